This design comes from an exercise in tuning for small area on the open sky130 flow, not from production work.
Where RTL was checked, it was by simulation tests only, not by an equivalence proof against the original.
The runs stand in the order in which they began. Some may have run side by side, so a run need not build on the results above it, and the first need not be the original design.
The series may have gaps, and a smaller design here may also do less where the tests do not look.
No functional check of the RTL was part of runs 2, 8 to 11, 13 to 15, 24 to 26, 28 and 29.
The flow treats the clock pin as an ideal source, which a real chip does not have.

<file path="flow/design.v">
module rc(input signed [23:0] ins, output signed [23:0] outs, input clk, input rst);
   function signed [23:0] div2(input signed [23:0] ins);
      begin
         if(ins < 0)
            div2 = ins >>> 4;
         else
            div2 = (ins + ((1 << 4)-1)) >>> 4;
      end
   endfunction
   reg signed [23:0] out_prev;
   always @ (posedge clk)
      if(rst) out_prev <= 0;
      else    out_prev <= outs;
   assign outs = ins - div2(out_prev) + out_prev; 
endmodule
module cr(input signed [23:0] ins, output signed [23:0] outs, input clk, input rst);
   function signed [23:0] div2(input signed [23:0] ins);
      begin
         if(ins < 0)
            div2 = ins >>> 4;
         else
            div2 = (ins + ((1 << 4)-1)) >>> 4;
      end
   endfunction
   reg signed [23:0] out_prev, in_prev;
   always @ (posedge clk) begin
      if(rst) begin
         out_prev <= 0;
         in_prev <= 0;
      end else begin
         out_prev <= outs;
         in_prev <= ins;
      end
   end
   assign outs = ins - in_prev + out_prev - div2(out_prev);
endmodule
module pd2(input signed [23:0] ins, 
          input signed [23:0] threshold, 
          output signed [23:0] peak_out,
          output valid_out,
          input read_shift,
          input clk,
          input rst);
   reg state;
   reg signed [23:0] peak1, peak2, peak;
   reg valid1, valid2;
   wire below_threshold = (ins < threshold) ? 1 : 0;
   wire write_shift = (state == 1) & below_threshold;
   assign peak_out = peak2;
   assign valid_out = valid2;
   always @ (posedge clk) begin
      if(rst) begin
         valid1 <= 0;
         valid2 <= 0;
         peak1 <= 0;
         peak2 <= 0;
      end else if(read_shift | write_shift) begin
         valid1 <= write_shift ? 1 : 0;
         valid2 <= valid1;
         peak1 <= write_shift ? peak : 0;  
         peak2 <= peak1;
      end
   end
   always @ (posedge clk) begin
      if(rst) begin
         state <= 0;
         peak <= 0;
      end else if(state == 0) begin
         if(below_threshold) begin
            state <= 0;
         end else begin
            state <= 1;
            peak <= ins;
         end
      end else begin
         if(below_threshold) begin
            state <= 0;
         end else begin
            if(ins > peak) peak <= ins;
            state <= 1;
         end
      end
   end
endmodule
module blink(input signed [23:0] ins, output signed [23:0] outs,
             output signed [23:0] peak_out, output valid_out,
             input clk, input rst);
   function signed [23:0] div2(input signed [23:0] ins);
      begin
         if(ins < 0)
            div2 = ins >>> 4;
         else
            div2 = (ins + ((1 << 4)-1)) >>> 4;
      end
   endfunction
   wire signed [23:0] rc1_out, rc2_out, rc3_out, rc4_out, cr1_out;
   wire read_shift = 1;
   rc rc1(ins,rc1_out,clk,rst);
   rc rc2(div2(rc1_out), rc2_out, clk,rst);
   rc rc3(div2(rc2_out), rc3_out, clk,rst);
   rc rc4(rc3_out, rc4_out, clk,rst);
   cr cr1(rc4_out, outs, clk,rst);
   pd2 pd(outs, 500, peak_out, valid_out, read_shift, clk,rst);
endmodule
</file>
<file path="flow/run.sh">
#!/bin/bash
# synth_recipe.tcl (not shown) runs the flow's synth.tcl, then flattens the netlist and writes it again
# the make line also repeats each setting of config.mk as NAME=value (left out here)
make -C /OpenROAD-flow-scripts/flow DESIGN_CONFIG=/design/flow/config.mk WORK_HOME=/design/flow/orfs CLKGATE_MAP_FILE= SYNTH_SCRIPT=/design/flow/synth_recipe.tcl finish
</file>
<file path="flow/config.mk">
export PLATFORM = sky130hd
export DESIGN_NAME = blink
export DESIGN_NICKNAME = blink
export VERILOG_FILES = /design/flow/design.v
export SDC_FILE = /design/flow/constraint.sdc
export NUM_CORES = 4
export LEC_CHECK = 0
export CAP_MARGIN = 20
export CORE_MARGIN = 2
export CORE_UTILIZATION = 40
export SLEW_MARGIN = 20
</file>
<file path="flow/constraint.sdc">
create_clock -name core_clock -period 25.0 [get_ports {clk}]
set_input_delay 5.0000 -clock core_clock [delete_from_list [all_inputs] [get_ports {clk}]]
set_output_delay 5.0000 -clock core_clock [all_outputs]
set_load 0.01 [all_outputs]
</file>
==> results_dict.tcl, run 1 <==
set metrics [dict create \
    start_kind "primary input" \
    cts.sinks 195 \
    worstHoldStart "pd.peak1[1]" \
    fillers 4253 \
    wl_per_cell_um 16.4 \
    routed_wl_mm 43.8 \
    yosysSeqAreaShare_pct 22.2 \
    r2r_start "rc1.out_prev[1]" \
    finClkSkew_ps 13.3 \
    synthArstFlopShare_pct 0 \
    setup.worst_path.class "primary input to output port" \
    critPathSlowestCell "or4_1" \
    critPathLaunch "ins[1]" \
    grt_pass1_vias 14010 \
    ys.flop_type "dfxtp_1" \
    hp-class "flip-flop to flip-flop" \
    finalSetupViolCount 0 \
    fin_crit_ps 24090 \
    hold_violations 0 \
    synth_top_area_share_pct 22.2 \
    path_clk_slew_ps 70 \
    drt_iter0_drc 832 \
    num-nets-final 2379 \
    initial_core_util_pct 40.7 \
    routabilityCongestion 0.885 \
    crit_path_end_kind "output port" \
    htreeDepth 4 \
    max_cap_violations 0 \
    avgViaCountPerCell 5.26 \
    grt_usage_pct 20.0 \
    grt_pass1_wl_mm 72.5 \
    final_area_mm2 0.0197 \
    dpl.hpwl_mm 35.6 \
    fmaxAchievable_mhz 41.5 \
    cts_hold_buf 0 \
    row_count 76 \
    ys_ff_latch 195 \
    numCtsBuffers 17 \
    drc 0 \
    die_area_mm2 0.0456 \
    area_growth_pct 12.1 \
    synth.cell_area_mm2 0.0176 \
    tritoncts "built" \
    grt_max_degree 91 \
    ios 75 \
    crit_fanout 9 \
    slew_headroom_pct 31.9 \
    placed_cell_area_mm2 0.0189 \
    slew_viol_final 0 \
    synth.avg_cell_area_um2 8.75 \
    fin_cells 2670 \
    cp.arrival_ps 19090 \
    final_antenna_net_count 0 \
    clk-insertion-delay-late_ps 470 \
    firstDrtPassIters 5 \
    synthCells 2008 \
    port_buffers 74 \
    overflow 0 \
    cts-root-buf "clkbuf_16" \
    crit_top_cell "fa_1" \
    yosysTopAreaCell "dfxtp_1" \
    layout_common_cells "inv_1, dfxtp_1, xnor2_1, ha_1, fa_1" \
    period_share_pct 96.4 \
    yosysWarnings 5 \
    rsz0062_at_grt "true" \
    clockBufferDepth 2 \
    drive_gt1_share_pct 5.18 \
    yosys-top-cells-area "dfxtp_1, fa_1, ha_1, xnor2_1, inv_1" \
    synth_edf_count 0 \
    placeableCoreArea_mm2 0.0432 \
    vias 14031 \
    synthDistinctLibCells 81 \
    tightest_slew_ps 1010 \
    die_y_um 214 \
    crit_path_max_incr_delay_ps 620 \
    crit_required_ps 20000 \
    dp_cells 2633 \
    final_common_cell "inv_1" \
    antenna_found_initial 2 \
    dieWidth_um 214 \
    n_antenna_cell 0 \
    outcome "timing/DRC/antenna clean" \
]
[final timing paths]
check                           depth (start not counted)          end  slack, ps
worst max-delay path                                   57     outs[23]        910
worst min-delay path                                    1  pd.peak2[1]        440
worst max register to register                         62  pd.peak[21]       6930
worst min register to register                          1  pd.peak2[1]        440
[timing repair]
item	in CTS	in global routing
setup endpoints to repair	3	10
pin swaps	0	5
buffers inserted	0	5
gates resized for setup	2	19
[cells by family (layout without fill, tap and decap cells)]
logic type / Yosys count / count (layout) / share of synthesized area, %
simple gates: 600 / 600 / 17.6
compound gates: 399 / 399 / 15.7
buf+inv: 294 / 371 / 6.40
fa+ha+maj: 282 / 282 / 26.0
xor+xnor: 233 / 233 / 11.8
flops: 195 / 195 / 22.2
mux: 5 / 5 / 0.313
[registers in the layout, indices dropped and copies added (netlist names)]
signal,cells
cr1.in_prev,24
cr1.out_prev,24
pd.peak1,24
pd.peak2,24
pd.peak,24
rc1.out_prev,24
rc2.out_prev,24
rc3.out_prev,24
pd.state,1
pd.valid1,1
pd.valid2,1
[through the flow]
step	hold WS [ps]	setup TNS (ps)	worst slack, ps	utilization [%]
after floorplan	414	0	1980	-
after global placement	416	0	139	43.9
after detailed placement	422	-584	-368	43.9
after CTS	441	0	43.2	45.3
after global routing	457	-64.2	-64.2	45.6
final	438	0	910	45.6
[routing by layer]
layer / global-route usage (%) / part of all wire (%)
met5: 0 / 0
met4: 5.72 / 1.7
met3: 2.83 / 3.5
met2: 34.4 / 48
met1: 26.2 / 46
[cell type report]
class / count / area [um^2] / share of cell area, %
well taps: 585 / 732 / 3.72
inverters: 245 / 922 / 4.68
clock inverters: 13 / 161 / 0.820
flip-flops and latches: 195 / 3900 / 19.8
multi-input cells: 1519 / 12600 / 64.2
clock buffers: 19 / 443 / 2.25
repair buffers: 94 / 892 / 4.53
[worst max-delay path: cells and delay by family]
kind | cells | cell delay (ps)
adder cells (fa/ha/maj) | 10 | 4120
AND/OR/NAND/NOR | 16 | 4040
AO/OA/AOI/OAI | 19 | 3360
XOR/XNOR | 7 | 1340
buffers and inverters | 5 | 1230
[Yosys cell counts (5+ instances only)]
cell type and instances:
nand4_1 28, a21oi_1 111, and3_1 26, a31oi_1 13, a311oi_1 6, nor3b_1 7, xnor2_1 145, a21o_1 42
o31ai_1 8, or2_2 5, nand2b_1 16, o21a_1 18, and2_1 31, o211ai_1 7, xor2_1 85, nor2b_1 92
o22ai_1 5, o31ai_2 19, a211oi_1 17, nand3_1 59, a2111oi_0 6, nor4_1 19, o21bai_1 16, inv_1 244
a41oi_1 5, nor3_1 43, or3_1 8, nor2_1 136, o2111ai_1 23, fa_1 138, ha_1 143, dfxtp_1 195
clkbuf_1 42, nand2_1 109, o21ai_0 64, a21boi_0 6
Power of run 1 is not shown: default switching activity piles up to over one toggle a cycle in this logic, so the estimate is an artifact.
==> run 2, diff against run 1 <==
==> flow/design.v (replaced) <==
module rca24(input [23:0] a, input [23:0] b, input ci, output [23:0] s);
   wire [24:0] c;
   assign c[0] = ci;
   genvar i;
   generate
      for (i = 0; i < 24; i = i + 1) begin : bit_
         assign s[i]   = a[i] ^ b[i] ^ c[i];
         assign c[i+1] = (a[i] & b[i]) | (a[i] & c[i]) | (b[i] & c[i]);
      end
   endgenerate
endmodule
module rbit(input [23:0] x, output r);
   assign r = ~x[23] & (|x[3:0]);
endmodule
module blink(input signed [23:0] ins, output signed [23:0] outs,
             output signed [23:0] peak_out, output valid_out,
             input clk, input rst);
   reg [23:0] h1, h2, h3, h4, e;
   wire [23:0] y1, y2, y3, y4, o;
   wire r1, r2, r3, r4, ro;
   rca24 a_y1(ins, h1, 1'b0, y1);
   rbit  b_1(y1, r1);
   rca24 a_y2({{4{y1[23]}}, y1[23:4]}, h2, r1, y2);
   rbit  b_2(y2, r2);
   rca24 a_y3({{4{y2[23]}}, y2[23:4]}, h3, r2, y3);
   rbit  b_3(y3, r3);
   rca24 a_y4(y3, h4, 1'b0, y4);
   rbit  b_4(y4, r4);
   rca24 a_o(y4, e, 1'b0, o);
   rbit  b_o(o, ro);
   assign outs = o;
   wire [23:0] n1, n2, n3, n4, ne;
   rca24 a_n1(y1, ~{{4{y1[23]}}, y1[23:4]}, ~r1, n1);
   rca24 a_n2(y2, ~{{4{y2[23]}}, y2[23:4]}, ~r2, n2);
   rca24 a_n3(y3, ~{{4{y3[23]}}, y3[23:4]}, ~r3, n3);
   rca24 a_n4(y4, ~{{4{y4[23]}}, y4[23:4]}, ~r4, n4);
   rca24 a_ne(e, ~{{4{o[23]}}, o[23:4]}, ~ro, ne);
   always @(posedge clk) begin
      if (rst) begin
         h1 <= 24'd0; h2 <= 24'd0; h3 <= 24'd0; h4 <= 24'd0; e <= 24'd0;
      end else begin
         h1 <= n1; h2 <= n2; h3 <= n3; h4 <= n4; e <= ne;
      end
   end
   reg state, valid1, valid2;
   reg signed [23:0] peak, hold;
   wire below = $signed(o) < 24'sd500;
   wire ws = state & below;
   wire load = ~below & (~state | ($signed(o) > peak));
   always @(posedge clk) begin
      if (rst) begin
         state <= 1'b0; valid1 <= 1'b0; valid2 <= 1'b0;
      end else begin
         state <= ~below;
         valid1 <= ws;
         valid2 <= valid1;
      end
   end
   always @(posedge clk) begin
      if (load) peak <= o;
      hold <= peak;
   end
   assign peak_out = valid2 ? hold : 24'd0;
   assign valid_out = valid2;
endmodule
==> run 2 against run 1 <==
Now fails the layout checks on negative setup slack. Die area is 39% lower. Worst hold slack worse by 68 ps. Synthesized area decreased by 40%. Sequential share of layout area grew 5.0 points. Clock-buffer cell count unchanged. Utilization increased by 11 points. Register-to-register slack worse by 18000 ps. Routed wire length fell by 54%. Synthesized cell count fell by 58%.
==> results_dict.tcl, run 2 <==
set metrics [dict create \
    outcome "complete, but fails checks" \
    so_faults "negative setup slack" \
    path_clk_slew_ps 70 \
    synth.avg_cell_area_um2 12.4 \
    yosys-top-cells-area "fa_1, dfxtp_1, edfxtp_1, inv_1, ha_1" \
    grt_pass1_vias 7290 \
    n_antenna_cell 0 \
    drt_iter0_drc 240 \
    area_growth_pct 40.0 \
    ys_ff_latch 171 \
    r2r_start "h1[0]" \
    die_area_mm2 0.0276 \
    placeableCoreArea_mm2 0.0260 \
    ys.flop_type "dfxtp_1" \
    max_cap_violations 0 \
    grt_max_degree 72 \
    dpl.hpwl_mm 16.1 \
    final_area_mm2 0.0148 \
    avgViaCountPerCell 4.34 \
    worstHoldStart "peak[9]" \
    slew_headroom_pct 49.3 \
    crit_required_ps 25300 \
    die_y_um 166 \
    synthArstFlopShare_pct 0 \
    rr_endpoint "e[23]" \
    routed_wl_mm 20.2 \
    cts_hold_buf 0 \
    port_buffers 74 \
    crit_top_cell "fa_2" \
    final_antenna_net_count 0 \
    slew_viol_final 0 \
    num-nets-final 1393 \
    ios 75 \
    r2r_slack_ps -10750 \
    routabilityCongestion 0.800 \
    start_kind "primary input" \
    crit_path_max_incr_delay_ps 490 \
    cp.arrival_ps 40340 \
    finalSetupViolCount 155 \
    tns_ps -1225300 \
    htreeDepth 4 \
    grt_pass1_wl_mm 35.3 \
    tightest_slew_ps 760 \
    fmaxAchievable_mhz 25.0 \
    numCtsBuffers 17 \
    row_count 59 \
    critPathLaunch "ins[0]" \
    yosysWarnings 1 \
    fin_cells 1464 \
    rsz0062_at_grt "true" \
    yosysMostFrequentCell "fa_1" \
    setup_slack_ps -15040 \
    crit_end "e[23]" \
    setup.worst_path.class "primary input to flip-flop" \
    period_share_pct 160 \
    drc 0 \
    synthDistinctLibCells 39 \
    antenna_found_initial 0 \
    placed_cell_area_mm2 0.0135 \
    crit_path_end_kind "flip-flop" \
    synth_top_area_share_pct 42.0 \
    fin_crit_ps 40040 \
    firstDrtPassIters 4 \
    drive_gt1_share_pct 43.6 \
    r2r_cells 110 \
    initial_core_util_pct 40.5 \
    vias 6358 \
    clk-insertion-delay-late_ps 430 \
    fillers 2198 \
    grt_usage_pct 16.1 \
    layout_common_cells "fa_2, inv_1, dfxtp_1" \
    dp_cells 1400 \
    hp-class "flip-flop to flip-flop" \
    wl_per_cell_um 13.8 \
    critPathSlowestCell "fa_2" \
    yosysTopAreaCell "fa_1" \
    synthCells 849 \
    clockBufferDepth 2 \
    cts-root-buf "clkbuf_16" \
    finClkSkew_ps 13.4 \
    cts.sinks 171 \
    synth_edf_count 24 \
    yosysSeqAreaShare_pct 34.8 \
    tritoncts "built" \
    synth.cell_area_mm2 0.0105 \
    dieWidth_um 166 \
    crit_fanout 2 \
    final_common_cell "fa_2" \
    dp_worst_setup_slack_ps -16560 \
    overflow 0 \
    hold_violations 0 \
    synthTopCellsByCount "fa_1, inv_1, dfxtp_1" \
]
==> run 2: changes by cell type after synthesis, sizes merged, moves of 63 or more <==
cell   change
xnor2    -133
ha       -113
nand2    -107
a21oi    -100
fa        +83
xor2      -79
inv       -63
nor2b     -63
o21ai     -63
==> run 2: final cells by class <==
class / instances / area (um^2) / share of cell area, %
multi-input combinational: 480 / 7000 / 47.5
clock inverter: 13 / 105 / 0.712
tap: 335 / 419 / 2.84
sequential: 171 / 3660 / 24.8
timing repair buffer: 264 / 2440 / 16.6
inverter: 182 / 686 / 4.65
clock buffer: 19 / 433 / 2.93
==> run 2: cells by family after synthesis <==
family          Yosys count  share of synthesized area, %
simple gates            174                          7.90
fa+ha+maj               253                          45.8
flops                   171                          34.8
compound gates           32                          2.02
buf+inv                 198                          7.06
xor+xnor                 21                          2.49
==> run 2: worst min path at each step <==
stage,to,slack (ps),cells after the start
2_1_floorplan,hold[10],350,0
3_3_place_gp,hold[2],350,0
3_5_place_dp,hold[5],350,0
4_1_cts,hold[7],370,0
5_1_grt,hold[9],370,0
6_report,hold[9],370,0
==> run 2: critical path, delay by kind of cell <==
family,cells,cell delay [ps]
buffers and inverters,6,340
AND/OR/NAND/NOR,1,50
adder cells (fa/ha/maj),94,33100
AO/OA/AOI/OAI,3,410
XOR/XNOR,7,1310
==> run 2: per-stage QoR <==
stage          utilization [%]  hold WS (ps)
2_1_floorplan                -           348
3_3_place_gp              51.9           354
3_5_place_dp              51.9           354
4_1_cts                   55.9           369
5_1_grt                   56.8           374
6_report                  56.8           370
==> run 2: repair_timing <==
action / CTS / global route
resized for setup: 179 / 38
gates cloned: 3 / 0
buffers inserted: 14 / 22
pin swaps: 39 / 41
endpoints found under the setup margin: 159 / 158
==> run 2: routing by layer <==
layer / vias to the layer above / GRT usage [%] / routed length, um
met3: 15 / 2.96 / 504
met2: 54 / 28.7 / 10900
met4: 0 / 4.09 / 242
met1: 3250 / 20.4 / 8520
met5: - / 0 / 0
li1: 3039 / - / -
Power of run 2 is left out for the same reason.
==> run 3, diff against run 2 <==
==> flow/design.v (replaced) <==
module fa(input a, input b, input c, output s, output co);
   assign s = a ^ b ^ c;
   assign co = (a & b) | (a & c) | (b & c);
endmodule
module rca24(input [23:0] a, input [23:0] b, input ci, output [23:0] s);
   wire [24:0] c;
   assign c[0] = ci;
   genvar i;
   generate
      for (i = 0; i < 24; i = i + 1) begin : bit_
         fa f(a[i], b[i], c[i], s[i], c[i+1]);
      end
   endgenerate
endmodule
module rnd(input [23:0] w, input c, output v);
   wire lo15 = &w[3:0];
   wire lo0 = ~|w[3:0];
   wire s = w[23] ^ (c & (&w[22:0]));           
   wire nz = ~((lo0 & ~c) | (lo15 & c));         
   assign v = (c & lo15) | (~s & nz);
endmodule
module blink(input signed [23:0] ins, output signed [23:0] outs,
             output signed [23:0] peak_out, output valid_out,
             input clk, input rst);
   reg [23:0] h1, a2, z3, z4, qq;
   reg b1, r1d, ud;
   wire [23:0] g2;
   rca24 a_g2(a2, ~{{4{a2[23]}}, a2[23:4]}, r1d, g2);
   wire v3, v4;
   rnd n_3(z3, ud, v3);
   rnd n_4(z4, ud, v4);
   wire [23:0] g3;
   rca24 a_g3(z3, ~{{4{z3[23]}}, z3[23:4]}, ud, g3);
   wire [23:0] g4;
   rca24 a_g4(z4, ~{{4{z4[23]}}, z4[23:4]}, ud, g4);
   wire rq = ~qq[23] & (|qq[3:0]);
   wire [23:0] fx = ~{{4{qq[23]}}, qq[23:4]};
   wire [23:0] fy = ~{{4{z4[23]}}, z4[23:4]};
   wire [23:0] fs, fc;
   genvar k;
   generate
      for (k = 0; k < 24; k = k + 1) begin : csa_
         fa f(qq[k], fx[k], fy[k], fs[k], fc[k]);
      end
   endgenerate
   wire [23:0] f;
   rca24 a_f(fs, {fc[22:0], ~rq}, ~v4, f);
   wire [23:0] y1;
   rca24 a_y1(ins, h1, b1, y1);
   wire r1 = ~y1[23] & (|y1[3:0]);
   wire [23:0] q1 = {{4{y1[23]}}, y1[23:4]};
   wire [23:0] m1;
   rca24 a_m1(y1, ~q1, 1'b0, m1);
   wire [23:0] a;
   rca24 a_a(q1, g2, ~ud, a);
   wire u;
   rnd n_2(a, r1, u);
   wire [23:0] z;
   rca24 a_z({{4{a[23]}}, a[23:4]}, g3, ~v3, z);
   wire [23:0] z4n;
   rca24 a_z4(z, g4, ~v4, z4n);
   wire [23:0] w;
   rca24 a_w(z, f, 1'b0, w);
   wire [23:0] all1;
   assign all1[0] = 1'b1;
   genvar j;
   generate
      for (j = 1; j < 24; j = j + 1) begin : inc_
         assign all1[j] = all1[j-1] & w[j-1];
      end
   endgenerate
   wire [23:0] o = w ^ ({24{u}} & all1);
   assign outs = o;
   always @(posedge clk) begin
      if (rst) begin
         h1 <= 24'd0; b1 <= 1'b0;
         a2 <= 24'd0; r1d <= 1'b0;
         z3 <= 24'd0; z4 <= 24'd0; ud <= 1'b0;
         qq <= 24'd0;
      end else begin
         h1 <= m1; b1 <= ~r1;
         a2 <= a; r1d <= r1;
         z3 <= z; z4 <= z4n; ud <= u;
         qq <= o;
      end
   end
   reg sd, vd;
   reg signed [23:0] pk;
   wire signed [23:0] qs = qq;
   wire below = qs < 24'sd500;
   wire load = ~below & (~sd | (qs > pk));
   always @(posedge clk) begin
      if (rst) begin
         sd <= 1'b0; vd <= 1'b0;
      end else begin
         sd <= ~below;
         vd <= sd & below;
      end
   end
   always @(posedge clk)
      if (load) pk <= qq;
   assign peak_out = vd ? pk : 24'd0;
   assign valid_out = vd;
endmodule
--- a/flow/config.mk
+++ b/flow/config.mk
@@ -9,3 +9,5 @@
 export CORE_MARGIN = 2
 export CORE_UTILIZATION = 40
 export SLEW_MARGIN = 20
+export SYNTH_HIERARCHICAL = 1
+export SYNTH_MINIMUM_KEEP_SIZE = 0
==> run 3 against run 2 <==
The run now finishes clean. Final area is 8.4% lower. Synthesized area is 6.8% higher. Utilization fell by 8.0 points. First-iteration DRC count shrank 7.1%. Highest routed layer unchanged.
==> results_dict.tcl, run 3 <==
set metrics [dict create \
    tns_ps 0 \
    fin_cells 1373 \
    r2r_cells 37 \
    cts.sinks 149 \
    clockBufferDepth 2 \
    row_count 61 \
    dp_worst_setup_slack_ps -646 \
    crit_fanout 3 \
    rsz0062_at_grt "false" \
    worstHoldStart "qq[0]" \
    synth_edf_count 24 \
    port_buffers 74 \
    r2r_start "h1[0]" \
    path_clk_slew_ps 60 \
    ios 75 \
    grt_pass1_wl_mm 35.7 \
    die_y_um 172 \
    cp.arrival_ps 19610 \
    outcome "timing/DRC/antenna clean" \
    max_cap_violations 0 \
    routabilityCongestion 0.829 \
    synthDistinctLibCells 46 \
    numCtsBuffers 17 \
    yosysMostFrequentCell "fa_1" \
    cts_hold_buf 0 \
    final_area_mm2 0.0135 \
    grt_pass1_vias 6854 \
    tritoncts "built" \
    yosysWarnings 7 \
    placed_cell_area_mm2 0.0127 \
    crit_path_max_incr_delay_ps 570 \
    overflow 0 \
    finalSetupViolCount 0 \
    hold_violations 0 \
    die_area_mm2 0.0295 \
    slew_viol_final 0 \
    drc 0 \
    crit_top_cell "fa_1" \
    vias 6104 \
    avgViaCountPerCell 4.45 \
    finClkSkew_ps 17.9 \
    placeableCoreArea_mm2 0.0277 \
    yosysSeqAreaShare_pct 28.6 \
    drive_gt1_share_pct 16.6 \
    crit_required_ps 20000 \
    routed_wl_mm 21.2 \
    hp-class "flip-flop to flip-flop" \
    min_to "pk[0]" \
    wl_per_cell_um 15.4 \
    drt_iter0_drc 223 \
    synthArstFlopShare_pct 0 \
    final_common_cell "fa_1" \
    dp_cells 1337 \
    period_share_pct 98.4 \
    grt_usage_pct 16.4 \
    num-nets-final 1297 \
    dpl.hpwl_mm 17.6 \
    yosysTopAreaCell "fa_1" \
    layout_common_cells "fa_1, inv_1, dfxtp_1" \
    synth.avg_cell_area_um2 13.1 \
    htreeDepth 4 \
    ys_ff_latch 149 \
    slew_headroom_pct 58.6 \
    area_growth_pct 20.1 \
    tightest_slew_ps 615 \
    start_kind "primary input" \
    cts-root-buf "clkbuf_16" \
    n_antenna_cell 0 \
    synth_top_area_share_pct 47.0 \
    yosys-top-cells-area "fa_1, dfxtp_1, edfxtp_1, nor2b_1, inv_1" \
    clk-insertion-delay-late_ps 450 \
    grt_max_degree 104 \
    fmaxAchievable_mhz 40.6 \
    dieWidth_um 172 \
    crit_path_end_kind "output port" \
    r2r_slack_ps 10320 \
    ys.flop_type "dfxtp_1" \
    fin_crit_ps 24610 \
    rr_endpoint "z4[23]" \
    initial_core_util_pct 40.6 \
    firstDrtPassIters 4 \
    antenna_found_initial 0 \
    synthCells 859 \
    synth.cell_area_mm2 0.0113 \
    holdPathStages 0 \
    critPathSlowestCell "fa_2" \
    setup.worst_path.class "primary input to output port" \
    setup_slack_ps 394 \
    synthTopCellsByCount "fa_1, inv_1, dfxtp_1" \
    final_antenna_net_count 0 \
]
[run 3: cell count changes in the layout (fill, tap and decap cells not counted), sizes merged, moves of 22 or more]
cell and change:
nor2b +86, fa +43, dfxtp -22, nor2 -91, inv -58, buf -166
clkdlybuf4s50 +23
[run 3: area by class of cell]
cell class	instances	area [um^2]
fill	2438	14200
timing repair buffer	120	1100
inverter	129	484
multi-input combinational	565	7650
sequential	149	3220
tap	378	473
clock buffer	20	458
clock inverter	12	126
[run 3: cells by family (layout without fill, tap and decap cells)]
kind of cell | after synthesis | count (layout) | share of synthesized area [%]
flip-flops | 149 | 149 | 28.6
XOR/XNOR | 23 | 23 | 2.06
buffers and inverters | 146 | 281 | 4.92
adder cells (fa/ha/maj) | 289 | 289 | 49.8
AND/OR/NAND/NOR | 225 | 225 | 13.0
other | 1 | 2 | 0.0333
AO/OA/AOI/OAI | 26 | 26 | 1.63
[run 3: critical path, delay by kind of cell]
kind | cells | cell delay (ps)
buf+inv | 2 | 590
xor+xnor | 1 | 170
fa+ha+maj | 35 | 13850
[run 3: how the worst max path moves through the flow]
| stage | to | from | cells after the start |
|---|---|---|---|
| after global routing | outs[23] | ins[0] | 38 |
| final | outs[23] | ins[0] | 38 |
| after CTS | outs[23] | ins[0] | 38 |
| after floorplan | outs[23] | ins[0] | 36 |
| after global placement | outs[23] | ins[0] | 38 |
| after detailed placement | outs[23] | ins[0] | 38 |
[run 3: timing repair]
| item | in CTS | in global routing |
|---|---|---|
| resized for setup | 47 | 23 |
| endpoints found under the setup margin | 3 | 8 |
| endpoints found under the hold margin | 0 | 0 |
| pin swaps | 21 | 13 |
| buffers inserted | 0 | 3 |
[run 3: through the flow]
step | hold WS, ps | utilization [%]
floorplan | 495 | -
global placement | 535 | 45.9
detailed placement | 535 | 45.9
CTS | 538 | 48.4
global route | 559 | 48.8
finish | 539 | 48.8
[run 3: per-module statistics from Yosys, one instance, submodules excluded, a selection]
module | flip-flops and latches | times used
blink | 149 | 1
fa | 0 | 264
rnd | 0 | 3
[run 3: layer usage]
layer / routed length, um / vias up / GRT usage (%) / part of all wire (%)
li1: - / 2867 / - / -
met1: 9200 / 3164 / 21.3 / 43
met2: 11100 / 61 / 28.1 / 53
met3: 616 / 12 / 3.45 / 2.9
met4: 226 / 0 / 3.87 / 1.1
met5: 0 / - / 0 / 0
Power of run 3 is left out for the same reason.
==> run 4, diff against run 3 <==
--- a/flow/config.mk
+++ b/flow/config.mk
@@ -7,7 +7,8 @@
 export LEC_CHECK = 0
 export CAP_MARGIN = 20
 export CORE_MARGIN = 2
-export CORE_UTILIZATION = 40
+export CORE_UTILIZATION = 65
+export CTS_BUF_LIST = sky130_fd_sc_hd__clkbuf_4 sky130_fd_sc_hd__clkbuf_8
 export SLEW_MARGIN = 20
 export SYNTH_HIERARCHICAL = 1
 export SYNTH_MINIMUM_KEEP_SIZE = 0
==> run 4 against run 3 <==
Still clean on timing, DRC and antenna. Non-clock buffer count increased by 3. Global-route usage increased by 10 points. Clock skew decreased by 1.3 ps. Largest cell class unchanged. Routed wire length increased by 0.97%. Worst setup slack got worse by 72 ps. Flip-flop and latch count unchanged. Synthesized cell count unchanged. Sequential share of layout area increased by 0.73 points. Maximum frequency decreased by 0.29%. Synthesized area unchanged.
==> results_dict.tcl, run 4 <==
set metrics [dict create \
    outcome "timing/DRC/antenna clean" \
    placeableCoreArea_mm2 0.0171 \
    drt_iter0_drc 199 \
    synthDistinctLibCells 46 \
    final_antenna_net_count 0 \
    fin_cells 1223 \
    drc 0 \
    wl_per_cell_um 17.5 \
    drive_gt1_share_pct 16.4 \
    ys.flop_type "dfxtp_1" \
    max_cap_violations 0 \
    critPathSlowestCell "fa_2" \
    routabilityCongestion 0.800 \
    clk-insertion-delay-late_ps 470 \
    die_y_um 136 \
    slew_headroom_pct 42.5 \
    crit_end "outs[23]" \
    vias 6279 \
    row_count 48 \
    crit_path_max_incr_delay_ps 510 \
    yosysMostFrequentCell "fa_1" \
    htreeDepth 4 \
    critPathLaunch "ins[0]" \
    crit_buf_inv 2 \
    hold_ws_ps 560 \
    seq_area_mm2 0.00322 \
    dieWidth_um 136 \
    placed_cell_area_mm2 0.0126 \
    yosys-top-cells-area "fa_1, dfxtp_1, edfxtp_1, nor2b_1, inv_1" \
    r2r_slack_ps 10200 \
    setup.worst_path.class "primary input to output port" \
    tritoncts "built" \
    die_area_mm2 0.0184 \
    cts_hold_buf 0 \
    yosysSeqAreaShare_pct 28.6 \
    area_growth_pct 16.6 \
    clockBufferDepth 2 \
    holdPathStages 0 \
    grt_pass1_vias 7203 \
    crit_path_end_kind "output port" \
    multi_input_area_mm2 0.00763 \
    grt_pass1_wl_mm 36.4 \
    cts.sinks 149 \
    slew_viol_final 0 \
    hold_violations 0 \
    synthTopCellsByCount "fa_1, inv_1, dfxtp_1" \
    firstDrtPassIters 4 \
    dp_worst_setup_slack_ps -782 \
    final_common_cell "fa_1" \
    finClkSkew_ps 16.6 \
    initial_core_util_pct 65.7 \
    numCtsBuffers 17 \
    fmaxAchievable_mhz 40.5 \
    r2r_cells 37 \
    dpl.hpwl_mm 17.8 \
    period_share_pct 98.7 \
    synth.avg_cell_area_um2 13.1 \
    hp-class "flip-flop to flip-flop" \
    synthArstFlopShare_pct 0 \
    path_clk_slew_ps 90 \
    antenna_found_initial 0 \
    ios 75 \
    grt_max_degree 111 \
    layout_common_cells "fa_1, inv_1, dfxtp_1" \
    fin_crit_ps 24680 \
    dp_cells 1189 \
    cts-root-buf "clkbuf_8" \
    num-nets-final 1300 \
    ys_ff_latch 149 \
    fillers 1108 \
    crit_fanout 3 \
    crit_top_cell "fa_2" \
    overflow 0 \
    synth_edf_count 24 \
    synth.cell_area_mm2 0.0113 \
    port_buffers 74 \
    synth_top_area_share_pct 47.0 \
    worstHoldStart "qq[0]" \
    avgViaCountPerCell 5.13 \
    routed_wl_mm 21.4 \
    yosysWarnings 7 \
    tightest_slew_ps 862 \
    crit_required_ps 20000 \
    cp.arrival_ps 19680 \
    grt_usage_pct 26.7 \
    setup_slack_ps 323 \
    synthCells 859 \
    start_kind "primary input" \
    r2r_start "h1[0]" \
    n_antenna_cell 0 \
    rr_endpoint "z4[23]" \
    yosysTopAreaCell "fa_1" \
    cp.depth 38 \
    finalSetupViolCount 0 \
    final_area_mm2 0.0131 \
    crit_family "adder cells" \
]
[run 4: cell counts after synthesis]
No cell type changed its count.
[run 4: worst min-delay path by stage]
stage               endpoint  slack [ps]
CTS                    pk[0]         570
global placement       pk[0]         550
detailed placement     pk[0]         560
finish                 pk[0]         560
floorplan              pk[0]         490
global route           pk[0]         570
[run 4: logic make-up (layout without fill, tap and decap cells)]
group           count (synthesis)  in the layout  share of synthesized area, %
buf+inv                       146            284                          4.92
flops                         149            149                          28.6
simple gates                  225            225                          13.0
xor+xnor                       23             23                          2.06
other cells                     1              2                        0.0333
fa+ha+maj                     289            289                          49.8
compound gates                 26             26                          1.63
[run 4: cell type report]
cell class / instances / area share (%)
Multi-Input combinational cell: 565 / 58.2
Sequential cell: 149 / 24.6
Timing Repair Buffer: 123 / 8.41
Inverter: 129 / 3.69
Tap cell: 225 / 2.15
Clock buffer: 20 / 2.10
Clock inverter: 12 / 0.897
[run 4: layer usage]
| layer | share of wire (%) | global-route usage (%) | up-vias |
|---|---|---|---|
| met2 | 56 | 47.1 | 78 |
| met5 | 0 | 0 | - |
| met1 | 40 | 35.4 | 3300 |
| met4 | 1.2 | 6.13 | 0 |
| met3 | 3.0 | 4.12 | 22 |
| li1 | - | - | 2879 |
[run 4: Yosys stat by module, one instance, submodules excluded, a selection]
module,cell area [um^2],times used
rnd,31.3,3
blink,5870,1
fa,20.0,264
[run 4: repair_timing]
action,CTS,global route
setup endpoints to repair,3,3
gates resized for setup,52,12
buffers inserted,1,1
pin swaps,24,9
[run 4: per-stage QoR]
step                      setup TNS [ps]  util [%]
after global routing               -37.4      76.6
after detailed placement           -1450      73.4
final                                  0      76.6
after CTS                              0      76.4
after global placement              -679      73.4
after floorplan                        0         -
Power of run 4 is left out for the same reason.
==> run 5, diff against run 4 <==
==> flow/design.v (replaced) <==
module fa(input a, input b, input c, output s, output co);
   assign s = a ^ b ^ c;
   assign co = (a & b) | (a & c) | (b & c);
endmodule
module rca24(input [23:0] a, input [23:0] b, input ci, output [23:0] s);
   wire [24:0] c;
   assign c[0] = ci;
   genvar i;
   generate
      for (i = 0; i < 24; i = i + 1) begin : bit_
         fa f(a[i], b[i], c[i], s[i], c[i+1]);
      end
   endgenerate
endmodule
module inv1(input a, output y);
   assign y = ~a;
endmodule
module maj(input a, input b, input c, output y);
   assign y = (a & b) | (a & c) | (b & c);
endmodule
module rnd(input [23:0] w, input c, output v);
   wire lo15 = &w[3:0];
   wire lo0 = ~|w[3:0];
   wire s = w[23] ^ (c & (&w[22:0]));           
   wire nz = ~((lo0 & ~c) | (lo15 & c));         
   assign v = (c & lo15) | (~s & nz);
endmodule
module blink(input signed [23:0] ins, output signed [23:0] outs,
             output signed [23:0] peak_out, output valid_out,
             input clk, input rst);
   reg [23:0] h1, a2n, z3n, z4n, qq;
   reg b1, r1d, ud;
   function [23:0] sh;
      input [23:0] x;
      sh = {{4{x[23]}}, x[23:4]};
   endfunction
   wire [23:0] a2 = ~a2n;
   wire [23:0] z3 = ~z3n;
   wire [23:0] z4 = ~z4n;
   wire [23:0] g2;
   rca24 a_g2(a2, sh(a2n), r1d, g2);
   wire v3, v4;
   rnd n_3(z3, ud, v3);
   rnd n_4(z4, ud, v4);
   wire [23:0] g3;
   rca24 a_g3(z3, sh(z3n), ud, g3);
   wire [23:0] g4;
   rca24 a_g4(z4, sh(z4n), ud, g4);
   wire rq = ~qq[23] & (|qq[3:0]);
   wire [23:0] fx = sh(~qq);
   wire [23:0] fy = sh(z4n);
   wire [23:0] fs, fc;
   genvar k;
   generate
      for (k = 0; k < 24; k = k + 1) begin : csa_
         fa f(qq[k], fx[k], fy[k], fs[k], fc[k]);
      end
   endgenerate
   wire [23:0] f;
   rca24 a_f(fs, {fc[22:0], ~rq}, ~v4, f);
   wire [23:0] y1;
   rca24 a_y1(ins, h1, b1, y1);
   wire r1 = ~y1[23] & (|y1[3:0]);
   wire [23:0] m1n;
   rca24 a_m1(~y1, sh(y1), 1'b1, m1n);
   wire [23:0] a;
   rca24 a_a(sh(y1), g2, ~ud, a);
   wire u;
   rnd n_2(a, r1, u);
   wire [23:0] z;
   rca24 a_z(sh(a), g3, ~v3, z);
   wire [23:0] z4x;
   rca24 a_z4(z, g4, ~v4, z4x);
   wire [23:0] w;
   rca24 a_w(z, f, 1'b0, w);
   wire [23:0] all1;
   assign all1[0] = 1'b1;
   genvar j;
   generate
      for (j = 1; j < 24; j = j + 1) begin : inc_
         assign all1[j] = all1[j-1] & w[j-1];
      end
   endgenerate
   wire [23:0] o = w ^ ({24{u}} & all1);
   assign outs = o;
   wire rstn;
   inv1 i_rstn(rst, rstn);
   always @(posedge clk) begin
      if (~rstn) begin
         h1 <= 24'd0; b1 <= 1'b0;
         a2n <= 24'hffffff; r1d <= 1'b0;
         z3n <= 24'hffffff; z4n <= 24'hffffff; ud <= 1'b0;
         qq <= 24'd0;
      end else begin
         h1 <= ~m1n; b1 <= ~r1;
         a2n <= ~a; r1d <= r1;
         z3n <= ~z; z4n <= ~z4x; ud <= u;
         qq <= o;
      end
   end
   reg sd, vd;
   reg [23:0] pkn;
   wire signed [23:0] qs = qq;
   wire below = qs < 24'sd500;
   wire [24:0] gc;
   assign gc[0] = 1'b0;
   genvar m;
   generate
      for (m = 0; m < 24; m = m + 1) begin : cmp_
         if (m == 23)
            maj c(~qq[m], ~pkn[m], gc[m], gc[m+1]);
         else
            maj c(qq[m], pkn[m], gc[m], gc[m+1]);
      end
   endgenerate
   wire load = ~below & (~sd | gc[24]);
   always @(posedge clk) begin
      if (rst) begin
         sd <= 1'b0; vd <= 1'b0;
      end else begin
         sd <= ~below;
         vd <= sd & below;
      end
   end
   always @(posedge clk)
      if (load) pkn <= ~qq;
   assign peak_out = vd ? ~pkn : 24'd0;
   assign valid_out = vd;
endmodule
==> run 5 against run 4 <==
Worst setup slack improved by 25 ps. Via count grew 0.33%. Sequential share of layout area up 0.82 points. Clock skew down 4.7 ps. Critical path type unchanged. Largest cell class unchanged.
==> results_dict.tcl, run 5 <==
set metrics [dict create \
    outcome "timing/DRC/antenna clean" \
    critPathSlowestCell "fa_2" \
    grt_pass1_vias 7444 \
    tightest_slew_ps 995 \
    num-nets-final 1258 \
    routed_wl_mm 21.4 \
    max_cap_violations 0 \
    dieWidth_um 133 \
    fillers 1020 \
    tritoncts "built" \
    final_common_cell "fa_1" \
    numCtsBuffers 17 \
    fmaxAchievable_mhz 40.6 \
    clk-insertion-delay-late_ps 470 \
    ys_ff_latch 149 \
    overflow 0 \
    drc 0 \
    synth.avg_cell_area_um2 12.8 \
    drt_iter0_drc 267 \
    wl_per_cell_um 17.9 \
    avgViaCountPerCell 5.27 \
    cts_hold_buf 0 \
    synthTopCellsByCount "fa_1, inv_1, dfxtp_1" \
    dpl.hpwl_mm 17.5 \
    yosysWarnings 7 \
    cp.arrival_ps 19650 \
    crit_fanout 2 \
    crit_family "adder cells" \
    ios 75 \
    crit_top_cell "fa_2" \
    crit_required_ps 20000 \
    synthCells 837 \
    synth.cell_area_mm2 0.0107 \
    fin_crit_ps 24650 \
    setup.worst_path.class "primary input to output port" \
    row_count 46 \
    grtUsageMet1_pct 31.8 \
    drive_gt1_share_pct 19.4 \
    die_area_mm2 0.0176 \
    antenna_found_initial 0 \
    grt_usage_pct 27.6 \
    finClkSkew_ps 11.9 \
    synthArstFlopShare_pct 0 \
    cts.sinks 149 \
    yosysMostFrequentCell "fa_1" \
    htreeDepth 4 \
    grt_max_degree 95 \
    routabilityCongestion 0.825 \
    firstDrtPassIters 5 \
    yosysTopAreaCell "fa_1" \
    use_met2_pct 50.7 \
    seq_area_mm2 0.00322 \
    area_growth_pct 18.3 \
    multi_input_area_mm2 0.00712 \
    path_clk_slew_ps 80 \
    crit_path_max_incr_delay_ps 580 \
    crit_buf_inv 2 \
    ys.flop_type "dfxtp_1" \
    yosys-top-cells-area "fa_1, dfxtp_1, edfxtp_1, inv_1, nand2_1" \
    placeableCoreArea_mm2 0.0160 \
    finalSetupViolCount 0 \
    grt_pass1_wl_mm 36.8 \
    layout_common_cells "fa_1, inv_1, dfxtp_1" \
    synth_edf_count 24 \
    slew_headroom_pct 33.7 \
    crit_path_end_kind "output port" \
    start_kind "primary input" \
    grtUsageMet3_pct 7.47 \
    yosysSeqAreaShare_pct 30.0 \
    clockBufferDepth 2 \
    synthDistinctLibCells 41 \
    hold_violations 0 \
    die_y_um 133 \
    rsz0062_at_grt "false" \
    cts-root-buf "clkbuf_8" \
    period_share_pct 98.6 \
    top_usage_layer "met2" \
    slew_viol_final 0 \
    n_antenna_cell 0 \
    port_buffers 74 \
    final_antenna_net_count 0 \
    synth_top_area_share_pct 49.2 \
    initial_core_util_pct 67.1 \
    fin_util_pct 79.3 \
    vias 6300 \
    hp-class "flip-flop to flip-flop" \
]
-- run 5: cell count changes after synthesis, sizes merged, moves of 4 or more --
cell,before,now
o21ai,2,6
nor2b,115,24
nand2,18,94
or3,0,5
nand4,17,11
maj3,0,24
xnor2,17,11
nor2,8,28
and2b,6,0
mux2i,0,4
nand3,9,5
ha,25,1
and2,28,15
-- run 5: per-stage QoR --
step / worst slack (ps) / hold slack (ps) / instance area, um^2 / setup TNS, ps / std cells
finish: 348 / 531 / 12700 / 0 / 1196
global route: 15.8 / 555 / 12700 / 0 / 1196
CTS: 13.2 / 532 / 12600 / 0 / 1195
detailed placement: -933 / 512 / 12100 / -2200 / 1161
global placement: -601 / 500 / 12100 / -1270 / 1161
floorplan: 114 / 470 / 10700 / 0 / 838
-- run 5: area by class of cell --
class	count	area share (%)
clock buffers	24	2.41
repair buffers	128	8.97
clock inverters	8	1.15
inverters	130	3.84
multi-input cells	541	56.1
flip-flops and latches	149	25.4
well taps	216	2.13
-- run 5: path summary, 6_finish.rpt --
check          from       end  slack, ps  cells past startpoint
max          ins[0]  outs[23]        350                     38
min           qq[0]    pkn[0]        530                      1
max reg2reg   h1[0]   z4n[23]      10250                     37
min reg2reg   qq[0]    pkn[0]        530                      1
-- run 5: Yosys stat by module (local to each module, per instance), a selection --
module / copies in the design / cell area (um^2) / cells
rnd: 3 / 31.3 / 4
fa: 264 / 20.0 / 1
inv1: 1 / 3.75 / 1
blink: 1 / 5080 / 536
maj: 24 / 11.3 / 1
-- run 5: repair_timing --
item | CTS | global route
gates resized for setup | 59 | 14
buffers inserted | 2 | 1
cloned | 0 | 0
endpoints found under the setup margin | 4 | 11
pin swaps | 28 | 8
-- run 5: per-layer routing --
layer / vias to the layer above / wire (um) / share of wire (%)
met1: 3342 / 7780 / 36
met4: 0 / 431 / 2.0
met3: 38 / 917 / 4.3
met2: 122 / 12200 / 57
met5: - / 0 / 0
li1: 2798 / - / -
-- run 5: cell families (layout without fill, tap and decap cells) --
family          count (synthesis)  in the layout  share of synthesized area [%]
fa+ha+maj                     289            289                           51.9
simple gates                  207            207                           9.79
flops                         149            149                           30.0
buf+inv                       148            290                           5.33
compound gates                 23             23                           1.31
xor+xnor                       15             15                           1.22
mux                             4              4                          0.373
other cells                     2              3                         0.0700
-- run 5: worst reg2reg max path, delay by kind of cell (launching register included) --
family	cells	cell delay [ps]
flip-flops	1	320
buffers and inverters	1	170
AND/OR/NAND/NOR	1	40
adder cells (fa/ha/maj)	35	14040
Power of run 5 is left out for the same reason.
==> run 6, diff against run 5 <==
--- a/flow/config.mk
+++ b/flow/config.mk
@@ -7,8 +7,10 @@
 export LEC_CHECK = 0
 export CAP_MARGIN = 20
 export CORE_MARGIN = 2
-export CORE_UTILIZATION = 65
-export CTS_BUF_LIST = sky130_fd_sc_hd__clkbuf_4 sky130_fd_sc_hd__clkbuf_8
+export CORE_UTILIZATION = 70
+export CTS_BUF_LIST = sky130_fd_sc_hd__clkbuf_8
+export CTS_CLUSTER_DIAMETER = 200
+export CTS_CLUSTER_SIZE = 40
 export SLEW_MARGIN = 20
 export SYNTH_HIERARCHICAL = 1
 export SYNTH_MINIMUM_KEEP_SIZE = 0
==> run 6 against run 5 <==
Still clean. Synthesized cell count is the same. Maximum frequency shrank 0.24%. Routed wire length grew 2.5%. Via count grew 1.0%. Largest cell class unchanged. Highest routed layer unchanged.
==> results_dict.tcl, run 6 <==
set metrics [dict create \
    critPathSlowestCell "fa_2" \
    r2r_start "h1[0]" \
    synth_edf_count 24 \
    numCtsBuffers 17 \
    final_common_cell "fa_1" \
    r2r_cells 37 \
    grt_pass1_vias 7429 \
    r2r_slack_ps 10260 \
    fin_util_pct 83.8 \
    drive_gt1_share_pct 18.9 \
    yosysWarnings 7 \
    cts_hold_buf 0 \
    clockBufferDepth 2 \
    wl_per_cell_um 18.7 \
    routabilityCongestion 0.834 \
    finClkSkew_ps 13.5 \
    num-nets-final 1257 \
    htreeDepth 4 \
    layout_common_cells "fa_1, inv_1, dfxtp_1" \
    synthDistinctLibCells 41 \
    drt_iter0_drc 300 \
    dieWidth_um 128 \
    vias 6363 \
    fin_crit_ps 24710 \
    synth.avg_cell_area_um2 12.8 \
    outcome "timing/DRC/antenna clean" \
    synth.cell_area_mm2 0.0107 \
    setup.worst_path.class "primary input to output port" \
    row_count 45 \
    ys_ff_latch 149 \
    start_kind "primary input" \
    avgViaCountPerCell 5.45 \
    worstHoldStart "qq[0]" \
    yosysMostFrequentCell "fa_1" \
    yosys-top-cells-area "fa_1, dfxtp_1, edfxtp_1, inv_1, nand2_1" \
    grt_max_degree 95 \
    period_share_pct 98.8 \
    routed_wl_mm 21.9 \
    hp-class "flip-flop to flip-flop" \
    synth_top_area_share_pct 49.2 \
    crit_top_cell "fa_2" \
    grtUsageMet3_pct 5.80 \
    path_clk_slew_ps 80 \
    grt_pass1_wl_mm 36.5 \
    dpl.hpwl_mm 17.0 \
    firstDrtPassIters 4 \
    dp_cells 1132 \
    max_cap_violations 0 \
    crit_required_ps 20000 \
    overflow 0 \
    synthTopCellsByCount "fa_1, inv_1, dfxtp_1" \
    tightest_slew_ps 984 \
    placeableCoreArea_mm2 0.0151 \
    synthCells 837 \
    top_usage_layer "met2" \
    grt_usage_pct 30.2 \
    clk-insertion-delay-late_ps 470 \
    fin_cells 1167 \
    final_antenna_net_count 0 \
    crit_path_end_kind "output port" \
    drc 0 \
    ys.flop_type "dfxtp_1" \
    port_buffers 74 \
    yosysSeqAreaShare_pct 30.0 \
    holdPathStages 1 \
    crit_fanout 3 \
    rsz0062_at_grt "false" \
    ios 75 \
    finalSetupViolCount 0 \
    die_y_um 128 \
    n_antenna_cell 0 \
    area_growth_pct 17.9 \
    slew_headroom_pct 34.4 \
    slew_viol_final 0 \
    cp.arrival_ps 19710 \
    crit_path_max_incr_delay_ps 570 \
    fmaxAchievable_mhz 40.5 \
    cts.sinks 149 \
    yosysTopAreaCell "fa_1" \
    initial_core_util_pct 71.1 \
    rr_endpoint "z4n[23]" \
    die_area_mm2 0.0163 \
    use_met2_pct 54.1 \
    cts-root-buf "clkbuf_8" \
    hold_violations 0 \
    grtUsageMet1_pct 35.7 \
    antenna_found_initial 0 \
    tritoncts "built" \
    min_to "pkn[0]" \
    synthArstFlopShare_pct 0 \
]
## run 6: cell counts after synthesis
Identical to the previous run, type by type.
## run 6: kinds of logic (layout without fill, tap and decap cells)
logic type,count (synthesis),in the layout,synth area share (%)
AO/OA/AOI/OAI,23,23,1.31
adder cells (fa/ha/maj),289,289,51.9
AND/OR/NAND/NOR,207,207,9.79
multiplexers,4,4,0.373
flip-flops,149,149,30.0
other,2,3,0.0700
buffers and inverters,148,289,5.33
XOR/XNOR,15,15,1.22
## run 6: through the flow
step                      instance area, um^2  hold WS, ps  TNS, ps  setup WS [ps]
after global placement                  12000          501     -860           -512
after detailed placement                12000          509    -2600          -1040
after global routing                    12700          542        0           10.5
final                                   12700          528        0            289
after floorplan                         10700          470        0            114
after CTS                               12600          533        0           2.49
## run 6: layer usage
metal | share of wire, % | up-vias
li1 | - | 2798
met1 | 36 | 3343
met2 | 57 | 159
met3 | 3.5 | 63
met4 | 3.4 | 0
met5 | 0 | -
## run 6: worst max-delay path, delay by kind of cell
| kind | cells | cell delay, ps |
|---|---|---|
| and+or+nand+nor | 2 | 660 |
| buffers and inverters | 2 | 980 |
| adders and majority gates | 33 | 13050 |
## run 6: cell type report
cell class                 count  area [um^2]
clock buffer                  18          248
tap                          188          235
sequential                   149         3220
multi-input combinational    541         7120
fill                         811         2440
clock inverter                14          171
inverter                     130          488
timing repair buffer         127         1160
## run 6: per-module statistics from Yosys, one instance, submodules excluded, excerpt
module	cell area, um^2	cells	flops+latches	times used
blink	5080	536	149	1
rnd	31.3	4	0	3
fa	20.0	1	0	264
maj	11.3	1	0	24
inv1	3.75	1	0	1
## run 6: how the worst max path moves through the flow
| stage | from | end | cells past startpoint |
|---|---|---|---|
| CTS | ins[0] | outs[23] | 38 |
| floorplan | ins[0] | outs[23] | 37 |
| global route | ins[0] | outs[23] | 38 |
| global placement | ins[0] | outs[23] | 38 |
| finish | ins[0] | outs[21] | 37 |
| detailed placement | ins[0] | outs[23] | 38 |
## run 6: repair_timing
action                                  4_1_cts  5_1_grt
resized for setup                            58       16
setup buffers                                 2        0
pin swaps                                    22       13
endpoints found under the setup margin        5        3
Power of run 6 is left out for the same reason.
==> run 7, diff against run 6 <==
==> flow/flow/run.sh (new file) <==
#!/bin/bash
# The standard layout, with two changes to how it is made:
#  - every port still gets a buffer, but the smallest one (buf_1) instead of
#    the delay buffer buffer_ports picks by itself;
#  - clock tree synthesis adds no dummy loads to balance the tree.
set -euo pipefail
export BUFFER_PORTS_ARGS="-buffer_cell sky130_fd_sc_hd__buf_1"
export CTS_ARGS="-sink_clustering_enable -repair_clock_nets -dont_use_dummy_load -buf_list sky130_fd_sc_hd__clkbuf_8 -sink_clustering_size 40 -sink_clustering_max_diameter 200"
bash standard.sh > standard.log 2>&1
==> flow/standard.sh (new file) <==
#!/bin/bash
# synth_recipe.tcl (not shown) runs the flow's synth.tcl, then flattens the netlist and writes it again
# the make line also repeats each setting of config.mk as NAME=value (left out here)
make -C /OpenROAD-flow-scripts/flow DESIGN_CONFIG=/design/flow/config.mk WORK_HOME=/design/flow/orfs CLKGATE_MAP_FILE= SYNTH_SCRIPT=/design/flow/synth_recipe.tcl "${@:-finish}"
removed: flow/run.sh
==> run 7 against run 6 <==
Still clean. Die area is the same. Final cell count down 4.8%. Utilization down 6.9 points. Clock skew is 10 ps higher. Via count fell by 5.0%. Critical path depth increased by 1. Flip-flop and latch count unchanged. Worst setup slack improved by 110 ps. Sequential share of layout area increased by 2.3 points. Synthesized area unchanged. Worst hold slack got worse by 3.0 ps. Largest cell class unchanged. Highest routed layer unchanged.
==> results_dict.tcl, run 7 <==
set metrics [dict create \
    rsz0062_at_grt "false" \
    ys_ff_latch 149 \
    yosys-top-cells-area "fa_1, dfxtp_1, edfxtp_1, inv_1, nand2_1" \
    setup.worst_path.class "primary input to output port" \
    htreeDepth 4 \
    clockBufferDepth 2 \
    drc 0 \
    hold_violations 0 \
    antenna_found_initial 0 \
    max_cap_violations 0 \
    crit_family "adder cells" \
    dp_worst_setup_slack_ps -189 \
    dpl.hpwl_mm 16.6 \
    period_share_pct 98.4 \
    synthTopCellsByCount "fa_1, inv_1, dfxtp_1" \
    drt_iter0_drc 370 \
    final_antenna_net_count 0 \
    fmaxAchievable_mhz 40.7 \
    cts-root-buf "clkbuf_8" \
    synth.cell_area_mm2 0.0107 \
    slew_viol_final 0 \
    grt_pass1_vias 7039 \
    hp-class "flip-flop to flip-flop" \
    row_count 45 \
    yosysSeqAreaShare_pct 30.0 \
    tns_ps 0 \
    crit_path_end_kind "output port" \
    grt_max_degree 74 \
    n_antenna_cell 0 \
    dieWidth_um 128 \
    tightest_slew_ps 764 \
    synthArstFlopShare_pct 0 \
    firstDrtPassIters 4 \
    cts.sinks 149 \
    numCtsBuffers 17 \
    crit_top_cell "fa_1" \
    final_common_cell "fa_1" \
    area_growth_pct 8.23 \
    start_kind "primary input" \
    yosysTopAreaCell "fa_1" \
    die_y_um 128 \
    crit_buf_inv 2 \
    cts_hold_buf 0 \
    grt_pass1_wl_mm 34.0 \
    die_area_mm2 0.0163 \
    num-nets-final 1216 \
    ys.flop_type "dfxtp_1" \
    path_clk_slew_ps 70 \
    synth_top_area_share_pct 49.2 \
    cp.arrival_ps 19600 \
    synth_edf_count 24 \
    tritoncts "built" \
    wl_per_cell_um 17.7 \
    routed_wl_mm 19.7 \
    initial_core_util_pct 71.1 \
    routabilityCongestion 0.824 \
    fin_crit_ps 24600 \
    critPathSlowestCell "fa_1" \
    setup_slack_ps 403 \
    yosysMostFrequentCell "fa_1" \
    synth.avg_cell_area_um2 12.8 \
    vias 6047 \
    finalSetupViolCount 0 \
    synthDistinctLibCells 41 \
    yosysWarnings 7 \
    avgViaCountPerCell 5.44 \
    overflow 0 \
    port_buffers 74 \
    outcome "timing/DRC/antenna clean" \
    crit_fanout 3 \
    ios 75 \
    clk-insertion-delay-late_ps 460 \
    grt_usage_pct 27.7 \
    slew_headroom_pct 49.1 \
    finClkSkew_ps 23.9 \
    crit_path_max_incr_delay_ps 580 \
    layout_common_cells "fa_1, inv_1, dfxtp_1" \
    placeableCoreArea_mm2 0.0151 \
    drive_gt1_share_pct 11.3 \
    crit_required_ps 20000 \
    synthCells 837 \
]
-- run 7: changes by cell type in the layout (fill, tap and decap cells not counted), moves of 2 or more --
cell and delta:
buf_1 +73, buf_4 -40, bufinv_16 -4, clkdlybuf4s50_1 -72, clkinv_2 -3, clkinv_4 -2
fa_1 +30, fa_2 -30, inv_1 -5
-- run 7: kinds of logic (layout without fill, tap and decap cells) --
logic type,after synthesis,in the layout,share of synthesized area [%]
compound gates,23,23,1.31
xor+xnor,15,15,1.22
fa+ha+maj,289,289,51.9
buf+inv,148,233,5.33
flops,149,149,30.0
mux,4,4,0.373
other cells,2,3,0.0700
simple gates,207,207,9.79
-- run 7: what timing repair did --
action / 4_1_cts / 5_1_grt
pin swaps: 0 / 6
setup buffers: 0 / 3
resized for setup: 21 / 19
endpoints found under the setup margin: 1 / 3
-- run 7: worst register-to-register path, delay by kind of cell, from the launching register on --
kind / cells / cell delay [ps]
fa+ha+maj: 35 / 14170
buf+inv: 1 / 160
flops: 1 / 330
simple gates: 1 / 50
-- run 7: layer usage --
| layer | global-route usage (%) | vias to the layer above | routed length (um) | part of all wire, % |
|---|---|---|---|---|
| met5 | 0 | - | 0 | 0 |
| met4 | 9.24 | 0 | 422 | 2.1 |
| met3 | 5.18 | 34 | 667 | 3.4 |
| met2 | 48.5 | 108 | 10900 | 56 |
| met1 | 35.4 | 3210 | 7650 | 39 |
| li1 | - | 2695 | - | - |
-- run 7: path summary, 6_finish.rpt --
check             slack [ps]       end    from  depth (start not counted)
hold / removal           520    pkn[0]   qq[0]                          1
setup reg to reg       10130   z4n[23]   h1[0]                         37
hold reg to reg          520    pkn[0]   qq[0]                          1
setup / recovery         400  outs[23]  ins[0]                         38
-- run 7: final cells by class --
type / instances / area [um^2]
Clock buffer: 17 / 234
Inverter: 130 / 488
Multi-Input combinational cell: 541 / 7050
Tap cell: 188 / 235
Timing Repair Buffer: 86 / 387
Sequential cell: 149 / 3220
Fill cell: 936 / 3470
-- run 7: per-module statistics from Yosys (local to each module, per instance), a selection --
module	times used	cell area [um^2]	cells	flip-flops and latches
blink	1	5080	536	149
fa	264	20.0	1	0
inv1	1	3.75	1	0
maj	24	11.3	1	0
rnd	3	31.3	4	0
-- run 7: per-stage QoR --
stage                     util, %  hold WS [ps]  std cells  instance area, um^2
after global routing         77.0           558       1111                11600
after floorplan                 -           470        838                10700
after detailed placement     74.4           517       1090                11200
final                        77.0           525       1111                11600
after global placement       74.4           503       1090                11200
after CTS                    76.4           535       1107                11500
Power of run 7 is left out for the same reason.
==> run 8, diff against run 7 <==
--- a/flow/design.v
+++ b/flow/design.v
@@ -17,6 +17,10 @@
 endmodule
 module maj(input a, input b, input c, output y);
    assign y = (a & b) | (a & c) | (b & c);
+endmodule
+module flipbit(input w, input p, input u, output o, output pn);
+   assign o = w ^ (u & p);
+   assign pn = p & w;
 endmodule
 module rnd(input [23:0] w, input c, output v);
    wire lo15 = &w[3:0];
@@ -73,15 +77,15 @@
    rca24 a_z4(z, g4, ~v4, z4x);
    wire [23:0] w;
    rca24 a_w(z, f, 1'b0, w);
-   wire [23:0] all1;
+   wire [24:0] all1;
+   wire [23:0] o;
    assign all1[0] = 1'b1;
    genvar j;
    generate
-      for (j = 1; j < 24; j = j + 1) begin : inc_
-         assign all1[j] = all1[j-1] & w[j-1];
+      for (j = 0; j < 24; j = j + 1) begin : inc_
+         flipbit fb(w[j], all1[j], u, o[j], all1[j+1]);
       end
    endgenerate
-   wire [23:0] o = w ^ ({24{u}} & all1);
    assign outs = o;
    wire rstn;
    inv1 i_rstn(rst, rstn);
@@ -99,21 +103,21 @@
       end
    end
    reg sd, vd;
-   reg [23:0] pkn;
+   reg [23:0] pk;
    wire signed [23:0] qs = qq;
    wire below = qs < 24'sd500;
    wire [24:0] gc;
-   assign gc[0] = 1'b0;
+   assign gc[0] = 1'b1;
    genvar m;
    generate
       for (m = 0; m < 24; m = m + 1) begin : cmp_
          if (m == 23)
-            maj c(~qq[m], ~pkn[m], gc[m], gc[m+1]);
+            maj c(~pk[m], qq[m], gc[m], gc[m+1]);
          else
-            maj c(qq[m], pkn[m], gc[m], gc[m+1]);
+            maj c(pk[m], ~qq[m], gc[m], gc[m+1]);
       end
    endgenerate
-   wire load = ~below & (~sd | gc[24]);
+   wire load = ~below & (~sd | ~gc[24]);
    always @(posedge clk) begin
       if (rst) begin
          sd <= 1'b0; vd <= 1'b0;
@@ -123,7 +127,7 @@
       end
    end
    always @(posedge clk)
-      if (load) pkn <= ~qq;
-   assign peak_out = vd ? ~pkn : 24'd0;
+      if (load) pk <= qq;
+   assign peak_out = vd ? pk : 24'd0;
    assign valid_out = vd;
 endmodule
==> flow/flow/run.sh (replaced) <==
#!/bin/bash
# The standard layout, with two changes to how it is made:
#  - every port still gets a buffer, but the smallest one (buf_1) instead of
#    the delay buffer buffer_ports picks by itself;
#  - clock tree synthesis adds no dummy loads to balance the tree.
set -euo pipefail
export BUFFER_PORTS_ARGS="-buffer_cell sky130_fd_sc_hd__buf_1"
export CTS_ARGS="-sink_clustering_enable -repair_clock_nets -dont_use_dummy_load -buf_list sky130_fd_sc_hd__clkbuf_8 -sink_clustering_size 30 -sink_clustering_max_diameter 400"
bash standard.sh > standard.log 2>&1
==> run 8 against run 7 <==
Clock-buffer cell count unchanged. Flip-flop and latch count unchanged. Non-clock buffer count decreased by 2. Worst hold slack improved by 3.3 ps. Largest cell class unchanged. Worst setup slack got worse by 20 ps. Synthesized area about the same. Utilization increased by 0.099 points. Final cell count decreased by 0.99%. Via count decreased by 5.2%. Still clean on timing, DRC and antenna. Sequential share of layout area about the same. Routed wire length decreased by 4.7%.
==> results_dict.tcl, run 8 <==
set metrics [dict create \
    outcome "timing/DRC/antenna clean" \
    yosysWarnings 7 \
    num-nets-final 1204 \
    setup.worst_path.class "primary input to output port" \
    critPathSlowestCell "fa_1" \
    clockBufferDepth 2 \
    path_clk_slew_ps 60 \
    cts.sinks 149 \
    synthCells 823 \
    tritoncts "built" \
    dr_wl_met3_um 369 \
    die_y_um 128 \
    crit_family "adder cells" \
    dpl.hpwl_mm 15.8 \
    initial_core_util_pct 71.2 \
    fillers 1003 \
    routabilityCongestion 0.812 \
    overflow 0 \
    final_antenna_net_count 0 \
    cts-root-buf "clkbuf_8" \
    grt_usage_pct 26.7 \
    vias 5732 \
    dieWidth_um 128 \
    wl_per_cell_um 17.1 \
    ios 75 \
    dp_worst_setup_slack_ps -133 \
    multi_input_area_mm2 0.00711 \
    placeableCoreArea_mm2 0.0151 \
    port_buffers 74 \
    crit_top_cell "fa_1" \
    layout_common_cells "fa_1, inv_1, dfxtp_1" \
    fin_util_pct 77.1 \
    clk-insertion-delay-late_ps 450 \
    n_antenna_cell 0 \
    drc 0 \
    routed_wl_mm 18.8 \
    crit_required_ps 20000 \
    top_layer "met4" \
    avgViaCountPerCell 5.21 \
    finalSetupViolCount 0 \
    setup_slack_ps 383 \
    die_area_mm2 0.0164 \
    crit_path_end_kind "output port" \
    route.met2.wl_mm 10.7 \
    slew_headroom_pct 43.0 \
    period_share_pct 98.5 \
    holdPathStages 0 \
    synth.avg_cell_area_um2 13.1 \
    final_common_cell "fa_1" \
    fin_crit_ps 24620 \
    max_cap_violations 0 \
    hold_violations 0 \
    grt_pass1_vias 6817 \
    fmaxAchievable_mhz 40.6 \
    numCtsBuffers 17 \
    hp-class "flip-flop to flip-flop" \
    synth.cell_area_mm2 0.0107 \
    area_growth_pct 8.29 \
    crit_buf_inv 2 \
    tightest_slew_ps 855 \
    firstDrtPassIters 4 \
    cp.arrival_ps 19620 \
    grt_max_degree 124 \
    cp.depth 38 \
    crit_path_max_incr_delay_ps 570 \
    crit_fanout 3 \
    r2r_cells 37 \
    seq_area_mm2 0.00322 \
    drive_gt1_share_pct 13.2 \
    start_kind "primary input" \
    row_count 45 \
    drt_iter0_drc 229 \
    htreeDepth 4 \
    antenna_found_initial 0 \
    route.layer.met1.wl_mm 7.34 \
    slew_viol_final 0 \
    grt_pass1_wl_mm 32.5 \
    cts_hold_buf 0 \
    finClkSkew_ps 17.5 \
]
run 8: cell count changes in the layout (fill, tap and decap cells not counted), moves of 6 or more:
cell	previous run	this run
o21ai_0	6	0
xnor2_1	11	23
and2_1	14	50
nor2_1	28	1
a21oi_1	8	0
nand4_1	9	3
and2_2	1	23
run 8: worst paths after layout:
path,from,endpoint,slack [ps]
hold / removal,qq[6],pk[6],530
hold reg to reg,qq[6],pk[6],530
setup / recovery,ins[0],outs[23],380
setup reg to reg,h1[0],qq[23],10070
run 8: per-layer routing:
metal | vias up | GRT usage [%]
met3 | 24 | 4.51
met2 | 62 | 48.8
met5 | - | 0
met1 | 3043 | 32.9
li1 | 2603 | -
met4 | 0 | 8.02
run 8: repair_timing:
| item | in CTS | in global routing |
|---|---|---|
| buffers inserted | 0 | 6 |
| endpoints found under the setup margin | 1 | 2 |
| pin swaps | 0 | 8 |
| gates resized for setup | 20 | 18 |
| endpoints found under the hold margin | 0 | 0 |
run 8: stage by stage:
| stage | hold slack [ps] | instances | setup TNS (ps) | area [um^2] |
|---|---|---|---|---|
| 2_1_floorplan | 471 | 826 | 0 | 10800 |
| 3_3_place_gp | 517 | 1077 | 0 | 11200 |
| 3_5_place_dp | 519 | 1077 | -133 | 11200 |
| 4_1_cts | 530 | 1094 | 0 | 11500 |
| 5_1_grt | 546 | 1100 | -3.03 | 11600 |
| 6_report | 528 | 1100 | 0 | 11600 |
run 8: area by class of cell:
class | count | share of cell area, %
clock buffer | 17 | 2.01
multi-input combinational | 536 | 61.1
timing repair buffer | 84 | 3.08
sequential | 149 | 27.7
inverter | 126 | 4.07
tap | 188 | 2.02
Power of run 8 is left out for the same reason.
==> run 9, diff against run 8 <==
==> flow/flow/run.sh (replaced) <==
#!/bin/bash
# The standard layout, with two changes to how it is made:
#  - every port still gets a buffer, but the smallest one (buf_1) instead of
#    the delay buffer buffer_ports picks by itself;
#  - clock tree synthesis adds no dummy loads to balance the tree.
set -euo pipefail
export BUFFER_PORTS_ARGS="-buffer_cell sky130_fd_sc_hd__buf_1"
export CTS_ARGS="-sink_clustering_enable -repair_clock_nets -dont_use_dummy_load -buf_list {sky130_fd_sc_hd__clkbuf_4 sky130_fd_sc_hd__clkbuf_8} -sink_clustering_size 16 -sink_clustering_max_diameter 100"
bash standard.sh > standard.log 2>&1
==> run 9 against run 8 <==
Worst hold slack is the same. Sequential share of layout area unchanged. Largest cell class unchanged. Routed wire length did not move. Maximum frequency did not move. First-iteration DRC count is the same. Global-route usage stayed put. Die area unchanged. Still clean on timing, DRC and antenna. Synthesized area unchanged. Register-to-register slack barely moved. Critical path depth stayed put. Critical endpoint unchanged. Highest routed layer unchanged.
==> results_dict.tcl, run 9 <==
set metrics [dict create \
    multi_input_area_mm2 0.00711 \
    clockBufferDepth 2 \
    firstDrtPassIters 4 \
    cp.arrival_ps 19620 \
    routabilityCongestion 0.812 \
    start_kind "primary input" \
    die_y_um 128 \
    synth.cell_area_mm2 0.0107 \
    port_buffers 74 \
    tns_ps 0 \
    placeableCoreArea_mm2 0.0151 \
    hp-class "flip-flop to flip-flop" \
    grtUsageMet3_pct 4.51 \
    cts-root-buf "clkbuf_8" \
    r2r_cells 37 \
    grtUsageMet1_pct 32.9 \
    outcome "timing/DRC/antenna clean" \
    finClkSkew_ps 17.5 \
    dieWidth_um 128 \
    area_growth_pct 8.29 \
    fin_crit_ps 24620 \
    grt_pass1_wl_mm 32.5 \
    r2r_start "h1[0]" \
    cts_hold_buf 0 \
    dpl.hpwl_mm 15.8 \
    routed_wl_mm 18.8 \
    max_cap_violations 0 \
    clk-insertion-delay-late_ps 450 \
    fillers 1003 \
    drt_iter0_drc 229 \
    finalSetupViolCount 0 \
    grt_usage_pct 26.7 \
    slew_headroom_pct 43.0 \
    overflow 0 \
    avgViaCountPerCell 5.21 \
    min_to "pk[6]" \
    r2r_slack_ps 10070 \
    crit_required_ps 20000 \
    htreeDepth 4 \
    final_common_cell "fa_1" \
    num-nets-final 1204 \
    ios 75 \
    tritoncts "built" \
    worstHoldStart "qq[6]" \
    top_usage_layer "met2" \
    synth.avg_cell_area_um2 13.1 \
    crit_path_max_incr_delay_ps 570 \
    drive_gt1_share_pct 13.2 \
    crit_top_cell "fa_1" \
    setup.worst_path.class "primary input to output port" \
    numCtsBuffers 17 \
    seq_area_mm2 0.00322 \
    row_count 45 \
    wl_per_cell_um 17.1 \
    use_met2_pct 48.8 \
    n_antenna_cell 0 \
    period_share_pct 98.5 \
    drc 0 \
    rr_endpoint "qq[23]" \
    final_antenna_net_count 0 \
    crit_path_end_kind "output port" \
    cts.sinks 149 \
    initial_core_util_pct 71.2 \
    vias 5732 \
    tightest_slew_ps 855 \
    grt_pass1_vias 6817 \
    slew_viol_final 0 \
    crit_fanout 3 \
    synthCells 823 \
    fmaxAchievable_mhz 40.6 \
    grt_max_degree 124 \
    layout_common_cells "fa_1, inv_1, dfxtp_1" \
    antenna_found_initial 0 \
    path_clk_slew_ps 60 \
    die_area_mm2 0.0164 \
    critPathSlowestCell "fa_1" \
    hold_violations 0 \
    yosysWarnings 7 \
    holdPathStages 0 \
]
run 9: worst max path at each step:
stage | start | slack, ps | endpoint
floorplan | ins[0] | 210 | outs[23]
global placement | ins[0] | 200 | outs[23]
detailed placement | ins[0] | -130 | outs[23]
CTS | ins[0] | 30 | outs[23]
global route | ins[0] | -3 | outs[23]
finish | ins[0] | 380 | outs[23]
run 9: per-stage QoR:
step           setup WS, ps  std cells  utilization (%)  hold slack, ps  cell area [um^2]
6_report                383       1100             77.1             528             11600
3_3_place_gp            199       1077             74.5             517             11200
5_1_grt               -3.03       1100             77.1             546             11600
2_1_floorplan           210        826                -             471             10800
3_5_place_dp           -133       1077             74.5             519             11200
4_1_cts                31.4       1094             76.4             530             11500
run 9: per-layer routing:
layer	up-vias	wire [um]
li1	2603	-
met1	3043	7340
met2	62	10700
met3	24	369
met4	0	343
met5	-	0
run 9: area by class of cell:
class / count / area share (%)
Multi-Input combinational cell: 536 / 61.1
Timing Repair Buffer: 84 / 3.08
Inverter: 126 / 4.07
Sequential cell: 149 / 27.7
Tap cell: 188 / 2.02
Clock buffer: 17 / 2.01
run 9: worst max-delay path: cells and delay by family:
kind                       cells  cell delay (ps)
adders and majority gates     35            14260
xor gates and xnor gates       1              120
buffers and inverters          2              240
run 9: timing repair:
action | in CTS | in global routing
endpoints found under the setup margin | 1 | 2
pin swaps | 0 | 8
gates resized for setup | 20 | 18
setup buffers | 0 | 6
Power of run 9 is left out for the same reason.
==> run 10, diff against run 9 <==
--- a/flow/design.v
+++ b/flow/design.v
@@ -17,10 +17,6 @@
 endmodule
 module maj(input a, input b, input c, output y);
    assign y = (a & b) | (a & c) | (b & c);
-endmodule
-module flipbit(input w, input p, input u, output o, output pn);
-   assign o = w ^ (u & p);
-   assign pn = p & w;
 endmodule
 module rnd(input [23:0] w, input c, output v);
    wire lo15 = &w[3:0];
@@ -77,15 +73,15 @@
    rca24 a_z4(z, g4, ~v4, z4x);
    wire [23:0] w;
    rca24 a_w(z, f, 1'b0, w);
-   wire [24:0] all1;
-   wire [23:0] o;
+   wire [23:0] all1;
    assign all1[0] = 1'b1;
    genvar j;
    generate
-      for (j = 0; j < 24; j = j + 1) begin : inc_
-         flipbit fb(w[j], all1[j], u, o[j], all1[j+1]);
+      for (j = 1; j < 24; j = j + 1) begin : inc_
+         assign all1[j] = all1[j-1] & w[j-1];
       end
    endgenerate
+   wire [23:0] o = w ^ ({24{u}} & all1);
    assign outs = o;
    wire rstn;
    inv1 i_rstn(rst, rstn);
==> flow/flow/run.sh (replaced) <==
#!/bin/bash
# The standard layout, with two changes to how it is made:
#  - every port still gets a buffer, but the smallest one (buf_1) instead of
#    the delay buffer buffer_ports picks by itself;
#  - clock tree synthesis adds no dummy loads to balance the tree.
set -euo pipefail
export BUFFER_PORTS_ARGS="-buffer_cell sky130_fd_sc_hd__buf_1"
export CTS_ARGS="-sink_clustering_enable -repair_clock_nets -dont_use_dummy_load -buf_list sky130_fd_sc_hd__clkbuf_4 -root_buf sky130_fd_sc_hd__clkbuf_8"
bash standard.sh > standard.log 2>&1
==> run 10 against run 9 <==
Synthesized cell count is 1.6% higher. Still clean on timing, DRC and antenna. First-iteration DRC count up 63%. Final cell count is 4.4% higher. Worst hold slack lost 11 ps. Register-to-register slack hardly changed. Synthesized area fell by 0.42%. Non-clock buffer count rose by 41.
==> results_dict.tcl, run 10 <==
set metrics [dict create \
    path_clk_slew_ps 120 \
    routed_wl_mm 20.2 \
    synth_edf_count 24 \
    synthArstFlopShare_pct 0 \
    multi_input_area_mm2 0.00708 \
    seq_area_mm2 0.00322 \
    clockBufferDepth 2 \
    final_common_cell "fa_1" \
    num-nets-final 1253 \
    synthDistinctLibCells 37 \
    die_area_mm2 0.0163 \
    placeableCoreArea_mm2 0.0151 \
    synthTopCellsByCount "fa_1, inv_1, dfxtp_1" \
    critPathSlowestCell "fa_2" \
    vias 6251 \
    layout_common_cells "fa_1, inv_1, dfxtp_1" \
    finClkSkew_ps 36.5 \
    n_antenna_cell 0 \
    cts.sinks 149 \
    overflow 0 \
    htreeDepth 4 \
    drt_iter0_drc 373 \
    fillers 989 \
    area_growth_pct 10.5 \
    dieWidth_um 128 \
    wl_per_cell_um 17.6 \
    synthCells 836 \
    rr_endpoint "qq[23]" \
    avgViaCountPerCell 5.45 \
    grt_pass1_wl_mm 34.7 \
    crit_end "outs[23]" \
    outcome "timing/DRC/antenna clean" \
    drc 0 \
    slew_headroom_pct 38.0 \
    hp-class "flip-flop to flip-flop" \
    fin_crit_ps 24650 \
    cts-root-buf "clkbuf_8" \
    tns_ps 0 \
    die_y_um 128 \
    crit_path_end_kind "output port" \
    ys_ff_latch 149 \
    yosysSeqAreaShare_pct 30.1 \
    yosys-top-cells-area "fa_1, dfxtp_1, edfxtp_1, inv_1, nand2_1" \
    synth_top_area_share_pct 49.4 \
    drive_gt1_share_pct 17.8 \
    slew_viol_final 0 \
    max_cap_violations 0 \
    start_kind "primary input" \
    r2r_slack_ps 10080 \
    grt_usage_pct 28.5 \
    antenna_found_initial 0 \
    numCtsBuffers 17 \
    yosysMostFrequentCell "fa_1" \
    fin_util_pct 78.3 \
    grt_pass1_vias 7306 \
    period_share_pct 98.6 \
    synth.cell_area_mm2 0.0107 \
    port_buffers 74 \
    ys.flop_type "dfxtp_1" \
    hold_violations 0 \
    grt_max_degree 91 \
    initial_core_util_pct 70.9 \
    cp.arrival_ps 19650 \
    yosysTopAreaCell "fa_1" \
    finalSetupViolCount 0 \
    clk-insertion-delay-late_ps 450 \
    rsz0062_at_grt "false" \
    tightest_slew_ps 930 \
    tritoncts "built" \
    critPathLaunch "ins[0]" \
    crit_required_ps 20000 \
    final_antenna_net_count 0 \
    row_count 45 \
    r2r_start "h1[0]" \
    synth.avg_cell_area_um2 12.8 \
    routabilityCongestion 0.848 \
    cts_hold_buf 0 \
    hold_ws_ps 517 \
    crit_path_max_incr_delay_ps 620 \
    ios 75 \
    dpl.hpwl_mm 17.2 \
    yosysWarnings 7 \
    fmaxAchievable_mhz 40.6 \
    crit_fanout 2 \
    firstDrtPassIters 6 \
    r2r_cells 37 \
    crit_top_cell "fa_2" \
    setup.worst_path.class "primary input to output port" \
]
## run 10: through the flow
stage               worst slack (ps)  area (um^2)  cells
floorplan                       8.16        10700    837
global placement                -148        11500   1127
detailed placement              -459        11500   1127
CTS                             9.38        11800   1146
global route                    12.5        11800   1148
finish                           353        11800   1148
## run 10: logic make-up (layout without fill, tap and decap cells)
kind of cell / count (synthesis) / in the layout / synth area share, %
compound gates: 27 / 27 / 1.54
xor+xnor: 13 / 13 / 1.06
fa+ha+maj: 289 / 289 / 52.1
buf+inv: 149 / 272 / 5.37
flops: 149 / 149 / 30.1
mux: 2 / 2 / 0.187
other cells: 2 / 3 / 0.0702
simple gates: 205 / 205 / 9.57
## run 10: layout make-up
cell class,count,area share (%)
multi-input combinational,539,59.9
sequential,149,27.3
timing repair buffer,125,5.60
inverter,130,4.13
tap,188,1.99
clock buffer,17,1.13
## run 10: modules after synthesis, one instance, submodules excluded, a selection
module | flip-flops and latches | times used
blink | 149 | 1
rnd | 0 | 3
fa | 0 | 264
maj | 0 | 24
inv1 | 0 | 1
## run 10: repair_timing
item	in CTS	in global routing
endpoints found under the hold margin	0	0
gates cloned	0	0
setup buffers	2	2
gates resized for setup	48	21
setup endpoints to repair	2	2
pin swaps	22	15
## run 10: worst min path at each step
stage | start | slack (ps) | depth (start not counted) | to
finish | qq[18] | 520 | 0 | pk[18]
global route | qq[18] | 520 | 0 | pk[18]
CTS | qq[18] | 510 | 0 | pk[18]
detailed placement | qq[6] | 510 | 0 | pk[6]
global placement | sd | 510 | 1 | vd
floorplan | sd | 470 | 1 | vd
## run 10: worst max-delay path: cells and delay by family
kind | cells | cell delay [ps]
fa+ha+maj | 35 | 13770
simple gates | 2 | 630
buf+inv | 2 | 210
## run 10: metal layers
metal | part of all wire (%) | vias up | routed length, um | global-route usage (%)
li1 | - | 2777 | - | -
met1 | 37 | 3263 | 7540 | 34.6
met2 | 56 | 147 | 11300 | 51.0
met3 | 3.1 | 64 | 622 | 4.23
met4 | 3.5 | 0 | 718 | 12.9
met5 | 0 | - | 0 | 0
Power of run 10 is left out for the same reason.
==> run 11, diff against run 10 <==
--- a/flow/design.v
+++ b/flow/design.v
@@ -98,32 +98,32 @@
          qq <= o;
       end
    end
-   reg sd, vd;
-   reg [23:0] pk;
+   reg sd, vdn;
+   reg [23:0] pkn;
    wire signed [23:0] qs = qq;
    wire below = qs < 24'sd500;
    wire [24:0] gc;
-   assign gc[0] = 1'b1;
+   assign gc[0] = 1'b0;
    genvar m;
    generate
       for (m = 0; m < 24; m = m + 1) begin : cmp_
          if (m == 23)
-            maj c(~pk[m], qq[m], gc[m], gc[m+1]);
+            maj c(~qq[m], ~pkn[m], gc[m], gc[m+1]);
          else
-            maj c(pk[m], ~qq[m], gc[m], gc[m+1]);
+            maj c(qq[m], pkn[m], gc[m], gc[m+1]);
       end
    endgenerate
-   wire load = ~below & (~sd | ~gc[24]);
+   wire load = ~below & (~sd | gc[24]);
    always @(posedge clk) begin
       if (rst) begin
-         sd <= 1'b0; vd <= 1'b0;
+         sd <= 1'b0; vdn <= 1'b1;
       end else begin
          sd <= ~below;
-         vd <= sd & below;
+         vdn <= ~(sd & below);
       end
    end
    always @(posedge clk)
-      if (load) pk <= qq;
-   assign peak_out = vd ? pk : 24'd0;
-   assign valid_out = vd;
+      if (load) pkn <= ~qq;
+   assign peak_out = ~(pkn | {24{vdn}});
+   assign valid_out = ~vdn;
 endmodule
==> flow/flow/run.sh (replaced) <==
#!/bin/bash
# The standard layout, with two changes to how it is made:
#  - every port still gets a buffer, but the smallest one (buf_1) instead of
#    the delay buffer buffer_ports picks by itself;
#  - clock tree synthesis adds no dummy loads to balance the tree.
set -euo pipefail
export BUFFER_PORTS_ARGS="-buffer_cell sky130_fd_sc_hd__buf_1"
export CTS_ARGS="-sink_clustering_enable -repair_clock_nets -dont_use_dummy_load -buf_list sky130_fd_sc_hd__clkbuf_8 -sink_clustering_size 40 -sink_clustering_max_diameter 200"
bash standard.sh > standard.log 2>&1
==> run 11 against run 10 <==
Still clean on timing, DRC and antenna. Utilization down 0.82 points. Non-clock buffer count down 31. Critical path depth down 1. Die area down 0.15%. Via count down 2.8%. Routed wire length up 1.4%. Sequential share of layout area up 0.39 points. Global-route usage about the same.
==> results_dict.tcl, run 11 <==
set metrics [dict create \
    r2r_slack_ps 10110 \
    routed_wl_mm 20.5 \
    fmaxAchievable_mhz 40.6 \
    crit_end "outs[23]" \
    hold_violations 0 \
    tritoncts "built" \
    clockBufferDepth 2 \
    final_antenna_net_count 0 \
    layout_common_cells "fa_1, inv_1, dfxtp_1" \
    clk-insertion-delay-late_ps 450 \
    outcome "timing/DRC/antenna clean" \
    grt_usage_pct 28.5 \
    synth.cell_area_mm2 0.0107 \
    die_area_mm2 0.0163 \
    area_growth_pct 9.13 \
    slew_headroom_pct 47.6 \
    placeableCoreArea_mm2 0.0150 \
    crit_fanout 3 \
    crit_path_end_kind "output port" \
    synth_edf_count 24 \
    critPathLaunch "ins[0]" \
    crit_path_max_incr_delay_ps 570 \
    cp.arrival_ps 19640 \
    n_antenna_cell 0 \
    drt_iter0_drc 352 \
    rr_endpoint "z4n[23]" \
    cts_hold_buf 0 \
    slew_viol_final 0 \
    period_share_pct 98.6 \
    tns_ps 0 \
    seq_area_mm2 0.00322 \
    vias 6076 \
    grt_pass1_wl_mm 34.6 \
    r2r_cells 37 \
    die_y_um 128 \
    yosysMostFrequentCell "fa_1" \
    grt_max_degree 76 \
    firstDrtPassIters 4 \
    dieWidth_um 128 \
    critPathSlowestCell "fa_1" \
    htreeDepth 4 \
    port_buffers 74 \
    synth.avg_cell_area_um2 12.7 \
    yosys-top-cells-area "fa_1, dfxtp_1, edfxtp_1, inv_1, nand2_1" \
    row_count 45 \
    ys.flop_type "dfxtp_1" \
    crit_top_cell "fa_2" \
    drc 0 \
    yosysTopAreaCell "fa_1" \
    ys_ff_latch 149 \
    multi_input_area_mm2 0.00702 \
    antenna_found_initial 0 \
    crit_required_ps 20000 \
    fillers 958 \
    drive_gt1_share_pct 13.4 \
    r2r_start "h1[0]" \
    synthTopCellsByCount "fa_1, inv_1, dfxtp_1" \
    initial_core_util_pct 71.0 \
    wl_per_cell_um 18.3 \
    yosysWarnings 7 \
    setup.worst_path.class "primary input to output port" \
    synthCells 839 \
    start_kind "primary input" \
    dpl.hpwl_mm 16.9 \
    synthArstFlopShare_pct 0 \
    numCtsBuffers 17 \
    max_cap_violations 0 \
    yosysSeqAreaShare_pct 30.2 \
    final_common_cell "fa_1" \
    num-nets-final 1225 \
    avgViaCountPerCell 5.43 \
    fin_crit_ps 24640 \
    finalSetupViolCount 0 \
    grt_pass1_vias 7050 \
    routabilityCongestion 0.842 \
    path_clk_slew_ps 80 \
    cts.sinks 149 \
    ios 75 \
    cts-root-buf "clkbuf_8" \
    synth_top_area_share_pct 49.5 \
    tightest_slew_ps 784 \
    finClkSkew_ps 22.1 \
    hp-class "flip-flop to flip-flop" \
    synthDistinctLibCells 40 \
    overflow 0 \
]
[run 11: cell count changes in the layout (fill, tap and decap cells not counted), sizes merged, moves of 2 or more]
cell / delta
or4: -2
nand2: +2
o31ai: -2
nor2: +23
a21oi: -2
buf: -31
and2: -24
mux2i: +2
xnor2: +2
[run 11: through the flow]
step	cell area, um^2	hold slack, ps	util (%)	cells	worst slack (ps)
final	11700	429	77.5	1120	361
after global routing	11700	449	77.5	1120	-27.0
after CTS	11500	426	76.5	1112	11.1
after detailed placement	11200	431	74.5	1094	-317
after global placement	11200	407	74.5	1094	81.8
after floorplan	10700	383	-	840	114
[run 11: logic make-up (layout without fill, tap and decap cells)]
| logic type | after synthesis | count (layout) | synth area share (%) |
|---|---|---|---|
| mux | 4 | 4 | 0.375 |
| compound gates | 23 | 23 | 1.31 |
| other cells | 2 | 3 | 0.0703 |
| simple gates | 207 | 207 | 9.27 |
| flops | 149 | 149 | 30.2 |
| buf+inv | 150 | 242 | 5.42 |
| fa+ha+maj | 289 | 289 | 52.1 |
| xor+xnor | 15 | 15 | 1.23 |
[run 11: cell type report]
type                    instances  area share, %
clock buffers                  17           2.01
repair buffers                 94           3.85
flip-flops and latches        149           27.7
well taps                     188           2.02
inverters                     131           4.22
multi-input cells             541           60.2
[run 11: worst max-delay path, delay by kind of cell]
family                     cells  cell delay [ps]
xor gates and xnor gates       1              140
adders and majority gates     35            14260
buffers and inverters          2              230
[run 11: worst min-delay path by stage]
stage                     startpoint  end  depth (start not counted)
final                             sd  vdn                          1
after global routing              sd  vdn                          1
after CTS                         sd  vdn                          1
after detailed placement          sd  vdn                          1
after global placement            sd  vdn                          1
after floorplan                   sd  vdn                          1
[run 11: timing repair]
item | CTS | global route
hold endpoints to repair | 0 | 0
buffers inserted | 1 | 7
resized for setup | 22 | 31
pin swaps | 3 | 14
gates cloned | 0 | 0
setup endpoints to repair | 1 | 3
[run 11: per-layer routing]
| metal | global-route usage (%) | up-vias | part of all wire (%) |
|---|---|---|---|
| met5 | 0 | - | 0 |
| met4 | 7.89 | 0 | 1.9 |
| met3 | 6.03 | 34 | 3.3 |
| met2 | 51.1 | 121 | 57 |
| met1 | 35.6 | 3200 | 38 |
| li1 | - | 2721 | - |
[run 11: Yosys stat by module, one instance, submodules excluded, a selection]
| module | flip-flops and latches | cells inside | copies in the design |
|---|---|---|---|
| blink | 149 | 538 | 1 |
| rnd | 0 | 4 | 3 |
| maj | 0 | 1 | 24 |
| inv1 | 0 | 1 | 1 |
| fa | 0 | 1 | 264 |
Power of run 11 is left out for the same reason.
==> run 12, diff against run 11 <==
--- a/flow/design.v
+++ b/flow/design.v
@@ -44,20 +44,9 @@
    rnd n_4(z4, ud, v4);
    wire [23:0] g3;
    rca24 a_g3(z3, sh(z3n), ud, g3);
-   wire [23:0] g4;
-   rca24 a_g4(z4, sh(z4n), ud, g4);
    wire rq = ~qq[23] & (|qq[3:0]);
-   wire [23:0] fx = sh(~qq);
-   wire [23:0] fy = sh(z4n);
-   wire [23:0] fs, fc;
-   genvar k;
-   generate
-      for (k = 0; k < 24; k = k + 1) begin : csa_
-         fa f(qq[k], fx[k], fy[k], fs[k], fc[k]);
-      end
-   endgenerate
-   wire [23:0] f;
-   rca24 a_f(fs, {fc[22:0], ~rq}, ~v4, f);
+   wire [23:0] gq;
+   rca24 a_gq(qq, sh(~qq), ~rq, gq);
    wire [23:0] y1;
    rca24 a_y1(ins, h1, b1, y1);
    wire r1 = ~y1[23] & (|y1[3:0]);
@@ -69,10 +58,12 @@
    rnd n_2(a, r1, u);
    wire [23:0] z;
    rca24 a_z(sh(a), g3, ~v3, z);
+   wire [23:0] t;
+   rca24 a_t(z, sh(z4n), ~v4, t);
    wire [23:0] z4x;
-   rca24 a_z4(z, g4, ~v4, z4x);
+   rca24 a_z4(t, z4, ud, z4x);
    wire [23:0] w;
-   rca24 a_w(z, f, 1'b0, w);
+   rca24 a_w(t, gq, 1'b0, w);
    wire [23:0] all1;
    assign all1[0] = 1'b1;
    genvar j;
==> run 12 against run 11 <==
Global-route usage shrank 0.45 points. Critical path depth grew 1. Final area shrank 0.73%. Routed wire length shrank 3.9%. Non-clock buffer count grew 32. Maximum frequency shrank 0.18%. Die area shrank 4.0%.
==> results_dict.tcl, run 12 <==
set metrics [dict create \
    outcome "timing/DRC/antenna clean" \
    fillers 881 \
    path_clk_slew_ps 80 \
    row_count 44 \
    dpl.hpwl_mm 15.6 \
    avgViaCountPerCell 5.32 \
    synth_top_area_share_pct 46.9 \
    crit_buf_inv 2 \
    firstDrtPassIters 4 \
    clk-insertion-delay-late_ps 460 \
    crit_top_cell "fa_2" \
    finClkSkew_ps 26.2 \
    ys.flop_type "dfxtp_1" \
    yosysWarnings 7 \
    setup_slack_ps 317 \
    grt_pass1_wl_mm 33.7 \
    wl_per_cell_um 17.5 \
    area_growth_pct 13.0 \
    slew_viol_final 0 \
    yosys-top-cells-area "fa_1, dfxtp_1, edfxtp_1, inv_1, nand2_1" \
    synth.cell_area_mm2 0.0102 \
    final_antenna_net_count 0 \
    n_antenna_cell 0 \
    holdPathStages 1 \
    grt_max_degree 103 \
    placeableCoreArea_mm2 0.0144 \
    start_kind "primary input" \
    die_area_mm2 0.0156 \
    period_share_pct 98.7 \
    cts-root-buf "clkbuf_8" \
    crit_family "adder cells" \
    cp.arrival_ps 19680 \
    fmaxAchievable_mhz 40.5 \
    crit_fanout 2 \
    synth_edf_count 24 \
    fin_crit_ps 24680 \
    synthDistinctLibCells 36 \
    synthArstFlopShare_pct 0 \
    tightest_slew_ps 1080 \
    critPathSlowestCell "fa_2" \
    setup.worst_path.class "primary input to output port" \
    overflow 0 \
    ios 75 \
    routabilityCongestion 0.835 \
    initial_core_util_pct 71.0 \
    grt_pass1_vias 7143 \
    worstHoldStart "sd" \
    yosysSeqAreaShare_pct 31.5 \
    yosysMostFrequentCell "fa_1" \
    fin_util_pct 80.2 \
    num-nets-final 1215 \
    grt_usage_pct 28.1 \
    htreeDepth 4 \
    port_buffers 74 \
    drt_iter0_drc 311 \
    dieWidth_um 125 \
    yosysTopAreaCell "fa_1" \
    crit_path_end_kind "output port" \
    crit_path_max_incr_delay_ps 580 \
    cp.depth 39 \
    routed_wl_mm 19.7 \
    final_common_cell "fa_1" \
    hp-class "flip-flop to flip-flop" \
    layout_common_cells "fa_1, inv_1, dfxtp_1" \
    cts.sinks 149 \
    synthTopCellsByCount "fa_1, inv_1, dfxtp_1" \
    slew_headroom_pct 28.1 \
    crit_required_ps 20000 \
    drc 0 \
    die_y_um 125 \
    synthCells 824 \
    antenna_found_initial 0 \
    ys_ff_latch 149 \
    max_cap_violations 0 \
    synth.avg_cell_area_um2 12.4 \
    hold_violations 0 \
    dp_worst_setup_slack_ps -758 \
    r2r_cells 41 \
    vias 6008 \
    drive_gt1_share_pct 22.1 \
    finalSetupViolCount 0 \
    r2r_start "b1" \
    numCtsBuffers 17 \
    critPathLaunch "ins[0]" \
    clockBufferDepth 2 \
    tritoncts "built" \
]
[run 12: changes by cell type after synthesis, sizes merged, moves of 3 or more]
cell / before / now
a21oi: 9 / 5
clkbuf: 16 / 20
fa: 264 / 240
mux2i: 4 / 8
nand2b: 3 / 8
nand3: 5 / 8
xnor2: 11 / 14
[run 12: routing by layer]
layer  share of wire [%]  up-vias  global-route usage (%)
met3                 5.2       28                    5.91
met4                 1.7        0                    7.78
met1                  36     3132                    35.1
met5                   0        -                       0
met2                  57      124                    50.4
li1                    -     2724                       -
[run 12: per-module statistics from Yosys, one instance, submodules excluded, excerpt]
module,times used,cells,flops+latches
blink,1,547,149
fa,240,1,0
inv1,1,1,0
maj,24,1,0
rnd,3,4,0
[run 12: final timing paths]
path | endpoint | slack (ps)
worst max-delay path | outs[23] | 320
worst min-delay path | vdn | 440
worst max register to register | qq[23] | 9800
worst min register to register | vdn | 440
[run 12: layout make-up]
type	count	area (um^2)	share of cell area, %
tap	184	230	1.99
multi-input combinational	526	6730	58.2
timing repair buffer	126	669	5.79
clock buffer	17	234	2.02
sequential	149	3220	27.9
inverter	128	480	4.15
[run 12: metrics by stage]
step	cell area [um^2]	hold slack [ps]	cells	TNS, ps
floorplan	10300	383	825	0
global placement	11100	405	1110	-449
detailed placement	11100	419	1110	-1530
CTS	11500	441	1128	-39.1
global route	11600	454	1130	-23.6
finish	11600	436	1130	0
[run 12: logic make-up after synthesis]
group / Yosys count / share of synthesized area, %
buffers and inverters: 150 / 5.52
adders and majority gates: 265 / 49.7
and+or+nand+nor: 216 / 9.90
muxes: 8 / 0.782
other: 2 / 0.0734
DFF: 149 / 31.5
AOI/OAI and AO/OA: 15 / 0.929
xor gates and xnor gates: 19 / 1.63
[run 12: what timing repair did]
action	4_1_cts	5_1_grt
hold endpoints to repair	0	0
endpoints found under the setup margin	3	3
pin swaps	39	32
gates resized for setup	58	14
cloned	0	0
hold buffers	0	0
setup buffers	1	2
[run 12: worst register-to-register path: cells and delay by family, from the launching register on]
kind          cells  cell delay, ps
buf+inv           3             330
fa+ha+maj        35           13930
simple gates      2             350
flops             1             320
mux               1             170
Power of run 12 is left out for the same reason.
==> run 13, diff against run 12 <==
--- a/flow/design.v
+++ b/flow/design.v
@@ -17,6 +17,10 @@
 endmodule
 module maj(input a, input b, input c, output y);
    assign y = (a & b) | (a & c) | (b & c);
+endmodule
+module flipbit(input w, input p, input u, output o, output pn);
+   assign o = w ^ (u & p);
+   assign pn = p & w;
 endmodule
 module rnd(input [23:0] w, input c, output v);
    wire lo15 = &w[3:0];
@@ -64,15 +68,15 @@
    rca24 a_z4(t, z4, ud, z4x);
    wire [23:0] w;
    rca24 a_w(t, gq, 1'b0, w);
-   wire [23:0] all1;
+   wire [24:0] all1;
+   wire [23:0] o;
    assign all1[0] = 1'b1;
    genvar j;
    generate
-      for (j = 1; j < 24; j = j + 1) begin : inc_
-         assign all1[j] = all1[j-1] & w[j-1];
+      for (j = 0; j < 24; j = j + 1) begin : inc_
+         flipbit fb(w[j], all1[j], u, o[j], all1[j+1]);
       end
    endgenerate
-   wire [23:0] o = w ^ ({24{u}} & all1);
    assign outs = o;
    wire rstn;
    inv1 i_rstn(rst, rstn);
==> run 13 against run 12 <==
Still clean on timing, DRC and antenna. Synthesized cell count is 2.7% lower. Clock-buffer cell count did not move. Sequential share of layout area is 0.088 points higher.
==> results_dict.tcl, run 13 <==
set metrics [dict create \
    fin_crit_ps 24620 \
    tightest_slew_ps 856 \
    cts-root-buf "clkbuf_8" \
    n_antenna_cell 0 \
    slew_viol_final 0 \
    hold_violations 0 \
    hp-class "flip-flop to flip-flop" \
    tns_ps 0 \
    tritoncts "built" \
    crit_required_ps 20000 \
    dieWidth_um 125 \
    crit_path_end_kind "output port" \
    synth.cell_area_mm2 0.0102 \
    crit_path_max_incr_delay_ps 610 \
    drive_gt1_share_pct 23.3 \
    htreeDepth 4 \
    dpl.hpwl_mm 14.9 \
    row_count 44 \
    fmaxAchievable_mhz 40.6 \
    drc 0 \
    ios 75 \
    max_cap_violations 0 \
    cts.sinks 149 \
    dp_cells 1092 \
    grt_pass1_vias 6921 \
    initial_core_util_pct 71.1 \
    grt_pass1_wl_mm 32.6 \
    clockBufferDepth 2 \
    path_clk_slew_ps 70 \
    final_common_cell "fa_1" \
    num-nets-final 1199 \
    die_y_um 125 \
    area_growth_pct 13.0 \
    slew_headroom_pct 42.9 \
    hold_ws_ps 526 \
    start_kind "primary input" \
    drt_iter0_drc 301 \
    layout_common_cells "fa_1, dfxtp_1, inv_1" \
    period_share_pct 98.5 \
    numCtsBuffers 17 \
    grt_max_degree 124 \
    finClkSkew_ps 19.0 \
    antenna_found_initial 0 \
    wl_per_cell_um 16.7 \
    clk-insertion-delay-late_ps 450 \
    crit_fanout 2 \
    die_area_mm2 0.0156 \
    final_antenna_net_count 0 \
    firstDrtPassIters 4 \
    outcome "timing/DRC/antenna clean" \
    finalSetupViolCount 0 \
    port_buffers 74 \
    critPathSlowestCell "fa_2" \
    crit_top_cell "fa_2" \
    cp.arrival_ps 19620 \
    synth.avg_cell_area_um2 12.7 \
    synthCells 802 \
    setup.worst_path.class "primary input to output port" \
    placeableCoreArea_mm2 0.0144 \
    grt_usage_pct 27.2 \
    routabilityCongestion 0.803 \
    dp_worst_setup_slack_ps -616 \
    overflow 0 \
    fin_cells 1115 \
    routed_wl_mm 18.6 \
    yosysWarnings 7 \
    setup_slack_ps 381 \
    cts_hold_buf 0 \
    r2r_slack_ps 9690 \
    vias 5763 \
    avgViaCountPerCell 5.17 \
]
==> run 13: stage by stage <==
| stage | util, % | cell area (um^2) |
|---|---|---|
| 2_1_floorplan | - | 10300 |
| 3_3_place_gp | 76.9 | 11100 |
| 3_5_place_dp | 76.9 | 11100 |
| 4_1_cts | 79.7 | 11400 |
| 5_1_grt | 80.3 | 11500 |
| 6_report | 80.3 | 11500 |
==> run 13: per-layer routing <==
metal	GRT usage, %	vias up	part of all wire (%)
met3	5.03	35	2.5
met5	0	-	0
met2	49.3	92	56
met1	33.4	3020	39
li1	-	2616	-
met4	8.33	0	2.0
==> run 13: path summary, 6_finish.rpt <==
| kind | start | cells past startpoint | to |
|---|---|---|---|
| worst max-delay path | ins[0] | 39 | outs[23] |
| worst min-delay path | sd | 1 | vdn |
| worst max register to register | h1[0] | 38 | z4n[23] |
| worst min register to register | sd | 1 | vdn |
==> run 13: area by class of cell <==
class                           count  area (um^2)
Multi-Input combinational cell    512         6700
Sequential cell                   149         3220
Fill cell                         867         2840
Timing Repair Buffer              125          666
Inverter                          128          480
Clock buffer                       17          234
Tap cell                          184          230
==> run 13: what timing repair did <==
action	4_1_cts	5_1_grt
buffers inserted	5	1
setup endpoints to repair	2	2
pin swaps	41	36
gates resized for setup	51	24
gates cloned	0	0
==> run 13: worst max-delay path: cells and delay by family <==
family	cells	cell delay [ps]
xor gates and xnor gates	1	180
adders and majority gates	36	14220
buffers and inverters	2	250
Power of run 13 is left out for the same reason.
==> run 14, diff against run 13 <==
--- a/flow/design.v
+++ b/flow/design.v
@@ -32,7 +32,7 @@
 module blink(input signed [23:0] ins, output signed [23:0] outs,
              output signed [23:0] peak_out, output valid_out,
              input clk, input rst);
-   reg [23:0] h1, a2n, z3n, z4n, qq;
+   reg [23:0] h1, a2n, z3n, z4n, qqn;
    reg b1, r1d, ud;
    function [23:0] sh;
       input [23:0] x;
@@ -41,6 +41,7 @@
    wire [23:0] a2 = ~a2n;
    wire [23:0] z3 = ~z3n;
    wire [23:0] z4 = ~z4n;
+   wire [23:0] qq = ~qqn;
    wire [23:0] g2;
    rca24 a_g2(a2, sh(a2n), r1d, g2);
    wire v3, v4;
@@ -50,7 +51,7 @@
    rca24 a_g3(z3, sh(z3n), ud, g3);
    wire rq = ~qq[23] & (|qq[3:0]);
    wire [23:0] gq;
-   rca24 a_gq(qq, sh(~qq), ~rq, gq);
+   rca24 a_gq(qq, sh(qqn), ~rq, gq);
    wire [23:0] y1;
    rca24 a_y1(ins, h1, b1, y1);
    wire r1 = ~y1[23] & (|y1[3:0]);
@@ -81,16 +82,19 @@
    wire rstn;
    inv1 i_rstn(rst, rstn);
    always @(posedge clk) begin
+      if (rst) begin
+         h1 <= 24'd0; b1 <= 1'b0; r1d <= 1'b0; ud <= 1'b0;
+      end else begin
+         h1 <= ~m1n; b1 <= ~r1; r1d <= r1; ud <= u;
+      end
+   end
+   always @(posedge clk) begin
       if (~rstn) begin
-         h1 <= 24'd0; b1 <= 1'b0;
-         a2n <= 24'hffffff; r1d <= 1'b0;
-         z3n <= 24'hffffff; z4n <= 24'hffffff; ud <= 1'b0;
-         qq <= 24'd0;
+         a2n <= 24'hffffff; z3n <= 24'hffffff; z4n <= 24'hffffff;
+         qqn <= 24'hffffff;
       end else begin
-         h1 <= ~m1n; b1 <= ~r1;
-         a2n <= ~a; r1d <= r1;
-         z3n <= ~z; z4n <= ~z4x; ud <= u;
-         qq <= o;
+         a2n <= ~a; z3n <= ~z; z4n <= ~z4x;
+         qqn <= ~o;
       end
    end
    reg sd, vdn;
@@ -118,7 +122,7 @@
       end
    end
    always @(posedge clk)
-      if (load) pkn <= ~qq;
+      if (load) pkn <= qqn;
    assign peak_out = ~(pkn | {24{vdn}});
    assign valid_out = ~vdn;
 endmodule
--- a/flow/flow/run.sh
+++ b/flow/flow/run.sh
@@ -6,4 +6,5 @@
 set -euo pipefail
 export BUFFER_PORTS_ARGS="-buffer_cell sky130_fd_sc_hd__buf_1"
 export CTS_ARGS="-sink_clustering_enable -repair_clock_nets -dont_use_dummy_load -buf_list sky130_fd_sc_hd__clkbuf_8 -sink_clustering_size 40 -sink_clustering_max_diameter 200"
+export SETUP_MOVE_SEQUENCE="unbuffer,sizeup,swap"
 bash standard.sh > standard.log 2>&1
==> run 14 against run 13 <==
Still clean on timing, DRC and antenna. Clock-buffer cell count stayed put. Synthesized area is 1.1% lower. Sequential share of layout area is 0.29 points higher. Die area is 1.0% lower. Non-clock buffer count is 1 lower. Synthesized cell count is 0.37% higher. Clock skew is 0.85 ps lower.
==> results_dict.tcl, run 14 <==
set metrics [dict create \
    outcome "timing/DRC/antenna clean" \
    grt_pass1_wl_mm 30.7 \
    crit_family "adder cells" \
    placed_cell_area_mm2 0.0110 \
    finClkSkew_ps 18.1 \
    crit_path_max_incr_delay_ps 600 \
    crit_fanout 2 \
    cp.arrival_ps 19650 \
    avgViaCountPerCell 5.23 \
    row_count 43 \
    r2r_cells 38 \
    tritoncts "built" \
    critPathSlowestCell "fa_2" \
    final_area_mm2 0.0114 \
    antenna_found_initial 0 \
    final_common_cell "fa_1" \
    grt_max_degree 79 \
    wl_per_cell_um 16.6 \
    clk-insertion-delay-late_ps 470 \
    n_antenna_cell 0 \
    cts-root-buf "clkbuf_8" \
    drc 0 \
    cp.depth 39 \
    max_cap_violations 0 \
    drt_iter0_drc 303 \
    routabilityCongestion 0.823 \
    period_share_pct 98.6 \
    seq_area_mm2 0.00322 \
    yosysWarnings 7 \
    placeableCoreArea_mm2 0.0140 \
    dp_worst_setup_slack_ps -611 \
    setup.worst_path.class "primary input to output port" \
    postCtsSetupBuffers 0 \
    slew_headroom_pct 28.3 \
    routed_wl_mm 18.5 \
    fin_util_pct 81.6 \
    crit_required_ps 20000 \
    slew_viol_final 0 \
    overflow 0 \
    layout_common_cells "fa_1, inv_1, dfxtp_1" \
    multi_input_area_mm2 0.00660 \
    clockBufferDepth 2 \
    ios 75 \
    synth.avg_cell_area_um2 12.5 \
    grt_pass1_vias 6734 \
    grt_usage_pct 27.1 \
    crit_top_cell "fa_2" \
    critPathLaunch "ins[0]" \
    hold_ws_ps 439 \
    crit_buf_inv 2 \
    fmaxAchievable_mhz 40.6 \
    r2r_start "b1" \
    drive_gt1_share_pct 23.8 \
    initial_core_util_pct 72.2 \
    setup_slack_ps 345 \
    crit_end "outs[23]" \
    hold_violations 0 \
    area_growth_pct 13.0 \
    fillers 838 \
    crit_path_end_kind "output port" \
    synthCells 805 \
    hp-class "flip-flop to flip-flop" \
    tightest_slew_ps 1070 \
    rsz0062_at_grt "true" \
    cts_hold_buf 0 \
    dpl.hpwl_mm 14.9 \
    numCtsBuffers 17 \
    port_buffers 74 \
    final_antenna_net_count 0 \
    die_area_mm2 0.0154 \
    cts.sinks 149 \
    htreeDepth 4 \
    dieWidth_um 124 \
    path_clk_slew_ps 70 \
    finalSetupViolCount 0 \
    fin_crit_ps 24650 \
    rr_endpoint "z4n[23]" \
    r2r_slack_ps 9750 \
    num-nets-final 1200 \
    vias 5812 \
    start_kind "primary input" \
    synth.cell_area_mm2 0.0101 \
    worstHoldStart "qqn[0]" \
    firstDrtPassIters 4 \
    die_y_um 124 \
]
## run 14: per-stage QoR
stage / TNS (ps) / cells
2_1_floorplan: 0 / 808
3_3_place_gp: -247 / 1095
3_5_place_dp: -1010 / 1095
4_1_cts: 0 / 1112
5_1_grt: -35.7 / 1112
6_report: 0 / 1112
## run 14: cell type report
class / instances / area share [%]
sequential: 149 / 28.2
multi-input combinational: 514 / 57.8
timing repair buffer: 124 / 5.73
tap: 180 / 1.97
inverter: 128 / 4.21
clock buffer: 17 / 2.05
## run 14: layer usage
metal	up-vias	track usage (%)	part of all wire, %
met4	0	10.3	2.2
li1	2622	-	-
met5	-	0	0
met2	94	48.8	57
met1	3057	32.3	38
met3	39	5.45	3.4
## run 14: worst min-delay path by stage
stage	endpoint	slack (ps)	cells after the start
2_1_floorplan	pkn[0]	410	0
3_3_place_gp	pkn[0]	430	0
3_5_place_dp	pkn[0]	430	0
4_1_cts	pkn[0]	450	0
5_1_grt	pkn[0]	470	0
6_report	pkn[0]	440	0
## run 14: repair_timing
item	CTS	global route
pin swaps	36	55
gates resized for setup	51	29
endpoints found under the setup margin	2	2
Power of run 14 is left out for the same reason.
==> run 15, diff against run 14 <==
--- a/flow/flow/run.sh
+++ b/flow/flow/run.sh
@@ -6,5 +6,4 @@
 set -euo pipefail
 export BUFFER_PORTS_ARGS="-buffer_cell sky130_fd_sc_hd__buf_1"
 export CTS_ARGS="-sink_clustering_enable -repair_clock_nets -dont_use_dummy_load -buf_list sky130_fd_sc_hd__clkbuf_8 -sink_clustering_size 40 -sink_clustering_max_diameter 200"
-export SETUP_MOVE_SEQUENCE="unbuffer,sizeup,swap"
 bash standard.sh > standard.log 2>&1
==> run 15 against run 14 <==
Clock skew increased by 1.0 ps. Clock-buffer cell count unchanged. Critical path type unchanged. Sequential share of layout area decreased by 0.056 points. Still clean. Via count increased by 0.12%. Non-clock buffer count increased by 4. Global-route usage decreased by 0.078 points. Routed wire length decreased by 0.65%. Worst hold slack about the same. Critical path depth unchanged. Synthesized cell count unchanged.
==> results_dict.tcl, run 15 <==
set metrics [dict create \
    die_y_um 124 \
    routed_wl_mm 18.4 \
    layout_common_cells "fa_1, inv_1, dfxtp_1" \
    crit_top_cell "fa_2" \
    synthCells 805 \
    dpl.hpwl_mm 14.9 \
    wl_per_cell_um 16.5 \
    synth.avg_cell_area_um2 12.5 \
    tightest_slew_ps 1040 \
    numCtsBuffers 17 \
    crit_buf_inv 2 \
    vias 5819 \
    period_share_pct 98.6 \
    cts-root-buf "clkbuf_8" \
    cts.sinks 149 \
    drive_gt1_share_pct 23.8 \
    crit_path_max_incr_delay_ps 600 \
    cts_hold_buf 0 \
    fmaxAchievable_mhz 40.6 \
    fin_cells 1116 \
    slew_headroom_pct 30.5 \
    initial_core_util_pct 72.2 \
    placeableCoreArea_mm2 0.0140 \
    finalSetupViolCount 0 \
    critPathSlowestCell "fa_2" \
    grt_usage_pct 27.1 \
    fin_util_pct 81.7 \
    area_growth_pct 13.2 \
    num-nets-final 1204 \
    grt_pass1_wl_mm 30.6 \
    clk-insertion-delay-late_ps 470 \
    placed_cell_area_mm2 0.0110 \
    yosysWarnings 7 \
    hold_violations 0 \
    hp-class "flip-flop to flip-flop" \
    start_kind "primary input" \
    grt_pass1_vias 6749 \
    crit_fanout 2 \
    path_clk_slew_ps 70 \
    grt_max_degree 79 \
    final_antenna_net_count 0 \
    fin_crit_ps 24650 \
    setup.worst_path.class "primary input to output port" \
    firstDrtPassIters 6 \
    slew_viol_final 0 \
    final_common_cell "fa_1" \
    routabilityCongestion 0.823 \
    row_count 43 \
    ios 75 \
    hold_ws_ps 439 \
    avgViaCountPerCell 5.21 \
    overflow 0 \
    finClkSkew_ps 19.1 \
    final_area_mm2 0.0114 \
    drc 0 \
    clockBufferDepth 2 \
    crit_family "adder cells" \
    port_buffers 74 \
    outcome "timing/DRC/antenna clean" \
    crit_path_end_kind "output port" \
    cp.arrival_ps 19650 \
    dieWidth_um 124 \
    dp_cells 1095 \
    tritoncts "built" \
    crit_required_ps 20000 \
    die_area_mm2 0.0154 \
    synth.cell_area_mm2 0.0101 \
    drt_iter0_drc 272 \
    antenna_found_initial 0 \
    htreeDepth 4 \
    max_cap_violations 0 \
    n_antenna_cell 0 \
]
==> run 15: layout make-up <==
type	instances	area [um^2]
Inverter	128	480
Sequential cell	149	3220
Fill cell	828	2550
Clock buffer	17	234
Tap cell	180	225
Multi-Input combinational cell	514	6590
Timing Repair Buffer	128	684
==> run 15: what timing repair did <==
action,CTS,global route
setup buffers,3,1
pin swaps,35,39
setup endpoints to repair,2,2
gates resized for setup,51,26
==> run 15: path summary, 6_finish.rpt <==
path,from,end,slack [ps],cells after the start
setup / recovery,ins[0],outs[23],350,39
hold / removal,qqn[0],pkn[0],440,0
setup reg to reg,h1[0],z4n[23],9820,38
hold reg to reg,qqn[0],pkn[0],440,0
==> run 15: worst register-to-register path: cells and delay by family (launching register included) <==
family	cells	cell delay [ps]
adders and majority gates	36	14520
buffers and inverters	1	160
DFF	1	320
and+or+nand+nor	1	50
==> run 15: per-layer routing <==
metal  global-route usage [%]  wire length, um
met1                     32.0             6850
met2                     49.0            10400
met5                        0                0
met4                     10.0              416
met3                     5.45              648
==> run 15: stage by stage <==
| step | setup WS, ps | setup TNS, ps |
|---|---|---|
| 6_report | 353 | 0 |
| 5_1_grt | -0.227 | -0.227 |
| 4_1_cts | 30.8 | 0 |
| 3_5_place_dp | -611 | -1010 |
| 3_3_place_gp | -238 | -247 |
| 2_1_floorplan | 10.3 | 0 |
Power of run 15 is left out for the same reason.
==> run 16, diff against run 15 <==
--- a/flow/design.v
+++ b/flow/design.v
@@ -22,6 +22,36 @@
    assign o = w ^ (u & p);
    assign pn = p & w;
 endmodule
+module ha(input a, input b, output s, output co);
+   assign s = a ^ b;
+   assign co = a & b;
+endmodule
+module rca24h(input [19:0] a, input [23:0] b, input ci, output [23:0] s);
+   wire [24:0] c;
+   assign c[0] = ci;
+   genvar i;
+   generate
+      for (i = 0; i < 20; i = i + 1) begin : bit_
+         fa f(a[i], b[i], c[i], s[i], c[i+1]);
+      end
+      for (i = 20; i < 24; i = i + 1) begin : top_
+         ha h(b[i], c[i], s[i], c[i+1]);
+      end
+   endgenerate
+endmodule
+module rca24o(input [23:0] a, input [19:0] b, input ci, output [23:0] s);
+   wire [24:0] c;
+   assign c[0] = ci;
+   genvar i;
+   generate
+      for (i = 0; i < 20; i = i + 1) begin : bit_
+         fa f(a[i], b[i], c[i], s[i], c[i+1]);
+      end
+      for (i = 20; i < 24; i = i + 1) begin : top_
+         fa f(a[i], 1'b1, c[i], s[i], c[i+1]);
+      end
+   endgenerate
+endmodule
 module rnd(input [23:0] w, input c, output v);
    wire lo15 = &w[3:0];
    wire lo0 = ~|w[3:0];
@@ -33,7 +63,8 @@
              output signed [23:0] peak_out, output valid_out,
              input clk, input rst);
    reg [23:0] h1, a2n, z3n, z4n, qqn;
-   reg b1, r1d, ud;
+   reg r1d, ud;
+   wire b1 = ~r1d;
    function [23:0] sh;
       input [23:0] x;
       sh = {{4{x[23]}}, x[23:4]};
@@ -43,12 +74,12 @@
    wire [23:0] z4 = ~z4n;
    wire [23:0] qq = ~qqn;
    wire [23:0] g2;
-   rca24 a_g2(a2, sh(a2n), r1d, g2);
+   rca24o a_g2(a2, {a2[23], a2n[22:4]}, r1d, g2);
    wire v3, v4;
    rnd n_3(z3, ud, v3);
    rnd n_4(z4, ud, v4);
    wire [23:0] g3;
-   rca24 a_g3(z3, sh(z3n), ud, g3);
+   rca24o a_g3(z3, {z3[23], z3n[22:4]}, ud, g3);
    wire rq = ~qq[23] & (|qq[3:0]);
    wire [23:0] gq;
    rca24 a_gq(qq, sh(qqn), ~rq, gq);
@@ -56,13 +87,14 @@
    rca24 a_y1(ins, h1, b1, y1);
    wire r1 = ~y1[23] & (|y1[3:0]);
    wire [23:0] m1n;
-   rca24 a_m1(~y1, sh(y1), 1'b1, m1n);
+   wire [23:0] y1n = ~y1;
+   rca24 a_m1(y1n, sh(y1), 1'b1, m1n);
    wire [23:0] a;
-   rca24 a_a(sh(y1), g2, ~ud, a);
+   rca24h a_a({y1n[23], y1[22:4]}, g2, ~ud, a);
    wire u;
    rnd n_2(a, r1, u);
    wire [23:0] z;
-   rca24 a_z(sh(a), g3, ~v3, z);
+   rca24h a_z({~a[23], a[22:4]}, g3, ~v3, z);
    wire [23:0] t;
    rca24 a_t(z, sh(z4n), ~v4, t);
    wire [23:0] z4x;
@@ -83,16 +115,18 @@
    inv1 i_rstn(rst, rstn);
    always @(posedge clk) begin
       if (rst) begin
-         h1 <= 24'd0; b1 <= 1'b0; r1d <= 1'b0; ud <= 1'b0;
+         r1d <= 1'b0; ud <= 1'b0;
       end else begin
-         h1 <= ~m1n; b1 <= ~r1; r1d <= r1; ud <= u;
+         r1d <= r1; ud <= u;
       end
    end
    always @(posedge clk) begin
       if (~rstn) begin
+         h1 <= 24'hffffff;
          a2n <= 24'hffffff; z3n <= 24'hffffff; z4n <= 24'hffffff;
          qqn <= 24'hffffff;
       end else begin
+         h1 <= ~m1n;
          a2n <= ~a; z3n <= ~z; z4n <= ~z4x;
          qqn <= ~o;
       end
--- a/flow/flow/run.sh
+++ b/flow/flow/run.sh
@@ -6,4 +6,5 @@
 set -euo pipefail
 export BUFFER_PORTS_ARGS="-buffer_cell sky130_fd_sc_hd__buf_1"
 export CTS_ARGS="-sink_clustering_enable -repair_clock_nets -dont_use_dummy_load -buf_list sky130_fd_sc_hd__clkbuf_8 -sink_clustering_size 40 -sink_clustering_max_diameter 200"
+export SETUP_MOVE_SEQUENCE="unbuffer,sizeup,swap"
 bash standard.sh > standard.log 2>&1
--- a/flow/config.mk
+++ b/flow/config.mk
@@ -11,6 +11,7 @@
 export CTS_BUF_LIST = sky130_fd_sc_hd__clkbuf_8
 export CTS_CLUSTER_DIAMETER = 200
 export CTS_CLUSTER_SIZE = 40
+export GPL_TIMING_DRIVEN = 0
 export SLEW_MARGIN = 20
 export SYNTH_HIERARCHICAL = 1
 export SYNTH_MINIMUM_KEEP_SIZE = 0
==> run 16 against run 15 <==
Still clean on timing, DRC and antenna. Routed wire length up 1.7%. Synthesized cell count rose by 0.12%. Synthesized area fell by 0.64%. Clock-buffer cell count unchanged. Critical path depth is the same. Worst setup slack worse by 1.9 ps. Die area down 0.62%. Largest cell class unchanged.
==> results_dict.tcl, run 16 <==
set metrics [dict create \
    outcome "timing/DRC/antenna clean" \
    yosysWarnings 7 \
    grt_max_degree 25 \
    fin_crit_ps 24650 \
    num-nets-final 1175 \
    die_area_mm2 0.0153 \
    start_kind "primary input" \
    crit_path_end_kind "output port" \
    overflow 0 \
    clk-insertion-delay-late_ps 460 \
    cts.sinks 148 \
    initial_core_util_pct 72.0 \
    grt_usage_pct 27.7 \
    routed_wl_mm 18.7 \
    row_count 43 \
    layout_common_cells "nand2_1, fa_1, inv_1" \
    cts_hold_buf 0 \
    drc 0 \
    avgViaCountPerCell 5.21 \
    port_buffers 74 \
    worstHoldStart "qqn[0]" \
    tightest_slew_ps 831 \
    path_clk_slew_ps 70 \
    cts-root-buf "clkbuf_8" \
    finClkSkew_ps 24.5 \
    antenna_found_initial 0 \
    dpl.hpwl_mm 15.1 \
    r2r_start "r1d" \
    routabilityCongestion 0.825 \
    rsz0062_at_grt "true" \
    dieWidth_um 124 \
    critPathSlowestCell "fa_2" \
    postCtsSetupBuffers 0 \
    crit_top_cell "fa_2" \
    crit_required_ps 20000 \
    finalSetupViolCount 0 \
    critPathLaunch "ins[0]" \
    numCtsBuffers 17 \
    synth.cell_area_mm2 0.0100 \
    grt_pass1_vias 6514 \
    crit_fanout 3 \
    htreeDepth 4 \
    tritoncts "built" \
    max_cap_violations 0 \
    vias 5665 \
    wl_per_cell_um 17.2 \
    fmaxAchievable_mhz 40.6 \
    ios 75 \
    final_common_cell "nand2_1" \
    period_share_pct 98.6 \
    cp.arrival_ps 19650 \
    final_antenna_net_count 0 \
    drive_gt1_share_pct 20.0 \
    synthCells 806 \
    r2r_slack_ps 9770 \
    crit_path_max_incr_delay_ps 590 \
    die_y_um 124 \
    firstDrtPassIters 4 \
    fin_util_pct 79.5 \
    slew_viol_final 0 \
    clockBufferDepth 2 \
    hold_violations 0 \
    slew_headroom_pct 44.4 \
    n_antenna_cell 0 \
    placeableCoreArea_mm2 0.0139 \
    hp-class "flip-flop to flip-flop" \
    drt_iter0_drc 198 \
    area_growth_pct 10.4 \
    grt_pass1_wl_mm 31.0 \
    setup.worst_path.class "primary input to output port" \
    synth.avg_cell_area_um2 12.4 \
    fillers 860 \
]
[run 16: worst paths after layout]
check              to  depth (start not counted)
min reg2reg    pkn[0]                          0
min            pkn[0]                          0
max reg2reg   z4n[23]                         38
max          outs[23]                         39
[run 16: what timing repair did]
| item | 4_1_cts | 5_1_grt |
|---|---|---|
| gates resized for setup | 60 | 25 |
| pin swaps | 29 | 22 |
| endpoints found under the setup margin | 3 | 2 |
| cloned | 0 | 0 |
[run 16: layer usage]
| metal | vias up | share of wire (%) | global-route usage (%) |
|---|---|---|---|
| li1 | 2571 | - | - |
| met1 | 2960 | 38 | 35.0 |
| met2 | 101 | 56 | 48.4 |
| met3 | 33 | 4.0 | 5.77 |
| met4 | 0 | 1.8 | 8.52 |
| met5 | - | 0 | 0 |
[run 16: worst max-delay path: cells and delay by family]
kind / cells / cell delay, ps
fa+ha+maj: 36 / 14240
xor+xnor: 1 / 130
buf+inv: 2 / 260
[run 16: through the flow]
step	cells	hold slack (ps)	cell area (um^2)	setup TNS, ps	setup slack (ps)
after floorplan	815	408	10100	0	26.8
after global placement	1069	425	10600	-745	-557
after detailed placement	1070	425	10600	-1690	-950
after CTS	1087	453	11000	0	5.82
after global routing	1087	462	11100	-59.6	-59.6
final	1087	461	11100	0	351
[run 16: final cells by class]
type	instances	area [um^2]	share of cell area [%]
Buffer	16	76.3	0.689
Clock buffer	17	234	2.11
Sequential cell	148	3200	28.9
Inverter	130	490	4.43
Timing Repair Buffer	75	290	2.62
Multi-Input combinational cell	521	6560	59.2
Tap cell	180	225	2.03
Power of run 16 is left out for the same reason.
==> run 17, diff against run 16 <==
==> flow/flow/run.sh (replaced) <==
#!/bin/bash
# The standard layout (standard.sh, with the standard synthesis), with three
# changes to how it is made:
#  - every port still gets a buffer, but the smallest one (buf_1) instead of
#    the delay buffer buffer_ports picks by itself;
#  - clock tree synthesis adds no dummy loads to balance the tree;
#  - setup repair only resizes gates and swaps pins (no new buffers).
# ORFS's full output goes to standard.log here; each step's own log is kept
# under orfs/logs/.
set -euo pipefail
export BUFFER_PORTS_ARGS="-buffer_cell sky130_fd_sc_hd__buf_1"
export CTS_ARGS="-sink_clustering_enable -repair_clock_nets -dont_use_dummy_load -buf_list sky130_fd_sc_hd__clkbuf_8 -sink_clustering_size 40 -sink_clustering_max_diameter 200"
export SETUP_MOVE_SEQUENCE="unbuffer,sizeup,swap"
bash standard.sh > standard.log 2>&1
==> run 17 against run 16 <==
Still clean on timing, DRC and antenna. Flip-flop and latch count unchanged. Utilization unchanged. First-iteration DRC count unchanged. Critical path type unchanged. Highest routed layer unchanged.
==> results_dict.tcl, run 17 <==
set metrics [dict create \
    avgViaCountPerCell 5.21 \
    critPathSlowestCell "fa_2" \
    crit_fanout 3 \
    postCtsSetupBuffers 0 \
    cts-root-buf "clkbuf_8" \
    hp-class "flip-flop to flip-flop" \
    hold_violations 0 \
    placeableCoreArea_mm2 0.0139 \
    clockBufferDepth 2 \
    finClkSkew_ps 24.5 \
    crit_required_ps 20000 \
    slew_viol_final 0 \
    drc 0 \
    dpl.hpwl_mm 15.1 \
    finalSetupViolCount 0 \
    r2r_cells 38 \
    firstDrtPassIters 4 \
    overflow 0 \
    n_antenna_cell 0 \
    ios 75 \
    crit_top_cell "fa_2" \
    grt_usage_pct 27.7 \
    synth.avg_cell_area_um2 12.4 \
    setup.worst_path.class "primary input to output port" \
    fin_cells 1087 \
    row_count 43 \
    num-nets-final 1175 \
    wl_per_cell_um 17.2 \
    vias 5665 \
    numCtsBuffers 17 \
    final_common_cell "nand2_1" \
    crit_path_max_incr_delay_ps 590 \
    grt_pass1_vias 6514 \
    holdPathStages 0 \
    clk-insertion-delay-late_ps 460 \
    outcome "timing/DRC/antenna clean" \
    die_area_mm2 0.0153 \
    top_usage_layer "met2" \
    slew_headroom_pct 44.4 \
    area_growth_pct 10.4 \
    routabilityCongestion 0.825 \
    initial_core_util_pct 72.0 \
    fin_crit_ps 24650 \
    drt_iter0_drc 198 \
    crit_path_end_kind "output port" \
    htreeDepth 4 \
    fmaxAchievable_mhz 40.6 \
    period_share_pct 98.6 \
    grt_max_degree 25 \
    routed_wl_mm 18.7 \
    use_met2_pct 48.4 \
    die_y_um 124 \
    rsz0062_at_grt "true" \
    synthCells 806 \
    cp.arrival_ps 19650 \
    tritoncts "built" \
    grtUsageMet3_pct 5.77 \
    max_cap_violations 0 \
    grtUsageMet1_pct 35.0 \
    final_antenna_net_count 0 \
    dieWidth_um 124 \
    tightest_slew_ps 831 \
    yosysWarnings 7 \
    start_kind "primary input" \
    path_clk_slew_ps 70 \
    synth.cell_area_mm2 0.0100 \
    layout_common_cells "nand2_1, fa_1, inv_1" \
    drive_gt1_share_pct 20.0 \
    cts.sinks 148 \
    grt_pass1_wl_mm 31.0 \
    dp_cells 1070 \
    antenna_found_initial 0 \
    port_buffers 74 \
]
## run 17: area by class of cell
type / instances / area [um^2]
buffer: 16 / 76.3
clock buffer: 17 / 234
fill: 860 / 2860
inverter: 130 / 490
multi-input combinational: 521 / 6560
sequential: 148 / 3200
tap: 180 / 225
timing repair buffer: 75 / 290
## run 17: timing repair
action,in CTS,in global routing
gates cloned,0,0
pin swaps,29,22
setup endpoints to repair,3,2
hold buffers,0,0
resized for setup,60,25
## run 17: worst paths after layout
kind              slack, ps  endpoint   start
setup reg to reg       9770   z4n[23]     r1d
hold / removal          460    pkn[0]  qqn[0]
hold reg to reg         460    pkn[0]  qqn[0]
setup / recovery        350  outs[23]  ins[0]
## run 17: worst max-delay path, delay by kind of cell
kind                     cells  cell delay (ps)
buffers and inverters        2              260
adder cells (fa/ha/maj)     36            14240
XOR/XNOR                     1              130
## run 17: metrics by stage
step	area (um^2)	setup TNS [ps]	setup slack [ps]	util, %	hold slack (ps)
floorplan	10100	0	26.8	-	408
global placement	10600	-745	-557	76.1	425
detailed placement	10600	-1690	-950	76.3	425
CTS	11000	0	5.82	79.0	453
global route	11100	-59.6	-59.6	79.5	462
finish	11100	0	351	79.5	461
## run 17: per-layer routing
metal	up-vias	wire, um
met1	2960	7170
met2	101	10400
met5	-	0
met4	0	327
li1	2571	-
met3	33	751
Power of run 17 is left out for the same reason.
==> run 18, diff against run 17 <==
--- a/flow/flow/run.sh
+++ b/flow/flow/run.sh
@@ -9,6 +9,6 @@
 # under orfs/logs/.
 set -euo pipefail
 export BUFFER_PORTS_ARGS="-buffer_cell sky130_fd_sc_hd__buf_1"
-export CTS_ARGS="-sink_clustering_enable -repair_clock_nets -dont_use_dummy_load -buf_list sky130_fd_sc_hd__clkbuf_8 -sink_clustering_size 40 -sink_clustering_max_diameter 200"
+export CTS_ARGS="-sink_clustering_enable -repair_clock_nets -dont_use_dummy_load -buf_list {sky130_fd_sc_hd__clkbuf_4 sky130_fd_sc_hd__clkbuf_8} -root_buf sky130_fd_sc_hd__clkbuf_8 -sink_clustering_size 12 -sink_clustering_max_diameter 60 -sink_clustering_buffer sky130_fd_sc_hd__clkbuf_4"
 export SETUP_MOVE_SEQUENCE="unbuffer,sizeup,swap"
 bash standard.sh > standard.log 2>&1
==> run 18 against run 17 <==
Synthesized area unchanged. Final cell count did not move. Highest routed layer unchanged. Flip-flop and latch count did not move. Routed wire length unchanged. Via count did not move. Utilization did not move. Critical path depth is the same. Clock-buffer cell count unchanged. Global-route usage unchanged.
==> results_dict.tcl, run 18 <==
set metrics [dict create \
    crit_buf_inv 2 \
    firstDrtPassIters 4 \
    finClkSkew_ps 24.5 \
    cp.depth 39 \
    crit_fanout 3 \
    r2r_cells 38 \
    vias 5665 \
    setup.worst_path.class "primary input to output port" \
    numCtsBuffers 17 \
    routed_wl_mm 18.7 \
    drc 0 \
    routabilityCongestion 0.825 \
    row_count 43 \
    die_area_mm2 0.0153 \
    synth.cell_area_mm2 0.0100 \
    cts-root-buf "clkbuf_8" \
    tightest_slew_ps 831 \
    n_antenna_cell 0 \
    period_share_pct 98.6 \
    cts_hold_buf 0 \
    hp-class "flip-flop to flip-flop" \
    die_y_um 124 \
    final_antenna_net_count 0 \
    crit_path_end_kind "output port" \
    fmaxAchievable_mhz 40.6 \
    rsz0062_at_grt "true" \
    outcome "timing/DRC/antenna clean" \
    yosysWarnings 7 \
    drt_iter0_drc 198 \
    final_common_cell "nand2_1" \
    start_kind "primary input" \
    drive_gt1_share_pct 20.0 \
    setup_slack_ps 351 \
    port_buffers 74 \
    crit_family "adder cells" \
    grt_usage_pct 27.7 \
    path_clk_slew_ps 70 \
    max_cap_violations 0 \
    wl_per_cell_um 17.2 \
    holdPathStages 0 \
    critPathSlowestCell "fa_2" \
    dieWidth_um 124 \
    hold_violations 0 \
    clk-insertion-delay-late_ps 460 \
    synthCells 806 \
    crit_required_ps 20000 \
    overflow 0 \
    tritoncts "built" \
    grt_pass1_wl_mm 31.0 \
    initial_core_util_pct 72.0 \
    postCtsSetupBuffers 0 \
    layout_common_cells "nand2_1, fa_1, inv_1" \
    slew_headroom_pct 44.4 \
    grt_pass1_vias 6514 \
    avgViaCountPerCell 5.21 \
    ios 75 \
    antenna_found_initial 0 \
    cts.sinks 148 \
    dpl.hpwl_mm 15.1 \
    finalSetupViolCount 0 \
    num-nets-final 1175 \
    crit_top_cell "fa_2" \
    htreeDepth 4 \
    area_growth_pct 10.4 \
    dp_worst_setup_slack_ps -950 \
    placeableCoreArea_mm2 0.0139 \
    cp.arrival_ps 19650 \
    fin_crit_ps 24650 \
    clockBufferDepth 2 \
    slew_viol_final 0 \
    synth.avg_cell_area_um2 12.4 \
    crit_path_max_incr_delay_ps 590 \
    grt_max_degree 25 \
]
-- run 18: repair_timing --
action,4_1_cts,5_1_grt
setup endpoints to repair,3,2
gates resized for setup,60,25
pin swaps,29,22
endpoints found under the hold margin,0,0
-- run 18: through the flow --
step | cell area (um^2) | setup TNS, ps | hold slack, ps | cells | utilization, %
final | 11100 | 0 | 461 | 1087 | 79.5
after global routing | 11100 | -59.6 | 462 | 1087 | 79.5
after CTS | 11000 | 0 | 453 | 1087 | 79.0
after detailed placement | 10600 | -1690 | 425 | 1070 | 76.3
after global placement | 10600 | -745 | 425 | 1069 | 76.1
after floorplan | 10100 | 0 | 408 | 815 | -
-- run 18: area by class of cell --
cell class / instances / area, um^2
Clock buffer: 17 / 234
Timing Repair Buffer: 75 / 290
Multi-Input combinational cell: 521 / 6560
Sequential cell: 148 / 3200
Buffer: 16 / 76.3
Inverter: 130 / 490
Tap cell: 180 / 225
Fill cell: 860 / 2860
-- run 18: layer usage --
| metal | track usage, % | vias to the layer above | share of wire (%) |
|---|---|---|---|
| li1 | - | 2571 | - |
| met1 | 35.0 | 2960 | 38 |
| met2 | 48.4 | 101 | 56 |
| met3 | 5.77 | 33 | 4.0 |
| met4 | 8.52 | 0 | 1.8 |
| met5 | 0 | - | 0 |
-- run 18: path summary, 6_finish.rpt --
kind	startpoint	endpoint	slack (ps)
worst max-delay path	ins[0]	outs[23]	350
worst min-delay path	qqn[0]	pkn[0]	460
worst max register to register	r1d	z4n[23]	9770
worst min register to register	qqn[0]	pkn[0]	460
Power of run 18 is left out for the same reason.
==> run 19, diff against run 18 <==
--- a/flow/flow/run.sh
+++ b/flow/flow/run.sh
@@ -9,6 +9,6 @@
 # under orfs/logs/.
 set -euo pipefail
 export BUFFER_PORTS_ARGS="-buffer_cell sky130_fd_sc_hd__buf_1"
-export CTS_ARGS="-sink_clustering_enable -repair_clock_nets -dont_use_dummy_load -buf_list {sky130_fd_sc_hd__clkbuf_4 sky130_fd_sc_hd__clkbuf_8} -root_buf sky130_fd_sc_hd__clkbuf_8 -sink_clustering_size 12 -sink_clustering_max_diameter 60 -sink_clustering_buffer sky130_fd_sc_hd__clkbuf_4"
+export CTS_ARGS="-repair_clock_nets -dont_use_dummy_load -buf_list sky130_fd_sc_hd__clkbuf_8"
 export SETUP_MOVE_SEQUENCE="unbuffer,sizeup,swap"
 bash standard.sh > standard.log 2>&1
==> run 19 against run 18 <==
Utilization stayed put. Final area is the same. Synthesized area unchanged. Global-route usage is the same. Still clean. Flip-flop and latch count is the same. Highest routed layer unchanged. Critical endpoint unchanged.
==> results_dict.tcl, run 19 <==
set metrics [dict create \
    start_kind "primary input" \
    period_share_pct 98.6 \
    avgViaCountPerCell 5.21 \
    worstHoldStart "qqn[0]" \
    critPathLaunch "ins[0]" \
    crit_required_ps 20000 \
    cp.arrival_ps 19650 \
    clockBufferDepth 2 \
    synth.cell_area_mm2 0.0100 \
    crit_fanout 3 \
    final_antenna_net_count 0 \
    dp_worst_setup_slack_ps -950 \
    layout_common_cells "nand2_1, fa_1, inv_1" \
    die_y_um 124 \
    placeableCoreArea_mm2 0.0139 \
    initial_core_util_pct 72.0 \
    grt_max_degree 25 \
    fin_crit_ps 24650 \
    crit_path_end_kind "output port" \
    yosysWarnings 7 \
    port_buffers 74 \
    n_antenna_cell 0 \
    wl_per_cell_um 17.2 \
    drt_iter0_drc 198 \
    tightest_slew_ps 831 \
    r2r_start "r1d" \
    cts.sinks 148 \
    overflow 0 \
    routed_wl_mm 18.7 \
    hold_violations 0 \
    holdPathStages 0 \
    grt_pass1_wl_mm 31.0 \
    r2r_cells 38 \
    outcome "timing/DRC/antenna clean" \
    row_count 43 \
    clk-insertion-delay-late_ps 460 \
    numCtsBuffers 17 \
    ios 75 \
    final_area_mm2 0.0111 \
    crit_path_max_incr_delay_ps 590 \
    cts-root-buf "clkbuf_8" \
    synthCells 806 \
    tns_ps 0 \
    setup.worst_path.class "primary input to output port" \
    fillers 860 \
    rr_endpoint "z4n[23]" \
    die_area_mm2 0.0153 \
    antenna_found_initial 0 \
    htreeDepth 4 \
    synth.avg_cell_area_um2 12.4 \
    routabilityCongestion 0.825 \
    finalSetupViolCount 0 \
    path_clk_slew_ps 70 \
    max_cap_violations 0 \
    cts_hold_buf 0 \
    drc 0 \
    fmaxAchievable_mhz 40.6 \
    slew_headroom_pct 44.4 \
    area_growth_pct 10.4 \
    drive_gt1_share_pct 20.0 \
    r2r_slack_ps 9770 \
    hp-class "flip-flop to flip-flop" \
    rsz0062_at_grt "true" \
    crit_top_cell "fa_2" \
    grt_usage_pct 27.7 \
    slew_viol_final 0 \
    num-nets-final 1175 \
    final_common_cell "nand2_1" \
    vias 5665 \
    setup_slack_ps 351 \
    firstDrtPassIters 4 \
    grt_pass1_vias 6514 \
    seq_area_mm2 0.00320 \
    dieWidth_um 124 \
    finClkSkew_ps 24.5 \
    dpl.hpwl_mm 15.1 \
    multi_input_area_mm2 0.00656 \
    critPathSlowestCell "fa_2" \
    placed_cell_area_mm2 0.0106 \
    tritoncts "built" \
    min_to "pkn[0]" \
]
run 19: worst max-delay path by stage:
stage,to
floorplan,outs[23]
global placement,outs[23]
detailed placement,outs[23]
CTS,outs[23]
global route,outs[23]
finish,outs[23]
run 19: routing by layer:
metal  track usage [%]  vias up  wire [um]
met5                 0        -          0
met4              8.52        0        327
met3              5.77       33        751
met2              48.4      101      10400
met1              35.0     2960       7170
li1                  -     2571          -
run 19: final cells by class:
type,count,area share (%)
Inverter,130,4.43
Clock buffer,17,2.11
Timing Repair Buffer,75,2.62
Multi-Input combinational cell,521,59.2
Buffer,16,0.689
Sequential cell,148,28.9
Tap cell,180,2.03
run 19: stage by stage:
| step | util (%) | hold WS [ps] | cells |
|---|---|---|---|
| after global routing | 79.5 | 462 | 1087 |
| final | 79.5 | 461 | 1087 |
| after floorplan | - | 408 | 815 |
| after detailed placement | 76.3 | 425 | 1070 |
| after CTS | 79.0 | 453 | 1087 |
| after global placement | 76.1 | 425 | 1069 |
run 19: worst max-delay path: cells and delay by family:
family | cells | cell delay [ps]
XOR/XNOR | 1 | 130
adder cells (fa/ha/maj) | 36 | 14240
buffers and inverters | 2 | 260
run 19: repair_timing:
item                       in CTS  in global routing
gates resized for setup        60                 25
setup buffers                   0                  0
pin swaps                      29                 22
setup endpoints to repair       3                  2
Power of run 19 is left out for the same reason.
==> run 20, diff against run 19 <==
--- a/flow/flow/run.sh
+++ b/flow/flow/run.sh
@@ -9,6 +9,7 @@
 # under orfs/logs/.
 set -euo pipefail
 export BUFFER_PORTS_ARGS="-buffer_cell sky130_fd_sc_hd__buf_1"
-export CTS_ARGS="-repair_clock_nets -dont_use_dummy_load -buf_list sky130_fd_sc_hd__clkbuf_8"
+export CTS_ARGS="-sink_clustering_enable -repair_clock_nets -dont_use_dummy_load -buf_list sky130_fd_sc_hd__clkbuf_8 -sink_clustering_size 40 -sink_clustering_max_diameter 200"
 export SETUP_MOVE_SEQUENCE="unbuffer,sizeup,swap"
+export MATCH_CELL_FOOTPRINT=0
 bash standard.sh > standard.log 2>&1
==> run 20 against run 19 <==
Still clean on timing, DRC and antenna. Maximum frequency unchanged. Synthesized cell count is the same. Final cell count unchanged. Synthesized area unchanged. Flip-flop and latch count did not move. Die area unchanged. Global-route usage stayed put. Via count unchanged. Worst hold slack is the same. Worst setup slack unchanged. Final area did not move. Critical path type unchanged.
==> results_dict.tcl, run 20 <==
set metrics [dict create \
    outcome "timing/DRC/antenna clean" \
    vias 5665 \
    critPathSlowestCell "fa_2" \
    routed_wl_mm 18.7 \
    synth.cell_area_mm2 0.0100 \
    fmaxAchievable_mhz 40.6 \
    crit_buf_inv 2 \
    crit_fanout 3 \
    die_y_um 124 \
    grt_pass1_vias 6514 \
    firstDrtPassIters 4 \
    tns_ps 0 \
    initial_core_util_pct 72.0 \
    crit_family "adder cells" \
    cts-root-buf "clkbuf_8" \
    hold_ws_ps 461 \
    crit_path_end_kind "output port" \
    port_buffers 74 \
    holdPathStages 0 \
    drt_iter0_drc 198 \
    clk-insertion-delay-late_ps 460 \
    grt_pass1_wl_mm 31.0 \
    period_share_pct 98.6 \
    crit_required_ps 20000 \
    placed_cell_area_mm2 0.0106 \
    critPathLaunch "ins[0]" \
    start_kind "primary input" \
    dieWidth_um 124 \
    finalSetupViolCount 0 \
    r2r_start "r1d" \
    final_common_cell "nand2_1" \
    rr_endpoint "z4n[23]" \
    n_antenna_cell 0 \
    clockBufferDepth 2 \
    rsz0062_at_grt "true" \
    setup.worst_path.class "primary input to output port" \
    r2r_slack_ps 9770 \
    finClkSkew_ps 24.5 \
    crit_path_max_incr_delay_ps 590 \
    row_count 43 \
    antenna_found_initial 0 \
    crit_end "outs[23]" \
    drive_gt1_share_pct 20.0 \
    dp_worst_setup_slack_ps -950 \
    synthCells 806 \
    num-nets-final 1175 \
    grt_max_degree 25 \
    ios 75 \
    hold_violations 0 \
    wl_per_cell_um 17.2 \
    cts_hold_buf 0 \
    r2r_cells 38 \
    slew_headroom_pct 44.4 \
    slew_viol_final 0 \
    avgViaCountPerCell 5.21 \
    path_clk_slew_ps 70 \
    hp-class "flip-flop to flip-flop" \
    htreeDepth 4 \
    final_antenna_net_count 0 \
    numCtsBuffers 17 \
    routabilityCongestion 0.825 \
    cp.depth 39 \
    cts.sinks 148 \
    drc 0 \
    area_growth_pct 10.4 \
    max_cap_violations 0 \
    crit_top_cell "fa_2" \
    final_area_mm2 0.0111 \
    overflow 0 \
    cp.arrival_ps 19650 \
    die_area_mm2 0.0153 \
    tritoncts "built" \
    grt_usage_pct 27.7 \
    dpl.hpwl_mm 15.1 \
    layout_common_cells "nand2_1, fa_1, inv_1" \
    yosysWarnings 7 \
    fin_crit_ps 24650 \
    placeableCoreArea_mm2 0.0139 \
    setup_slack_ps 351 \
    tightest_slew_ps 831 \
    synth.avg_cell_area_um2 12.4 \
]
==> run 20: final cells by class <==
type / count / area [um^2]
multi-input combinational: 521 / 6560
sequential: 148 / 3200
fill: 860 / 2860
inverter: 130 / 490
timing repair buffer: 75 / 290
clock buffer: 17 / 234
tap: 180 / 225
buffer: 16 / 76.3
==> run 20: per-stage QoR <==
step | util (%) | instances
6_report | 79.5 | 1087
5_1_grt | 79.5 | 1087
4_1_cts | 79.0 | 1087
3_5_place_dp | 76.3 | 1070
3_3_place_gp | 76.1 | 1069
2_1_floorplan | - | 815
==> run 20: how the worst min path moves through the flow <==
| stage | start | endpoint | slack [ps] |
|---|---|---|---|
| 2_1_floorplan | qqn[0] | pkn[0] | 410 |
| 3_3_place_gp | qqn[0] | pkn[0] | 430 |
| 3_5_place_dp | qqn[0] | pkn[0] | 420 |
| 4_1_cts | qqn[1] | pkn[1] | 450 |
| 5_1_grt | qqn[1] | pkn[1] | 460 |
| 6_report | qqn[0] | pkn[0] | 460 |
==> run 20: worst reg2reg max path: cells and delay by family (launching register included) <==
kind / cells / cell delay, ps
fa+ha+maj: 36 / 14620
buf+inv: 1 / 60
flops: 1 / 350
simple gates: 1 / 40
==> run 20: repair_timing <==
| item | CTS | global route |
|---|---|---|
| cloned | 0 | 0 |
| endpoints found under the setup margin | 3 | 2 |
| resized for setup | 60 | 25 |
| pin swaps | 29 | 22 |
| setup buffers | 0 | 0 |
==> run 20: metal layers <==
layer,part of all wire [%],vias to the layer above,track usage (%)
met1,38,2960,35.0
li1,-,2571,-
met3,4.0,33,5.77
met4,1.8,0,8.52
met5,0,-,0
met2,56,101,48.4
Power of run 20 is left out for the same reason.
==> run 21, diff against run 20 <==
--- a/flow/flow/run.sh
+++ b/flow/flow/run.sh
@@ -11,5 +11,6 @@
 export BUFFER_PORTS_ARGS="-buffer_cell sky130_fd_sc_hd__buf_1"
 export CTS_ARGS="-sink_clustering_enable -repair_clock_nets -dont_use_dummy_load -buf_list sky130_fd_sc_hd__clkbuf_8 -sink_clustering_size 40 -sink_clustering_max_diameter 200"
 export SETUP_MOVE_SEQUENCE="unbuffer,sizeup,swap"
+export RECOVER_POWER=100
 export MATCH_CELL_FOOTPRINT=0
 bash standard.sh > standard.log 2>&1
==> run 21 against run 20 <==
Final area hardly changed. Clock skew is 0.96 ps lower. Utilization hardly changed. Synthesized cell count stayed put. Routed wire length is 0.37% lower. Critical path type unchanged. Global-route usage stayed put. Worst setup slack worse by 1.1 ps. Worst hold slack hardly changed. Die area stayed put. Register-to-register slack hardly changed. Flip-flop and latch count stayed put. Maximum frequency hardly changed.
==> results_dict.tcl, run 21 <==
set metrics [dict create \
    dp_worst_setup_slack_ps -950 \
    cp.arrival_ps 19650 \
    start_kind "primary input" \
    tritoncts "built" \
    final_area_mm2 0.0111 \
    tns_ps 0 \
    rsz0062_at_grt "true" \
    setup_slack_ps 350 \
    synth.avg_cell_area_um2 12.4 \
    grt_max_degree 25 \
    initial_core_util_pct 72.0 \
    slew_viol_final 0 \
    crit_path_end_kind "output port" \
    crit_path_max_incr_delay_ps 590 \
    crit_fanout 3 \
    grt_usage_pct 27.7 \
    critPathSlowestCell "fa_2" \
    worstHoldStart "qqn[1]" \
    placeableCoreArea_mm2 0.0139 \
    r2r_start "r1d" \
    num-nets-final 1175 \
    n_antenna_cell 0 \
    htreeDepth 4 \
    outcome "timing/DRC/antenna clean" \
    cts-root-buf "clkbuf_8" \
    clk-insertion-delay-late_ps 460 \
    drc 0 \
    fmaxAchievable_mhz 40.6 \
    layout_common_cells "nand2_1, fa_1, inv_1" \
    routed_wl_mm 18.6 \
    crit_family "adder cells" \
    ios 75 \
    r2r_cells 38 \
    final_common_cell "nand2_1" \
    rr_endpoint "z4n[23]" \
    crit_top_cell "fa_2" \
    hold_ws_ps 461 \
    synth.cell_area_mm2 0.0100 \
    drt_iter0_drc 226 \
    hp-class "flip-flop to flip-flop" \
    placed_cell_area_mm2 0.0106 \
    dpl.hpwl_mm 15.1 \
    crit_buf_inv 2 \
    dieWidth_um 124 \
    path_clk_slew_ps 70 \
    routabilityCongestion 0.825 \
    cts_hold_buf 0 \
    fin_crit_ps 24650 \
    finalSetupViolCount 0 \
    drive_gt1_share_pct 19.7 \
    period_share_pct 98.6 \
    clockBufferDepth 2 \
    area_growth_pct 10.3 \
    tightest_slew_ps 857 \
    cts.sinks 148 \
    finClkSkew_ps 23.5 \
    final_antenna_net_count 0 \
    r2r_slack_ps 9770 \
    avgViaCountPerCell 5.19 \
    firstDrtPassIters 4 \
    synthCells 806 \
    vias 5642 \
    hold_violations 0 \
    numCtsBuffers 17 \
    slew_headroom_pct 42.7 \
    crit_required_ps 20000 \
    port_buffers 74 \
    die_area_mm2 0.0153 \
    max_cap_violations 0 \
    wl_per_cell_um 17.1 \
    antenna_found_initial 0 \
    die_y_um 124 \
    grt_pass1_vias 6514 \
    holdPathStages 0 \
    overflow 0 \
    yosysWarnings 7 \
    grt_pass1_wl_mm 31.0 \
    setup.worst_path.class "primary input to output port" \
    min_to "pkn[1]" \
    row_count 43 \
    critPathLaunch "ins[0]" \
]
run 21: cell types whose count changed in the layout (fill, tap and decap cells not counted), sizes merged:
cell,before,now
clkbuf,20,23
buf,88,85
run 21: area by class of cell:
type / count / area (um^2)
Fill cell: 861 / 2860
Inverter: 130 / 490
Multi-Input combinational cell: 521 / 6560
Clock buffer: 17 / 234
Sequential cell: 148 / 3200
Timing Repair Buffer: 75 / 290
Tap cell: 180 / 225
Buffer: 16 / 73.8
run 21: routing by layer:
| metal | GRT usage, % | vias to the layer above | wire [um] |
|---|---|---|---|
| met5 | 0 | - | 0 |
| met4 | 8.52 | 0 | 305 |
| met3 | 5.77 | 31 | 748 |
| met2 | 48.4 | 104 | 10400 |
| met1 | 35.0 | 2936 | 7170 |
| li1 | - | 2571 | - |
run 21: worst max-delay path by stage:
stage / endpoint / cells past startpoint
floorplan: outs[23] / 38
global placement: outs[23] / 40
detailed placement: outs[23] / 40
CTS: outs[23] / 39
global route: outs[23] / 39
finish: outs[23] / 39
run 21: timing repair:
item | in CTS | in global routing
endpoints found under the setup margin | 3 | 2
pin swaps | 29 | 22
resized for setup | 60 | 25
setup buffers | 0 | 0
run 21: worst reg2reg max path: cells and delay by family, from the launching register on:
family | cells | cell delay (ps)
buffers and inverters | 1 | 60
adders and majority gates | 36 | 14640
DFF | 1 | 350
and+or+nand+nor | 1 | 40
run 21: metrics by stage:
step	utilization, %	std cells
final	79.5	1087
after floorplan	-	815
after global routing	79.5	1087
after global placement	76.1	1069
after detailed placement	76.3	1070
after CTS	79.0	1087
Power of run 21 is left out for the same reason.
==> run 22, diff against run 21 <==
--- a/flow/flow/run.sh
+++ b/flow/flow/run.sh
@@ -11,6 +11,4 @@
 export BUFFER_PORTS_ARGS="-buffer_cell sky130_fd_sc_hd__buf_1"
 export CTS_ARGS="-sink_clustering_enable -repair_clock_nets -dont_use_dummy_load -buf_list sky130_fd_sc_hd__clkbuf_8 -sink_clustering_size 40 -sink_clustering_max_diameter 200"
 export SETUP_MOVE_SEQUENCE="unbuffer,sizeup,swap"
-export RECOVER_POWER=100
-export MATCH_CELL_FOOTPRINT=0
 bash standard.sh > standard.log 2>&1
--- a/flow/config.mk
+++ b/flow/config.mk
@@ -7,7 +7,7 @@
 export LEC_CHECK = 0
 export CAP_MARGIN = 20
 export CORE_MARGIN = 2
-export CORE_UTILIZATION = 70
+export CORE_UTILIZATION = 85
 export CTS_BUF_LIST = sky130_fd_sc_hd__clkbuf_8
 export CTS_CLUSTER_DIAMETER = 200
 export CTS_CLUSTER_SIZE = 40
==> run 22 against run 21 <==
The flow now stops in global routing (5_1_grt). Synthesized cell count unchanged. Synthesized area unchanged.
==> results_dict.tcl, run 22 <==
set metrics [dict create \
    die_y_um 113 \
    synth.avg_cell_area_um2 12.4 \
    yosysWarnings 7 \
    numCtsBuffers 17 \
    grt_pass1_wl_mm 59.4 \
    synth.cell_area_mm2 0.0100 \
    grt_max_degree 25 \
    row_count 39 \
    overflow 6 \
    ios 75 \
    dieWidth_um 113 \
    synthCells 806 \
    clockBufferDepth 2 \
    initial_core_util_pct 87.5 \
    dpl.hpwl_mm 19.4 \
    cts-root-buf "clkbuf_8" \
    outcome "aborted with a tool error" \
    cts_hold_buf 0 \
    lastStage "global routing (5_1_grt)" \
    cts.sinks 148 \
    htreeDepth 4 \
    port_buffers 74 \
    grt_usage_pct 66.7 \
    routabilityCongestion 0.861 \
    dp_worst_setup_slack_ps -1040 \
    grt_pass1_vias 9552 \
    placed_cell_area_mm2 0.0106 \
    error "[ERROR GRT-0116] Global routing finished with congestion. Check the congestion regions in the DRC Viewer." \
]
==> run 22: worst max path at each step <==
| stage | startpoint | end | slack [ps] | cells after the start |
|---|---|---|---|---|
| 2_1_floorplan | ins[0] | outs[23] | 30 | 38 |
| 3_3_place_gp | ins[0] | outs[23] | -510 | 40 |
| 3_5_place_dp | ins[0] | outs[23] | -1040 | 39 |
| 4_1_cts | ins[0] | outs[23] | -110 | 39 |
==> run 22: through the flow <==
stage / TNS (ps) / utilization, % / hold slack [ps] / cells
floorplan: 0 / - / 408 / 815
global placement: -649 / 92.0 / 428 / 1032
detailed placement: -1950 / 92.3 / 435 / 1033
CTS: -114 / 96.0 / 466 / 1050
==> run 22: what timing repair did <==
| item | CTS |
|---|---|
| endpoints found under the setup margin | 4 |
| resized for setup | 78 |
| buffers inserted | 0 |
| pin swaps | 40 |
==> run 22: per-layer routing <==
layer,GRT usage [%],overflow
met4,67.7,3
met1,65.7,0
met3,42.7,1
met5,1.18,0
met2,91.6,2
==> run 23, diff against run 22 <==
--- a/flow/config.mk
+++ b/flow/config.mk
@@ -7,7 +7,7 @@
 export LEC_CHECK = 0
 export CAP_MARGIN = 20
 export CORE_MARGIN = 2
-export CORE_UTILIZATION = 85
+export CORE_UTILIZATION = 78
 export CTS_BUF_LIST = sky130_fd_sc_hd__clkbuf_8
 export CTS_CLUSTER_DIAMETER = 200
 export CTS_CLUSTER_SIZE = 40
==> run 23 against run 22 <==
Now clean on timing, DRC and antenna. Synthesized area unchanged. Synthesized cell count unchanged.
==> results_dict.tcl, run 23 <==
set metrics [dict create \
    outcome "timing/DRC/antenna clean" \
    crit_fanout 3 \
    grt_usage_pct 35.0 \
    placeableCoreArea_mm2 0.0126 \
    die_y_um 117 \
    final_area_mm2 0.0111 \
    layout_common_cells "nand2_1, fa_1, inv_1" \
    fin_crit_ps 24690 \
    cts.sinks 148 \
    port_buffers 74 \
    synth.cell_area_mm2 0.0100 \
    clockBufferDepth 2 \
    placed_cell_area_mm2 0.0106 \
    tightest_slew_ps 816 \
    fin_cells 1079 \
    hp-class "flip-flop to flip-flop" \
    numCtsBuffers 17 \
    hold_violations 0 \
    final_common_cell "nand2_1" \
    finClkSkew_ps 24.9 \
    crit_path_end_kind "output port" \
    grt_pass1_wl_mm 36.0 \
    synth.avg_cell_area_um2 12.4 \
    synthCells 806 \
    avgViaCountPerCell 5.59 \
    dieWidth_um 117 \
    cts-root-buf "clkbuf_8" \
    crit_family "adder cells" \
    worstHoldStart "qqn[1]" \
    grt_pass1_vias 7168 \
    routed_wl_mm 21.4 \
    critPathLaunch "ins[0]" \
    crit_required_ps 20000 \
    drt_iter0_drc 386 \
    period_share_pct 98.8 \
    setup_slack_ps 309 \
    wl_per_cell_um 19.8 \
    crit_top_cell "fa_2" \
    htreeDepth 4 \
    row_count 41 \
    vias 6034 \
    clk-insertion-delay-late_ps 480 \
    n_antenna_cell 0 \
    ios 75 \
    path_clk_slew_ps 90 \
    tritoncts "built" \
    max_cap_violations 0 \
    dpl.hpwl_mm 16.3 \
    area_growth_pct 10.2 \
    dp_worst_setup_slack_ps -940 \
    critPathSlowestCell "fa_2" \
    firstDrtPassIters 5 \
    slew_viol_final 0 \
    crit_buf_inv 2 \
    r2r_start "r1d" \
    drc 0 \
    initial_core_util_pct 79.8 \
    routabilityCongestion 0.835 \
    setup.worst_path.class "primary input to output port" \
    rsz0062_at_grt "false" \
    overflow 0 \
    drive_gt1_share_pct 20.0 \
    dp_cells 1062 \
    die_area_mm2 0.0138 \
    yosysWarnings 7 \
    final_antenna_net_count 0 \
    finalSetupViolCount 0 \
    crit_path_max_incr_delay_ps 630 \
    cp.arrival_ps 19690 \
    slew_headroom_pct 45.5 \
    start_kind "primary input" \
    antenna_found_initial 0 \
    grt_max_degree 25 \
    fmaxAchievable_mhz 40.5 \
    fin_util_pct 88.0 \
    num-nets-final 1175 \
]
## run 23: stage by stage
stage / hold WS [ps] / setup TNS, ps
after floorplan: 408 / 0
after global placement: 425 / -668
after detailed placement: 437 / -1620
after CTS: 426 / 0
after global routing: 427 / 0
final: 424 / 0
## run 23: worst paths after layout
| check | cells after the start | end | slack [ps] |
|---|---|---|---|
| min | 0 | pkn[1] | 420 |
| max | 39 | outs[23] | 310 |
| max reg2reg | 38 | z4n[23] | 9730 |
| min reg2reg | 0 | pkn[1] | 420 |
## run 23: metal layers
metal	share of wire, %	routed length [um]	track usage (%)	up-vias
met4	3.8	814	15.7	0
met1	35	7380	40.7	3192
met5	0	0	0	-
met2	57	12200	63.2	202
met3	4.6	981	7.00	77
li1	-	-	-	2563
## run 23: timing repair
action / 4_1_cts / 5_1_grt
gates resized for setup: 75 / 9
setup buffers: 0 / 0
pin swaps: 45 / 24
setup endpoints to repair: 3 / 1
hold buffers: 0 / 0
endpoints found under the hold margin: 0 / 0
## run 23: cell type report
class,instances,area [um^2]
Clock buffer,17,234
Tap cell,172,215
Buffer,16,76.3
Fill cell,559,1510
Timing Repair Buffer,75,290
Multi-Input combinational cell,521,6560
Sequential cell,148,3200
Inverter,130,488
Power of run 23 is left out for the same reason.
==> run 24, diff against run 23 <==
--- a/flow/design.v
+++ b/flow/design.v
@@ -25,6 +25,47 @@
 module ha(input a, input b, output s, output co);
    assign s = a ^ b;
    assign co = a & b;
+endmodule
+module cla4(input [3:0] a, input [3:0] b, input ci, output c4);
+   wire [3:0] g = a & b;
+   wire [3:0] t = a | b;
+   assign c4 = g[3] | (t[3] & g[2]) | (t[3] & t[2] & g[1])
+             | (t[3] & t[2] & t[1] & g[0]) | (t[3] & t[2] & t[1] & t[0] & ci);
+endmodule
+module rca24l(input [23:0] a, input [23:0] b, input ci, output [23:0] s);
+   wire [24:0] c;
+   wire unused;
+   assign c[0] = ci;
+   cla4 l(a[3:0], b[3:0], ci, c[4]);
+   genvar i;
+   generate
+      for (i = 0; i < 3; i = i + 1) begin : lo_
+         fa f(a[i], b[i], c[i], s[i], c[i+1]);
+      end
+      fa f3(a[3], b[3], c[3], s[3], unused);
+      for (i = 4; i < 24; i = i + 1) begin : bit_
+         fa f(a[i], b[i], c[i], s[i], c[i+1]);
+      end
+   endgenerate
+endmodule
+module rca24hl(input [19:0] a, input [23:0] b, input ci, output [23:0] s);
+   wire [24:0] c;
+   wire unused;
+   assign c[0] = ci;
+   cla4 l(a[3:0], b[3:0], ci, c[4]);
+   genvar i;
+   generate
+      for (i = 0; i < 3; i = i + 1) begin : lo_
+         fa f(a[i], b[i], c[i], s[i], c[i+1]);
+      end
+      fa f3(a[3], b[3], c[3], s[3], unused);
+      for (i = 4; i < 20; i = i + 1) begin : bit_
+         fa f(a[i], b[i], c[i], s[i], c[i+1]);
+      end
+      for (i = 20; i < 24; i = i + 1) begin : top_
+         ha h(b[i], c[i], s[i], c[i+1]);
+      end
+   endgenerate
 endmodule
 module rca24h(input [19:0] a, input [23:0] b, input ci, output [23:0] s);
    wire [24:0] c;
@@ -84,13 +125,13 @@
    wire [23:0] gq;
    rca24 a_gq(qq, sh(qqn), ~rq, gq);
    wire [23:0] y1;
-   rca24 a_y1(ins, h1, b1, y1);
+   rca24l a_y1(ins, h1, b1, y1);
    wire r1 = ~y1[23] & (|y1[3:0]);
    wire [23:0] m1n;
    wire [23:0] y1n = ~y1;
    rca24 a_m1(y1n, sh(y1), 1'b1, m1n);
    wire [23:0] a;
-   rca24h a_a({y1n[23], y1[22:4]}, g2, ~ud, a);
+   rca24hl a_a({y1n[23], y1[22:4]}, g2, ~ud, a);
    wire u;
    rnd n_2(a, r1, u);
    wire [23:0] z;
--- a/flow/config.mk
+++ b/flow/config.mk
@@ -7,7 +7,7 @@
 export LEC_CHECK = 0
 export CAP_MARGIN = 20
 export CORE_MARGIN = 2
-export CORE_UTILIZATION = 78
+export CORE_UTILIZATION = 70
 export CTS_BUF_LIST = sky130_fd_sc_hd__clkbuf_8
 export CTS_CLUSTER_DIAMETER = 200
 export CTS_CLUSTER_SIZE = 40
==> run 24 against run 23 <==
Still clean on timing, DRC and antenna. Via count is 5.6% lower. First-iteration DRC count down 33%. Utilization is 9.6 points lower. Clock skew shrank 4.8 ps. Critical path type unchanged.
==> results_dict.tcl, run 24 <==
set metrics [dict create \
    grt_usage_pct 27.3 \
    dieWidth_um 124 \
    port_buffers 74 \
    fmaxAchievable_mhz 40.8 \
    fillers 882 \
    grt_pass1_vias 6838 \
    max_cap_violations 0 \
    final_antenna_net_count 0 \
    cts.sinks 148 \
    seq_area_mm2 0.00320 \
    period_share_pct 98.1 \
    finalSetupViolCount 0 \
    vias 5696 \
    row_count 43 \
    synth.cell_area_mm2 0.0101 \
    n_antenna_cell 0 \
    outcome "timing/DRC/antenna clean" \
    drive_gt1_share_pct 11.0 \
    multi_input_area_mm2 0.00645 \
    drc 0 \
    setup.worst_path.class "primary input to output port" \
    antenna_found_initial 0 \
    avgViaCountPerCell 5.18 \
    drt_iter0_drc 258 \
    overflow 0 \
    critPathSlowestCell "fa_2" \
    dpl.hpwl_mm 15.4 \
    grt_pass1_wl_mm 33.0 \
    ios 75 \
    routed_wl_mm 18.4 \
    crit_top_cell "fa_1" \
    clk-insertion-delay-late_ps 460 \
    htreeDepth 4 \
    routabilityCongestion 0.834 \
    fin_crit_ps 24530 \
    path_clk_slew_ps 70 \
    numCtsBuffers 17 \
    placeableCoreArea_mm2 0.0140 \
    die_area_mm2 0.0155 \
    placed_cell_area_mm2 0.0107 \
    slew_viol_final 0 \
    setup_slack_ps 472 \
    hold_violations 0 \
    grt_max_degree 25 \
    crit_path_end_kind "output port" \
    finClkSkew_ps 20.1 \
    tritoncts "built" \
    crit_fanout 8 \
    start_kind "primary input" \
    rsz0062_at_grt "false" \
    crit_path_max_incr_delay_ps 800 \
    yosysWarnings 7 \
    slew_headroom_pct 43.2 \
    clockBufferDepth 2 \
    initial_core_util_pct 72.5 \
    postCtsSetupBuffers 0 \
    firstDrtPassIters 4 \
    wl_per_cell_um 16.7 \
    area_growth_pct 8.22 \
    crit_required_ps 20000 \
    final_common_cell "fa_1" \
    dp_worst_setup_slack_ps -118 \
    hp-class "flip-flop to flip-flop" \
    layout_common_cells "fa_1, nand2_1, inv_1" \
    die_y_um 124 \
    synthCells 818 \
    tightest_slew_ps 850 \
    fin_util_pct 78.4 \
    cts-root-buf "clkbuf_8" \
    synth.avg_cell_area_um2 12.4 \
    cp.arrival_ps 19530 \
    final_area_mm2 0.0110 \
    num-nets-final 1187 \
]
run 24: worst max-delay path, delay by kind of cell:
| kind | cells | cell delay [ps] |
|---|---|---|
| adder cells (fa/ha/maj) | 33 | 13860 |
| buffers and inverters | 3 | 340 |
| AO/OA/AOI/OAI | 2 | 170 |
| XOR/XNOR | 1 | 130 |
run 24: stage by stage:
stage               hold slack (ps)  setup TNS, ps  std cells
floorplan                       408              0        827
global placement                426              0       1081
detailed placement              427           -118       1082
CTS                             435              0       1099
global route                    454              0       1099
finish                          451              0       1099
run 24: layer usage:
metal / global-route usage, % / vias to the layer above / share of wire (%)
met2: 48.8 / 81 / 55
met1: 34.2 / 2964 / 40
met3: 6.40 / 27 / 3.4
li1: - / 2624 / -
met4: 6.21 / 0 / 1.2
met5: 0 / - / 0
run 24: timing repair:
item	in CTS	in global routing
resized for setup	1	12
cloned	0	0
hold buffers	0	0
setup endpoints to repair	1	1
pin swaps	0	4
run 24: final cells by class:
class / count / area share, %
inverters: 130 / 4.47
flip-flops and latches: 148 / 29.2
repair buffers: 75 / 2.65
multi-input cells: 533 / 58.8
clock buffers: 17 / 2.13
plain buffers: 16 / 0.684
well taps: 180 / 2.05
run 24: path summary, 6_finish.rpt:
path           from  endpoint  slack, ps  cells after the start
max reg2reg     r1d   qqn[23]      10110                     39
min          qqn[1]    pkn[1]        450                      0
max          ins[0]  outs[23]        470                     39
min reg2reg  qqn[1]    pkn[1]        450                      0
Power of run 24 is left out for the same reason.
==> run 25, diff against run 24 <==
--- a/flow/design.v
+++ b/flow/design.v
@@ -131,7 +131,7 @@
    wire [23:0] y1n = ~y1;
    rca24 a_m1(y1n, sh(y1), 1'b1, m1n);
    wire [23:0] a;
-   rca24hl a_a({y1n[23], y1[22:4]}, g2, ~ud, a);
+   rca24h a_a({y1n[23], y1[22:4]}, g2, ~ud, a);
    wire u;
    rnd n_2(a, r1, u);
    wire [23:0] z;
@@ -144,11 +144,18 @@
    rca24 a_w(t, gq, 1'b0, w);
    wire [24:0] all1;
    wire [23:0] o;
-   assign all1[0] = 1'b1;
+   assign all1[0] = u;
    genvar j;
    generate
-      for (j = 0; j < 24; j = j + 1) begin : inc_
-         flipbit fb(w[j], all1[j], u, o[j], all1[j+1]);
+      for (j = 0; j < 12; j = j + 1) begin : inc_
+         ha h(w[j], all1[j], o[j], all1[j+1]);
+      end
+   endgenerate
+   wire [24:12] hi1;
+   assign hi1[12] = 1'b1;
+   generate
+      for (j = 12; j < 24; j = j + 1) begin : flp_
+         flipbit fb(w[j], hi1[j], all1[12], o[j], hi1[j+1]);
       end
    endgenerate
    assign outs = o;
==> run 25 against run 24 <==
Die area down 1.3%. Synthesized cell count down 3.7%. Sequential share of layout area up 0.43 points. Register-to-register slack worse by 20 ps. Critical endpoint unchanged. Clock skew up 1.3 ps. Final cell count down 2.8%. Critical path depth unchanged. Worst hold slack about the same. Routed wire length down 6.6%. Clock-buffer cell count unchanged.
==> results_dict.tcl, run 25 <==
set metrics [dict create \
    outcome "timing/DRC/antenna clean" \
    slew_headroom_pct 44.5 \
    ios 75 \
    finalSetupViolCount 0 \
    critPathSlowestCell "fa_2" \
    antenna_found_initial 0 \
    crit_top_cell "fa_1" \
    synth.cell_area_mm2 0.00999 \
    cp.arrival_ps 19530 \
    area_growth_pct 8.16 \
    drt_iter0_drc 236 \
    n_antenna_cell 0 \
    clockBufferDepth 2 \
    start_kind "primary input" \
    avgViaCountPerCell 5.15 \
    cts.sinks 148 \
    synthCells 788 \
    numCtsBuffers 17 \
    htreeDepth 4 \
    fin_crit_ps 24530 \
    crit_required_ps 20000 \
    die_y_um 123 \
    initial_core_util_pct 71.7 \
    layout_common_cells "fa_1, nand2_1, inv_1" \
    tritoncts "built" \
    grt_pass1_vias 6377 \
    multi_input_area_mm2 0.00630 \
    path_clk_slew_ps 70 \
    period_share_pct 98.1 \
    port_buffers 74 \
    hp-class "flip-flop to flip-flop" \
    cts-root-buf "clkbuf_8" \
    drc 0 \
    dpl.hpwl_mm 14.7 \
    dieWidth_um 123 \
    postCtsSetupBuffers 0 \
    synth.avg_cell_area_um2 12.7 \
    final_common_cell "fa_1" \
    crit_path_max_incr_delay_ps 790 \
    grt_usage_pct 26.2 \
    grt_max_degree 25 \
    row_count 43 \
    clk-insertion-delay-late_ps 460 \
    fmaxAchievable_mhz 40.8 \
    final_antenna_net_count 0 \
    crit_path_end_kind "output port" \
    crit_fanout 8 \
    hold_ws_ps 450 \
    firstDrtPassIters 4 \
    hold_violations 0 \
    fillers 937 \
    tightest_slew_ps 831 \
    vias 5503 \
    die_area_mm2 0.0152 \
    drive_gt1_share_pct 9.57 \
    rsz0062_at_grt "false" \
    grt_pass1_wl_mm 29.6 \
    finClkSkew_ps 21.4 \
    yosysWarnings 7 \
    overflow 0 \
    num-nets-final 1168 \
    routabilityCongestion 0.812 \
    wl_per_cell_um 16.0 \
    placeableCoreArea_mm2 0.0139 \
    setup.worst_path.class "primary input to output port" \
    seq_area_mm2 0.00320 \
    max_cap_violations 0 \
    routed_wl_mm 17.1 \
    slew_viol_final 0 \
]
run 25: cell count changes in the layout (fill, tap and decap cells not counted), moves of 12 or more:
cell / before / now
and2_2: 23 / 11
xnor2_1: 23 / 11
nand2_1: 148 / 136
ha_1: 8 / 20
run 25: per-stage QoR:
stage / instance area [um^2] / setup TNS, ps / util [%] / setup slack, ps / instances
final: 10800 / 0 / 77.6 / 474 / 1068
after global routing: 10800 / 0 / 77.6 / 22.6 / 1068
after CTS: 10800 / 0 / 77.4 / 165 / 1068
after detailed placement: 10500 / -33.5 / 75.7 / -33.5 / 1051
after global placement: 10500 / 0 / 75.6 / 279 / 1051
after floorplan: 10000 / 0 / - / 946 / 797
run 25: area by class of cell:
| class | instances | area share [%] |
|---|---|---|
| plain buffers | 16 | 0.694 |
| inverters | 130 | 4.54 |
| multi-input cells | 503 | 58.3 |
| repair buffers | 74 | 2.58 |
| flip-flops and latches | 148 | 29.6 |
| clock buffers | 17 | 2.16 |
| well taps | 180 | 2.08 |
run 25: layer usage:
metal	routed length [um]	track usage [%]
met1	7070	34.1
met2	9340	45.6
met3	530	5.03
met4	209	7.46
met5	0	0
run 25: path summary, 6_finish.rpt:
kind                from  slack (ps)  cells after the start        to
setup / recovery  ins[0]         470                     39  outs[23]
hold / removal    qqn[0]         450                      0    pkn[0]
setup reg to reg     r1d       10090                     39   qqn[23]
hold reg to reg   qqn[0]         450                      0    pkn[0]
run 25: repair_timing:
item | in CTS | in global routing
hold endpoints to repair | 0 | 0
hold buffers | 0 | 0
pin swaps | 0 | 1
gates resized for setup | 1 | 12
endpoints found under the setup margin | 1 | 1
run 25: critical path: cells and delay by family:
family | cells | cell delay, ps
adder cells (fa/ha/maj) | 33 | 13800
AO/OA/AOI/OAI | 2 | 170
buffers and inverters | 3 | 340
XOR/XNOR | 1 | 200
Power of run 25 is left out for the same reason.
==> run 26, diff against run 25 <==
--- a/flow/flow/run.sh
+++ b/flow/flow/run.sh
@@ -11,4 +11,6 @@
 export BUFFER_PORTS_ARGS="-buffer_cell sky130_fd_sc_hd__buf_1"
 export CTS_ARGS="-sink_clustering_enable -repair_clock_nets -dont_use_dummy_load -buf_list sky130_fd_sc_hd__clkbuf_8 -sink_clustering_size 40 -sink_clustering_max_diameter 200"
 export SETUP_MOVE_SEQUENCE="unbuffer,sizeup,swap"
+export PRE_CTS_TCL=$PWD/flow/pre_cts.tcl
+export POST_CTS_TCL=$PWD/flow/post_cts.tcl
 bash standard.sh > standard.log 2>&1
==> flow/flow/post_cts.tcl (new file) <==
set_max_fanout 100000 [current_design]
==> flow/flow/pre_cts.tcl (new file) <==
set_max_fanout 40 [current_design]
==> run 26 against run 25 <==
Synthesized area unchanged. Worst hold slack unchanged. Critical path depth stayed put. Routed wire length is the same. Critical endpoint unchanged. Largest cell class unchanged.
==> results_dict.tcl, run 26 <==
set metrics [dict create \
    outcome "timing/DRC/antenna clean" \
    cp.arrival_ps 19530 \
    slew_headroom_pct 44.5 \
    seq_area_mm2 0.00320 \
    ios 75 \
    crit_top_cell "fa_1" \
    die_y_um 123 \
    grt_usage_pct 26.2 \
    wl_per_cell_um 16.0 \
    synth.avg_cell_area_um2 12.7 \
    r2r_slack_ps 10090 \
    tightest_slew_ps 831 \
    crit_required_ps 20000 \
    avgViaCountPerCell 5.15 \
    crit_fanout 8 \
    port_buffers 74 \
    grt_pass1_wl_mm 29.6 \
    cts.sinks 148 \
    start_kind "primary input" \
    drive_gt1_share_pct 9.57 \
    area_growth_pct 8.16 \
    final_common_cell "fa_1" \
    firstDrtPassIters 4 \
    dieWidth_um 123 \
    grt_max_degree 25 \
    vias 5503 \
    slew_viol_final 0 \
    crit_family "adder cells" \
    fin_crit_ps 24530 \
    setup_slack_ps 474 \
    crit_path_max_incr_delay_ps 790 \
    max_cap_violations 0 \
    cp.depth 39 \
    rsz0062_at_grt "false" \
    yosysWarnings 7 \
    hold_violations 0 \
    multi_input_area_mm2 0.00630 \
    overflow 0 \
    placeableCoreArea_mm2 0.0139 \
    min_to "pkn[0]" \
    crit_path_end_kind "output port" \
    r2r_start "r1d" \
    synth.cell_area_mm2 0.00999 \
    routed_wl_mm 17.1 \
    num-nets-final 1168 \
    setup.worst_path.class "primary input to output port" \
    finClkSkew_ps 21.4 \
    tritoncts "built" \
    initial_core_util_pct 71.7 \
    crit_buf_inv 3 \
    final_antenna_net_count 0 \
    drt_iter0_drc 236 \
    synthCells 788 \
    path_clk_slew_ps 70 \
    routabilityCongestion 0.812 \
    hold_ws_ps 450 \
    r2r_cells 39 \
    drc 0 \
    hp-class "flip-flop to flip-flop" \
    finalSetupViolCount 0 \
    antenna_found_initial 0 \
    grt_pass1_vias 6377 \
    row_count 43 \
    critPathSlowestCell "fa_2" \
    rr_endpoint "qqn[23]" \
    clk-insertion-delay-late_ps 460 \
    critPathLaunch "ins[0]" \
    worstHoldStart "qqn[0]" \
    n_antenna_cell 0 \
    dpl.hpwl_mm 14.7 \
    dp_worst_setup_slack_ps -33.5 \
    period_share_pct 98.1 \
    die_area_mm2 0.0152 \
    fillers 937 \
    layout_common_cells "fa_1, nand2_1, inv_1" \
    holdPathStages 0 \
    fmaxAchievable_mhz 40.8 \
]
-- run 26: layout make-up --
| type | count | share of cell area, % |
|---|---|---|
| plain buffers | 16 | 0.694 |
| well taps | 180 | 2.08 |
| multi-input cells | 503 | 58.3 |
| clock buffers | 17 | 2.16 |
| flip-flops and latches | 148 | 29.6 |
| inverters | 130 | 4.54 |
| repair buffers | 74 | 2.58 |
-- run 26: worst max path at each step --
stage	end	slack (ps)
2_1_floorplan	outs[23]	950
3_3_place_gp	outs[23]	280
5_1_grt	outs[23]	20
6_report	outs[23]	470
3_5_place_dp	outs[23]	-30
-- run 26: per-layer routing --
layer	global-route usage (%)	wire, um	vias to the layer above
met5	0	0	-
met4	7.46	209	0
met3	5.03	530	20
met2	45.6	9340	68
met1	34.1	7070	2878
li1	-	-	2537
-- run 26: per-stage QoR --
step                      std cells  setup TNS [ps]  area, um^2  utilization (%)
after global placement         1051               0       10500             75.6
after detailed placement       1051           -33.5       10500             75.7
after floorplan                 797               0       10000                -
after global routing           1068               0       10800             77.6
final                          1068               0       10800             77.6
-- run 26: worst reg2reg max path, delay by kind of cell (launching register included) --
family / cells / cell delay (ps)
buffers and inverters: 2 / 170
and+or+nand+nor: 1 / 60
DFF: 1 / 370
AOI/OAI and AO/OA: 2 / 170
xor gates and xnor gates: 1 / 200
adders and majority gates: 33 / 13810
Power of run 26 is left out for the same reason.
==> run 27, diff against run 26 <==
--- a/flow/design.v
+++ b/flow/design.v
@@ -147,15 +147,15 @@
    assign all1[0] = u;
    genvar j;
    generate
-      for (j = 0; j < 12; j = j + 1) begin : inc_
+      for (j = 0; j < 16; j = j + 1) begin : inc_
          ha h(w[j], all1[j], o[j], all1[j+1]);
       end
    endgenerate
-   wire [24:12] hi1;
-   assign hi1[12] = 1'b1;
-   generate
-      for (j = 12; j < 24; j = j + 1) begin : flp_
-         flipbit fb(w[j], hi1[j], all1[12], o[j], hi1[j+1]);
+   wire [24:16] hi1;
+   assign hi1[16] = 1'b1;
+   generate
+      for (j = 16; j < 24; j = j + 1) begin : flp_
+         flipbit fb(w[j], hi1[j], all1[16], o[j], hi1[j+1]);
       end
    endgenerate
    assign outs = o;
--- a/flow/flow/run.sh
+++ b/flow/flow/run.sh
@@ -11,6 +11,4 @@
 export BUFFER_PORTS_ARGS="-buffer_cell sky130_fd_sc_hd__buf_1"
 export CTS_ARGS="-sink_clustering_enable -repair_clock_nets -dont_use_dummy_load -buf_list sky130_fd_sc_hd__clkbuf_8 -sink_clustering_size 40 -sink_clustering_max_diameter 200"
 export SETUP_MOVE_SEQUENCE="unbuffer,sizeup,swap"
-export PRE_CTS_TCL=$PWD/flow/pre_cts.tcl
-export POST_CTS_TCL=$PWD/flow/post_cts.tcl
 bash standard.sh > standard.log 2>&1
removed: flow/flow/post_cts.tcl
removed: flow/flow/pre_cts.tcl
==> run 27 against run 26 <==
Final area down 0.26%. Still clean on timing, DRC and antenna. Final cell count is 0.75% lower. Highest routed layer unchanged. Via count up 0.51%.
==> results_dict.tcl, run 27 <==
set metrics [dict create \
    outcome "timing/DRC/antenna clean" \
    max_cap_violations 0 \
    firstDrtPassIters 6 \
    ios 75 \
    port_buffers 74 \
    crit_path_max_incr_delay_ps 780 \
    drt_iter0_drc 274 \
    grt_pass1_wl_mm 30.1 \
    cts-root-buf "clkbuf_8" \
    r2r_cells 39 \
    vias 5531 \
    synth.avg_cell_area_um2 12.8 \
    cts.sinks 148 \
    crit_required_ps 20000 \
    clockBufferDepth 2 \
    wl_per_cell_um 16.3 \
    final_antenna_net_count 0 \
    crit_fanout 8 \
    period_share_pct 98.1 \
    routabilityCongestion 0.852 \
    fmaxAchievable_mhz 40.8 \
    layout_common_cells "fa_1, nand2_1, inv_1" \
    placeableCoreArea_mm2 0.0139 \
    drive_gt1_share_pct 9.32 \
    cp.arrival_ps 19520 \
    grt_pass1_vias 6494 \
    initial_core_util_pct 71.8 \
    start_kind "primary input" \
    synth.cell_area_mm2 0.00996 \
    grt_usage_pct 26.7 \
    final_common_cell "fa_1" \
    yosysWarnings 7 \
    synthCells 780 \
    antenna_found_initial 0 \
    tightest_slew_ps 848 \
    crit_path_end_kind "output port" \
    fin_crit_ps 24520 \
    finalSetupViolCount 0 \
    numCtsBuffers 17 \
    area_growth_pct 8.21 \
    critPathSlowestCell "fa_2" \
    grt_max_degree 25 \
    avgViaCountPerCell 5.22 \
    drc 0 \
    setup.worst_path.class "primary input to output port" \
    cts_hold_buf 0 \
    overflow 0 \
    dieWidth_um 123 \
    clk-insertion-delay-late_ps 450 \
    tns_ps 0 \
    dpl.hpwl_mm 14.9 \
    fillers 879 \
    finClkSkew_ps 17.4 \
    die_y_um 123 \
    tritoncts "built" \
    crit_top_cell "fa_1" \
    num-nets-final 1164 \
    routed_wl_mm 17.3 \
    hold_violations 0 \
    postCtsSetupBuffers 0 \
    die_area_mm2 0.0152 \
    htreeDepth 4 \
    slew_viol_final 0 \
    hp-class "flip-flop to flip-flop" \
    row_count 43 \
    path_clk_slew_ps 70 \
    holdPathStages 0 \
    slew_headroom_pct 43.3 \
    n_antenna_cell 0 \
]
run 27: through the flow:
stage,std cells,util [%],hold WS (ps),worst slack (ps),area [um^2]
after floorplan,789,-,408,946,10000
after global placement,1043,75.7,427,283,10500
after detailed placement,1043,75.7,423,-94.7,10500
after CTS,1060,77.4,451,105,10700
after global routing,1060,77.7,456,-23.8,10800
final,1060,77.7,449,485,10800
run 27: per-layer routing:
layer,vias to the layer above,GRT usage [%],routed length (um)
met2,86,47.1,9540
li1,2511,-,-
met1,2920,34.1,6760
met3,14,4.98,836
met4,0,7.03,168
met5,-,0,0
run 27: worst paths after layout:
path | startpoint | endpoint | slack (ps)
setup / recovery | ins[0] | outs[23] | 480
hold / removal | qqn[0] | pkn[0] | 450
setup reg to reg | r1d | qqn[23] | 10140
hold reg to reg | qqn[0] | pkn[0] | 450
run 27: worst max-delay path: cells and delay by family:
kind            cells  cell delay (ps)
compound gates      2              170
xor+xnor            1              190
fa+ha+maj          33            13780
buf+inv             3              340
run 27: layout make-up:
| class | count | area (um^2) | share of cell area [%] |
|---|---|---|---|
| flip-flops and latches | 148 | 3200 | 29.7 |
| well taps | 180 | 225 | 2.09 |
| inverters | 130 | 490 | 4.55 |
| repair buffers | 74 | 279 | 2.59 |
| plain buffers | 16 | 75.1 | 0.696 |
| clock buffers | 17 | 234 | 2.17 |
| multi-input cells | 495 | 6280 | 58.2 |
run 27: timing repair:
item                                    4_1_cts  5_1_grt
resized for setup                             1       13
pin swaps                                     0        4
endpoints found under the setup margin        1        1
Power of run 27 is left out for the same reason.
==> run 28, diff against run 27 <==
--- a/flow/design.v
+++ b/flow/design.v
@@ -44,6 +44,16 @@
       end
       fa f3(a[3], b[3], c[3], s[3], unused);
       for (i = 4; i < 24; i = i + 1) begin : bit_
+         fa f(a[i], b[i], c[i], s[i], c[i+1]);
+      end
+   endgenerate
+endmodule
+module rca24z(input [23:0] a, input [23:0] b, output [23:0] s);
+   wire [24:0] c;
+   ha h0(a[0], b[0], s[0], c[1]);
+   genvar i;
+   generate
+      for (i = 1; i < 24; i = i + 1) begin : bit_
          fa f(a[i], b[i], c[i], s[i], c[i+1]);
       end
    endgenerate
@@ -141,7 +151,7 @@
    wire [23:0] z4x;
    rca24 a_z4(t, z4, ud, z4x);
    wire [23:0] w;
-   rca24 a_w(t, gq, 1'b0, w);
+   rca24z a_w(t, gq, w);
    wire [24:0] all1;
    wire [23:0] o;
    assign all1[0] = u;
@@ -151,10 +161,11 @@
          ha h(w[j], all1[j], o[j], all1[j+1]);
       end
    endgenerate
-   wire [24:16] hi1;
-   assign hi1[16] = 1'b1;
-   generate
-      for (j = 16; j < 24; j = j + 1) begin : flp_
+   wire [24:17] hi1;
+   assign o[16] = w[16] ^ all1[16];
+   assign hi1[17] = w[16];
+   generate
+      for (j = 17; j < 24; j = j + 1) begin : flp_
          flipbit fb(w[j], hi1[j], all1[16], o[j], hi1[j+1]);
       end
    endgenerate
@@ -183,11 +194,11 @@
    reg [23:0] pkn;
    wire signed [23:0] qs = qq;
    wire below = qs < 24'sd500;
-   wire [24:0] gc;
-   assign gc[0] = 1'b0;
+   wire [24:1] gc;
+   assign gc[1] = qq[0] & pkn[0];
    genvar m;
    generate
-      for (m = 0; m < 24; m = m + 1) begin : cmp_
+      for (m = 1; m < 24; m = m + 1) begin : cmp_
          if (m == 23)
             maj c(~qq[m], ~pkn[m], gc[m], gc[m+1]);
          else
==> run 28 against run 27 <==
Utilization is 0.29 points lower. Register-to-register slack worse by 90 ps. Non-clock buffer count stayed put. Clock skew fell by 1.8 ps. Flip-flop and latch count did not move. Clock-buffer cell count stayed put. Final area fell by 0.37%. Critical path type unchanged.
==> results_dict.tcl, run 28 <==
set metrics [dict create \
    routabilityCongestion 0.836 \
    synth.avg_cell_area_um2 12.8 \
    slew_headroom_pct 44.8 \
    row_count 43 \
    path_clk_slew_ps 70 \
    ios 75 \
    hp-class "flip-flop to flip-flop" \
    period_share_pct 98.3 \
    antenna_found_initial 0 \
    grt_pass1_wl_mm 30.0 \
    r2r_slack_ps 10050 \
    wl_per_cell_um 16.9 \
    tritoncts "built" \
    setup.worst_path.class "primary input to output port" \
    tightest_slew_ps 826 \
    finClkSkew_ps 15.5 \
    crit_fanout 8 \
    crit_path_max_incr_delay_ps 780 \
    synth.cell_area_mm2 0.00994 \
    clk-insertion-delay-late_ps 450 \
    numCtsBuffers 17 \
    final_common_cell "fa_1" \
    hold_violations 0 \
    placeableCoreArea_mm2 0.0139 \
    outcome "timing/DRC/antenna clean" \
    clockBufferDepth 2 \
    final_antenna_net_count 0 \
    slew_viol_final 0 \
    die_area_mm2 0.0152 \
    finalSetupViolCount 0 \
    r2r_cells 39 \
    die_y_um 123 \
    htreeDepth 4 \
    cts-root-buf "clkbuf_8" \
    fillers 914 \
    overflow 0 \
    port_buffers 74 \
    initial_core_util_pct 71.6 \
    yosysWarnings 7 \
    firstDrtPassIters 4 \
    crit_path_end_kind "output port" \
    rsz0062_at_grt "false" \
    fmaxAchievable_mhz 40.7 \
    grt_usage_pct 27.0 \
    drt_iter0_drc 195 \
    grt_pass1_vias 6349 \
    n_antenna_cell 0 \
    crit_required_ps 20000 \
    critPathSlowestCell "fa_2" \
    cp.arrival_ps 19570 \
    start_kind "primary input" \
    drive_gt1_share_pct 9.27 \
    avgViaCountPerCell 5.21 \
    vias 5491 \
    synthCells 777 \
    dpl.hpwl_mm 15.1 \
    routed_wl_mm 17.8 \
    num-nets-final 1158 \
    grt_max_degree 25 \
    fin_crit_ps 24570 \
    area_growth_pct 8.10 \
    max_cap_violations 0 \
    cts_hold_buf 0 \
    dieWidth_um 123 \
    tns_ps 0 \
    drc 0 \
    crit_top_cell "fa_1" \
    holdPathStages 0 \
    cts.sinks 148 \
    layout_common_cells "fa_1, nand2_1, inv_1" \
]
run 28: metal layers:
layer	wire length, um	global-route usage, %	part of all wire [%]
met1	7180	33.6	40
met2	9810	48.4	55
met3	520	5.26	2.9
met4	285	7.88	1.6
met5	0	0	0
run 28: worst max-delay path, delay by kind of cell:
kind / cells / cell delay [ps]
buf+inv: 3 / 370
fa+ha+maj: 33 / 13810
xor+xnor: 1 / 190
compound gates: 2 / 170
run 28: timing repair:
action                     4_1_cts  5_1_grt
resized for setup                1       12
setup buffers                    0        0
setup endpoints to repair        1        1
pin swaps                        0        3
run 28: final timing paths:
path,to,startpoint
setup / recovery,outs[23],ins[0]
hold / removal,pkn[1],qqn[1]
setup reg to reg,qqn[23],r1d
hold reg to reg,pkn[1],qqn[1]
run 28: area by class of cell:
cell class                 instances  area, um^2  share of cell area [%]
buffer                            16        76.3                   0.710
multi-input combinational        489        6240                    58.1
inverter                         130         488                    4.54
timing repair buffer              74         279                    2.60
sequential                       148        3200                    29.8
tap                              180         225                    2.10
clock buffer                      17         234                    2.18
run 28: metrics by stage:
step                std cells  utilization (%)  hold slack (ps)  setup slack (ps)  area, um^2
finish                   1054             77.4              449               429       10700
global route             1054             77.4              456              10.6       10700
CTS                      1054             77.2              450              91.1       10700
detailed placement       1037             75.5              423             -83.2       10500
global placement         1037             75.4              427               271       10500
floorplan                 783                -              408               946        9960
Power of run 28 is left out for the same reason.
==> run 29, diff against run 28 <==
--- a/flow/design.v
+++ b/flow/design.v
@@ -157,16 +157,8 @@
    assign all1[0] = u;
    genvar j;
    generate
-      for (j = 0; j < 16; j = j + 1) begin : inc_
+      for (j = 0; j < 24; j = j + 1) begin : inc_
          ha h(w[j], all1[j], o[j], all1[j+1]);
-      end
-   endgenerate
-   wire [24:17] hi1;
-   assign o[16] = w[16] ^ all1[16];
-   assign hi1[17] = w[16];
-   generate
-      for (j = 17; j < 24; j = j + 1) begin : flp_
-         flipbit fb(w[j], hi1[j], all1[16], o[j], hi1[j+1]);
       end
    endgenerate
    assign outs = o;
==> run 29 against run 28 <==
Still clean. Clock skew up 7.3 ps. Via count down 1.3%. Utilization up 0.42 points. Sequential share of layout area barely moved. Worst setup slack improved by 73 ps. Global-route usage shrank 0.33 points. Worst hold slack worse by 7.1 ps.
==> results_dict.tcl, run 29 <==
set metrics [dict create \
    outcome "timing/DRC/antenna clean" \
    synthDistinctLibCells 29 \
    tightest_slew_ps 849 \
    drive_gt1_share_pct 10.8 \
    fin_util_pct 77.8 \
    antenna_found_initial 0 \
    synth_edf_count 24 \
    fillers 881 \
    yosysSeqAreaShare_pct 32.4 \
    port_buffers 74 \
    placed_cell_area_mm2 0.0104 \
    routed_wl_mm 17.6 \
    fin_cells 1041 \
    cp.arrival_ps 19500 \
    fmaxAchievable_mhz 40.8 \
    area_growth_pct 8.72 \
    fin_crit_ps 24500 \
    grt_usage_pct 26.7 \
    ys_ff_latch 148 \
    dpl.hpwl_mm 15.0 \
    grt_max_degree 25 \
    die_y_um 123 \
    n_antenna_cell 0 \
    synthArstFlopShare_pct 0 \
    wl_per_cell_um 16.9 \
    firstDrtPassIters 4 \
    routabilityCongestion 0.858 \
    avgViaCountPerCell 5.20 \
    hold_violations 0 \
    yosys-top-cells-area "fa_1, dfxtp_1, edfxtp_1, inv_1, nand2_1" \
    synth.cell_area_mm2 0.00990 \
    clockBufferDepth 2 \
    synthCells 764 \
    ys.flop_type "dfxtp_1" \
    cts_hold_buf 0 \
    finalSetupViolCount 0 \
    slew_headroom_pct 43.3 \
    cts.sinks 148 \
    period_share_pct 98.0 \
    yosysMostFrequentCell "fa_1" \
    start_kind "primary input" \
    final_area_mm2 0.0108 \
    crit_required_ps 20000 \
    final_antenna_net_count 0 \
    synth.avg_cell_area_um2 13.0 \
    critPathSlowestCell "fa_2" \
    crit_top_cell "ha_1" \
    slew_viol_final 0 \
    layout_common_cells "fa_1, inv_1, nand2_1, dfxtp_1, buf_1" \
    finClkSkew_ps 22.8 \
    synthTopCellsByCount "fa_1, inv_1, dfxtp_1, nand2_1, ha_1" \
    initial_core_util_pct 71.6 \
    grt_pass1_wl_mm 29.7 \
    final_common_cell "fa_1" \
    vias 5418 \
    overflow 0 \
    grt_pass1_vias 6309 \
    dr_wl_met3_um 521 \
    numCtsBuffers 17 \
    num-nets-final 1153 \
    row_count 43 \
    path_clk_slew_ps 80 \
    route.met2.wl_mm 9.65 \
    max_cap_violations 0 \
    seq_area_mm2 0.00320 \
    multi_input_area_mm2 0.00625 \
    tritoncts "built" \
    yosysWarnings 7 \
    drc 0 \
    dieWidth_um 123 \
    htreeDepth 4 \
    top_layer "met4" \
    crit_path_max_incr_delay_ps 760 \
    cts-root-buf "clkbuf_8" \
    hp-class "flip-flop to flip-flop" \
    drt_iter0_drc 265 \
    crit_fanout 8 \
    setup.worst_path.class "primary input to output port" \
    crit_path_end_kind "output port" \
    route.layer.met1.wl_mm 7.27 \
    postCtsSetupBuffers 0 \
    dp_cells 1024 \
    yosysTopAreaCell "fa_1" \
    die_area_mm2 0.0151 \
    synth_top_area_share_pct 46.7 \
    clk-insertion-delay-late_ps 440 \
    ios 75 \
    placeableCoreArea_mm2 0.0138 \
    hold_ws_ps 442 \
]
run 29: cell families after synthesis:
kind of cell / Yosys count / share of synthesized area [%]
fa+ha+maj: 288 / 53.6
other cells: 3 / 0.114
simple gates: 166 / 7.08
buf+inv: 146 / 5.69
compound gates: 13 / 1.11
flops: 148 / 32.4
run 29: Yosys stat by module, one instance, submodules excluded, a selection:
module | flops+latches | cell area, um^2 | times used | cells
fa | 0 | 20.0 | 231 | 1
rnd | 0 | 31.3 | 3 | 4
rca24o | 0 | 3.75 | 2 | 1
blink | 148 | 4440 | 1 | 456
inv1 | 0 | 3.75 | 1 | 1
ha | 0 | 12.5 | 33 | 1
run 29: layer usage:
| layer | vias up | track usage (%) |
|---|---|---|
| met3 | 25 | 5.58 |
| li1 | 2469 | - |
| met1 | 2837 | 33.9 |
| met2 | 87 | 47.5 |
| met5 | - | 0 |
| met4 | 0 | 6.39 |
run 29: layout make-up:
type	count	share of cell area [%]
buffer	16	0.698
clock buffer	17	2.17
tap	180	2.09
timing repair buffer	74	2.60
inverter	130	4.54
sequential	148	29.8
multi-input combinational	476	58.1
run 29: worst max-delay path, delay by kind of cell:
kind                       cells  cell delay (ps)
adders and majority gates     50            13720
buffers and inverters          3              360
AOI/OAI and AO/OA              3              330
and+or+nand+nor                1               70
run 29: worst paths after layout:
path | from | endpoint | slack (ps) | cells past startpoint
worst max-delay path | ins[0] | outs[23] | 500 | 57
worst min-delay path | qqn[1] | pkn[1] | 440 | 0
worst max register to register | a2n[0] | qqn[23] | 9670 | 53
worst min register to register | qqn[1] | pkn[1] | 440 | 0
run 29: per-stage QoR:
step | worst slack, ps | TNS (ps)
detailed placement | -607 | -1350
finish | 501 | 0
CTS | 17.2 | 0
floorplan | 737 | 0
global placement | -342 | -511
global route | -27.8 | -27.8
run 29: repair_timing:
action	4_1_cts	5_1_grt
cloned	0	0
pin swaps	3	3
setup endpoints to repair	4	3
resized for setup	16	17
Power of run 29 is left out for the same reason.
==> run 30, diff against run 29 <==
--- a/flow/design.v
+++ b/flow/design.v
@@ -157,8 +157,16 @@
    assign all1[0] = u;
    genvar j;
    generate
-      for (j = 0; j < 24; j = j + 1) begin : inc_
+      for (j = 0; j < 20; j = j + 1) begin : inc_
          ha h(w[j], all1[j], o[j], all1[j+1]);
+      end
+   endgenerate
+   wire [24:21] hi1;
+   assign o[20] = w[20] ^ all1[20];
+   assign hi1[21] = w[20];
+   generate
+      for (j = 21; j < 24; j = j + 1) begin : flp_
+         flipbit fb(w[j], hi1[j], all1[20], o[j], hi1[j+1]);
       end
    endgenerate
    assign outs = o;
==> run 30 against run 29 <==
Still clean. Worst hold slack gained 11 ps. First-iteration DRC count shrank 1.5%. Global-route usage shrank 0.096 points. Register-to-register slack gained 580 ps. Flip-flop and latch count is the same. Routed wire length shrank 1.8%. Synthesized cell count grew 0.65%. Die area grew 0.12%. Sequential share of layout area grew 0.080 points. Via count shrank 0.11%. Critical path depth shrank 19. Non-clock buffer count is the same. Critical path type unchanged. Critical endpoint unchanged.
==> results_dict.tcl, run 30 <==
set metrics [dict create \
    grtUsageMet3_pct 5.40 \
    final_common_cell "fa_1" \
    critPathSlowestCell "fa_1" \
    drt_iter0_drc 261 \
    firstDrtPassIters 5 \
    slew_viol_final 0 \
    overflow 0 \
    placed_cell_area_mm2 0.0104 \
    dpl.hpwl_mm 14.8 \
    row_count 43 \
    period_share_pct 97.6 \
    dp_worst_setup_slack_ps -226 \
    top_usage_layer "met2" \
    final_antenna_net_count 0 \
    setup_slack_ps 603 \
    outcome "timing/DRC/antenna clean" \
    dp_cells 1029 \
    max_cap_violations 0 \
    crit_path_max_incr_delay_ps 570 \
    initial_core_util_pct 71.7 \
    num-nets-final 1154 \
    grt_pass1_wl_mm 29.5 \
    htreeDepth 4 \
    start_kind "primary input" \
    finalSetupViolCount 0 \
    rr_endpoint "qqn[23]" \
    hold_violations 0 \
    clockBufferDepth 2 \
    grt_max_degree 25 \
    ios 75 \
    layout_common_cells "fa_1, inv_1, nand2_1" \
    routed_wl_mm 17.3 \
    synth.cell_area_mm2 0.00991 \
    cts.sinks 148 \
    clk-insertion-delay-late_ps 460 \
    cp.arrival_ps 19400 \
    cts-root-buf "clkbuf_8" \
    drc 0 \
    numCtsBuffers 17 \
    grt_pass1_vias 6086 \
    n_antenna_cell 0 \
    wl_per_cell_um 16.6 \
    drive_gt1_share_pct 9.24 \
    rsz0062_at_grt "false" \
    fmaxAchievable_mhz 41.0 \
    finClkSkew_ps 23.3 \
    synthCells 769 \
    slew_headroom_pct 44.0 \
    grt_usage_pct 26.6 \
    routabilityCongestion 0.841 \
    r2r_start "r1d" \
    fin_crit_ps 24400 \
    min_to "pkn[1]" \
    holdPathStages 0 \
    port_buffers 74 \
    postCtsSetupBuffers 0 \
    path_clk_slew_ps 60 \
    setup.worst_path.class "primary input to output port" \
    placeableCoreArea_mm2 0.0138 \
    dieWidth_um 123 \
    hp-class "flip-flop to flip-flop" \
    fin_cells 1046 \
    area_growth_pct 8.30 \
    tritoncts "built" \
    crit_path_end_kind "output port" \
    synth.avg_cell_area_um2 12.9 \
    die_y_um 123 \
    final_area_mm2 0.0107 \
    antenna_found_initial 0 \
    yosysWarnings 7 \
    tightest_slew_ps 838 \
    r2r_cells 38 \
    crit_required_ps 20000 \
    r2r_slack_ps 10250 \
    grtUsageMet1_pct 35.8 \
    use_met2_pct 45.9 \
    fillers 898 \
    crit_top_cell "fa_1" \
    vias 5412 \
    avgViaCountPerCell 5.17 \
    tns_ps 0 \
    die_area_mm2 0.0151 \
    worstHoldStart "qqn[1]" \
    crit_fanout 3 \
]
run 30: critical path, delay by kind of cell:
kind            cells  cell delay [ps]
compound gates      2              170
xor+xnor            1              220
fa+ha+maj          33            13710
buf+inv             2              270
run 30: stage by stage:
stage | utilization (%) | hold WS, ps
final | 77.6 | 453
after global routing | 77.6 | 455
after CTS | 77.4 | 449
after detailed placement | 75.5 | 434
after global placement | 75.5 | 428
after floorplan | - | 408
run 30: how the worst max path moves through the flow:
stage / startpoint / to / slack, ps / cells past startpoint
global route: ins[0] / outs[22] / 20 / 54
detailed placement: ins[0] / outs[21] / -230 / 55
finish: ins[0] / outs[23] / 600 / 38
global placement: ins[0] / outs[21] / 160 / 55
floorplan: ins[0] / outs[23] / 950 / 37
CTS: ins[0] / outs[21] / 80 / 55
run 30: routing by layer:
metal,up-vias,wire length [um]
li1,2481,-
met1,2837,7250
met2,77,9370
met3,17,516
met4,0,192
met5,-,0
run 30: area by class of cell:
type                            instances  area (um^2)  area share, %
Multi-Input combinational cell        481         6220           58.0
Sequential cell                       148         3200           29.9
Inverter                              130          490           4.57
Timing Repair Buffer                   74          282           2.62
Clock buffer                           17          234           2.18
Tap cell                              180          225           2.10
Buffer                                 16         76.3          0.711
run 30: timing repair:
action / in CTS / in global routing
gates resized for setup: 5 / 15
setup endpoints to repair: 5 / 6
pin swaps: 1 / 1
hold buffers: 0 / 0
Power of run 30 is left out for the same reason.
==> run 31, diff against run 30 <==
--- a/flow/flow/run.sh
+++ b/flow/flow/run.sh
@@ -9,6 +9,6 @@
 # under orfs/logs/.
 set -euo pipefail
 export BUFFER_PORTS_ARGS="-buffer_cell sky130_fd_sc_hd__buf_1"
-export CTS_ARGS="-sink_clustering_enable -repair_clock_nets -dont_use_dummy_load -buf_list sky130_fd_sc_hd__clkbuf_8 -sink_clustering_size 40 -sink_clustering_max_diameter 200"
+export CTS_ARGS="-sink_clustering_enable -repair_clock_nets -dont_use_dummy_load -buf_list sky130_fd_sc_hd__clkbuf_8 -sink_clustering_size 40 -sink_clustering_max_diameter 200 -distance_between_buffers 500 -branching_point_buffers_distance 500"
 export SETUP_MOVE_SEQUENCE="unbuffer,sizeup,swap"
 bash standard.sh > standard.log 2>&1
==> run 31 against run 30 <==
Routed wire length down 0.95%. Via count decreased by 0.52%. Final area unchanged. Maximum frequency is essentially flat. Global-route usage is 0.11 points higher. Clock skew barely moved. Critical path depth is the same. Register-to-register slack barely moved. Flip-flop and latch count unchanged.
==> results_dict.tcl, run 31 <==
set metrics [dict create \
    dpl.hpwl_mm 14.8 \
    grt_max_degree 25 \
    layout_common_cells "fa_1, inv_1, nand2_1" \
    fmaxAchievable_mhz 41.0 \
    yosysWarnings 7 \
    hp-class "flip-flop to flip-flop" \
    critPathSlowestCell "fa_1" \
    cts-root-buf "clkbuf_8" \
    path_clk_slew_ps 60 \
    initial_core_util_pct 71.7 \
    cts.sinks 148 \
    crit_fanout 3 \
    grt_pass1_vias 6088 \
    slew_headroom_pct 43.1 \
    crit_required_ps 20000 \
    crit_top_cell "fa_1" \
    fin_crit_ps 24390 \
    postCtsSetupBuffers 0 \
    routabilityCongestion 0.841 \
    numCtsBuffers 17 \
    drive_gt1_share_pct 9.24 \
    clockBufferDepth 2 \
    drc 0 \
    firstDrtPassIters 4 \
    setup.worst_path.class "primary input to output port" \
    crit_family "adder cells" \
    tightest_slew_ps 852 \
    period_share_pct 97.5 \
    num-nets-final 1154 \
    max_cap_violations 0 \
    drt_iter0_drc 284 \
    start_kind "primary input" \
    rsz0062_at_grt "false" \
    hold_violations 0 \
    outcome "timing/DRC/antenna clean" \
    finClkSkew_ps 23.3 \
    dp_cells 1029 \
    fin_cells 1046 \
    crit_path_max_incr_delay_ps 570 \
    die_area_mm2 0.0151 \
    placeableCoreArea_mm2 0.0138 \
    wl_per_cell_um 16.4 \
    clk-insertion-delay-late_ps 480 \
    synth.cell_area_mm2 0.00991 \
    crit_buf_inv 2 \
    routed_wl_mm 17.2 \
    dieWidth_um 123 \
    n_antenna_cell 0 \
    slew_viol_final 0 \
    finalSetupViolCount 0 \
    final_common_cell "fa_1" \
    hold_ws_ps 454 \
    avgViaCountPerCell 5.15 \
    ios 75 \
    vias 5384 \
    r2r_slack_ps 10260 \
    synth.avg_cell_area_um2 12.9 \
    htreeDepth 4 \
    port_buffers 74 \
    grt_usage_pct 26.7 \
    synthCells 769 \
    area_growth_pct 8.30 \
    tns_ps 0 \
    die_y_um 123 \
    row_count 43 \
    overflow 0 \
    antenna_found_initial 0 \
    tritoncts "built" \
    final_antenna_net_count 0 \
    grt_pass1_wl_mm 29.4 \
    crit_path_end_kind "output port" \
    cp.arrival_ps 19390 \
]
run 31: cell counts in the layout (fill, tap and decap cells not counted):
No cell type changed its count.
run 31: metal layers:
layer / GRT usage, % / vias up / share of wire [%]
met1: 35.4 / 2795 / 40
li1: - / 2484 / -
met4: 7.81 / 0 / 1.5
met3: 5.54 / 22 / 4.4
met2: 45.4 / 83 / 54
met5: 0 / - / 0
run 31: final cells by class:
type | count | area, um^2
Sequential cell | 148 | 3200
Tap cell | 180 | 225
Clock buffer | 17 | 234
Multi-Input combinational cell | 481 | 6220
Buffer | 16 | 76.3
Fill cell | 899 | 3100
Timing Repair Buffer | 74 | 282
Inverter | 130 | 490
run 31: what timing repair did:
item                                    in CTS  in global routing
endpoints found under the setup margin       5                  6
hold buffers                                 0                  0
gates resized for setup                      4                 16
pin swaps                                    1                  2
run 31: stage by stage:
step	setup slack (ps)	cell area, um^2	utilization (%)
floorplan	946	9930	-
global placement	161	10400	75.5
detailed placement	-226	10400	75.5
CTS	6.69	10700	77.3
global route	54.0	10700	77.6
finish	614	10700	77.6
run 31: final timing paths:
kind / startpoint / to / cells after the start
max: ins[0] / outs[23] / 38
min: qqn[1] / pkn[1] / 0
max reg2reg: r1d / qqn[23] / 38
min reg2reg: qqn[1] / pkn[1] / 0
Power of run 31 is left out for the same reason.
==> run 32, diff against run 31 <==
--- a/flow/flow/run.sh
+++ b/flow/flow/run.sh
@@ -9,6 +9,6 @@
 # under orfs/logs/.
 set -euo pipefail
 export BUFFER_PORTS_ARGS="-buffer_cell sky130_fd_sc_hd__buf_1"
-export CTS_ARGS="-sink_clustering_enable -repair_clock_nets -dont_use_dummy_load -buf_list sky130_fd_sc_hd__clkbuf_8 -sink_clustering_size 40 -sink_clustering_max_diameter 200 -distance_between_buffers 500 -branching_point_buffers_distance 500"
+export CTS_ARGS="-sink_clustering_enable -repair_clock_nets -dont_use_dummy_load -buf_list sky130_fd_sc_hd__clkbuf_8 -sink_clustering_size 40 -sink_clustering_max_diameter 200 -sink_clustering_levels 1"
 export SETUP_MOVE_SEQUENCE="unbuffer,sizeup,swap"
 bash standard.sh > standard.log 2>&1
==> run 32 against run 31 <==
Highest routed layer unchanged. Flip-flop and latch count stayed put. Sequential share of layout area is the same. Still clean on timing, DRC and antenna. Critical path depth unchanged.
==> results_dict.tcl, run 32 <==
set metrics [dict create \
    outcome "timing/DRC/antenna clean" \
    htreeDepth 4 \
    grt_pass1_vias 6086 \
    dpl.hpwl_mm 14.8 \
    fin_crit_ps 24400 \
    period_share_pct 97.6 \
    clk-insertion-delay-late_ps 460 \
    finalSetupViolCount 0 \
    rsz0062_at_grt "false" \
    numCtsBuffers 17 \
    die_area_mm2 0.0151 \
    hold_ws_ps 453 \
    rr_endpoint "qqn[23]" \
    crit_top_cell "fa_1" \
    synth.cell_area_mm2 0.00991 \
    hold_violations 0 \
    num-nets-final 1154 \
    avgViaCountPerCell 5.17 \
    die_y_um 123 \
    antenna_found_initial 0 \
    ios 75 \
    fmaxAchievable_mhz 41.0 \
    tightest_slew_ps 838 \
    dieWidth_um 123 \
    cp.arrival_ps 19400 \
    slew_viol_final 0 \
    finClkSkew_ps 23.3 \
    drt_iter0_drc 261 \
    vias 5412 \
    r2r_start "r1d" \
    crit_required_ps 20000 \
    critPathLaunch "ins[0]" \
    clockBufferDepth 2 \
    final_antenna_net_count 0 \
    synth.avg_cell_area_um2 12.9 \
    fin_cells 1046 \
    drc 0 \
    grt_pass1_wl_mm 29.5 \
    setup.worst_path.class "primary input to output port" \
    row_count 43 \
    drive_gt1_share_pct 9.24 \
    overflow 0 \
    cts-root-buf "clkbuf_8" \
    area_growth_pct 8.30 \
    tritoncts "built" \
    r2r_slack_ps 10250 \
    crit_fanout 3 \
    crit_path_end_kind "output port" \
    wl_per_cell_um 16.6 \
    critPathSlowestCell "fa_1" \
    dp_cells 1029 \
    slew_headroom_pct 44.0 \
    final_common_cell "fa_1" \
    holdPathStages 0 \
    start_kind "primary input" \
    max_cap_violations 0 \
    n_antenna_cell 0 \
    firstDrtPassIters 5 \
    cts.sinks 148 \
    r2r_cells 38 \
    port_buffers 74 \
    routabilityCongestion 0.841 \
    initial_core_util_pct 71.7 \
    crit_path_max_incr_delay_ps 570 \
    worstHoldStart "qqn[1]" \
    layout_common_cells "fa_1, inv_1, nand2_1" \
    routed_wl_mm 17.3 \
    yosysWarnings 7 \
    cts_hold_buf 0 \
    grt_usage_pct 26.6 \
    placeableCoreArea_mm2 0.0138 \
    grt_max_degree 25 \
    synthCells 769 \
    min_to "pkn[1]" \
    path_clk_slew_ps 60 \
    hp-class "flip-flop to flip-flop" \
]
[run 32: repair_timing]
action | in CTS | in global routing
endpoints found under the setup margin | 5 | 6
pin swaps | 1 | 1
buffers inserted | 0 | 0
gates resized for setup | 5 | 15
[run 32: area by class of cell]
cell class | count | area [um^2]
Fill cell | 898 | 3100
Buffer | 16 | 76.3
Inverter | 130 | 490
Clock buffer | 17 | 234
Sequential cell | 148 | 3200
Tap cell | 180 | 225
Multi-Input combinational cell | 481 | 6220
Timing Repair Buffer | 74 | 282
[run 32: worst max-delay path, delay by kind of cell]
kind	cells	cell delay, ps
buf+inv	2	270
fa+ha+maj	33	13710
compound gates	2	170
xor+xnor	1	220
[run 32: routing by layer]
| metal | up-vias | part of all wire [%] | global-route usage [%] |
|---|---|---|---|
| met5 | - | 0 | 0 |
| met4 | 0 | 1.1 | 5.47 |
| met3 | 17 | 3.0 | 5.40 |
| met2 | 77 | 54 | 45.9 |
| met1 | 2837 | 42 | 35.8 |
| li1 | 2481 | - | - |
[run 32: how the worst max path moves through the flow]
stage	to	cells past startpoint
6_report	outs[23]	38
5_1_grt	outs[22]	54
4_1_cts	outs[21]	55
3_5_place_dp	outs[21]	55
3_3_place_gp	outs[21]	55
2_1_floorplan	outs[23]	37
[run 32: stage by stage]
step | setup TNS [ps] | worst slack [ps] | cell area (um^2) | utilization [%]
2_1_floorplan | 0 | 946 | 9930 | -
3_3_place_gp | 0 | 161 | 10400 | 75.5
3_5_place_dp | -811 | -226 | 10400 | 75.5
4_1_cts | 0 | 76.7 | 10700 | 77.4
5_1_grt | 0 | 23.3 | 10700 | 77.6
6_report | 0 | 603 | 10700 | 77.6
Power of run 32 is left out for the same reason.
==> run 33, diff against run 32 <==
--- a/flow/flow/run.sh
+++ b/flow/flow/run.sh
@@ -9,6 +9,7 @@
 # under orfs/logs/.
 set -euo pipefail
 export BUFFER_PORTS_ARGS="-buffer_cell sky130_fd_sc_hd__buf_1"
-export CTS_ARGS="-sink_clustering_enable -repair_clock_nets -dont_use_dummy_load -buf_list sky130_fd_sc_hd__clkbuf_8 -sink_clustering_size 40 -sink_clustering_max_diameter 200 -sink_clustering_levels 1"
+export CTS_ARGS="-sink_clustering_enable -repair_clock_nets -dont_use_dummy_load -buf_list sky130_fd_sc_hd__clkbuf_8 -sink_clustering_size 40 -sink_clustering_max_diameter 200"
 export SETUP_MOVE_SEQUENCE="unbuffer,sizeup,swap"
+export POST_CTS_TCL=$PWD/flow/post_cts.tcl
 bash standard.sh > standard.log 2>&1
==> flow/flow/post_cts.tcl (new file) <==
estimate_parasitics -placement
set small [get_lib_cells sky130_fd_sc_hd__clkbuf_4]
set kept 0
foreach inst [get_cells -filter "ref_name == sky130_fd_sc_hd__clkbuf_8"] {
  set out [get_pins -of_objects $inst -filter "direction == output"]
  set net [get_nets -of_objects $out]
  set loads [get_pins -of_objects $net -filter "direction == input"]
  set all_ff 1
  foreach l $loads {
    if { ![string match "*dfxtp*" [get_property [get_cells -of_objects $l] ref_name]] && ![string match "*edfxtp*" [get_property [get_cells -of_objects $l] ref_name]] } { set all_ff 0 }
  }
  if { !$all_ff } { continue }
  replace_cell $inst $small
  estimate_parasitics -placement
  set worst 0
  foreach l $loads {
    set s [expr max([get_property $l slew_max_rise], [get_property $l slew_max_fall])]
    if { $s > $worst } { set worst $s }
  }
  if { $worst > 100e-12 && $worst > 0.100 } {
    replace_cell $inst [get_lib_cells sky130_fd_sc_hd__clkbuf_8]
    estimate_parasitics -placement
  } else {
    incr kept
  }
  puts "clock buffer [get_full_name $inst]: [llength $loads] loads, worst slew $worst"
}
puts "clock buffers made smaller: $kept"
detailed_placement
==> run 33 against run 32 <==
Synthesized area stayed put. Final area is 0.41% lower. Register-to-register slack hardly changed. Non-clock buffer count stayed put. First-iteration DRC count is 1.5% higher. Final cell count stayed put. Worst setup slack worse by 8.4 ps. Via count hardly changed. Maximum frequency hardly changed. Global-route usage hardly changed. Utilization is 0.32 points lower. Critical endpoint unchanged. Largest cell class unchanged.
==> results_dict.tcl, run 33 <==
set metrics [dict create \
    crit_required_ps 20000 \
    critPathSlowestCell "fa_1" \
    slew_viol_final 0 \
    path_clk_slew_ps 90 \
    placeableCoreArea_mm2 0.0138 \
    num-nets-final 1154 \
    fin_util_pct 77.3 \
    routed_wl_mm 17.4 \
    final_common_cell "fa_1" \
    wl_per_cell_um 16.6 \
    start_kind "primary input" \
    slew_headroom_pct 44.5 \
    tightest_slew_ps 830 \
    clk-insertion-delay-late_ps 450 \
    grt_max_degree 25 \
    tritoncts "built" \
    grt_usage_pct 26.7 \
    synth.avg_cell_area_um2 12.9 \
    drt_iter0_drc 265 \
    area_growth_pct 7.85 \
    dieWidth_um 123 \
    n_antenna_cell 0 \
    cts.sinks 148 \
    rsz0062_at_grt "false" \
    finClkSkew_ps 30.4 \
    avgViaCountPerCell 5.17 \
    firstDrtPassIters 4 \
    tns_ps 0 \
    setup.worst_path.class "primary input to output port" \
    final_antenna_net_count 0 \
    die_y_um 123 \
    hold_violations 0 \
    hp-class "flip-flop to flip-flop" \
    ios 75 \
    outcome "timing/DRC/antenna clean" \
    crit_top_cell "fa_1" \
    fin_cells 1046 \
    layout_common_cells "fa_1, inv_1, nand2_1" \
    synth.cell_area_mm2 0.00991 \
    vias 5411 \
    yosysWarnings 7 \
    drive_gt1_share_pct 9.24 \
    initial_core_util_pct 71.7 \
    finalSetupViolCount 0 \
    fin_crit_ps 24410 \
    port_buffers 74 \
    top_usage_layer "met2" \
    crit_path_max_incr_delay_ps 570 \
    grt_pass1_vias 6079 \
    period_share_pct 97.6 \
    dpl.hpwl_mm 14.8 \
    use_met2_pct 45.8 \
    row_count 43 \
    routabilityCongestion 0.841 \
    dp_cells 1029 \
    synthCells 769 \
    die_area_mm2 0.0151 \
    overflow 0 \
    crit_path_end_kind "output port" \
    grt_pass1_wl_mm 29.5 \
    grtUsageMet3_pct 4.98 \
    antenna_found_initial 0 \
    fmaxAchievable_mhz 41.0 \
    grtUsageMet1_pct 35.9 \
    crit_fanout 3 \
    r2r_slack_ps 10250 \
    cp.arrival_ps 19410 \
    drc 0 \
    max_cap_violations 0 \
]
==> run 33: through the flow <==
step	setup WS [ps]	hold slack, ps	area (um^2)
5_1_grt	23.3	464	10700
3_5_place_dp	-226	434	10400
2_1_floorplan	946	408	9930
3_3_place_gp	161	428	10400
6_report	595	466	10700
==> run 33: worst paths after layout <==
path	from	endpoint	cells past startpoint
setup / recovery	ins[0]	outs[23]	38
setup reg to reg	r1d	qqn[23]	38
hold / removal	qqn[1]	pkn[1]	0
hold reg to reg	qqn[1]	pkn[1]	0
==> run 33: final cells by class <==
type | instances | area [um^2]
Tap cell | 180 | 225
Timing Repair Buffer | 74 | 282
Inverter | 130 | 490
Buffer | 16 | 76.3
Fill cell | 907 | 3140
Sequential cell | 148 | 3200
Multi-Input combinational cell | 481 | 6220
Clock buffer | 17 | 190
==> run 33: worst max-delay path, delay by kind of cell <==
family / cells / cell delay, ps
AO/OA/AOI/OAI: 2 / 170
buffers and inverters: 2 / 270
XOR/XNOR: 1 / 220
adder cells (fa/ha/maj): 33 / 13720
==> run 33: per-layer routing <==
layer,part of all wire (%),wire length (um)
met5,0,0
met2,54,9390
met1,40,6980
met4,0.92,159
met3,4.8,825
Power of run 33 is left out for the same reason.
==> run 34, diff against run 33 <==
--- a/flow/flow/run.sh
+++ b/flow/flow/run.sh
@@ -1,10 +1,13 @@
 #!/bin/bash
-# The standard layout (standard.sh, with the standard synthesis), with three
+# The standard layout (standard.sh, with the standard synthesis), with four
 # changes to how it is made:
 #  - every port still gets a buffer, but the smallest one (buf_1) instead of
 #    the delay buffer buffer_ports picks by itself;
 #  - clock tree synthesis adds no dummy loads to balance the tree;
-#  - setup repair only resizes gates and swaps pins (no new buffers).
+#  - setup repair only resizes gates and swaps pins (no new buffers);
+#  - after clock tree synthesis, post_cts.tcl swaps leaf clock buffers for
+#    the smaller clkbuf_4 where the flip-flops they drive keep a clock slew
+#    under 100 ps.
 # ORFS's full output goes to standard.log here; each step's own log is kept
 # under orfs/logs/.
 set -euo pipefail
--- a/flow/flow/post_cts.tcl
+++ b/flow/flow/post_cts.tcl
@@ -17,7 +17,7 @@
     set s [expr max([get_property $l slew_max_rise], [get_property $l slew_max_fall])]
     if { $s > $worst } { set worst $s }
   }
-  if { $worst > 100e-12 && $worst > 0.100 } {
+  if { $worst > 0.100 } {
     replace_cell $inst [get_lib_cells sky130_fd_sc_hd__clkbuf_8]
     estimate_parasitics -placement
   } else {
==> run 34 against run 33 <==
Critical endpoint unchanged. Still clean on timing, DRC and antenna. Die area stayed put. Largest cell class unchanged. Non-clock buffer count stayed put. Maximum frequency stayed put.
==> results_dict.tcl, run 34 <==
set metrics [dict create \
    fillers 907 \
    crit_top_cell "fa_1" \
    start_kind "primary input" \
    grtUsageMet3_pct 4.98 \
    slew_viol_final 0 \
    finClkSkew_ps 30.4 \
    dpl.hpwl_mm 14.8 \
    overflow 0 \
    n_antenna_cell 0 \
    top_usage_layer "met2" \
    use_met2_pct 45.8 \
    crit_family "adder cells" \
    avgViaCountPerCell 5.17 \
    ios 75 \
    clk-insertion-delay-late_ps 450 \
    antenna_found_initial 0 \
    period_share_pct 97.6 \
    synth.cell_area_mm2 0.00991 \
    max_cap_violations 0 \
    tightest_slew_ps 830 \
    dp_cells 1029 \
    area_growth_pct 7.85 \
    drc 0 \
    cp.arrival_ps 19410 \
    drive_gt1_share_pct 9.24 \
    routabilityCongestion 0.841 \
    initial_core_util_pct 71.7 \
    finalSetupViolCount 0 \
    layout_common_cells "fa_1, inv_1, nand2_1" \
    rsz0062_at_grt "false" \
    synthCells 769 \
    fmaxAchievable_mhz 41.0 \
    drt_iter0_drc 265 \
    fin_crit_ps 24410 \
    fin_cells 1046 \
    crit_buf_inv 2 \
    grt_pass1_wl_mm 29.5 \
    die_area_mm2 0.0151 \
    cts.sinks 148 \
    crit_fanout 3 \
    yosysWarnings 7 \
    num-nets-final 1154 \
    hold_violations 0 \
    crit_required_ps 20000 \
    placeableCoreArea_mm2 0.0138 \
    crit_path_end_kind "output port" \
    firstDrtPassIters 4 \
    final_common_cell "fa_1" \
    vias 5411 \
    tritoncts "built" \
    routed_wl_mm 17.4 \
    critPathSlowestCell "fa_1" \
    setup.worst_path.class "primary input to output port" \
    port_buffers 74 \
    dieWidth_um 123 \
    grtUsageMet1_pct 35.9 \
    grt_usage_pct 26.7 \
    grt_pass1_vias 6079 \
    grt_max_degree 25 \
    path_clk_slew_ps 90 \
    outcome "timing/DRC/antenna clean" \
    wl_per_cell_um 16.6 \
    row_count 43 \
    final_antenna_net_count 0 \
    synth.avg_cell_area_um2 12.9 \
    die_y_um 123 \
    hp-class "flip-flop to flip-flop" \
    crit_path_max_incr_delay_ps 570 \
    slew_headroom_pct 44.5 \
]
[run 34: cell counts in the layout (fill, tap and decap cells not counted)]
Identical to the previous run, type by type.
[run 34: area by class of cell]
cell class	count	area, um^2	share of cell area, %
timing repair buffer	74	282	2.63
multi-input combinational	481	6220	58.2
inverter	130	490	4.59
buffer	16	76.3	0.714
clock buffer	17	190	1.78
sequential	148	3200	30.0
tap	180	225	2.11
[run 34: path summary, 6_finish.rpt]
kind | from | to | slack [ps] | depth (start not counted)
worst max-delay path | ins[0] | outs[23] | 590 | 38
worst min register to register | qqn[1] | pkn[1] | 470 | 0
worst max register to register | r1d | qqn[23] | 10250 | 38
worst min-delay path | qqn[1] | pkn[1] | 470 | 0
[run 34: stage by stage]
stage / instance area [um^2] / hold slack, ps / utilization, % / setup TNS (ps) / setup WS, ps
after floorplan: 9930 / 408 / - / 0 / 946
after global placement: 10400 / 428 / 75.5 / 0 / 161
after detailed placement: 10400 / 434 / 75.5 / -811 / -226
after global routing: 10700 / 464 / 77.3 / 0 / 23.3
final: 10700 / 466 / 77.3 / 0 / 595
[run 34: per-layer routing]
metal  wire length (um)  share of wire (%)  vias up
li1                   -                  -     2482
met1               6980                 40     2819
met2               9390                 54       97
met3                825                4.8       13
met4                159               0.92        0
met5                  0                  0        -
[run 34: worst reg2reg max path: cells and delay by family, from the launching register on]
| kind | cells | cell delay (ps) |
|---|---|---|
| AO/OA/AOI/OAI | 2 | 170 |
| AND/OR/NAND/NOR | 1 | 70 |
| XOR/XNOR | 1 | 220 |
| flip-flops | 1 | 350 |
| buffers and inverters | 1 | 70 |
| adder cells (fa/ha/maj) | 33 | 13730 |
Power of run 34 is left out for the same reason.
==> run 35, diff against run 34 <==
--- a/flow/flow/run.sh
+++ b/flow/flow/run.sh
@@ -7,7 +7,7 @@
 #  - setup repair only resizes gates and swaps pins (no new buffers);
 #  - after clock tree synthesis, post_cts.tcl swaps leaf clock buffers for
 #    the smaller clkbuf_4 where the flip-flops they drive keep a clock slew
-#    under 100 ps.
+#    under 112 ps.
 # ORFS's full output goes to standard.log here; each step's own log is kept
 # under orfs/logs/.
 set -euo pipefail
--- a/flow/flow/post_cts.tcl
+++ b/flow/flow/post_cts.tcl
@@ -17,7 +17,7 @@
     set s [expr max([get_property $l slew_max_rise], [get_property $l slew_max_fall])]
     if { $s > $worst } { set worst $s }
   }
-  if { $worst > 0.100 } {
+  if { $worst > 0.112 } {
     replace_cell $inst [get_lib_cells sky130_fd_sc_hd__clkbuf_8]
     estimate_parasitics -placement
   } else {
==> run 35 against run 34 <==
Worst hold slack got worse by 2.9 ps. Flip-flop and latch count did not move. Final cell count did not move. Maximum frequency barely moved. Worst setup slack improved by 3.5 ps.
==> results_dict.tcl, run 35 <==
set metrics [dict create \
    dp_cells 1029 \
    avgViaCountPerCell 5.16 \
    slew_headroom_pct 43.5 \
    antenna_found_initial 0 \
    hold_violations 0 \
    crit_top_cell "fa_1" \
    dpl.hpwl_mm 14.8 \
    wl_per_cell_um 16.6 \
    clk-insertion-delay-late_ps 440 \
    start_kind "primary input" \
    routed_wl_mm 17.3 \
    critPathSlowestCell "fa_1" \
    synthCells 769 \
    outcome "timing/DRC/antenna clean" \
    yosysWarnings 7 \
    finalSetupViolCount 0 \
    synth.cell_area_mm2 0.00991 \
    drt_iter0_drc 242 \
    vias 5399 \
    crit_fanout 3 \
    dieWidth_um 123 \
    seq_area_mm2 0.00320 \
    row_count 43 \
    n_antenna_cell 0 \
    grt_pass1_vias 6074 \
    fillers 909 \
    tightest_slew_ps 846 \
    drive_gt1_share_pct 9.24 \
    fin_cells 1046 \
    overflow 0 \
    period_share_pct 97.6 \
    grt_pass1_wl_mm 29.5 \
    crit_path_end_kind "output port" \
    crit_path_max_incr_delay_ps 570 \
    die_area_mm2 0.0151 \
    rsz0062_at_grt "false" \
    placeableCoreArea_mm2 0.0138 \
    grt_usage_pct 26.7 \
    ios 75 \
    critPathLaunch "ins[0]" \
    initial_core_util_pct 71.7 \
    die_y_um 123 \
    fmaxAchievable_mhz 41.0 \
    r2r_start "r1d" \
    hold_ws_ps 463 \
    hp-class "flip-flop to flip-flop" \
    cts.sinks 148 \
    drc 0 \
    finClkSkew_ps 36.7 \
    worstHoldStart "qqn[1]" \
    crit_required_ps 20000 \
    synth.avg_cell_area_um2 12.9 \
    grt_max_degree 25 \
    slew_viol_final 0 \
    tritoncts "built" \
    routabilityCongestion 0.841 \
    setup.worst_path.class "primary input to output port" \
    port_buffers 74 \
    final_common_cell "fa_1" \
    final_antenna_net_count 0 \
    max_cap_violations 0 \
    area_growth_pct 7.60 \
    cp.arrival_ps 19400 \
    fin_crit_ps 24400 \
    path_clk_slew_ps 90 \
    multi_input_area_mm2 0.00622 \
    firstDrtPassIters 4 \
    layout_common_cells "fa_1, inv_1, nand2_1" \
    num-nets-final 1154 \
]
-- run 35: cell count changes in the layout (fill, tap and decap cells not counted) --
| cell | before | now |
|---|---|---|
| clkbuf_8 | 10 | 6 |
| clkbuf_4 | 7 | 11 |
-- run 35: critical path, delay by kind of cell --
| family | cells | cell delay, ps |
|---|---|---|
| adders and majority gates | 33 | 13710 |
| buffers and inverters | 2 | 270 |
| xor gates and xnor gates | 1 | 220 |
| AOI/OAI and AO/OA | 2 | 170 |
-- run 35: cell type report --
cell class	count	area share (%)
Multi-Input combinational cell	481	58.3
Sequential cell	148	30.0
Inverter	130	4.60
Timing Repair Buffer	74	2.64
Tap cell	180	2.11
Clock buffer	17	1.55
Buffer	16	0.716
-- run 35: worst paths after layout --
| path | depth (start not counted) | end | slack [ps] |
|---|---|---|---|
| max reg2reg | 38 | qqn[23] | 10240 |
| max | 38 | outs[23] | 600 |
| min reg2reg | 0 | pkn[1] | 460 |
| min | 0 | pkn[1] | 460 |
-- run 35: per-stage QoR --
| step | setup WS [ps] | area [um^2] | util [%] | TNS (ps) |
|---|---|---|---|---|
| global route | 23.3 | 10700 | 77.1 | 0 |
| detailed placement | -226 | 10400 | 75.5 | -811 |
| floorplan | 946 | 9930 | - | 0 |
| global placement | 161 | 10400 | 75.5 | 0 |
| finish | 598 | 10700 | 77.1 | 0 |
-- run 35: routing by layer --
layer / share of wire [%] / track usage (%) / wire length [um] / vias to the layer above
li1: - / - / - / 2483
met1: 41 / 35.9 / 7080 / 2815
met2: 54 / 45.8 / 9360 / 84
met3: 4.3 / 4.98 / 740 / 17
met4: 0.95 / 6.32 / 165 / 0
met5: 0 / 0 / 0 / -
Power of run 35 is left out for the same reason.

## afterwards: timing with drivers on the ports
Ports are ideal in the flow. The routed layouts listed here were re-timed in OpenROAD. Step 1: set_driving_cell puts a clkbuf_16 on clk and a buf_2 on each other input, an assumption about the parent block. Step 2 also shifts input and output timing later by t, the mid clock arrival at the registers, as if the neighbouring blocks saw the same clock. Three values: ideal ports, drivers, drivers and shift; two values: the first two.
run | t, ns | setup WS [ns] | slew at the worst register clock pin (ns)
run 1 | 0.518 | 0.910 / 0.886 / 0.886 | 0.08 / 0.08
run 2 | 0.475 | -15.035 / -15.027 / -15.502 | 0.07 / 0.07
run 3 | 0.488 | 0.394 / 0.371 / 0.371 | 0.07 / 0.07
run 4 | 0.502 | 0.323 / 0.298 / 0.298 | 0.09 / 0.09
run 5 | 0.502 | 0.348 / 0.323 / 0.323 | 0.08 / 0.08
run 6 | 0.506 | 0.289 / 0.265 / 0.265 | 0.09 / 0.09
run 7 | 0.487 | 0.403 / 0.382 / 0.382 | 0.09 / 0.09
run 8 | 0.484 | 0.383 / 0.357 / 0.357 | 0.08 / 0.08
run 9 | 0.484 | 0.383 / 0.357 / 0.357 | 0.08 / 0.08
run 10 | 0.475 | 0.353 / 0.332 / 0.332 | 0.12 / 0.12
run 11 | 0.481 | 0.361 / 0.339 / 0.339 | 0.08 / 0.08
run 12 | 0.477 | 0.317 / 0.295 / 0.295 | 0.08 / 0.08
run 13 | 0.482 | 0.381 / 0.358 / 0.358 | 0.08 / 0.08
run 14 | 0.495 | 0.345 / 0.326 / 0.326 | 0.08 / 0.08
run 15 | 0.494 | 0.353 / 0.334 / 0.334 | 0.08 / 0.08
run 16 | 0.485 | 0.351 / 0.330 / 0.330 | 0.09 / 0.09
run 17 | 0.485 | 0.351 / 0.330 / 0.330 | 0.09 / 0.09
run 18 | 0.485 | 0.351 / 0.330 / 0.330 | 0.09 / 0.09
run 19 | 0.485 | 0.351 / 0.330 / 0.330 | 0.09 / 0.09
run 20 | 0.485 | 0.351 / 0.330 / 0.330 | 0.09 / 0.09
run 21 | 0.488 | 0.350 / 0.329 / 0.329 | 0.09 / 0.09
run 23 | 0.506 | 0.309 / 0.289 / 0.289 | 0.09 / 0.09
run 24 | 0.492 | 0.472 / 0.453 / 0.453 | 0.08 / 0.08
run 25 | 0.489 | 0.474 / 0.454 / 0.454 | 0.09 / 0.09
run 26 | 0.489 | 0.474 / 0.454 / 0.454 | 0.09 / 0.09
run 27 | 0.476 | 0.485 / 0.465 / 0.465 | 0.08 / 0.08
run 28 | 0.482 | 0.429 / 0.408 / 0.408 | 0.08 / 0.08
run 29 | 0.471 | 0.501 / 0.480 / 0.480 | 0.08 / 0.08
run 30 | 0.490 | 0.603 / 0.582 / 0.582 | 0.08 / 0.08
run 31 | 0.508 | 0.614 / 0.593 / 0.593 | 0.08 / 0.08
run 32 | 0.490 | 0.603 / 0.582 / 0.582 | 0.08 / 0.08
run 33 | 0.474 | 0.595 / 0.574 / 0.574 | 0.10 / 0.10
run 34 | 0.474 | 0.595 / 0.574 / 0.574 | 0.10 / 0.10
run 35 | 0.466 | 0.598 / 0.577 / 0.577 | 0.11 / 0.11
For run 2, which loses most, drivers alone change the setup slack by +0.008 ns; drivers and shift together by -0.467 ns.
